From an optimization exercise on the open Yosys and OpenROAD flow, aimed at small area; shortcuts taken in it are not production practice.
RTL that was checked went through simulation tests only; none was proved equivalent to the original.
Order is by start time. A run may have started before the one above it ended, and the first run may already hold edits.
Not every run is shown, and edits may drop behaviour that the tests do not exercise.
Function not checked in runs 4, 5, 14, 15, 17 to 20 and 22: the RTL went through the layout flow alone.
The clock cells of runs 6 to 24 come from the design's own scripts or RTL, not from TritonCTS.
The flow treats the clock pin as an ideal source. Dropping or thinning the clock tree relies on that and would not hold on a real chip.
Power figures rest on the tool's default switching activity, not on a simulated workload.

===== design/flow/run.sh =====
#!/bin/bash
# synth_recipe.tcl (not shown) runs the flow's synth.tcl, then flattens the netlist and writes it again
# the make line also repeats each setting of config.mk as NAME=value (left out here)
make -C /OpenROAD-flow-scripts/flow DESIGN_CONFIG=/design/flow/config.mk WORK_HOME=/design/flow/orfs CLKGATE_MAP_FILE= SYNTH_SCRIPT=/design/flow/synth_recipe.tcl finish

===== design/flow/config.mk =====
export PLATFORM = sky130hd
export DESIGN_NAME = top_time_clock
export DESIGN_NICKNAME = top_time_clock
export VERILOG_FILES = /design/flow/design.v
export SDC_FILE = /design/flow/constraint.sdc
export NUM_CORES = 4
export LEC_CHECK = 0
export CAP_MARGIN = 20
export CORE_MARGIN = 2
export CORE_UTILIZATION = 40
export SLEW_MARGIN = 20

===== design/flow/constraint.sdc =====
create_clock -name core_clock -period 12.0 [get_ports {i_clk}]
set_input_delay 2.4000 -clock core_clock [delete_from_list [all_inputs] [get_ports {i_clk}]]
set_output_delay 2.4000 -clock core_clock [all_outputs]
set_load 0.01 [all_outputs]

===== design/flow/design.v =====
`timescale 1ns / 1ps
module clock_divider(
    input i_clk,
    input i_reset,
    output o_clk,
    output o_tick
    );
    reg r_clk;
    reg [31:0] r_counter;
    assign o_clk = r_clk;
    assign o_tick = (r_counter == 5-1) && !r_clk;
    always @(posedge i_clk or posedge i_reset) begin
        if(i_reset) begin
            r_clk <= 1'b0;
            r_counter <= 0;
        end
        else begin
            if(r_counter == 5-1) begin
                r_counter <= 0;
                r_clk <= ~r_clk;
            end
            else begin
                r_counter <= r_counter + 1;
            end
        end
    end
endmodule
`timescale 1ns / 1ps
module counter_fnd(
    input i_clk,
    input i_reset,
    input i_en,
    output [2:0] o_counter
    );
    reg [2:0] r_counter;
    assign o_counter = r_counter;
    always @(posedge i_clk or posedge i_reset) begin
        if(i_reset) begin
            r_counter <= 0;
        end
        else if(i_en) begin
            r_counter <= r_counter + 1;
        end
    end
endmodule
`timescale 1ns / 1ps
module DecoderFndDigit(
    input [2:0] i_select,
    output [3:0] o_digitPosition
    );
    reg [3:0] r_digitPosition;
    assign o_digitPosition = r_digitPosition;
    always @(i_select) begin
        case(i_select)
            3'b000 : r_digitPosition = 4'b1110;
            3'b001 : r_digitPosition = 4'b1101;
            3'b010 : r_digitPosition = 4'b1011;
            3'b011 : r_digitPosition = 4'b0111;
            3'b100 : r_digitPosition = 4'b1110;
            3'b101 : r_digitPosition = 4'b1101;
            3'b110 : r_digitPosition = 4'b1011;
            3'b111 : r_digitPosition = 4'b0111;
        endcase
    end
endmodule
`timescale 1ns / 1ps
module time_clock_counter(
    input i_clk, i_reset, i_en,
    input i_inc_hour, i_inc_min, i_clr_sec,
    output [5:0] o_hour, o_min, o_sec,
    output [6:0] o_ms
    );
    reg [5:0] r_hour, r_min, r_sec;
    reg [9:0] r_ms;
    assign o_hour = r_hour;
    assign o_min = r_min;
    assign o_sec = r_sec;
    assign o_ms = r_ms/10;
    always @(posedge i_clk or posedge i_reset) begin
        if(i_reset) begin
            r_hour <= 0;
            r_min <= 0;
            r_sec <= 0;
            r_ms <= 0;
        end
        else begin
            if(i_en) begin
            if(r_ms == 999) begin
                r_ms <= 0;
                if(r_sec == 59) begin
                    r_sec <= 0;
                    if(r_min == 59) begin
                        r_min <= 0;
                        if(r_hour == 23) begin
                            r_hour <= 0;
                        end
                        else begin
                            r_hour <= r_hour + 1;
                        end
                    end
                    else begin
                        r_min <= r_min + 1;
                    end
                end
                else begin
                    r_sec <= r_sec + 1;
                end
            end
            else begin
                r_ms <= r_ms + 1;
            end
            end
            if(i_clr_sec) begin
                r_sec <= 0;
                r_ms <= 0;
            end
            if(i_inc_min) begin
                if(r_min == 59) r_min <= 0;
                else r_min <= r_min + 1;
            end
            if(i_inc_hour) begin
                if(r_hour == 23) r_hour <= 0;
                else r_hour <= r_hour + 1;
            end
        end
    end
endmodule
`timescale 1ns / 1ps
module digit_divider(
    input [5:0] i_a, i_b,
    output [3:0] o_four, o_three, o_two, o_one
    );
    assign o_four = i_a/10%10;
    assign o_three = i_a%10;
    assign o_two = i_b/10%10;
    assign o_one = i_b%10;
endmodule
`timescale 1ns / 1ps
module digit_divider_sec(
    input [5:0] i_a,
    input [6:0] i_b,
    output [3:0] o_four, o_three, o_two, o_one
    );
    assign o_four = i_a/10%10;
    assign o_three = i_a%10;
    assign o_two = i_b/10%10;
    assign o_one = i_b%10;
endmodule
`timescale 1ns / 1ps
module comparator(
    input [6:0] i_ms,
    output [3:0] o_fndDP
    );
    assign o_fndDP  = (i_ms < 50) ? 11 : 10;
endmodule
`timescale 1ns / 1ps
module Mux_8x1(
    input [3:0] i_a, i_b, i_c, i_d, i_a1, i_b1, i_c1, i_d1,
    input [2:0] i_sel,
    output [3:0] o_y
    );
    reg [3:0] r_y;
    assign o_y = r_y;
    always @(*) begin
        case (i_sel)
            3'b000 : r_y = i_a;
            3'b001 : r_y = i_b;
            3'b010 : r_y = i_c;
            3'b011 : r_y = i_d;
            3'b100 : r_y = i_a1;
            3'b101 : r_y = i_b1;
            3'b110 : r_y = i_c1;
            3'b111 : r_y = i_d1;
        endcase
    end
endmodule
`timescale 1ns / 1ps
module Mux_2x1(
    input [3:0] i_a, i_b,
    input i_mode, i_onOff,
    output [3:0] o_y
    );
    reg [3:0] r_y;
    assign o_y = r_y;
    always @(*) begin
        if(i_onOff) begin
            r_y = 8'hff;
        end
        else begin
            case (i_mode)
                1'b0 : r_y = i_a;
                1'b1 : r_y = i_b; 
            endcase
        end
    end
endmodule
`timescale 1ns / 1ps
module BCDtoFND_decoder(
    input [3:0] i_value,
    output [7:0] o_font
    );
    reg [7:0] r_font;
    assign o_font = r_font;
    always @(i_value) begin
        r_font = 8'hff;
        case (i_value)
            4'h0 : r_font = 8'hc0;
            4'h1 : r_font = 8'hf9;
            4'h2 : r_font = 8'ha4;
            4'h3 : r_font = 8'hb0;
            4'h4 : r_font = 8'h99;
            4'h5 : r_font = 8'h92;
            4'h6 : r_font = 8'h82;
            4'h7 : r_font = 8'hf8;
            4'h8 : r_font = 8'h80;
            4'h9 : r_font = 8'h90;
            4'ha : r_font = 8'h7f;
        endcase
    end
endmodule
`timescale 1ns / 1ps
module top_time_clock(
    input i_clk, i_reset, i_mode, i_onOff,
    input i_inc_hour, i_inc_min, i_clr_sec,
    output [7:0] o_font,
    output [3:0] o_digit
    );
    wire w_clk, w_tick;
    wire [2:0] w_fndCounter;
    wire [5:0] w_hour, w_min, w_sec;
    wire [6:0] w_ms;
    wire [3:0] w_four, w_three, w_two, w_one, w_hour_min, w_four_s, w_three_s, w_two_s, w_one_s, w_sec_ms, w_value;
    clock_divider clk_div(
        .i_clk(i_clk),
        .i_reset(i_reset),
        .o_clk(w_clk),
        .o_tick(w_tick)
    );
    counter_fnd cnt_fnd(
        .i_clk(i_clk),
        .i_reset(i_reset),
        .i_en(w_tick),
        .o_counter(w_fndCounter)
    );
    DecoderFndDigit fnd_decoder(
        .i_select(w_fndCounter),
        .o_digitPosition(o_digit)
    );
    time_clock_counter time_cnt(
        .i_clk(i_clk),
        .i_reset(i_reset),
        .i_en(w_tick),
        .i_inc_hour(i_inc_hour),
        .i_inc_min(i_inc_min),
        .i_clr_sec(i_clr_sec),
        .o_hour(w_hour),
        .o_min(w_min),
        .o_sec(w_sec),
        .o_ms(w_ms)
    );
    digit_divider hour_min_div(
        .i_a(w_hour),
        .i_b(w_min),
        .o_four(w_four),
        .o_three(w_three),
        .o_two(w_two),
        .o_one(w_one)
    );
    wire [3:0] w_fndDP;
    comparator cmp(
        .i_ms(w_ms),
        .o_fndDP(w_fndDP)
    );
    Mux_8x1 hour_min(
        .i_a(w_one),
        .i_b(w_two),
        .i_c(w_three),
        .i_d(w_four),
        .i_a1(11),
        .i_b1(11),
        .i_c1(w_fndDP),
        .i_d1(11),
        .i_sel(w_fndCounter),
        .o_y(w_hour_min)
    );
    digit_divider_sec sec_div(
        .i_a(w_sec),
        .i_b(w_ms),
        .o_four(w_four_s),
        .o_three(w_three_s),
        .o_two(w_two_s),
        .o_one(w_one_s)
    );
    Mux_8x1 sec(
        .i_a(w_one_s),
        .i_b(w_two_s),
        .i_c(w_three_s),
        .i_d(w_four_s),
        .i_a1(11),
        .i_b1(11),
        .i_c1(w_fndDP),
        .i_d1(11),
        .i_sel(w_fndCounter),
        .o_y(w_sec_ms)
    );
    Mux_2x1 hour_sec_mode(
        .i_onOff(i_onOff),
        .i_a(w_hour_min),
        .i_b(w_sec_ms),
        .i_mode(i_mode),
        .o_y(w_value)
    );
    BCDtoFND_decoder BCD(
        .i_value(w_value),
        .o_font(o_font)
    );
endmodule

==> flow_metrics.env, run 1 <==
export IMPL_outcome="timing/DRC/antenna clean"
export IMPL_slew_viol_final=0
export IMPL_fin_util_pct=44.05
export IMPL_grt_start_max_net_pins=65
export IMPL_grt_pass1_wl_mm=26.12
export IMPL_crit_type="flip-flop to output port"
export IMPL_r2r_end="clk_div.r_counter[31]$_DFF_PP0_"
export IMPL_ant_nets=0
export IMPL_synthToLayoutAreaGrowth_pct=8.847
export IMPL_clockBufferDepth=2
export IMPL_drt_total_wl_mm=15.56
export IMPL_p_clk_share_pct=33.0
export IMPL_ff2ff_setup_slack_ns=8.97
export IMPL_vias_per_cell=5.827
export IMPL_place_gp_congestion=0.8857
export IMPL_drv_cap=0
export IMPL_post_cts_buffers=0
export IMPL_cts_tree="built"
export IMPL_slew_headroom_pct=46.10
export IMPL_grt_overflow_total=0
export IMPL_io_pin_count=19
export IMPL_required_ns=9.60
export IMPL_max_freq_mhz=102.5
export IMPL_crit_path_start_kind="flip-flop"
export IMPL_comb_power_share_pct=34.8
export IMPL_final_setup_skew_ns=0.005806
export IMPL_dr_pass1_iters=5
export IMPL_crit_family="compound AO/OA/AOI/OAI gates"
export IMPL_timing_final_ws_setup_ns=2.241
export IMPL_synth_edf_count=0
export IMPL_synthDistinctLibCells=101
export IMPL_tightest_slew_ns=0.8037
export IMPL_cp_max_fo=19
export IMPL_drive_above_1_share_pct=8.965
export IMPL_synthCells=787
export IMPL_clk_pin_slew_ns=0.05
export IMPL_num_vias=5874
export IMPL_die_x_um=129.9
export IMPL_power_switching_mw=0.2844
export IMPL_cpPeakStageDelay_ns=0.57
export IMPL_synthFlopType="dfrtp_1"
export IMPL_first_global_vias=5246
export IMPL_syn_nets=825
export IMPL_clock_latency_ns=0.32
export IMPL_dp_slack_ns=2.704
export IMPL_nNetsFinal=825
export IMPL_h_tree_depth=3
export IMPL_cts_made_buffers=9
export IMPL_rr_worst_depth=13
export IMPL_setup_viol=0
export IMPL_start_util_pct=40.47
export IMPL_power_total_mw=0.8306
export IMPL_core_mm2=0.01566
export IMPL_synth_area_per_cell_um2=8.051
export IMPL_crit_buf_inv=4
export IMPL_design_area_mm2=0.006897
export IMPL_cp_end_kind="output port"
export IMPL_min_period_ns=9.759
export IMPL_row_count=46
export IMPL_grt_use_total_pct=19.02
export IMPL_drt_iter0_drc=560
export IMPL_irDropWorstVdd_mv=0.1813
export IMPL_numPlacedInstances=992
export IMPL_swShare_pct=34.25
export IMPL_dpl_hpwl_mm=11.75
export IMPL_p_per_area_mw_per_mm2=120.4
export IMPL_synth_async_sr_flop_share_pct=100.0
export IMPL_ys_ff_latch=64
export IMPL_startpoint="time_cnt.r_ms[7]$_DFFE_PP0P_"
export IMPL_crit_cells=27
export IMPL_yosysSeqAreaShare_pct=25.28
export IMPL_portBuffers=18
export IMPL_n_antenna_cell=0
export IMPL_netlist_area_mm2=0.006336
export IMPL_wl_per_cell_um=15.43
export IMPL_drc=0
export IMPL_cp_data_arrival_time_ns=7.36
export IMPL_whs_ns=0.4797
export IMPL_fin_cells=1008
export IMPL_hold_buffers=0
export IMPL_dpl_cell_area_mm2=0.006581
export IMPL_leakage_nw=2.758
export IMPL_worst_path_max_delay_cell="a211oi_2"
export IMPL_fin_crit_sh_pct=81.33
export IMPL_cts_resized=0
export IMPL_root_buffer="clkbuf_16"
export IMPL_fin_setup_tns_ns=0
export IMPL_cts_sinks=64
export IMPL_antenna_found_initial=0
export IMPL_min_path_type="flip-flop to flip-flop"
export IMPL_rsz0062_at_grt="false"
export IMPL_yosysWarnings=13
export IMPL_finalHoldViolations=0
export IMPL_r2r_start="clk_div.r_counter[6]$_DFF_PP0_"
export IMPL_p_int_mw=0.5461
export IMPL_critPathCapture="o_font[1]"
export IMPL_die_height_um=129.9
export IMPL_fp_dieArea_mm2=0.01686
export IMPL_seqPwrFrac_pct=32.2
==> state kept, by name (all words and copies together) (netlist names) <==
name and flops:
time_cnt.r_sec 6, clk_div.r_clk 1, time_cnt.r_hour 6, time_cnt.r_ms 10
cnt_fnd.r_counter 3, time_cnt.r_min 6, clk_div.r_counter 32
==> area by class of cell <==
cell class | instances | area (um2)
inverter | 41 | 153.9
sequential | 64 | 1602
clock buffer | 13 | 250.2
fill | 1609 | 8758
timing repair buffer | 23 | 217.7
multi-input combinational | 648 | 4338
clock inverter | 3 | 65.06
tap | 216 | 270.3
==> worst register-to-register path, delay by kind of cell, from the launching register on <==
family                    cells  cell delay, ns
xor gates and xnor gates      1            0.13
DFF                           1            0.41
and+or+nand+nor              12            2.39
==> how the worst min path moves through the flow <==
stage / startpoint / to / slack [ns] / cells after the start
2_1_floorplan: clk_div.r_clk$_DFFE_PP0N_ / clk_div.r_clk$_DFFE_PP0N_ / 0.44 / 1
3_3_place_gp: clk_div.r_clk$_DFFE_PP0N_ / clk_div.r_clk$_DFFE_PP0N_ / 0.46 / 1
3_5_place_dp: clk_div.r_counter[31]$_DFF_PP0_ / clk_div.r_counter[31]$_DFF_PP0_ / 0.47 / 1
4_1_cts: clk_div.r_counter[31]$_DFF_PP0_ / clk_div.r_counter[31]$_DFF_PP0_ / 0.48 / 1
5_1_grt: clk_div.r_clk$_DFFE_PP0N_ / clk_div.r_clk$_DFFE_PP0N_ / 0.50 / 1
6_report: clk_div.r_counter[31]$_DFF_PP0_ / clk_div.r_counter[31]$_DFF_PP0_ / 0.48 / 1
==> routing by layer <==
metal  track usage, %  wire (um)  vias to the layer above
met5                0          0                        -
li1                 -          -                     2920
met1            27.12       7345                     2750
met3            2.501        718                       30
met2            29.47       7118                      174
met4            7.021        375                        0
==> cells in the final DEF, fill, tap and decap left out, drive strengths merged, types with 6 or more instances in the layout <==
master / netlist / routed
a31oi: 13 / 13
clkbuf: 25 / 13
nor3: 28 / 28
nor2b: 8 / 8
nand4: 12 / 12
and2: 6 / 6
or2: 8 / 8
a21oi: 49 / 49
xnor2: 42 / 42
nand2b: 12 / 12
nand2: 69 / 69
clkdlybuf4s50: 0 / 18
a211oi: 15 / 15
nand3: 42 / 42
dfrtp: 64 / 64
o21ai: 48 / 48
inv: 41 / 41
mux2: 7 / 7
ha: 31 / 31
o31ai: 8 / 8
nor2: 81 / 81
a32oi: 6 / 6
mux2i: 14 / 14
o21a: 9 / 9
or3: 6 / 6
and3: 8 / 8
a311oi: 9 / 9
xor2: 8 / 8
a21o: 6 / 6
nor4: 10 / 10
o22ai: 6 / 6
==> cells in the mapped netlist (all sizes together) (15+ instances only) <==
cell type / n / area, um2
a211oi: 15 / 140.1
a21oi: 49 / 252.8
clkbuf: 25 / 153.9
dfrtp: 64 / 1602
ha: 31 / 387.9
inv: 41 / 153.9
nand2: 69 / 261.5
nand3: 42 / 215.2
nor2: 81 / 309.0
nor3: 28 / 150.1
o21ai: 48 / 240.2
xnor2: 42 / 367.9
==> cell families (layout without fill, tap and decap cells) <==
kind of cell / after synthesis / in the layout / synth area share (%)
xor+xnor: 50 / 50 / 6.912
fa+ha+maj: 31 / 31 / 6.122
flops: 64 / 64 / 25.28
buf+inv: 75 / 80 / 6.359
simple gates: 317 / 317 / 25.39
compound gates: 229 / 229 / 26.42
mux: 21 / 21 / 3.515
==> power groups by stage <==
| stage | Combinational, mW | Clock (mW) | Sequential [mW] |
|---|---|---|---|
| after global placement | 0.285 | 0 | 0.270 |
| after detailed placement | 0.286 | 0 | 0.270 |
| final | 0.289 | 0.274 | 0.268 |
| after CTS | 0.287 | 0.281 | 0.267 |
| after global routing | 0.329 | 0.291 | 0.272 |
| after floorplan | 0.239 | 0 | 0.260 |
==> inputs of run 2 (changes only) <==
==> design/flow/design.v (replaced) <==
`timescale 1ns / 1ps
module top_time_clock(
    input i_clk, i_reset, i_mode, i_onOff,
    input i_inc_hour, i_inc_min, i_clr_sec,
    output [7:0] o_font,
    output [3:0] o_digit
    );
    reg [3:0] r_p;                  
    reg [2:0] r_s;                  
    reg [3:0] r_u;                  
    reg [3:0] r_cu, r_ct;           
    reg [3:0] r_su;  reg [2:0] r_st;    
    reg [3:0] r_mu;  reg [2:0] r_mt;    
    reg [3:0] r_hu;  reg [1:0] r_ht;    
    wire tick   = (r_p == 4'd4);
    wire u9     = (r_u == 4'd9);
    wire cu9    = (r_cu == 4'd9);
    wire ct9    = (r_ct == 4'd9);
    wire su9    = (r_su == 4'd9);
    wire st5    = (r_st == 3'd5);
    wire mu9    = (r_mu == 4'd9);
    wire mt5    = (r_mt == 3'd5);
    wire hu9    = (r_hu == 4'd9);
    wire h23    = (r_ht == 2'd2) && (r_hu == 4'd3);
    wire cu_inc  = tick & u9;
    wire ct_inc  = cu_inc & cu9;
    wire su_inc  = ct_inc & ct9;
    wire st_inc  = su_inc & su9;
    wire m_carry = st_inc & st5;
    wire mu_inc  = i_inc_min | m_carry;
    wire mt_inc  = mu_inc & mu9;
    wire h_carry = m_carry & mu9 & mt5;
    wire hu_inc  = i_inc_hour | h_carry;
    always @(posedge i_clk or posedge i_reset) begin
        if (i_reset) begin
            r_p <= 0; r_s <= 0; r_u <= 0; r_cu <= 0; r_ct <= 0;
            r_su <= 0; r_st <= 0; r_mu <= 0; r_mt <= 0; r_hu <= 0; r_ht <= 0;
        end else begin
            r_p <= (r_p == 4'd9) ? 4'd0 : r_p + 4'd1;
            if (tick) r_s <= r_s + 3'd1;
            if (i_clr_sec) begin
                r_u <= 0; r_cu <= 0; r_ct <= 0; r_su <= 0; r_st <= 0;
            end else begin
                if (tick)   r_u  <= u9  ? 4'd0 : r_u + 4'd1;
                if (cu_inc) r_cu <= cu9 ? 4'd0 : r_cu + 4'd1;
                if (ct_inc) r_ct <= ct9 ? 4'd0 : r_ct + 4'd1;
                if (su_inc) r_su <= su9 ? 4'd0 : r_su + 4'd1;
                if (st_inc) r_st <= st5 ? 3'd0 : r_st + 3'd1;
            end
            if (mu_inc) r_mu <= mu9 ? 4'd0 : r_mu + 4'd1;
            if (mt_inc) r_mt <= mt5 ? 3'd0 : r_mt + 3'd1;
            if (hu_inc) begin
                if (h23) begin
                    r_hu <= 0; r_ht <= 0;
                end else if (hu9) begin
                    r_hu <= 0; r_ht <= r_ht + 2'd1;
                end else begin
                    r_hu <= r_hu + 4'd1;
                end
            end
        end
    end
    assign o_digit = ~(4'b0001 << r_s[1:0]);
    reg [3:0] digit;
    always @(*) begin
        case ({i_mode, r_s[1:0]})
            3'b000: digit = r_mu;
            3'b001: digit = {1'b0, r_mt};
            3'b010: digit = r_hu;
            3'b011: digit = {2'b00, r_ht};
            3'b100: digit = r_cu;
            3'b101: digit = r_ct;
            3'b110: digit = r_su;
            default: digit = {1'b0, r_st};
        endcase
    end
    reg [6:0] seg;
    always @(*) begin
        case (digit)
            4'd0: seg = 7'h40;
            4'd1: seg = 7'h79;
            4'd2: seg = 7'h24;
            4'd3: seg = 7'h30;
            4'd4: seg = 7'h19;
            4'd5: seg = 7'h12;
            4'd6: seg = 7'h02;
            4'd7: seg = 7'h78;
            4'd8: seg = 7'h00;
            default: seg = 7'h10;
        endcase
    end
    wire blank = i_onOff | r_s[2];
    assign o_font[6:0] = blank ? 7'h7f : seg;
    assign o_font[7] = ~(~i_onOff & (r_s == 3'd6) & (r_ct >= 4'd5));
endmodule
==> run 2 against run 1 <==
  * Still clean on timing, DRC and antenna
  * Hold slack gained 0.028 ns
  * Area after synthesis down 60%
  * Flip-flop and latch count is 25 lower
  * Via count decreased by 65%
  * Critical path depth down 19
==> flow_metrics.env, run 2 <==
export IMPL_nNetsFinal=319
export IMPL_drt_iter0_drc=103
export IMPL_row_count=29
export IMPL_tightest_slew_ns=0.9332
export IMPL_min_period_ns=7.490
export IMPL_n_antenna_cell=0
export IMPL_irDropWorstVdd_mv=0.07518
export IMPL_fin_crit_sh_pct=62.42
export IMPL_cp_data_arrival_time_ns=5.09
export IMPL_power_total_mw=0.3679
export IMPL_ant_nets=0
export IMPL_cp_end_kind="output port"
export IMPL_slew_headroom_pct=37.32
export IMPL_io_pin_count=19
export IMPL_grt_use_met1_pct=21.99
export IMPL_crit_buf_inv=2
export IMPL_crit_path_start_kind="input port"
export IMPL_antenna_found_initial=0
export IMPL_worst_path_max_delay_cell="clkdlybuf4s50_1"
export IMPL_drt_total_wl_mm=5.399
export IMPL_start_util_pct=40.82
export IMPL_layout_commonest_cell="dfrtp_1"
export IMPL_yosys_area_top_type_share_pct=38.09
export IMPL_root_buffer="clkbuf_8"
export IMPL_grt_busiest_layer="met2"
export IMPL_yosysSeqAreaShare_pct=38.09
export IMPL_grt_overflow_total=0
export IMPL_yosys_area_top_type="dfrtp_1"
export IMPL_cts_made_buffers=5
export IMPL_h_tree_depth=2
export IMPL_required_ns=9.60
export IMPL_timing_final_ws_setup_ns=4.510
export IMPL_cts_sinks=39
export IMPL_path_common_cell="clkdlybuf4s50_1"
export IMPL_synth_area_per_cell_um2=9.217
export IMPL_syn_nets=304
export IMPL_whs_ns=0.5077
export IMPL_die_height_um=84.04
export IMPL_yosysWarnings=1
export IMPL_wl_per_cell_um=14.55
export IMPL_synth_async_sr_flop_share_pct=100.0
export IMPL_rsz0062_at_grt="false"
export IMPL_first_global_vias=1862
export IMPL_grt_pass1_wl_mm=9.121
export IMPL_clk_pin_slew_ns=0.09
export IMPL_fin_cells=371
export IMPL_clockBufferDepth=2
export IMPL_core_mm2=0.006277
export IMPL_synth_most_common_cell="dfrtp_1"
export IMPL_hold_buffers=0
export IMPL_setup_viol=0
export IMPL_finalHoldViolations=0
export IMPL_grtUsageMet2_pct=25.32
export IMPL_clock_latency_ns=0.29
export IMPL_dpl_hpwl_mm=3.951
export IMPL_cts_resized=0
export IMPL_crit_family="buffers and inverters"
export IMPL_die_x_um=84.04
export IMPL_synth_area_leaders="dfrtp_1, ha_1, mux2i_1"
export IMPL_netlist_area_mm2=0.002562
export IMPL_max_freq_mhz=133.5
export IMPL_crit_type="input port to output port"
export IMPL_vias_per_cell=5.482
export IMPL_fin_setup_tns_ns=0
export IMPL_final_setup_skew_ns=0.008142
export IMPL_drive_above_1_share_pct=7.483
export IMPL_min_path_type="flip-flop to flip-flop"
export IMPL_grt_use_total_pct=15.85
export IMPL_slew_viol_final=0
export IMPL_outcome="timing/DRC/antenna clean"
export IMPL_nFillCells=621
export IMPL_grt_start_max_net_pins=40
export IMPL_fp_dieArea_mm2=0.007063
export IMPL_synthDistinctLibCells=52
export IMPL_synth_edf_count=0
export IMPL_dp_slack_ns=4.535
export IMPL_dr_pass1_iters=4
export IMPL_synthCells=278
export IMPL_post_cts_buffers=0
export IMPL_drc=0
export IMPL_cts_tree="built"
export IMPL_num_vias=2034
export IMPL_synthFlopType="dfrtp_1"
export IMPL_cp_max_fo=11
export IMPL_place_gp_congestion=0.8494
export IMPL_leakage_nw=1.233
export IMPL_met3_usage_pct=3.462
export IMPL_portBuffers=18
export IMPL_p_per_area_mw_per_mm2=127.2
export IMPL_path_cells="clkdlybuf4s50_1 -> nor2b_1 -> nor2_1 -> a22oi_1 -> ha_1 -> and2_1 -> o31ai_1 -> clkdlybuf4s50_1"
export IMPL_final_cell_mix="dfrtp_1, nand2_1, nor2_1"
export IMPL_drv_cap=0
export IMPL_synth_common_cells="dfrtp_1, nand2_1, nor2_1"
export IMPL_numPlacedInstances=363
export IMPL_cpPeakStageDelay_ns=0.63
export IMPL_synthToLayoutAreaGrowth_pct=12.89
export IMPL_ys_ff_latch=39
run 2: changes by cell type in the layout (fill, tap and decap cells not counted), sizes merged, moves of 11 or more:
cell / before / now
nor2: 81 / 23
nand2: 69 / 27
a21oi: 49 / 13
nand3: 42 / 8
o21ai: 48 / 15
xnor2: 42 / 10
dfrtp: 64 / 39
inv: 41 / 20
nor3: 28 / 8
a211oi: 15 / 1
ha: 31 / 19
nand2b: 12 / 1
nand4: 12 / 1
run 2: final cells by class:
class | instances | area, um2 | share of cell area, %
Multi-Input combinational cell | 207 | 1461 | 50.52
Sequential cell | 39 | 975.9 | 33.74
Timing Repair Buffer | 20 | 195.2 | 6.747
Tap cell | 77 | 96.34 | 3.330
Inverter | 20 | 75.07 | 2.595
Clock buffer | 5 | 68.82 | 2.379
Clock inverter | 3 | 20.02 | 0.6920
run 2: layer usage:
layer,vias to the layer above,routed length (um)
met5,-,0
met4,0,19
met3,2,229
met2,35,2603
met1,982,2546
li1,1015,-
run 2: cell families (layout without fill, tap and decap cells):
family,count (synthesis),in the layout,share of synthesized area (%)
compound gates,61,61,16.70
xor+xnor,13,13,4.443
fa+ha+maj,19,19,9.277
buf+inv,32,48,4.882
flops,39,39,38.09
mux,16,16,6.494
simple gates,98,98,20.12
run 2: final timing paths:
path,from,slack (ns),cells after the start,end
setup reg to reg,r_p[1]$_DFF_PP0_,8.87,5,r_mt[2]$_DFFE_PP0P_
max in group asynchronous,i_reset,9.12,3,r_ht[0]$_DFFE_PP0P_
min in group asynchronous,i_reset,2.53,3,r_u[1]$_DFFE_PP0P_
setup / recovery,i_mode,4.51,8,o_font[3]
hold reg to reg,r_s[2]$_DFFE_PP0N_,0.51,1,r_s[2]$_DFFE_PP0N_
hold / removal,r_s[2]$_DFFE_PP0N_,0.51,1,r_s[2]$_DFFE_PP0N_
run 2: report_power, final:
group	switching [mW]	internal [mW]
combinational	0.0418	0.0485
clock	0.0494	0.0405
sequential	0.0358	0.152
total	0.127	0.241
run 2: stage by stage:
| step | util (%) | area (um2) |
|---|---|---|
| finish | 46.08 | 2893 |
| global route | 46.08 | 2893 |
| CTS | 46.08 | 2893 |
| detailed placement | 44.67 | 2804 |
| global placement | 44.67 | 2804 |
| floorplan | - | 2562 |
==> inputs of run 3 (changes only) <==
==> design/flow/flow/run.sh (new file) <==
#!/bin/bash
# Own layout flow: the standard synthesis (standard.sh synth), then an area-oriented
# re-mapping of the combinational logic only (every register instance kept with its name
# and cell type), then the standard ORFS steps from floorplan to finish, with buf_1 port
# buffers and a small clock tree. Each tool writes its own log in this folder.
set -euo pipefail
source flow/params.sh
WORK=$PWD
RES=$WORK/orfs/results/$FLOW_PLATFORM/top_time_clock/base
export REMAP_LIB=$FLOW_HOME/platforms/$FLOW_PLATFORM/lib/sky130_fd_sc_hd__tt_025C_1v80.lib
export FLOW_TOP

bash standard.sh synth > 1_synth_standard.log 2>&1
cp $RES/1_2_yosys.v $WORK/synth_standard.v

best=""; best_area=""
for s in flow/abc_*.script; do
  n=$(basename $s .script)
  export REMAP_IN=$WORK/synth_standard.v REMAP_OUT=$WORK/remap_$n.v REMAP_SCRIPT=$WORK/$s
  if timeout 900 yosys -c flow/remap.tcl > remap_$n.log 2>&1; then
    a=$(awk '/Chip area/ {print $NF}' $REMAP_OUT.stat)
    echo "$n $a" >> remap_areas.log
    if [[ -z "$best" ]] || awk "BEGIN{exit !($a < $best_area)}"; then best=$REMAP_OUT; best_area=$a; fi
  fi
done
echo "best: $best $best_area" >> remap_areas.log
if [[ -n "$best" ]]; then
  cp $best $RES/1_2_yosys.v
  touch $RES/1_2_yosys.v
fi

bash standard.sh finish \
  "BUFFER_PORTS_ARGS=-buffer_cell sky130_fd_sc_hd__buf_1" \
  "CTS_ARGS=$CTS_ARGS" \
  > 2_finish_standard.log 2>&1
==> design/flow/flow/abc_a1.script (new file) <==
strash
&get -n
&st
&dch
&nf -a
&put
==> design/flow/flow/abc_b4.script (new file) <==
strash
&get -n
&deepsyn -T 20
&put
dch -f
amap
==> design/flow/flow/abc_b5.script (new file) <==
strash
&get -n
&deepsyn -T 20
&put
dch -f
map -a
topo
dnsize
==> design/flow/flow/params.sh (new file) <==
CTS_ARGS="-sink_clustering_enable -repair_clock_nets -buf_list sky130_fd_sc_hd__clkbuf_4 -dont_use_dummy_load"
==> design/flow/flow/remap.tcl (new file) <==
# Re-map the combinational logic of the standard synthesis netlist for area.
# Registers are kept as they are (instances, names and cell types).
yosys -import
set lib $::env(REMAP_LIB)
set du {}
foreach c {*probe* *lpflow* *clkdly* *dlygate* *dlymetal* *_16 *_12 *clkbuf* *clkinv* *bufbuf* *bufinv*} {
  lappend du -dont_use $c
}
read_liberty -ignore_miss_func $lib
read_verilog $::env(REMAP_IN)
hierarchy -top $::env(FLOW_TOP)
setattr -mod -set keep_hierarchy 1 sky130_fd_sc_hd__df*
flatten
setattr -mod -set blackbox 1 sky130_fd_sc_hd__df*
hierarchy -top $::env(FLOW_TOP)
yosys rename -hide w:*.*
opt_clean -purge
abc -liberty $lib {*}$du -script $::env(REMAP_SCRIPT)
opt_clean -purge
splitnets
opt_clean -purge
hilomap -singleton -hicell sky130_fd_sc_hd__conb_1 HI -locell sky130_fd_sc_hd__conb_1 LO
insbuf -buf sky130_fd_sc_hd__buf_1 A X
opt_clean -purge
tee -o $::env(REMAP_OUT).stat stat -liberty $lib
write_verilog -noattr -noexpr -nohex -nodec $::env(REMAP_OUT)
==> design/flow/standard.sh (new file) <==
#!/bin/bash
# synth_recipe.tcl (not shown) runs the flow's synth.tcl, then flattens the netlist and writes it again
# the make line also repeats each setting of config.mk as NAME=value (left out here)
make -C /OpenROAD-flow-scripts/flow DESIGN_CONFIG=/design/flow/config.mk WORK_HOME=/design/flow/orfs CLKGATE_MAP_FILE= SYNTH_SCRIPT=/design/flow/synth_recipe.tcl "${@:-finish}"
removed: design/flow/run.sh
==> run 3 against run 2 <==
  * Register-to-register slack got worse by 1.2 ns
  * Final area down 25%
  * Die area fell by 22%
  * Area after synthesis shrank 23%
  * Highest routed layer unchanged
  * Largest cell class is now flip-flops and latches
  * Worst setup slack improved by 1.1 ns
  * Fmax is 17% higher
  * Non-clock buffer count decreased by 1
  * Still clean
  * First-iteration DRC count grew 11%
==> flow_metrics.env, run 3 <==
export IMPL_netlist_area_mm2=0.001972
export IMPL_io_pin_count=19
export IMPL_required_ns=9.60
export IMPL_timing_final_ws_setup_ns=5.594
export IMPL_worst_path_max_delay_cell="o41ai_1"
export IMPL_dp_slack_ns=5.645
export IMPL_vias_per_cell=4.964
export IMPL_post_cts_buffers=0
export IMPL_clockBufferDepth=2
export IMPL_numPlacedInstances=333
export IMPL_wl_per_cell_um=12.48
export IMPL_irDropWorstVdd_mv=0.07133
export IMPL_grt_use_total_pct=17.25
export IMPL_cts_resized=0
export IMPL_crit_type="input port to output port"
export IMPL_dpl_hpwl_mm=3.252
export IMPL_drv_cap=0
export IMPL_tightest_slew_ns=0.7590
export IMPL_clock_latency_ns=0.34
export IMPL_drc=0
export IMPL_portBuffers=18
export IMPL_yosysWarnings=1
export IMPL_cp_end_kind="output port"
export IMPL_cts_made_buffers=5
export IMPL_max_freq_mhz=156.1
export IMPL_leakage_nw=0.9697
export IMPL_final_setup_skew_ns=0.01642
export IMPL_cts_sinks=39
export IMPL_h_tree_depth=2
export IMPL_cp_data_arrival_time_ns=4.01
export IMPL_fp_dieArea_mm2=0.005507
export IMPL_synthCells=247
export IMPL_die_height_um=74.21
export IMPL_drt_total_wl_mm=4.218
export IMPL_place_gp_congestion=0.8411
export IMPL_syn_nets=254
export IMPL_path_common_cell="buf_1"
export IMPL_first_global_vias=1572
export IMPL_grt_pass1_wl_mm=7.251
export IMPL_start_util_pct=41.75
export IMPL_dr_pass1_iters=4
export IMPL_row_count=25
export IMPL_layout_commonest_cell="nor2_1"
export IMPL_num_vias=1678
export IMPL_rsz0062_at_grt="false"
export IMPL_fin_util_pct=45.91
export IMPL_path_cells="buf_1 -> inv_1 -> o21ai_0 -> o41ai_1 -> nand2_1 -> nor2_1 -> nor3_1 -> or2_0 -> buf_1"
export IMPL_slew_headroom_pct=49.40
export IMPL_p_per_area_mw_per_mm2=126.4
export IMPL_setup_viol=0
export IMPL_min_period_ns=6.406
export IMPL_die_x_um=74.21
export IMPL_drive_above_1_share_pct=2.214
export IMPL_n_antenna_cell=0
export IMPL_nNetsFinal=280
export IMPL_finalHoldViolations=0
export IMPL_crit_path_start_kind="input port"
export IMPL_cp_max_fo=5
export IMPL_min_path_type="flip-flop to flip-flop"
export IMPL_cpPeakStageDelay_ns=0.50
export IMPL_final_cell_mix="nor2_1, inv_1, dfrtp_1"
export IMPL_cts_tree="built"
export IMPL_ff2ff_setup_slack_ns=7.65
export IMPL_fin_crit_sh_pct=53.38
export IMPL_clk_pin_slew_ns=0.09
export IMPL_drt_iter0_drc=114
export IMPL_antenna_found_initial=0
export IMPL_power_total_mw=0.2741
export IMPL_root_buffer="clkbuf_4"
export IMPL_core_mm2=0.004723
export IMPL_grt_start_max_net_pins=40
export IMPL_synth_area_per_cell_um2=7.983
export IMPL_fin_cells=338
export IMPL_ant_nets=0
export IMPL_slew_viol_final=0
export IMPL_synthToLayoutAreaGrowth_pct=9.962
export IMPL_outcome="timing/DRC/antenna clean"
export IMPL_grt_overflow_total=0
export IMPL_fin_setup_tns_ns=0
export IMPL_hold_buffers=0
-- run 3: cell type report --
class,instances,area (um2)
Clock buffer,5,37.54
Fill cell,479,2555
Inverter,49,183.9
Multi-Input combinational cell,159,812.0
Sequential cell,39,975.9
Tap cell,67,83.83
Timing Repair Buffer,19,75.07
-- run 3: worst paths after layout --
check                              startpoint                  end  cells after the start
setup / recovery                       i_mode            o_font[3]                      9
hold / removal             r_u[3]$_DFFE_PP0P_   r_u[3]$_DFFE_PP0P_                      1
setup reg to reg             r_p[1]$_DFF_PP0_  r_hu[3]$_DFFE_PP0P_                     27
hold reg to reg            r_u[3]$_DFFE_PP0P_   r_u[3]$_DFFE_PP0P_                      1
max in group asynchronous             i_reset  r_hu[1]$_DFFE_PP0P_                      3
min in group asynchronous             i_reset  r_st[1]$_DFFE_PP0P_                      3
-- run 3: report_power, final --
part | leakage [nW] | switching [mW] | total [mW] | internal (mW)
Sequential | 0.495 | 0.0119 | 0.162 | 0.150
Clock | 0.0230 | 0.0385 | 0.0581 | 0.0196
Combinational | 0.452 | 0.0349 | 0.0542 | 0.0193
Total | 0.970 | 0.0853 | 0.274 | 0.189
-- run 3: per-layer routing --
| layer | wire [um] | track usage, % | vias to the layer above | part of all wire [%] |
|---|---|---|---|---|
| li1 | - | - | 876 | - |
| met3 | 161 | 4.065 | 5 | 3.8 |
| met4 | 61 | 4.762 | 0 | 1.4 |
| met2 | 1834 | 26.19 | 25 | 43 |
| met1 | 2161 | 24.85 | 772 | 51 |
| met5 | 0 | 0 | - | 0 |
-- run 3: stage by stage --
stage                     instance area (um2)  hold slack (ns)
after floorplan                          1972           0.4371
after global placement                   2131           0.4664
after detailed placement                 2131           0.4641
after CTS                                2168           0.4859
after global routing                     2168           0.5237
final                                    2168           0.4828
-- run 3: worst max-delay path: cells and delay by family --
kind	cells	cell delay, ns
compound gates	2	0.59
buf+inv	3	0.36
simple gates	4	0.65
==> inputs of run 4 (changes only) <==
==> design/flow/design.v (replaced) <==
`timescale 1ns / 1ps
module top_time_clock(
    input i_clk, i_reset, i_mode, i_onOff,
    input i_inc_hour, i_inc_min, i_clr_sec,
    output [7:0] o_font,
    output [3:0] o_digit
    );
    reg [2:0] r_q; reg r_t;
    reg [2:0] r_s;
    reg [3:0] r_u;
    reg [6:0] r_c;
    reg [5:0] r_sec, r_min;
    reg [4:0] r_hour;
    wire w = r_q[2] & ~r_q[1];
    wire tick = w & ~r_t;
    wire u9 = (r_u == 4'd9);
    wire c99 = (r_c == 7'd99);
    wire s59 = (r_sec == 6'd59);
    wire m59 = (r_min == 6'd59);
    wire h23 = (r_hour == 5'd23);
    wire c_inc = tick & u9;
    wire s_inc = c_inc & c99;
    wire m_carry = s_inc & s59;
    wire m_inc = i_inc_min | m_carry;
    wire h_inc = i_inc_hour | (m_carry & m59);
    always @(posedge i_clk or posedge i_reset) begin
        if (i_reset) begin
            r_q <= 0; r_t <= 0; r_s <= 0; r_u <= 0; r_c <= 0; r_sec <= 0; r_min <= 0; r_hour <= 0;
        end else begin
            r_q <= {r_q[1:0], ~(r_q[1] | r_q[2])};
            if (w) r_t <= ~r_t;
            if (tick) r_s <= r_s + 3'd1;
            if (i_clr_sec) begin
                r_u <= 0; r_c <= 0; r_sec <= 0;
            end else begin
                if (tick) r_u <= u9 ? 4'd0 : r_u + 4'd1;
                if (c_inc) r_c <= c99 ? 7'd0 : r_c + 7'd1;
                if (s_inc) r_sec <= s59 ? 6'd0 : r_sec + 6'd1;
            end
            if (m_inc) r_min <= m59 ? 6'd0 : r_min + 6'd1;
            if (h_inc) r_hour <= h23 ? 5'd0 : r_hour + 5'd1;
        end
    end
    assign o_digit = ~(4'b0001 << r_s[1:0]);
    reg [6:0] x;
    always @(*) begin
        case ({i_mode, r_s[1]})
            2'b00: x = {1'b0, r_min};
            2'b01: x = {2'b0, r_hour};
            2'b10: x = r_c;
            default: x = {1'b0, r_sec};
        endcase
    end
    wire [3:0] digit = r_s[0] ? x / 7'd10 : x % 7'd10;
    reg [6:0] seg;
    always @(*) begin
        case (digit)
            4'd0: seg = 7'h40;
            4'd1: seg = 7'h79;
            4'd2: seg = 7'h24;
            4'd3: seg = 7'h30;
            4'd4: seg = 7'h19;
            4'd5: seg = 7'h12;
            4'd6: seg = 7'h02;
            4'd7: seg = 7'h78;
            4'd8: seg = 7'h00;
            default: seg = 7'h10;
        endcase
    end
    wire blank = i_onOff | r_s[2];
    assign o_font[6:0] = blank ? 7'h7f : seg;
    assign o_font[7] = ~(~i_onOff & (r_s == 3'd6) & (r_c >= 7'd50));
endmodule
==> design/flow/flow/abc_c1.script (new file) <==
strash
&get -n
&deepsyn -T 15 -S 1
&put
dch -f
amap -m
==> design/flow/flow/abc_c2.script (new file) <==
strash
&get -n
&deepsyn -T 15 -S 2
&put
dch -f
amap -m
==> design/flow/flow/abc_c3.script (new file) <==
strash
&get -n
&deepsyn -T 15 -S 3
&put
dch -f
amap -m
removed: design/flow/flow/abc_a1.script
removed: design/flow/flow/abc_b5.script
==> run 4 against run 3 <==
  * Largest cell class unchanged
  * Clock power shrank 6.0%
  * Die area fell by 4.4%
  * Count of clock-buffer cells in the layout is the same
  * Still clean
  * Global-route usage shrank 1.0 points
  * Cell count is 6.8% lower
  * Highest routed layer unchanged
  * Register-to-register slack improved by 0.49 ns
  * First-iteration DRC count decreased by 18%
  * Synthesized cell count decreased by 3.2%
  * Final area shrank 5.1%
==> flow_metrics.env, run 4 <==
export IMPL_outcome="timing/DRC/antenna clean"
export IMPL_multi_input_comb_area_um2=872.1
export IMPL_p_per_area_mw_per_mm2=137.4
export IMPL_cts_made_buffers=5
export IMPL_comb_power_share_pct=29.5
export IMPL_n_antenna_cell=0
export IMPL_synth_area_per_cell_um2=7.863
export IMPL_power_switching_mw=0.09983
export IMPL_reg_top3="r_c (7), r_min (6), r_sec (6)"
export IMPL_p_int_mw=0.1827
export IMPL_ant_nets=0
export IMPL_first_global_vias=1438
export IMPL_cts_resized=0
export IMPL_grt_pass1_wl_mm=6.658
export IMPL_required_ns=9.60
export IMPL_num_vias=1642
export IMPL_cts_tree="built"
export IMPL_layout_commonest_cell="nor2_1"
export IMPL_drv_cap=0
export IMPL_worst_path_max_delay_cell="o21ai_0"
export IMPL_die_height_um=72.55
export IMPL_synthCells=239
export IMPL_path_cells="buf_1 -> or2_0 -> o22ai_1 -> a31oi_1 -> o21ai_0 -> nor3_1 -> o21ai_0 -> a21oi_1 -> o21a_1 -> or2_0 -> a21boi_0 -> nand2_1 -> o21ai_0 -> o22ai_1 -> o21ai_0 -> a21oi_1 -> nor2b_1 -> o31ai_1 -> o21bai_1 -> buf_1"
export IMPL_start_util_pct=42.29
export IMPL_swShare_pct=35.33
export IMPL_seqPwrFrac_pct=51.2
export IMPL_vias_per_cell=5.213
export IMPL_grt_overflow_total=0
export IMPL_fin_setup_tns_ns=0
export IMPL_wl_per_cell_um=12.94
export IMPL_cpPeakStageDelay_ns=0.45
export IMPL_tightest_slew_ns=0.5716
export IMPL_regMostFlops="r_c"
export IMPL_rsz0062_at_grt="false"
export IMPL_cts_sinks=35
export IMPL_place_gp_congestion=0.8729
export IMPL_dr_pass1_iters=5
export IMPL_drt_iter0_drc=93
export IMPL_fin_cells=315
export IMPL_grt_use_total_pct=16.25
export IMPL_clockBufferDepth=2
export IMPL_nNetsFinal=272
export IMPL_cp_data_arrival_time_ns=6.40
export IMPL_slew_viol_final=0
export IMPL_synthToLayoutAreaGrowth_pct=9.454
export IMPL_setup_viol=0
export IMPL_fp_dieArea_mm2=0.005263
export IMPL_h_tree_depth=2
export IMPL_leakage_nw=0.8918
export IMPL_cp_max_fo=6
export IMPL_io_pin_count=19
export IMPL_drt_total_wl_mm=4.076
export IMPL_path_common_cell="o21ai_0"
export IMPL_max_freq_mhz=113.6
export IMPL_slew_headroom_pct=61.77
export IMPL_min_path_type="flip-flop to flip-flop"
export IMPL_p_clk_share_pct=19.3
export IMPL_final_setup_skew_ns=0.01191
export IMPL_finalHoldViolations=0
export IMPL_irDropWorstVdd_mv=0.06966
export IMPL_numPlacedInstances=310
export IMPL_grt_start_max_net_pins=36
export IMPL_die_x_um=72.55
export IMPL_seqCellArea_um2=875.8
export IMPL_post_cts_buffers=0
export IMPL_nFillCells=464
export IMPL_netlist_area_mm2=0.001879
export IMPL_hold_buffers=0
export IMPL_fin_crit_sh_pct=73.36
export IMPL_final_cell_mix="nor2_1, inv_1, dfrtp_1"
export IMPL_clock_latency_ns=0.33
export IMPL_drc=0
export IMPL_crit_type="input port to output port"
export IMPL_dpl_hpwl_mm=3.101
export IMPL_core_mm2=0.004444
export IMPL_min_period_ns=8.804
export IMPL_row_count=24
export IMPL_cp_end_kind="output port"
export IMPL_antenna_found_initial=0
export IMPL_syn_nets=246
export IMPL_largest_register_ffs=7
export IMPL_clk_pin_slew_ns=0.10
export IMPL_whs_ns=0.3634
export IMPL_drive_above_1_share_pct=2.281
export IMPL_yosysWarnings=1
export IMPL_portBuffers=18
export IMPL_root_buffer="clkbuf_4"
export IMPL_crit_path_start_kind="input port"
## run 4: through the flow
stage	power (mW)	utilization (%)	setup WS [ns]	cell area, um2
2_1_floorplan	0.2107	-	4.018	1879
4_1_cts	0.2853	46.28	3.275	2057
3_3_place_gp	0.2297	45.44	3.551	2019
6_report	0.2825	46.28	3.196	2057
5_1_grt	0.3056	46.28	2.622	2057
3_5_place_dp	0.2292	45.44	3.296	2019
## run 4: worst max-delay path, delay by kind of cell
family / cells / cell delay (ns)
AOI/OAI and AO/OA: 13 / 2.63
and+or+nand+nor: 5 / 1.03
buffers and inverters: 2 / 0.34
## run 4: final cells by class
class	instances	share of cell area (%)
Inverter	35	6.387
Tap cell	52	3.163
Multi-Input combinational cell	169	42.40
Sequential cell	35	42.58
Clock buffer	5	1.825
Timing Repair Buffer	19	3.650
## run 4: path summary, 6_finish.rpt
path                                  start              endpoint  slack [ns]  cells after the start
hold / removal             r_q[0]$_DFF_PP0_      r_q[1]$_DFF_PP0_        0.36                      0
max in group asynchronous           i_reset  r_sec[3]$_DFFE_PP0P_        9.55                      3
setup / recovery                     i_mode             o_font[3]        3.20                     20
hold reg to reg            r_q[0]$_DFF_PP0_      r_q[1]$_DFF_PP0_        0.36                      0
setup reg to reg           r_q[1]$_DFF_PP0_  r_min[4]$_DFFE_PP0P_        8.14                     21
min in group asynchronous           i_reset    r_u[1]$_DFFE_PP0P_        2.12                      3
## run 4: power by group through the flow
stage	sequential, mW	combinational (mW)	clock [mW]
global route	0.147	0.0962	0.0628
finish	0.145	0.0834	0.0546
detailed placement	0.147	0.0823	0
floorplan	0.143	0.0677	0
CTS	0.144	0.0828	0.0581
global placement	0.147	0.0830	0
## run 4: routing by layer
layer	GRT usage, %	routed length [um]	vias to the layer above
li1	-	-	867
met1	23.65	2106	722
met2	22.83	1702	43
met3	4.167	180	10
met4	6.790	87	0
met5	0	0	-
==> inputs of run 5 (changes only) <==
==> design/flow/flow/params.sh (replaced) <==
CTS_ARGS="-sink_clustering_enable -repair_clock_nets -buf_list sky130_fd_sc_hd__clkbuf_8 -sink_clustering_size 50 -sink_clustering_max_diameter 1000 -dont_use_dummy_load"
==> run 5 against run 4 <==
  * Largest power group unchanged
  * Combinational power barely moved
  * Highest routed layer unchanged
  * Non-clock buffer count is the same
  * Clock skew decreased by 0.0029 ns
==> flow_metrics.env, run 5 <==
export IMPL_p_int_mw=0.2007
export IMPL_grt_pass1_wl_mm=6.658
export IMPL_synthCells=239
export IMPL_grt_overflow_total=0
export IMPL_cts_resized=0
export IMPL_crit_type="input port to output port"
export IMPL_final_setup_skew_ns=0.008979
export IMPL_yosysWarnings=1
export IMPL_layout_commonest_cell="nor2_1"
export IMPL_r2r_end="r_min[4]$_DFFE_PP0P_"
export IMPL_wl_per_cell_um=12.93
export IMPL_fin_setup_tns_ns=0
export IMPL_start_util_pct=42.29
export IMPL_required_ns=9.60
export IMPL_netlist_area_mm2=0.001879
export IMPL_comb_power_share_pct=27.5
export IMPL_slew_viol_final=0
export IMPL_setup_viol=0
export IMPL_min_path_cells=0
export IMPL_seqPwrFrac_pct=47.7
export IMPL_drt_iter0_drc=78
export IMPL_cts_made_buffers=5
export IMPL_synthToLayoutAreaGrowth_pct=11.12
export IMPL_ant_nets=0
export IMPL_h_tree_depth=2
export IMPL_nNetsFinal=272
export IMPL_max_freq_mhz=113.3
export IMPL_portBuffers=18
export IMPL_drive_above_1_share_pct=2.281
export IMPL_drv_cap=0
export IMPL_regMostFlops="r_c"
export IMPL_worstHoldStart="r_q[0]$_DFF_PP0_"
export IMPL_post_cts_buffers=0
export IMPL_cts_sinks=35
export IMPL_cp_data_arrival_time_ns=6.43
export IMPL_crit_path_start_kind="input port"
export IMPL_antenna_found_initial=0
export IMPL_synth_area_per_cell_um2=7.863
export IMPL_finalHoldViolations=0
export IMPL_rr_worst_depth=21
export IMPL_row_count=24
export IMPL_core_mm2=0.004444
export IMPL_hold_buffers=0
export IMPL_die_height_um=72.55
export IMPL_grt_use_total_pct=16.34
export IMPL_rsz0062_at_grt="false"
export IMPL_slew_headroom_pct=61.77
export IMPL_largest_register_ffs=7
export IMPL_fin_crit_sh_pct=73.54
export IMPL_min_to="r_q[1]$_DFF_PP0_"
export IMPL_design_area_mm2=0.002088
export IMPL_drt_total_wl_mm=4.073
export IMPL_min_path_type="flip-flop to flip-flop"
export IMPL_drc=0
export IMPL_syn_nets=246
export IMPL_reg_top3="r_c (7), r_min (6), r_sec (6)"
export IMPL_final_cell_mix="nor2_1, inv_1, dfrtp_1"
export IMPL_dr_pass1_iters=5
export IMPL_irDropWorstVdd_mv=0.06630
export IMPL_place_gp_congestion=0.8729
export IMPL_leakage_nw=0.9047
export IMPL_r2r_start="r_q[1]$_DFF_PP0_"
export IMPL_n_antenna_cell=0
export IMPL_ff2ff_setup_slack_ns=8.14
export IMPL_power_switching_mw=0.1027
export IMPL_dpl_hpwl_mm=3.101
export IMPL_outcome="timing/DRC/antenna clean"
export IMPL_fp_dieArea_mm2=0.005263
export IMPL_io_pin_count=19
export IMPL_root_buffer="clkbuf_8"
export IMPL_first_global_vias=1438
export IMPL_p_per_area_mw_per_mm2=145.3
export IMPL_dpl_cell_area_mm2=0.002019
export IMPL_tightest_slew_ns=0.5717
export IMPL_num_vias=1643
export IMPL_min_period_ns=8.825
export IMPL_clockBufferDepth=2
export IMPL_clk_pin_slew_ns=0.07
export IMPL_cp_max_fo=6
export IMPL_swShare_pct=33.85
export IMPL_vias_per_cell=5.216
export IMPL_die_x_um=72.55
export IMPL_nFillCells=464
export IMPL_p_clk_share_pct=24.7
export IMPL_grt_start_max_net_pins=36
export IMPL_clock_latency_ns=0.28
export IMPL_cp_end_kind="output port"
export IMPL_cts_tree="built"
-- run 5: worst max-delay path, cell delays in order --
cell and delay [ns]:
buf_1 0.18, or2_0 0.31, o22ai_1 0.14, a31oi_1 0.15, o21ai_0 0.22, nor3_1 0.26
o21ai_0 0.17, a21oi_1 0.17, o21a_1 0.15, or2_0 0.14, a21boi_0 0.26, nand2_1 0.15
o21ai_0 0.34, o22ai_1 0.12, o21ai_0 0.45, a21oi_1 0.09, nor2b_1 0.17, o31ai_1 0.24
o21bai_1 0.15, buf_1 0.16
-- run 5: worst max-delay path by stage --
stage / from / to / slack, ns / cells past startpoint
after floorplan: i_mode / o_font[3] / 4.02 / 18
after global placement: i_mode / o_font[3] / 3.55 / 20
after detailed placement: i_mode / o_font[3] / 3.30 / 20
after CTS: i_mode / o_font[3] / 3.27 / 20
after global routing: i_mode / o_font[3] / 2.62 / 20
final: i_mode / o_font[3] / 3.17 / 20
-- run 5: area by class of cell --
| class | instances | area, um2 | area share [%] |
|---|---|---|---|
| Multi-Input combinational cell | 169 | 872.1 | 41.76 |
| Clock buffer | 5 | 68.82 | 3.295 |
| Timing Repair Buffer | 19 | 75.07 | 3.595 |
| Tap cell | 52 | 65.06 | 3.116 |
| Sequential cell | 35 | 875.8 | 41.94 |
| Inverter | 35 | 131.4 | 6.291 |
-- run 5: per-stage QoR --
stage	cells	worst slack [ns]	power, mW	hold slack, ns	util [%]
finish	315	3.175	0.3035	0.3556	46.99
floorplan	239	4.018	0.2107	0.3312	-
CTS	315	3.275	0.3051	0.3622	46.99
detailed placement	310	3.296	0.2292	0.3402	45.44
global route	315	2.622	0.3256	0.3750	46.99
global placement	310	3.551	0.2297	0.3415	45.44
-- run 5: per-layer routing --
metal / track usage (%) / part of all wire, %
met4: 7.407 / 3.1
met3: 4.167 / 3.8
met1: 23.74 / 52
met2: 22.73 / 41
met5: 0 / 0
-- run 5: power by group through the flow --
stage / clock [mW] / sequential, mW / combinational [mW]
6_report: 0.0751 / 0.145 / 0.0836
5_1_grt: 0.0828 / 0.147 / 0.0962
4_1_cts: 0.0777 / 0.145 / 0.0828
3_5_place_dp: 0 / 0.147 / 0.0823
3_3_place_gp: 0 / 0.147 / 0.0830
2_1_floorplan: 0 / 0.143 / 0.0677
==> inputs of run 6 (changes only) <==
--- a/design/flow/design.v
+++ b/design/flow/design.v
@@ -14,9 +14,9 @@
     wire w = r_q[2] & ~r_q[1];
     wire tick = w & ~r_t;
-    wire u9 = (r_u == 4'd9);
-    wire c99 = (r_c == 7'd99);
-    wire s59 = (r_sec == 6'd59);
-    wire m59 = (r_min == 6'd59);
-    wire h23 = (r_hour == 5'd23);
+    wire u9 = r_u[3] & r_u[0];
+    wire c99 = r_c[6] & r_c[5] & r_c[1] & r_c[0];
+    wire s59 = r_sec[5] & r_sec[4] & r_sec[3] & r_sec[1] & r_sec[0];
+    wire m59 = r_min[5] & r_min[4] & r_min[3] & r_min[1] & r_min[0];
+    wire h23 = r_hour[4] & r_hour[2] & r_hour[1] & r_hour[0];
     wire c_inc = tick & u9;
     wire s_inc = c_inc & c99;
@@ -52,5 +52,214 @@
         endcase
     end
-    wire [3:0] digit = r_s[0] ? x / 7'd10 : x % 7'd10;
+    reg [3:0] tens, ones;
+    always @(*) begin
+        case (x)
+            7'd0: tens = 4'd0;
+            7'd1: tens = 4'd0;
+            7'd2: tens = 4'd0;
+            7'd3: tens = 4'd0;
+            7'd4: tens = 4'd0;
+            7'd5: tens = 4'd0;
+            7'd6: tens = 4'd0;
+            7'd7: tens = 4'd0;
+            7'd8: tens = 4'd0;
+            7'd9: tens = 4'd0;
+            7'd10: tens = 4'd1;
+            7'd11: tens = 4'd1;
+            7'd12: tens = 4'd1;
+            7'd13: tens = 4'd1;
+            7'd14: tens = 4'd1;
+            7'd15: tens = 4'd1;
+            7'd16: tens = 4'd1;
+            7'd17: tens = 4'd1;
+            7'd18: tens = 4'd1;
+            7'd19: tens = 4'd1;
+            7'd20: tens = 4'd2;
+            7'd21: tens = 4'd2;
+            7'd22: tens = 4'd2;
+            7'd23: tens = 4'd2;
+            7'd24: tens = 4'd2;
+            7'd25: tens = 4'd2;
+            7'd26: tens = 4'd2;
+            7'd27: tens = 4'd2;
+            7'd28: tens = 4'd2;
+            7'd29: tens = 4'd2;
+            7'd30: tens = 4'd3;
+            7'd31: tens = 4'd3;
+            7'd32: tens = 4'd3;
+            7'd33: tens = 4'd3;
+            7'd34: tens = 4'd3;
+            7'd35: tens = 4'd3;
+            7'd36: tens = 4'd3;
+            7'd37: tens = 4'd3;
+            7'd38: tens = 4'd3;
+            7'd39: tens = 4'd3;
+            7'd40: tens = 4'd4;
+            7'd41: tens = 4'd4;
+            7'd42: tens = 4'd4;
+            7'd43: tens = 4'd4;
+            7'd44: tens = 4'd4;
+            7'd45: tens = 4'd4;
+            7'd46: tens = 4'd4;
+            7'd47: tens = 4'd4;
+            7'd48: tens = 4'd4;
+            7'd49: tens = 4'd4;
+            7'd50: tens = 4'd5;
+            7'd51: tens = 4'd5;
+            7'd52: tens = 4'd5;
+            7'd53: tens = 4'd5;
+            7'd54: tens = 4'd5;
+            7'd55: tens = 4'd5;
+            7'd56: tens = 4'd5;
+            7'd57: tens = 4'd5;
+            7'd58: tens = 4'd5;
+            7'd59: tens = 4'd5;
+            7'd60: tens = 4'd6;
+            7'd61: tens = 4'd6;
+            7'd62: tens = 4'd6;
+            7'd63: tens = 4'd6;
+            7'd64: tens = 4'd6;
+            7'd65: tens = 4'd6;
+            7'd66: tens = 4'd6;
+            7'd67: tens = 4'd6;
+            7'd68: tens = 4'd6;
+            7'd69: tens = 4'd6;
+            7'd70: tens = 4'd7;
+            7'd71: tens = 4'd7;
+            7'd72: tens = 4'd7;
+            7'd73: tens = 4'd7;
+            7'd74: tens = 4'd7;
+            7'd75: tens = 4'd7;
+            7'd76: tens = 4'd7;
+            7'd77: tens = 4'd7;
+            7'd78: tens = 4'd7;
+            7'd79: tens = 4'd7;
+            7'd80: tens = 4'd8;
+            7'd81: tens = 4'd8;
+            7'd82: tens = 4'd8;
+            7'd83: tens = 4'd8;
+            7'd84: tens = 4'd8;
+            7'd85: tens = 4'd8;
+            7'd86: tens = 4'd8;
+            7'd87: tens = 4'd8;
+            7'd88: tens = 4'd8;
+            7'd89: tens = 4'd8;
+            7'd90: tens = 4'd9;
+            7'd91: tens = 4'd9;
+            7'd92: tens = 4'd9;
+            7'd93: tens = 4'd9;
+            7'd94: tens = 4'd9;
+            7'd95: tens = 4'd9;
+            7'd96: tens = 4'd9;
+            7'd97: tens = 4'd9;
+            7'd98: tens = 4'd9;
+            7'd99: tens = 4'd9;
+            default: tens = 4'bx;
+        endcase
+        case (x)
+            7'd0: ones = 4'd0;
+            7'd1: ones = 4'd1;
+            7'd2: ones = 4'd2;
+            7'd3: ones = 4'd3;
+            7'd4: ones = 4'd4;
+            7'd5: ones = 4'd5;
+            7'd6: ones = 4'd6;
+            7'd7: ones = 4'd7;
+            7'd8: ones = 4'd8;
+            7'd9: ones = 4'd9;
+            7'd10: ones = 4'd0;
+            7'd11: ones = 4'd1;
+            7'd12: ones = 4'd2;
+            7'd13: ones = 4'd3;
+            7'd14: ones = 4'd4;
+            7'd15: ones = 4'd5;
+            7'd16: ones = 4'd6;
+            7'd17: ones = 4'd7;
+            7'd18: ones = 4'd8;
+            7'd19: ones = 4'd9;
+            7'd20: ones = 4'd0;
+            7'd21: ones = 4'd1;
+            7'd22: ones = 4'd2;
+            7'd23: ones = 4'd3;
+            7'd24: ones = 4'd4;
+            7'd25: ones = 4'd5;
+            7'd26: ones = 4'd6;
+            7'd27: ones = 4'd7;
+            7'd28: ones = 4'd8;
+            7'd29: ones = 4'd9;
+            7'd30: ones = 4'd0;
+            7'd31: ones = 4'd1;
+            7'd32: ones = 4'd2;
+            7'd33: ones = 4'd3;
+            7'd34: ones = 4'd4;
+            7'd35: ones = 4'd5;
+            7'd36: ones = 4'd6;
+            7'd37: ones = 4'd7;
+            7'd38: ones = 4'd8;
+            7'd39: ones = 4'd9;
+            7'd40: ones = 4'd0;
+            7'd41: ones = 4'd1;
+            7'd42: ones = 4'd2;
+            7'd43: ones = 4'd3;
+            7'd44: ones = 4'd4;
+            7'd45: ones = 4'd5;
+            7'd46: ones = 4'd6;
+            7'd47: ones = 4'd7;
+            7'd48: ones = 4'd8;
+            7'd49: ones = 4'd9;
+            7'd50: ones = 4'd0;
+            7'd51: ones = 4'd1;
+            7'd52: ones = 4'd2;
+            7'd53: ones = 4'd3;
+            7'd54: ones = 4'd4;
+            7'd55: ones = 4'd5;
+            7'd56: ones = 4'd6;
+            7'd57: ones = 4'd7;
+            7'd58: ones = 4'd8;
+            7'd59: ones = 4'd9;
+            7'd60: ones = 4'd0;
+            7'd61: ones = 4'd1;
+            7'd62: ones = 4'd2;
+            7'd63: ones = 4'd3;
+            7'd64: ones = 4'd4;
+            7'd65: ones = 4'd5;
+            7'd66: ones = 4'd6;
+            7'd67: ones = 4'd7;
+            7'd68: ones = 4'd8;
+            7'd69: ones = 4'd9;
+            7'd70: ones = 4'd0;
+            7'd71: ones = 4'd1;
+            7'd72: ones = 4'd2;
+            7'd73: ones = 4'd3;
+            7'd74: ones = 4'd4;
+            7'd75: ones = 4'd5;
+            7'd76: ones = 4'd6;
+            7'd77: ones = 4'd7;
+            7'd78: ones = 4'd8;
+            7'd79: ones = 4'd9;
+            7'd80: ones = 4'd0;
+            7'd81: ones = 4'd1;
+            7'd82: ones = 4'd2;
+            7'd83: ones = 4'd3;
+            7'd84: ones = 4'd4;
+            7'd85: ones = 4'd5;
+            7'd86: ones = 4'd6;
+            7'd87: ones = 4'd7;
+            7'd88: ones = 4'd8;
+            7'd89: ones = 4'd9;
+            7'd90: ones = 4'd0;
+            7'd91: ones = 4'd1;
+            7'd92: ones = 4'd2;
+            7'd93: ones = 4'd3;
+            7'd94: ones = 4'd4;
+            7'd95: ones = 4'd5;
+            7'd96: ones = 4'd6;
+            7'd97: ones = 4'd7;
+            7'd98: ones = 4'd8;
+            7'd99: ones = 4'd9;
+            default: ones = 4'bx;
+        endcase
+    end
+    wire [3:0] digit = r_s[0] ? tens : ones;
     reg [6:0] seg;
     always @(*) begin
--- a/design/flow/flow/run.sh
+++ b/design/flow/flow/run.sh
@@ -14,13 +14,19 @@
 cp $RES/1_2_yosys.v $WORK/synth_standard.v
 
+for s in flow/abc_*.script; do
+  n=$(basename $s .script)
+  ( export REMAP_IN=$WORK/synth_standard.v REMAP_OUT=$WORK/remap_$n.v REMAP_SCRIPT=$WORK/$s
+    timeout 900 yosys -c flow/remap.tcl > remap_$n.log 2>&1 || true ) &
+  while (( $(jobs -r | wc -l) >= ${NUM_CORES:-4} )); do sleep 1; done
+done
+wait
 best=""; best_area=""
 for s in flow/abc_*.script; do
   n=$(basename $s .script)
-  export REMAP_IN=$WORK/synth_standard.v REMAP_OUT=$WORK/remap_$n.v REMAP_SCRIPT=$WORK/$s
-  if timeout 900 yosys -c flow/remap.tcl > remap_$n.log 2>&1; then
-    a=$(awk '/Chip area/ {print $NF}' $REMAP_OUT.stat)
-    echo "$n $a" >> remap_areas.log
-    if [[ -z "$best" ]] || awk "BEGIN{exit !($a < $best_area)}"; then best=$REMAP_OUT; best_area=$a; fi
-  fi
+  f=$WORK/remap_$n.v
+  [[ -f $f.stat && -f $f ]] || continue
+  a=$(awk '/Chip area/ {print $NF}' $f.stat)
+  echo "$n $a" >> remap_areas.log
+  if [[ -z "$best" ]] || awk "BEGIN{exit !($a < $best_area)}"; then best=$f; best_area=$a; fi
 done
 echo "best: $best $best_area" >> remap_areas.log
@@ -33,3 +39,4 @@
   "BUFFER_PORTS_ARGS=-buffer_cell sky130_fd_sc_hd__buf_1" \
   "CTS_ARGS=$CTS_ARGS" \
+  "PRE_CTS_TCL=$PRE_CTS_TCL" \
   > 2_finish_standard.log 2>&1
==> design/flow/flow/abc_c4.script (new file) <==
strash
&get -n
&deepsyn -T 15 -S 28
&put
dch -f
amap -m
==> design/flow/flow/abc_c5.script (new file) <==
strash
&get -n
&deepsyn -T 15 -S 35
&put
dch -f
amap -m
==> design/flow/flow/abc_c6.script (new file) <==
strash
&get -n
&deepsyn -T 15 -S 42
&put
dch -f
amap -m
==> design/flow/flow/cts_single.tcl (new file) <==
# PRE_CTS hook: build the clock tree by hand as one clock buffer that drives every
# register clock pin (no skew between registers), and skip TritonCTS.
set block [ord::get_db_block]
set db [ord::get_db]
set bufname $::env(CLOCK_BUF_CELL)
set master [$db findMaster $bufname]
set clk_port [$block findBTerm $::env(CLOCK_PORT_NAME)]
set clknet [$clk_port getNet]
set newnet [odb::dbNet_create $block clknet_root]
$newnet setSigType CLOCK
set inst [odb::dbInst_create $block $master clkbuf_root]
set sx 0; set sy 0; set n 0
foreach it [$clknet getITerms] {
  set ii [$it getInst]
  set loc [$ii getLocation]
  set sx [expr {$sx + [lindex $loc 0]}]
  set sy [expr {$sy + [lindex $loc 1]}]
  incr n
  $it disconnect
  $it connect $newnet
}
puts "clock buffer $bufname drives $n clock pins"
[$inst findITerm A] connect $clknet
[$inst findITerm X] connect $newnet
$inst setLocation [expr {$sx / $n}] [expr {$sy / $n}]
$inst setPlacementStatus PLACED
rename clock_tree_synthesis orig_clock_tree_synthesis
proc clock_tree_synthesis { args } { puts "clock_tree_synthesis skipped: clock buffer built by hand" }
==> design/flow/flow/params.sh (replaced) <==
CTS_ARGS="-sink_clustering_enable -repair_clock_nets -buf_list sky130_fd_sc_hd__clkbuf_4 -dont_use_dummy_load"
# one hand-made clock buffer instead of TritonCTS (empty PRE_CTS_TCL keeps TritonCTS)
PRE_CTS_TCL=$PWD/flow/cts_single.tcl
export CLOCK_BUF_CELL=sky130_fd_sc_hd__clkbuf_16
export CLOCK_PORT_NAME=i_clk
==> run 6 against run 5 <==
  * Still clean on timing, DRC and antenna
  * Worst setup slack gained 0.73 ns
  * Final area shrank 3.1%
  * Synthesized cell count shrank 2.1%
  * Register-to-register slack gained 0.30 ns
  * Fmax grew 9.1%
  * Largest cell class unchanged
  * Largest power group unchanged
==> flow_metrics.env, run 6 <==
export IMPL_outcome="timing/DRC/antenna clean"
export IMPL_numPlacedInstances=305
export IMPL_crit_family="compound AO/OA/AOI/OAI gates"
export IMPL_p_clk_share_pct=17.5
export IMPL_slew_headroom_pct=61.78
export IMPL_min_path_type="flip-flop to flip-flop"
export IMPL_final_setup_skew_ns=0.002723
export IMPL_min_to="r_q[1]$_DFF_PP0_"
export IMPL_required_ns=9.60
export IMPL_max_freq_mhz=123.6
export IMPL_ff2ff_setup_slack_ns=8.44
export IMPL_rsz0062_at_grt="false"
export IMPL_timing_final_ws_setup_ns=3.908
export IMPL_cp_data_arrival_time_ns=5.69
export IMPL_ant_nets=0
export IMPL_synthCells=234
export IMPL_final_cell_mix="nor2_1, dfrtp_1, inv_1"
export IMPL_clk_pin_slew_ns=0.12
export IMPL_p_per_area_mw_per_mm2=125.8
export IMPL_irDropWorstVdd_mv=0.06569
export IMPL_min_path_cells=0
export IMPL_antenna_found_initial=0
export IMPL_nNetsFinal=263
export IMPL_hold_buffers=0
export IMPL_cp_end_kind="output port"
export IMPL_synthToLayoutAreaGrowth_pct=8.889
export IMPL_netlist_area_mm2=0.001858
export IMPL_fin_setup_tns_ns=0
export IMPL_layout_commonest_cell="nor2_1"
export IMPL_setup_viol=0
export IMPL_worst_path_max_delay_cell="a222oi_1"
export IMPL_place_gp_congestion=0.8831
export IMPL_swShare_pct=32.03
export IMPL_power_total_mw=0.2546
export IMPL_min_period_ns=8.092
export IMPL_syn_nets=241
export IMPL_wl_per_cell_um=13.03
export IMPL_path_cells="buf_1 -> inv_1 -> nand2_1 -> o22a_1 -> o221ai_1 -> inv_1 -> nor2_1 -> a21oi_1 -> inv_1 -> a32oi_1 -> a31oi_1 -> a222oi_1 -> inv_1 -> nor2_1 -> inv_1 -> a21oi_1 -> a21oi_1 -> nor2_1 -> a31oi_1 -> o21a_1 -> a21boi_0 -> buf_1"
export IMPL_drv_cap=0
export IMPL_rr_worst_depth=16
export IMPL_first_global_vias=1545
export IMPL_n_antenna_cell=0
export IMPL_row_count=24
export IMPL_drt_total_wl_mm=3.988
export IMPL_cp_max_fo=7
export IMPL_dr_pass1_iters=4
export IMPL_portBuffers=18
export IMPL_tightest_slew_ns=0.5681
export IMPL_drt_iter0_drc=145
export IMPL_start_util_pct=42.09
export IMPL_worstHoldStart="r_q[0]$_DFF_PP0_"
export IMPL_comb_power_share_pct=25.1
export IMPL_drc=0
export IMPL_regMostFlops="r_c"
export IMPL_r2r_end="r_hour[3]$_DFFE_PP0P_"
export IMPL_fp_dieArea_mm2=0.005206
export IMPL_fin_crit_sh_pct=67.43
export IMPL_core_mm2=0.004414
export IMPL_nFillCells=467
export IMPL_grt_start_max_net_pins=36
export IMPL_fin_util_pct=45.83
export IMPL_grt_use_total_pct=16.66
export IMPL_vias_per_cell=5.265
export IMPL_slew_viol_final=0
export IMPL_dpl_hpwl_mm=3.186
export IMPL_io_pin_count=19
export IMPL_r2r_start="r_q[1]$_DFF_PP0_"
export IMPL_reg_top3="r_c (7), r_min (6), r_sec (6)"
export IMPL_finalHoldViolations=0
export IMPL_crit_buf_inv=7
export IMPL_power_switching_mw=0.08156
export IMPL_crit_path_start_kind="input port"
export IMPL_cts_resized=0
export IMPL_post_cts_buffers=0
export IMPL_synth_area_per_cell_um2=7.940
export IMPL_cpPeakStageDelay_ns=0.35
export IMPL_leakage_nw=0.8547
export IMPL_drive_above_1_share_pct=0.7874
export IMPL_grt_pass1_wl_mm=7.155
export IMPL_yosysWarnings=1
export IMPL_crit_type="input port to output port"
export IMPL_die_x_um=72.16
export IMPL_num_vias=1611
export IMPL_p_int_mw=0.1730
export IMPL_seqPwrFrac_pct=57.4
export IMPL_grt_overflow_total=0
export IMPL_dp_slack_ns=3.971
export IMPL_clock_latency_ns=0.18
export IMPL_die_height_um=72.16
export IMPL_largest_register_ffs=7
export IMPL_path_common_cell="inv_1"
export IMPL_fin_cells=306
## run 6: power groups by stage
stage,clock network [mW],registers (mW),logic (mW)
finish,0.0446,0.146,0.0639
global placement,0,0.149,0.0635
floorplan,0,0.144,0.0515
CTS,0.0329,0.149,0.0641
detailed placement,0,0.149,0.0638
global route,0.0501,0.149,0.0739
## run 6: worst reg2reg max path, cell delays in order, from the launching register on
cell,delay [ns]
dfrtp_1,0.42
nor2b_1,0.14
nand2_1,0.13
inv_1,0.13
nand2_1,0.07
nor3_1,0.30
nand2_1,0.18
nor4_1,0.52
nand2_1,0.10
nor3_1,0.45
a21oi_1,0.17
nor2_1,0.19
and2_0,0.25
nand2_1,0.12
nor2_1,0.13
nor2_1,0.05
a31oi_1,0.13
## run 6: area by class of cell
cell class / count / area, um2 / share of cell area [%]
multi-input combinational: 165 / 854.6 / 42.24
sequential: 35 / 875.8 / 43.29
buffer: 1 / 25.02 / 1.237
inverter: 34 / 127.6 / 6.308
tap: 52 / 65.06 / 3.216
timing repair buffer: 19 / 75.07 / 3.711
## run 6: how the worst max path moves through the flow
stage               startpoint   endpoint  slack, ns  cells after the start
detailed placement      i_mode  o_font[0]       3.97                     22
CTS                     i_mode  o_font[0]       3.94                     22
global route            i_mode  o_font[0]       3.37                     22
global placement        i_mode  o_font[0]       4.02                     22
finish                  i_mode  o_font[0]       3.91                     22
floorplan               i_mode  o_font[0]       4.43                     19
## run 6: through the flow
| step | hold WS [ns] | instance area [um2] |
|---|---|---|
| CTS | 0.3459 | 2023 |
| global placement | 0.3343 | 1998 |
| global route | 0.3786 | 2023 |
| floorplan | 0.3312 | 1858 |
| detailed placement | 0.3435 | 1998 |
| finish | 0.3715 | 2023 |
## run 6: routing by layer
layer	global-route usage (%)	vias up	share of wire, %
met4	1.468	0	0.73
met5	0	-	0
met2	27.93	18	46
met3	0.8333	2	2.4
met1	24.93	740	51
li1	-	851	-
==> inputs of run 7 (changes only) <==
==> design/flow/flow/cts_single.tcl (replaced) <==
# PRE_CTS hook: build the clock tree by hand and skip TritonCTS. The register clock pins
# are split into CLOCK_BUF_COUNT groups by x position; each group gets one clock buffer
# at its centre, and every buffer is driven straight from the clock port (one level of
# buffers, so all registers see the same clock arrival).
set block [ord::get_db_block]
set db [ord::get_db]
set master [$db findMaster $::env(CLOCK_BUF_CELL)]
set nbuf $::env(CLOCK_BUF_COUNT)
set clknet [[$block findBTerm $::env(CLOCK_PORT_NAME)] getNet]
set sinks {}
foreach it [$clknet getITerms] {
  set loc [[$it getInst] getLocation]
  lappend sinks [list [lindex $loc 0] [lindex $loc 1] $it]
}
set sinks [lsort -integer -index 0 $sinks]
set n [llength $sinks]
for {set b 0} {$b < $nbuf} {incr b} {
  set lo [expr {($b * $n) / $nbuf}]
  set hi [expr {(($b + 1) * $n) / $nbuf - 1}]
  set net [odb::dbNet_create $block clknet_$b]
  $net setSigType CLOCK
  set inst [odb::dbInst_create $block $master clkbuf_$b]
  set sx 0; set sy 0; set k 0
  foreach s [lrange $sinks $lo $hi] {
    lassign $s x y it
    set sx [expr {$sx + $x}]; set sy [expr {$sy + $y}]; incr k
    $it disconnect
    $it connect $net
  }
  [$inst findITerm A] connect $clknet
  [$inst findITerm X] connect $net
  $inst setLocation [expr {$sx / $k}] [expr {$sy / $k}]
  $inst setPlacementStatus PLACED
  puts "clock buffer clkbuf_$b ($::env(CLOCK_BUF_CELL)) drives $k clock pins"
}
rename clock_tree_synthesis orig_clock_tree_synthesis
proc clock_tree_synthesis { args } { puts "clock_tree_synthesis skipped: clock buffers built by hand" }
==> design/flow/flow/params.sh (replaced) <==
CTS_ARGS="-sink_clustering_enable -repair_clock_nets -buf_list sky130_fd_sc_hd__clkbuf_4 -dont_use_dummy_load"
# one hand-made clock buffer instead of TritonCTS (empty PRE_CTS_TCL keeps TritonCTS)
PRE_CTS_TCL=$PWD/flow/cts_single.tcl
export CLOCK_BUF_CELL=sky130_fd_sc_hd__clkbuf_8
export CLOCK_BUF_COUNT=2
export CLOCK_PORT_NAME=i_clk
==> run 7 against run 6 <==
  * Critical path type unchanged
  * Final area is 0.19% higher
  * Largest power group unchanged
  * Critical endpoint unchanged
  * Sequential power hardly changed
  * Highest routed layer unchanged
  * Clock power is 3% higher
  * Still clean on timing, DRC and antenna
==> flow_metrics.env, run 7 <==
export IMPL_worst_path_max_delay_cell="o221ai_1"
export IMPL_slew_viol_final=0
export IMPL_syn_nets=249
export IMPL_n_antenna_cell=0
export IMPL_p_clk_share_pct=18.0
export IMPL_min_period_ns=8.426
export IMPL_core_mm2=0.004414
export IMPL_timing_final_ws_setup_ns=3.574
export IMPL_hold_buffers=0
export IMPL_path_common_cell="nor2_1"
export IMPL_die_x_um=72.18
export IMPL_p_per_area_mw_per_mm2=126.3
export IMPL_clk_pin_slew_ns=0.10
export IMPL_finalHoldViolations=0
export IMPL_ant_nets=0
export IMPL_dr_pass1_iters=4
export IMPL_rr_worst_depth=16
export IMPL_leakage_nw=0.8645
export IMPL_p_int_mw=0.1708
export IMPL_cts_resized=0
export IMPL_rsz0062_at_grt="false"
export IMPL_synth_area_per_cell_um2=7.683
export IMPL_grt_pass1_wl_mm=7.327
export IMPL_crit_type="input port to output port"
export IMPL_drc=0
export IMPL_crit_buf_inv=5
export IMPL_design_area_mm2=0.002027
export IMPL_synthToLayoutAreaGrowth_pct=9.017
export IMPL_path_cells="buf_1 -> inv_1 -> nand2_1 -> o221ai_1 -> inv_1 -> nor2_1 -> nor2_1 -> nor2_1 -> a21oi_1 -> nor2_1 -> nand2_1 -> o21ai_0 -> a31oi_1 -> o21ai_0 -> o21ai_0 -> a31oi_1 -> inv_1 -> a21oi_1 -> nor2_1 -> nor2_1 -> a31oi_1 -> o21a_1 -> o21a_1 -> buf_1"
export IMPL_startpoint="i_mode"
export IMPL_numPlacedInstances=313
export IMPL_drt_iter0_drc=164
export IMPL_power_switching_mw=0.08511
export IMPL_vias_per_cell=5.397
export IMPL_dpl_hpwl_mm=3.203
export IMPL_seqPwrFrac_pct=57.1
export IMPL_fp_dieArea_mm2=0.005209
export IMPL_drt_total_wl_mm=4.209
export IMPL_comb_power_share_pct=24.9
export IMPL_worstHoldStart="r_q[0]$_DFF_PP0_"
export IMPL_required_ns=9.60
export IMPL_max_freq_mhz=118.7
export IMPL_yosysWarnings=1
export IMPL_multi_input_comb_area_um2=855.8
export IMPL_nFillCells=448
export IMPL_crit_cells=24
export IMPL_drv_cap=0
export IMPL_crit_path_start_kind="input port"
export IMPL_final_cell_mix="nor2_1, dfrtp_1, inv_1"
export IMPL_post_cts_buffers=0
export IMPL_clock_latency_ns=0.17
export IMPL_reg_top3="r_c (7), r_min (6), r_sec (6)"
export IMPL_cp_data_arrival_time_ns=6.03
export IMPL_dpl_cell_area_mm2=0.001999
export IMPL_num_vias=1700
export IMPL_nNetsFinal=272
export IMPL_layout_commonest_cell="nor2_1"
export IMPL_row_count=24
export IMPL_synthCells=242
export IMPL_largest_register_ffs=7
export IMPL_tightest_slew_ns=0.6580
export IMPL_irDropWorstVdd_mv=0.08270
export IMPL_outcome="timing/DRC/antenna clean"
export IMPL_cp_max_fo=5
export IMPL_place_gp_congestion=0.8259
export IMPL_grt_use_total_pct=17.08
export IMPL_drive_above_1_share_pct=1.141
export IMPL_cp_end_kind="output port"
export IMPL_regMostFlops="r_c"
export IMPL_swShare_pct=33.26
export IMPL_portBuffers=18
export IMPL_io_pin_count=19
export IMPL_antenna_found_initial=0
export IMPL_netlist_area_mm2=0.001859
export IMPL_min_path_cells=0
export IMPL_start_util_pct=42.12
export IMPL_power_total_mw=0.2559
export IMPL_first_global_vias=1630
export IMPL_crit_family="compound AO/OA/AOI/OAI gates"
export IMPL_seqCellArea_um2=875.8
export IMPL_fin_setup_tns_ns=0
export IMPL_cpPeakStageDelay_ns=0.40
export IMPL_fin_crit_sh_pct=70.22
export IMPL_slew_headroom_pct=55.73
export IMPL_fin_cells=315
export IMPL_die_height_um=72.18
export IMPL_grt_start_max_net_pins=36
export IMPL_min_path_type="flip-flop to flip-flop"
export IMPL_grt_overflow_total=0
export IMPL_r2r_start="r_q[1]$_DFF_PP0_"
export IMPL_final_setup_skew_ns=0.01712
export IMPL_setup_viol=0
export IMPL_wl_per_cell_um=13.36
export IMPL_dp_slack_ns=3.650
==> run 7: changes by cell type in the layout (fill, tap and decap cells not counted), moves of 2 or more <==
cell / previous run / this run
a21oi_1: 12 / 16
o221ai_1: 4 / 2
o21ai_0: 13 / 18
or2_0: 3 / 1
a31oi_1: 7 / 5
a211oi_1: 4 / 7
nor2_1: 53 / 59
nand2_1: 21 / 24
clkbuf_8: 0 / 2
==> run 7: final timing paths <==
path | endpoint | slack (ns)
min reg2reg | r_q[1]$_DFF_PP0_ | 0.36
max in group asynchronous | r_c[3]$_DFFE_PP0P_ | 9.39
max | o_font[0] | 3.57
min | r_q[1]$_DFF_PP0_ | 0.36
max reg2reg | r_min[4]$_DFFE_PP0P_ | 8.66
min in group asynchronous | r_c[5]$_DFFE_PP0P_ | 2.28
==> run 7: power groups by stage <==
stage | clock network [mW] | registers (mW) | logic (mW)
detailed placement | 0 | 0.149 | 0.0635
floorplan | 0 | 0.144 | 0.0509
global placement | 0 | 0.149 | 0.0619
finish | 0.0460 | 0.146 | 0.0637
global route | 0.0520 | 0.148 | 0.0749
CTS | 0.0329 | 0.149 | 0.0638
==> run 7: layout make-up <==
type	instances	share of cell area (%)
Buffer	2	1.358
Inverter	34	6.296
Multi-Input combinational cell	173	42.22
Sequential cell	35	43.21
Tap cell	52	3.210
Timing Repair Buffer	19	3.704
==> run 7: worst reg2reg max path, cell delays in order (launching register included) <==
cell     delay, ns
dfrtp_1       0.41
nor2b_1       0.25
and3_1        0.29
nand2_1       0.11
nor2_1        0.14
inv_1         0.09
nor4_1        0.57
nand2_1       0.13
nor3_1        0.31
nor2_1        0.11
nor2_1        0.14
inv_1         0.08
nor2_1        0.18
o21a_1        0.20
nand2_1       0.10
nand2_1       0.07
o21ai_0       0.07
==> run 7: per-stage QoR <==
stage,utilization (%),hold slack [ns]
2_1_floorplan,-,0.3312
3_3_place_gp,45.29,0.3343
3_5_place_dp,45.29,0.3428
4_1_cts,45.92,0.3389
5_1_grt,45.92,0.3651
6_report,45.92,0.3586
==> run 7: per-layer routing <==
metal  share of wire (%)  vias up  GRT usage (%)
li1                    -      874              -
met1                  49      782          24.10
met2                  44       37          29.05
met3                 5.5        7          1.806
met4                 1.4        0          2.725
met5                   0        -              0
==> inputs of run 8 (changes only) <==
==> design/flow/flow/params.sh (replaced) <==
CTS_ARGS="-sink_clustering_enable -repair_clock_nets -buf_list sky130_fd_sc_hd__clkbuf_4 -dont_use_dummy_load"
# one hand-made clock buffer instead of TritonCTS (empty PRE_CTS_TCL keeps TritonCTS)
PRE_CTS_TCL=$PWD/flow/cts_single.tcl
export CLOCK_BUF_CELL=sky130_fd_sc_hd__clkbuf_16
export CLOCK_BUF_COUNT=1
export CLOCK_PORT_NAME=i_clk
--- a/design/flow/config.mk
+++ b/design/flow/config.mk
@@ -8,4 +8,5 @@
 export CAP_MARGIN = 20
 export CORE_MARGIN = 2
-export CORE_UTILIZATION = 40
+export CORE_UTILIZATION = 60
+export PLACE_DENSITY = 0.7
 export SLEW_MARGIN = 20
==> run 8 against run 7 <==
  * Worst setup slack better by 0.25 ns
  * Cell count shrank 8.9%
  * Fmax increased by 3.1%
  * Final area decreased by 1.4%
  * Synthesized cell count decreased by 3.3%
  * Flip-flop and latch count unchanged
  * Critical path depth fell by 2
  * First-iteration DRC count is 23% lower
  * Largest power group unchanged
  * Die area is 32% lower
  * Clock power fell by 8.3%
  * Global-route usage is 5.6 points higher
==> flow_metrics.env, run 8 <==
export IMPL_clk_pin_slew_ns=0.12
export IMPL_startpoint="i_mode"
export IMPL_first_global_vias=1485
export IMPL_nNetsFinal=263
export IMPL_core_mm2=0.003003
export IMPL_slew_headroom_pct=61.43
export IMPL_finalHoldViolations=0
export IMPL_reg_top3="r_c (7), r_min (6), r_sec (6)"
export IMPL_vias_per_cell=5.711
export IMPL_drv_cap=0
export IMPL_regMostFlops="r_c"
export IMPL_yosysWarnings=1
export IMPL_dpl_hpwl_mm=2.996
export IMPL_clock_latency_ns=0.17
export IMPL_outcome="timing/DRC/antenna clean"
export IMPL_setup_viol=0
export IMPL_drt_iter0_drc=127
export IMPL_cp_data_arrival_time_ns=5.77
export IMPL_grt_overflow_total=0
export IMPL_row_count=20
export IMPL_crit_type="input port to output port"
export IMPL_fin_crit_sh_pct=68.10
export IMPL_die_height_um=59.65
export IMPL_fin_setup_tns_ns=0
export IMPL_largest_register_ffs=7
export IMPL_slew_viol_final=0
export IMPL_num_vias=1639
export IMPL_min_path_type="flip-flop to flip-flop"
export IMPL_layout_commonest_cell="nor2_1"
export IMPL_grt_start_max_net_pins=36
export IMPL_n_antenna_cell=0
export IMPL_min_path_cells=0
export IMPL_synthToLayoutAreaGrowth_pct=7.610
export IMPL_final_setup_skew_ns=0.003460
export IMPL_design_area_mm2=0.001999
export IMPL_irDropWorstVdd_mv=0.1239
export IMPL_worstHoldStart="r_q[0]$_DFF_PP0_"
export IMPL_io_pin_count=19
export IMPL_drive_above_1_share_pct=0.7874
export IMPL_cp_max_fo=6
export IMPL_r2r_start="r_q[1]$_DFF_PP0_"
export IMPL_crit_path_start_kind="input port"
export IMPL_synthCells=234
export IMPL_rsz0062_at_grt="false"
export IMPL_ant_nets=0
export IMPL_portBuffers=18
export IMPL_wl_per_cell_um=13.00
export IMPL_antenna_found_initial=0
export IMPL_min_period_ns=8.171
export IMPL_cp_end_kind="output port"
export IMPL_fp_dieArea_mm2=0.003558
export IMPL_hold_buffers=0
export IMPL_cts_resized=0
export IMPL_leakage_nw=0.8547
export IMPL_place_gp_congestion=0.8705
export IMPL_p_per_area_mw_per_mm2=126.4
export IMPL_dr_pass1_iters=5
export IMPL_max_freq_mhz=122.4
export IMPL_tightest_slew_ns=0.5732
export IMPL_required_ns=9.60
export IMPL_rr_worst_depth=16
export IMPL_synth_area_per_cell_um2=7.940
export IMPL_grt_pass1_wl_mm=6.382
export IMPL_die_x_um=59.65
export IMPL_final_cell_mix="nor2_1, dfrtp_1, inv_1"
export IMPL_drt_total_wl_mm=3.730
export IMPL_grt_use_total_pct=22.69
export IMPL_post_cts_buffers=0
export IMPL_drc=0
export IMPL_dpl_cell_area_mm2=0.001974
export IMPL_syn_nets=241
export IMPL_netlist_area_mm2=0.001858
export IMPL_start_util_pct=61.87
[run 8: cell type report]
cell class | count | area [um2]
Buffer | 1 | 25.02
Fill cell | 268 | 1003
Multi-Input combinational cell | 165 | 854.6
Sequential cell | 35 | 875.8
Inverter | 34 | 127.6
Timing Repair Buffer | 19 | 75.07
Tap cell | 33 | 41.29
[run 8: report_power, final]
| part | internal [mW] | switching, mW | total (mW) |
|---|---|---|---|
| clock network | 0.0156 | 0.0266 | 0.0422 |
| registers | 0.133 | 0.0131 | 0.146 |
| logic | 0.0244 | 0.0401 | 0.0644 |
[run 8: layer usage]
metal	GRT usage, %	routed length, um	vias up
li1	-	-	851
met1	33.81	1807	764
met2	38.35	1770	20
met3	0.6494	100	4
met4	2.857	51	0
met5	0	0	-
[run 8: path summary, 6_finish.rpt]
kind | slack [ns] | endpoint
min reg2reg | 0.37 | r_q[1]$_DFF_PP0_
max in group asynchronous | 9.44 | r_u[3]$_DFFE_PP0P_
max | 3.83 | o_font[0]
max reg2reg | 8.37 | r_hour[3]$_DFFE_PP0P_
min | 0.37 | r_q[1]$_DFF_PP0_
min in group asynchronous | 2.26 | r_q[0]$_DFF_PP0_
[run 8: worst max-delay path, cell delays in order]
cell      delay, ns
buf_1          0.20
inv_1          0.12
nand2_1        0.16
o22ai_1        0.09
a31oi_1        0.40
nor2b_1        0.12
nor2_1         0.15
inv_1          0.07
nor2_1         0.13
o221a_1        0.24
a31oi_1        0.08
a222oi_1       0.39
inv_1          0.10
nor2_1         0.13
inv_1          0.07
a21oi_1        0.16
a21oi_1        0.07
nor2_1         0.13
a31oi_1        0.07
o21a_1         0.22
a21boi_0       0.12
buf_1          0.16
[run 8: per-stage QoR]
| stage | std cells | hold slack [ns] | worst slack, ns | utilization (%) | power (mW) |
|---|---|---|---|---|---|
| 2_1_floorplan | 234 | 0.3312 | 4.435 | - | 0.1959 |
| 3_3_place_gp | 286 | 0.3397 | 3.928 | 65.75 | 0.2117 |
| 3_5_place_dp | 286 | 0.3357 | 3.888 | 65.75 | 0.2125 |
| 4_1_cts | 287 | 0.3460 | 3.870 | 66.58 | 0.2456 |
| 5_1_grt | 287 | 0.3955 | 3.431 | 66.58 | 0.2709 |
| 6_report | 287 | 0.3677 | 3.829 | 66.58 | 0.2527 |
==> inputs of run 9 (changes only) <==
==> design/flow/flow/abc_j1.script (new file) <==
strash
&get -n
&deepsyn -J 400 -T 240 -S 11
&put
dch -f
amap -m
==> design/flow/flow/abc_j2.script (new file) <==
strash
&get -n
&deepsyn -J 400 -T 240 -S 22
&put
dch -f
amap -m
==> design/flow/flow/abc_j3.script (new file) <==
strash
&get -n
&deepsyn -J 400 -T 240 -S 33
&put
dch -f
amap -m
==> design/flow/flow/abc_j4.script (new file) <==
strash
&get -n
&deepsyn -J 400 -T 240 -S 44
&put
dch -f
amap -m
==> design/flow/flow/abc_j5.script (new file) <==
strash
&get -n
&deepsyn -J 400 -T 240 -S 55
&put
dch -f
amap -m
==> design/flow/flow/abc_j6.script (new file) <==
strash
&get -n
&deepsyn -J 400 -T 240 -S 66
&put
dch -f
amap -m
==> design/flow/flow/abc_j7.script (new file) <==
strash
&get -n
&deepsyn -J 400 -T 240 -S 77
&put
dch -f
amap -m
==> design/flow/flow/abc_j8.script (new file) <==
strash
&get -n
&deepsyn -J 400 -T 240 -S 88
&put
dch -f
amap -m
==> design/flow/flow/abc_k1.script (new file) <==
strash
&get -n
&deepsyn -J 400 -T 240 -S 5
&put
dch -f
map -a
--- a/design/flow/config.mk
+++ b/design/flow/config.mk
@@ -8,5 +8,4 @@
 export CAP_MARGIN = 20
 export CORE_MARGIN = 2
-export CORE_UTILIZATION = 60
-export PLACE_DENSITY = 0.7
+export CORE_UTILIZATION = 40
 export SLEW_MARGIN = 20
removed: design/flow/flow/abc_b4.script
removed: design/flow/flow/abc_c1.script
removed: design/flow/flow/abc_c2.script
removed: design/flow/flow/abc_c3.script
removed: design/flow/flow/abc_c4.script
removed: design/flow/flow/abc_c5.script
removed: design/flow/flow/abc_c6.script
==> run 9 against run 8 <==
  * Cell count is 7.3% higher
  * Clock power is 7.3% higher
  * Critical path depth is 2 lower
  * Highest routed layer unchanged
  * Core utilization is 21 points lower
  * Still clean on timing, DRC and antenna
  * Total power is 4.4% higher
  * Critical path type unchanged
==> flow_metrics.env, run 9 <==
export IMPL_outcome="timing/DRC/antenna clean"
export IMPL_drv_cap=0
export IMPL_drc=0
export IMPL_grt_use_total_pct=15.84
export IMPL_die_height_um=72.11
export IMPL_core_mm2=0.004414
export IMPL_finalHoldViolations=0
export IMPL_fin_util_pct=45.78
export IMPL_antenna_found_initial=0
export IMPL_leakage_nw=0.8689
export IMPL_min_path_type="flip-flop to flip-flop"
export IMPL_vias_per_cell=5.208
export IMPL_fp_dieArea_mm2=0.005200
export IMPL_r2r_start="r_q[1]$_DFF_PP0_"
export IMPL_fin_cells=308
export IMPL_synthCells=236
export IMPL_tightest_slew_ns=0.9546
export IMPL_nNetsFinal=265
export IMPL_cp_data_arrival_time_ns=5.82
export IMPL_required_ns=9.60
export IMPL_clk_pin_slew_ns=0.12
export IMPL_cp_max_fo=6
export IMPL_largest_register_ffs=7
export IMPL_drt_total_wl_mm=3.859
export IMPL_dpl_cell_area_mm2=0.001996
export IMPL_yosysWarnings=1
export IMPL_min_to="r_q[1]$_DFF_PP0_"
export IMPL_crit_path_start_kind="input port"
export IMPL_worstHoldStart="r_q[0]$_DFF_PP0_"
export IMPL_ff2ff_setup_slack_ns=8.82
export IMPL_final_setup_skew_ns=0.004337
export IMPL_rr_worst_depth=16
export IMPL_io_pin_count=19
export IMPL_die_x_um=72.11
export IMPL_cp_end_kind="output port"
export IMPL_clock_latency_ns=0.18
export IMPL_p_per_area_mw_per_mm2=130.5
export IMPL_first_global_vias=1537
export IMPL_layout_commonest_cell="nor2_1"
export IMPL_synthToLayoutAreaGrowth_pct=8.901
export IMPL_grt_overflow_total=0
export IMPL_irDropWorstVdd_mv=0.07449
export IMPL_wl_per_cell_um=12.53
export IMPL_place_gp_congestion=0.8182
export IMPL_min_path_cells=0
export IMPL_max_freq_mhz=121.7
export IMPL_r2r_end="r_hour[3]$_DFFE_PP0P_"
export IMPL_slew_headroom_pct=34.71
export IMPL_reg_top3="r_c (7), r_min (6), r_sec (6)"
export IMPL_dpl_hpwl_mm=3.022
export IMPL_drt_iter0_drc=107
export IMPL_portBuffers=18
export IMPL_setup_viol=0
export IMPL_seqPwrFrac_pct=54.0
export IMPL_grt_pass1_wl_mm=6.858
export IMPL_power_total_mw=0.2638
export IMPL_num_vias=1604
export IMPL_p_clk_share_pct=17.2
export IMPL_fin_crit_sh_pct=68.50
export IMPL_row_count=24
export IMPL_design_area_mm2=0.002021
export IMPL_power_switching_mw=0.08842
export IMPL_slew_viol_final=0
export IMPL_fin_setup_tns_ns=0
export IMPL_comb_power_share_pct=28.9
export IMPL_cts_resized=0
export IMPL_swShare_pct=33.52
export IMPL_rsz0062_at_grt="false"
export IMPL_syn_nets=243
export IMPL_crit_type="input port to output port"
export IMPL_synth_area_per_cell_um2=7.862
export IMPL_netlist_area_mm2=0.001856
export IMPL_drive_above_1_share_pct=0.7813
export IMPL_min_period_ns=8.220
export IMPL_dr_pass1_iters=4
export IMPL_dp_slack_ns=3.844
export IMPL_whs_ns=0.3653
export IMPL_grt_start_max_net_pins=36
export IMPL_regMostFlops="r_c"
export IMPL_start_util_pct=42.04
export IMPL_timing_final_ws_setup_ns=3.780
export IMPL_hold_buffers=0
export IMPL_post_cts_buffers=0
export IMPL_n_antenna_cell=0
export IMPL_ant_nets=0
export IMPL_numPlacedInstances=307
export IMPL_final_cell_mix="nor2_1, inv_1, dfrtp_1"
export IMPL_p_int_mw=0.1754
run 9: critical path, cell delays in order:
cell and delay [ns]:
buf_1 0.13, or2_0 0.31, o22a_1 0.23, o21ai_0 0.09
nor2b_1 0.31, or2_0 0.21, nor2_1 0.07, inv_1 0.07
o21ai_0 0.08, o21bai_1 0.19, nor3_1 0.16, a211oi_1 0.08
a31oi_1 0.25, inv_1 0.10, nor2b_1 0.23, o21ai_0 0.14
o21ai_0 0.27, o32a_1 0.22, o21a_1 0.13, buf_1 0.14
run 9: power by group through the flow:
stage | clock (mW) | combinational [mW] | sequential (mW)
floorplan | 0 | 0.0611 | 0.142
global placement | 0 | 0.0758 | 0.144
detailed placement | 0 | 0.0764 | 0.144
CTS | 0.0329 | 0.0766 | 0.145
global route | 0.0520 | 0.0902 | 0.145
finish | 0.0453 | 0.0762 | 0.142
run 9: worst max path at each step:
stage	start	to	slack [ns]	cells past startpoint
2_1_floorplan	i_mode	o_font[4]	4.20	18
3_3_place_gp	i_mode	o_font[4]	4.01	20
3_5_place_dp	i_mode	o_font[4]	3.84	20
4_1_cts	i_mode	o_font[0]	3.82	20
5_1_grt	i_mode	o_font[4]	3.32	20
6_report	i_mode	o_font[0]	3.78	20
run 9: area by class of cell:
type,instances,area (um2)
plain buffers,1,25.02
fillers,461,2394
inverters,38,142.6
multi-input cells,163,837.1
flip-flops and latches,35,875.8
well taps,52,65.06
repair buffers,19,75.07
run 9: per-layer routing:
metal	wire, um	part of all wire, %	track usage [%]	vias to the layer above
li1	-	-	-	846
met1	1995	52	23.13	718
met2	1641	43	26.20	32
met3	113	2.9	0.5556	8
met4	108	2.8	3.774	0
met5	0	0	0	-
==> inputs of run 10 (changes only) <==
--- a/design/flow/config.mk
+++ b/design/flow/config.mk
@@ -9,3 +9,4 @@
 export CORE_MARGIN = 2
 export CORE_UTILIZATION = 40
+export PLACE_DENSITY = 0.75
 export SLEW_MARGIN = 20
==> run 10 against run 9 <==
  * Via count rose by 2.1%
  * Critical path depth did not move
  * First-iteration DRC count fell by 16%
  * Register-to-register slack barely moved
  * Clock power barely moved
  * Area after synthesis did not move
  * Global-route usage fell by 0.82 points
  * Combinational power rose by 0.9%
  * Flip-flop and latch count did not move
  * Synthesized cell count did not move
  * Final area did not move
==> flow_metrics.env, run 10 <==
export IMPL_outcome="timing/DRC/antenna clean"
export IMPL_design_area_mm2=0.002021
export IMPL_post_cts_buffers=0
export IMPL_syn_nets=243
export IMPL_yosysWarnings=1
export IMPL_netlist_area_mm2=0.001856
export IMPL_irDropWorstVdd_mv=0.06581
export IMPL_regMostFlops="r_c"
export IMPL_layout_commonest_cell="nor2_1"
export IMPL_slew_headroom_pct=33.15
export IMPL_tightest_slew_ns=0.9775
export IMPL_drv_cap=0
export IMPL_worst_path_max_delay_cell="or2_0"
export IMPL_finalHoldViolations=0
export IMPL_power_total_mw=0.2649
export IMPL_required_ns=9.60
export IMPL_r2r_start="r_q[1]$_DFF_PP0_"
export IMPL_p_per_area_mw_per_mm2=131.1
export IMPL_grt_start_max_net_pins=36
export IMPL_start_util_pct=42.04
export IMPL_path_cells="buf_1 -> or2_0 -> o22a_1 -> o21ai_0 -> nor2b_1 -> or2_0 -> nor2_1 -> inv_1 -> o21ai_0 -> o21bai_1 -> nor3_1 -> a211oi_1 -> a31oi_1 -> inv_1 -> nor2b_1 -> o21ai_0 -> o21ai_0 -> o32a_1 -> o21a_1 -> buf_1"
export IMPL_io_pin_count=19
export IMPL_grt_pass1_wl_mm=6.561
export IMPL_crit_family="compound AO/OA/AOI/OAI gates"
export IMPL_nNetsFinal=265
export IMPL_die_height_um=72.11
export IMPL_whs_ns=0.3656
export IMPL_die_x_um=72.11
export IMPL_grt_use_total_pct=15.02
export IMPL_r2r_end="r_hour[3]$_DFFE_PP0P_"
export IMPL_cp_max_fo=6
export IMPL_num_vias=1637
export IMPL_fin_util_pct=45.78
export IMPL_clk_pin_slew_ns=0.12
export IMPL_min_to="r_q[1]$_DFF_PP0_"
export IMPL_drt_total_wl_mm=3.766
export IMPL_swShare_pct=33.79
export IMPL_fin_crit_sh_pct=68.75
export IMPL_antenna_found_initial=0
export IMPL_fp_dieArea_mm2=0.005200
export IMPL_slew_viol_final=0
export IMPL_power_switching_mw=0.08949
export IMPL_cts_resized=0
export IMPL_final_setup_skew_ns=0.006339
export IMPL_dr_pass1_iters=4
export IMPL_fin_setup_tns_ns=0
export IMPL_rsz0062_at_grt="false"
export IMPL_vias_per_cell=5.315
export IMPL_p_int_mw=0.1754
export IMPL_drive_above_1_share_pct=0.7813
export IMPL_min_period_ns=8.250
export IMPL_crit_buf_inv=4
export IMPL_synthCells=236
export IMPL_clock_latency_ns=0.18
export IMPL_setup_viol=0
export IMPL_place_gp_congestion=0.8240
export IMPL_p_clk_share_pct=17.2
export IMPL_cp_data_arrival_time_ns=5.85
export IMPL_crit_path_start_kind="input port"
export IMPL_ff2ff_setup_slack_ns=8.81
export IMPL_row_count=24
export IMPL_cpPeakStageDelay_ns=0.31
export IMPL_wl_per_cell_um=12.23
export IMPL_drt_iter0_drc=90
export IMPL_dpl_cell_area_mm2=0.001996
export IMPL_max_freq_mhz=121.2
export IMPL_reg_top3="r_c (7), r_min (6), r_sec (6)"
export IMPL_grt_overflow_total=0
export IMPL_comb_power_share_pct=29.0
export IMPL_portBuffers=18
export IMPL_dpl_hpwl_mm=2.896
export IMPL_hold_buffers=0
export IMPL_first_global_vias=1556
export IMPL_synth_area_per_cell_um2=7.862
export IMPL_n_antenna_cell=0
export IMPL_worstHoldStart="r_q[0]$_DFF_PP0_"
export IMPL_core_mm2=0.004414
export IMPL_path_common_cell="o21ai_0"
export IMPL_min_path_type="flip-flop to flip-flop"
export IMPL_largest_register_ffs=7
export IMPL_ant_nets=0
export IMPL_final_cell_mix="nor2_1, inv_1, dfrtp_1"
export IMPL_crit_type="input port to output port"
export IMPL_seqPwrFrac_pct=53.8
export IMPL_min_path_cells=0
export IMPL_rr_worst_depth=16
export IMPL_drc=0
export IMPL_leakage_nw=0.8689
export IMPL_cp_end_kind="output port"
export IMPL_synthToLayoutAreaGrowth_pct=8.901
[run 10: worst reg2reg max path: stages, from the launching register on]
cell,delay (ns)
dfrtp_1,0.41
nor2b_1,0.13
nand2_1,0.12
inv_1,0.12
nand2_1,0.08
nor3_1,0.29
nand2_1,0.16
nor3_1,0.30
nand2_1,0.14
nor2_1,0.13
and4_1,0.27
a21oi_1,0.11
nor2_1,0.20
nand2_1,0.12
nor2_1,0.23
inv_1,0.09
o32ai_1,0.22
[run 10: layout make-up]
cell class	instances	area (um2)
tap	52	65.06
timing repair buffer	19	75.07
sequential	35	875.8
fill	448	2394
multi-input combinational	163	837.1
buffer	1	25.02
inverter	38	142.6
[run 10: power groups by stage]
stage	sequential [mW]	clock [mW]	combinational [mW]
after detailed placement	0.145	0	0.0760
after global routing	0.144	0.0501	0.0876
final	0.142	0.0455	0.0769
after floorplan	0.142	0	0.0611
after global placement	0.144	0	0.0737
after CTS	0.145	0.0329	0.0763
[run 10: layer usage]
layer  vias to the layer above  GRT usage [%]  wire, um
li1                        850              -         -
met1                       744          21.40      1896
met2                        39          26.20      1688
met3                         4         0.8333       154
met4                         0          1.677        26
met5                         -              0         0
[run 10: worst max-delay path by stage]
stage | start | end | slack, ns | cells past startpoint
3_3_place_gp | i_mode | o_font[0] | 4.07 | 20
2_1_floorplan | i_mode | o_font[4] | 4.20 | 18
6_report | i_mode | o_font[0] | 3.75 | 20
3_5_place_dp | i_mode | o_font[4] | 3.84 | 20
4_1_cts | i_mode | o_font[4] | 3.83 | 20
5_1_grt | i_mode | o_font[4] | 3.37 | 20
[run 10: through the flow]
stage | std cells | setup WS [ns]
global route | 308 | 3.368
finish | 308 | 3.750
CTS | 308 | 3.828
global placement | 307 | 4.067
detailed placement | 307 | 3.843
floorplan | 236 | 4.204
==> inputs of run 11 (changes only) <==
==> design/flow/flow/params.sh (replaced) <==
CTS_ARGS="-sink_clustering_enable -repair_clock_nets -buf_list sky130_fd_sc_hd__clkbuf_4 -dont_use_dummy_load"
# one hand-made clock buffer instead of TritonCTS (empty PRE_CTS_TCL keeps TritonCTS)
PRE_CTS_TCL=$PWD/flow/cts_single.tcl
export CLOCK_BUF_CELL=sky130_fd_sc_hd__clkbuf_8
export CLOCK_BUF_COUNT=2
export CLOCK_PORT_NAME=i_clk
--- a/design/flow/config.mk
+++ b/design/flow/config.mk
@@ -9,4 +9,3 @@
 export CORE_MARGIN = 2
 export CORE_UTILIZATION = 40
-export PLACE_DENSITY = 0.75
 export SLEW_MARGIN = 20
==> run 11 against run 10 <==
  * Total power decreased by 0.38%
  * Sequential power about the same
  * Area after synthesis unchanged
  * Fmax increased by 0.16%
  * Critical path depth unchanged
==> flow_metrics.env, run 11 <==
export IMPL_crit_path_start_kind="input port"
export IMPL_power_total_mw=0.2638
export IMPL_wl_per_cell_um=12.59
export IMPL_worst_path_max_delay_cell="nor2b_1"
export IMPL_numPlacedInstances=307
export IMPL_place_gp_congestion=0.8182
export IMPL_drv_cap=0
export IMPL_dpl_cell_area_mm2=0.001996
export IMPL_antenna_found_initial=0
export IMPL_tightest_slew_ns=0.9439
export IMPL_worstHoldStart="r_q[0]$_DFF_PP0_"
export IMPL_drive_above_1_share_pct=1.167
export IMPL_reg_top3="r_c (7), r_min (6), r_sec (6)"
export IMPL_nNetsFinal=266
export IMPL_min_path_type="flip-flop to flip-flop"
export IMPL_seqPwrFrac_pct=53.9
export IMPL_grt_start_max_net_pins=36
export IMPL_min_path_cells=0
export IMPL_fin_crit_sh_pct=68.64
export IMPL_cp_data_arrival_time_ns=5.84
export IMPL_core_mm2=0.004414
export IMPL_slew_headroom_pct=35.44
export IMPL_netlist_area_mm2=0.001856
export IMPL_max_freq_mhz=121.4
export IMPL_drt_total_wl_mm=3.891
export IMPL_rr_worst_depth=16
export IMPL_cp_end_kind="output port"
export IMPL_dr_pass1_iters=4
export IMPL_power_switching_mw=0.08860
export IMPL_drt_iter0_drc=102
export IMPL_regMostFlops="r_c"
export IMPL_comb_power_share_pct=28.8
export IMPL_ant_nets=0
export IMPL_grt_pass1_wl_mm=6.900
export IMPL_portBuffers=18
export IMPL_slew_viol_final=0
export IMPL_leakage_nw=0.8709
export IMPL_yosysWarnings=1
export IMPL_finalHoldViolations=0
export IMPL_fin_cells=309
export IMPL_cts_resized=0
export IMPL_io_pin_count=19
export IMPL_min_period_ns=8.237
export IMPL_post_cts_buffers=0
export IMPL_hold_buffers=0
export IMPL_grt_overflow_total=0
export IMPL_path_common_cell="o21ai_0"
export IMPL_largest_register_ffs=7
export IMPL_cp_max_fo=6
export IMPL_drc=0
export IMPL_p_clk_share_pct=17.2
export IMPL_fin_util_pct=45.83
export IMPL_synth_area_per_cell_um2=7.862
export IMPL_cpPeakStageDelay_ns=0.32
export IMPL_start_util_pct=42.04
export IMPL_irDropWorstVdd_mv=0.1131
export IMPL_n_antenna_cell=0
export IMPL_vias_per_cell=5.139
export IMPL_dpl_hpwl_mm=3.022
export IMPL_outcome="timing/DRC/antenna clean"
export IMPL_first_global_vias=1538
export IMPL_rsz0062_at_grt="false"
export IMPL_setup_viol=0
export IMPL_syn_nets=243
export IMPL_fin_setup_tns_ns=0
export IMPL_synthCells=236
export IMPL_die_height_um=72.11
export IMPL_crit_type="input port to output port"
export IMPL_fp_dieArea_mm2=0.005200
export IMPL_path_cells="buf_1 -> or2_0 -> o22a_1 -> o21ai_0 -> nor2b_1 -> or2_0 -> nor2_1 -> inv_1 -> o21ai_0 -> o21bai_1 -> nor3_1 -> a211oi_1 -> a31oi_1 -> inv_1 -> nor2b_1 -> o21ai_0 -> o21ai_0 -> o32a_1 -> o21a_1 -> buf_1"
export IMPL_swShare_pct=33.58
export IMPL_row_count=24
export IMPL_clk_pin_slew_ns=0.10
export IMPL_num_vias=1588
export IMPL_startpoint="i_mode"
export IMPL_layout_commonest_cell="nor2_1"
export IMPL_r2r_start="r_q[1]$_DFF_PP0_"
export IMPL_p_int_mw=0.1752
export IMPL_clock_latency_ns=0.16
export IMPL_p_per_area_mw_per_mm2=130.4
export IMPL_final_cell_mix="nor2_1, inv_1, dfrtp_1"
export IMPL_final_setup_skew_ns=0.007876
export IMPL_design_area_mm2=0.002023
export IMPL_die_x_um=72.11
export IMPL_required_ns=9.60
export IMPL_synthToLayoutAreaGrowth_pct=9.036
export IMPL_grt_use_total_pct=15.96
run 11: cell types whose count changed in the layout (fill, tap and decap cells not counted):
| cell | before | now |
|---|---|---|
| clkbuf_8 | 0 | 2 |
| clkbuf_16 | 1 | 0 |
run 11: layer usage:
metal  up-vias  wire (um)  track usage (%)
met5         -          0                0
met4         0        108            3.774
met3         8        133           0.9722
met2        33       1656            26.20
met1       698       1993            23.21
li1        849          -                -
run 11: power by group through the flow:
stage          Combinational [mW]  Clock, mW  Sequential (mW)
4_1_cts                    0.0766     0.0329            0.145
5_1_grt                    0.0902     0.0519            0.145
6_report                   0.0761     0.0454            0.142
3_5_place_dp               0.0764          0            0.144
3_3_place_gp               0.0758          0            0.144
2_1_floorplan              0.0611          0            0.142
run 11: path summary, 6_finish.rpt:
path	to	slack [ns]
hold / removal	r_q[1]$_DFF_PP0_	0.36
max in group asynchronous	r_u[0]$_DFFE_PP0P_	9.39
setup / recovery	o_font[0]	3.76
min in group asynchronous	r_c[1]$_DFFE_PP0P_	2.29
setup reg to reg	r_hour[3]$_DFFE_PP0P_	8.84
hold reg to reg	r_q[1]$_DFF_PP0_	0.36
run 11: final cells by class:
class,count,area (um2)
repair buffers,19,75.07
multi-input cells,163,837.1
fillers,460,2391
well taps,52,65.06
flip-flops and latches,35,875.8
inverters,38,142.6
plain buffers,2,27.53
run 11: worst max-delay path: cells and delay by family:
family | cells | cell delay (ns)
and+or+nand+nor | 6 | 1.30
buffers and inverters | 4 | 0.44
AOI/OAI and AO/OA | 10 | 1.71
run 11: stage by stage:
step / worst slack [ns] / hold WS (ns)
after CTS: 3.823 / 0.3411
after global placement: 4.009 / 0.3339
after detailed placement: 3.844 / 0.3449
final: 3.763 / 0.3601
after global routing: 3.324 / 0.3699
after floorplan: 4.204 / 0.3312
==> inputs of run 12 (changes only) <==
==> design/flow/design.v (replaced) <==
`timescale 1ns / 1ps
module top_time_clock(
    input i_clk, i_reset, i_mode, i_onOff,
    input i_inc_hour, i_inc_min, i_clr_sec,
    output [7:0] o_font,
    output [3:0] o_digit
    );
    reg [2:0] r_q; reg r_t;
    reg [2:0] r_s;
    reg [3:0] r_u;
    reg [6:0] r_c;
    reg [5:0] r_sec, r_min;
    reg [4:0] r_hour;
    wire w = r_q[2] & ~r_q[1];
    wire tick = w & ~r_t;
    wire u9 = r_u[3] & r_u[0];
    wire c99 = r_c[6] & r_c[5] & r_c[1] & r_c[0];
    wire s59 = r_sec[5] & r_sec[4] & r_sec[3] & r_sec[1] & r_sec[0];
    wire m59 = r_min[5] & r_min[4] & r_min[3] & r_min[1] & r_min[0];
    wire h23 = r_hour[4] & r_hour[2] & r_hour[1] & r_hour[0];
    wire c_inc = tick & u9;
    wire s_inc = c_inc & c99;
    wire m_carry = s_inc & s59;
    wire m_inc = i_inc_min | m_carry;
    wire h_inc = i_inc_hour | (m_carry & m59);
    always @(posedge i_clk or posedge i_reset) begin
        if (i_reset) begin
            r_q <= 0; r_t <= 0; r_s <= 0; r_u <= 0; r_c <= 0; r_sec <= 0; r_min <= 0; r_hour <= 0;
        end else begin
            r_q <= {r_q[1:0], ~(r_q[1] | r_q[2])};
            if (w) r_t <= ~r_t;
            if (tick) r_s <= r_s + 3'd1;
            if (i_clr_sec) begin
                r_u <= 0; r_c <= 0; r_sec <= 0;
            end else begin
                if (tick) r_u <= u9 ? 4'd0 : r_u + 4'd1;
                if (c_inc) r_c <= c99 ? 7'd0 : r_c + 7'd1;
                if (s_inc) r_sec <= s59 ? 6'd0 : r_sec + 6'd1;
            end
            if (m_inc) r_min <= m59 ? 6'd0 : r_min + 6'd1;
            if (h_inc) r_hour <= h23 ? 5'd0 : r_hour + 5'd1;
        end
    end
    assign o_digit = ~(4'b0001 << r_s[1:0]);
    reg [6:0] x;
    always @(*) begin
        case ({i_mode, r_s[1]})
            2'b00: x = {1'b0, r_min};
            2'b01: x = {2'b0, r_hour};
            2'b10: x = r_c;
            default: x = {1'b0, r_sec};
        endcase
    end
    function [3:0] a3; input [3:0] v; a3 = (v >= 4'd5) ? v + 4'd3 : v; endfunction
    wire [3:0] dd_a = a3({1'b0, x[6:4]});
    wire [3:0] dd_b = a3({dd_a[2:0], x[3]});
    wire [3:0] dd_c = a3({dd_b[2:0], x[2]});
    wire [3:0] dd_d = a3({dd_c[2:0], x[1]});
    wire [3:0] ones = {dd_d[2:0], x[0]};
    wire [3:0] tens = {dd_a[3], dd_b[3], dd_c[3], dd_d[3]};
    wire [3:0] digit = r_s[0] ? tens : ones;
    reg [6:0] seg;
    always @(*) begin
        case (digit)
            4'd0: seg = 7'h40;
            4'd1: seg = 7'h79;
            4'd2: seg = 7'h24;
            4'd3: seg = 7'h30;
            4'd4: seg = 7'h19;
            4'd5: seg = 7'h12;
            4'd6: seg = 7'h02;
            4'd7: seg = 7'h78;
            4'd8: seg = 7'h00;
            default: seg = 7'h10;
        endcase
    end
    wire blank = i_onOff | r_s[2];
    assign o_font[6:0] = blank ? 7'h7f : seg;
    assign o_font[7] = ~(~i_onOff & (r_s == 3'd6) & (r_c >= 7'd50));
endmodule
==> run 12 against run 11 <==
  * Still clean
  * First-iteration DRC count is 29% higher
  * Final area fell by 0.93%
  * Sequential share of layout area increased by 0.41 points
  * Die area decreased by 0.95%
  * Total power shrank 2.1%
  * Hold slack better by 0.00057 ns
  * Clock power up 2%
  * Global-route usage decreased by 0.61 points
  * Register-to-register slack worse by 0.58 ns
  * Clock skew up 0.0024 ns
  * Flip-flop and latch count did not move
  * Synthesized cell count increased by 0.85%
  * Largest power group unchanged
  * Highest routed layer unchanged
==> flow_metrics.env, run 12 <==
export IMPL_min_to="r_q[1]$_DFF_PP0_"
export IMPL_r2r_start="r_q[1]$_DFF_PP0_"
export IMPL_fin_crit_sh_pct=65.34
export IMPL_clk_pin_slew_ns=0.10
export IMPL_nFillCells=470
export IMPL_final_cell_mix="nor2_1, inv_1, dfrtp_1"
export IMPL_cts_resized=0
export IMPL_die_height_um=71.77
export IMPL_crit_type="input port to output port"
export IMPL_start_util_pct=41.89
export IMPL_core_mm2=0.004384
export IMPL_grt_overflow_total=0
export IMPL_netlist_area_mm2=0.001837
export IMPL_setup_viol=0
export IMPL_io_pin_count=19
export IMPL_rsz0062_at_grt="false"
export IMPL_dpl_cell_area_mm2=0.001977
export IMPL_post_cts_buffers=0
export IMPL_rr_worst_depth=18
export IMPL_cp_max_fo=7
export IMPL_crit_path_start_kind="input port"
export IMPL_first_global_vias=1559
export IMPL_wl_per_cell_um=12.13
export IMPL_synthCells=238
export IMPL_cp_end_kind="output port"
export IMPL_slew_viol_final=0
export IMPL_drive_above_1_share_pct=1.158
export IMPL_regMostFlops="r_c"
export IMPL_finalHoldViolations=0
export IMPL_reg_top3="r_c (7), r_min (6), r_sec (6)"
export IMPL_fin_setup_tns_ns=0
export IMPL_design_area_mm2=0.002004
export IMPL_num_vias=1598
export IMPL_drc=0
export IMPL_final_setup_skew_ns=0.01025
export IMPL_min_path_cells=0
export IMPL_syn_nets=245
export IMPL_portBuffers=18
export IMPL_antenna_found_initial=0
export IMPL_tightest_slew_ns=0.5888
export IMPL_grt_start_max_net_pins=36
export IMPL_ff2ff_setup_slack_ns=8.26
export IMPL_die_x_um=71.77
export IMPL_n_antenna_cell=0
export IMPL_max_freq_mhz=127.5
export IMPL_min_path_type="flip-flop to flip-flop"
export IMPL_place_gp_congestion=0.8943
export IMPL_vias_per_cell=5.138
export IMPL_r2r_end="r_min[5]$_DFFE_PP0P_"
export IMPL_drt_total_wl_mm=3.772
export IMPL_synth_area_per_cell_um2=7.717
export IMPL_cp_data_arrival_time_ns=5.44
export IMPL_irDropWorstVdd_mv=0.06838
export IMPL_p_per_area_mw_per_mm2=128.8
export IMPL_fp_dieArea_mm2=0.005150
export IMPL_drv_cap=0
export IMPL_largest_register_ffs=7
export IMPL_drt_iter0_drc=132
export IMPL_layout_commonest_cell="nor2_1"
export IMPL_grt_use_total_pct=15.35
export IMPL_outcome="timing/DRC/antenna clean"
export IMPL_grt_pass1_wl_mm=6.644
export IMPL_dr_pass1_iters=4
export IMPL_ant_nets=0
export IMPL_clock_latency_ns=0.17
export IMPL_leakage_nw=0.8791
export IMPL_dpl_hpwl_mm=2.944
export IMPL_row_count=24
export IMPL_yosysWarnings=1
export IMPL_nNetsFinal=268
export IMPL_synthToLayoutAreaGrowth_pct=9.128
export IMPL_hold_buffers=0
export IMPL_worstHoldStart="r_q[0]$_DFF_PP0_"
export IMPL_min_period_ns=7.840
export IMPL_slew_headroom_pct=60.39
export IMPL_required_ns=9.60
run 12: layer usage:
layer / up-vias / GRT usage (%) / wire length [um]
met1: 729 / 20.90 / 1910
met2: 27 / 26.44 / 1678
li1: 839 / - / -
met4: 0 / 3.564 / 34
met5: - / 0 / 0
met3: 3 / 1.547 / 149
run 12: per-stage QoR:
stage               total power, mW  util, %  hold WS, ns  setup slack [ns]  std cells
CTS                          0.2472    45.72       0.3373             4.199        311
floorplan                    0.1969        -       0.3312             4.570        238
global route                 0.2784    45.72       0.3834             3.726        311
finish                       0.2582    45.72       0.3607             4.160        311
detailed placement           0.2139    45.09       0.3373             4.208        309
global placement             0.2138    45.09       0.3333             4.212        309
run 12: layout make-up:
type	count	area (um2)	area share, %
inverter	42	157.7	7.865
timing repair buffer	19	75.07	3.745
sequential	35	875.8	43.70
multi-input combinational	161	803.3	40.07
tap	52	65.06	3.246
buffer	2	27.53	1.373
run 12: power breakdown:
| group | switching (mW) | leakage, nW | total, mW | internal, mW |
|---|---|---|---|---|
| Sequential | 0.0120 | 0.442 | 0.145 | 0.133 |
| Clock | 0.0307 | 0.0144 | 0.0462 | 0.0156 |
| Combinational | 0.0421 | 0.423 | 0.0667 | 0.0246 |
run 12: how the worst max path moves through the flow:
stage | from | endpoint | slack (ns) | cells after the start
4_1_cts | i_mode | o_font[0] | 4.20 | 21
3_5_place_dp | i_mode | o_font[0] | 4.21 | 17
5_1_grt | i_mode | o_font[0] | 3.73 | 21
2_1_floorplan | i_mode | o_font[0] | 4.57 | 17
3_3_place_gp | i_mode | o_font[0] | 4.21 | 21
6_report | i_mode | o_font[0] | 4.16 | 21
run 12: worst max-delay path, stage by stage:
cell and delay [ns]:
buf_1 0.08, nand2_1 0.21, a21oi_1 0.09, o21a_1 0.12, nor2_1 0.09, o21ai_0 0.17, nor2_1 0.22, nor2_1 0.08
nand2_1 0.09, o21ai_0 0.10, a31o_1 0.21, or2_0 0.25, o21ai_0 0.32, and3_1 0.24, nor2_1 0.06, nor2_1 0.11
nor2_1 0.07, a21oi_1 0.14, o21ai_0 0.13, nor2_1 0.11, buf_1 0.15
==> inputs of run 13 (changes only) <==
==> design/flow/design.v (replaced) <==
`timescale 1ns / 1ps
module top_time_clock(
    input i_clk, i_reset, i_mode, i_onOff,
    input i_inc_hour, i_inc_min, i_clr_sec,
    output [7:0] o_font,
    output [3:0] o_digit
    );
    reg [2:0] r_q; reg r_t;         
    reg [2:0] r_s;                  
    reg [3:0] r_u;                  
    reg [3:0] r_cu, r_ct;           
    reg [5:0] r_sec, r_min;
    reg [4:0] r_hour;
    wire w = r_q[2] & ~r_q[1];
    wire tick = w & ~r_t;
    wire u9 = r_u[3] & r_u[0];
    wire cu9 = r_cu[3] & r_cu[0];
    wire ct9 = r_ct[3] & r_ct[0];
    wire s59 = r_sec[5] & r_sec[4] & r_sec[3] & r_sec[1] & r_sec[0];
    wire m59 = r_min[5] & r_min[4] & r_min[3] & r_min[1] & r_min[0];
    wire h23 = r_hour[4] & r_hour[2] & r_hour[1] & r_hour[0];
    wire cu_inc = tick & u9;
    wire ct_inc = cu_inc & cu9;
    wire s_inc = ct_inc & ct9;
    wire m_carry = s_inc & s59;
    wire m_inc = i_inc_min | m_carry;
    wire h_inc = i_inc_hour | (m_carry & m59);
    always @(posedge i_clk or posedge i_reset) begin
        if (i_reset) begin
            r_q <= 0; r_t <= 0; r_s <= 0; r_u <= 0; r_cu <= 0; r_ct <= 0;
            r_sec <= 0; r_min <= 0; r_hour <= 0;
        end else begin
            r_q <= {r_q[1:0], ~(r_q[1] | r_q[2])};
            if (w) r_t <= ~r_t;
            if (tick) r_s <= r_s + 3'd1;
            if (i_clr_sec) begin
                r_u <= 0; r_cu <= 0; r_ct <= 0; r_sec <= 0;
            end else begin
                if (tick) r_u <= u9 ? 4'd0 : r_u + 4'd1;
                if (cu_inc) r_cu <= cu9 ? 4'd0 : r_cu + 4'd1;
                if (ct_inc) r_ct <= ct9 ? 4'd0 : r_ct + 4'd1;
                if (s_inc) r_sec <= s59 ? 6'd0 : r_sec + 6'd1;
            end
            if (m_inc) r_min <= m59 ? 6'd0 : r_min + 6'd1;
            if (h_inc) r_hour <= h23 ? 5'd0 : r_hour + 5'd1;
        end
    end
    assign o_digit = ~(4'b0001 << r_s[1:0]);
    reg [5:0] x;
    always @(*) begin
        case ({i_mode, r_s[1]})
            2'b00: x = r_min;
            2'b01: x = {1'b0, r_hour};
            default: x = r_sec;
        endcase
    end
    function [3:0] a3; input [3:0] v; a3 = (v >= 4'd5) ? v + 4'd3 : v; endfunction
    wire [3:0] dd_a = a3({1'b0, x[5:3]});
    wire [3:0] dd_b = a3({dd_a[2:0], x[2]});
    wire [3:0] dd_c = a3({dd_b[2:0], x[1]});
    wire [3:0] ones = {dd_c[2:0], x[0]};
    wire [3:0] tens = {1'b0, dd_a[3], dd_b[3], dd_c[3]};
    wire [3:0] digit = (i_mode & ~r_s[1]) ? (r_s[0] ? r_ct : r_cu) : (r_s[0] ? tens : ones);
    reg [6:0] seg;
    always @(*) begin
        case (digit)
            4'd0: seg = 7'h40;
            4'd1: seg = 7'h79;
            4'd2: seg = 7'h24;
            4'd3: seg = 7'h30;
            4'd4: seg = 7'h19;
            4'd5: seg = 7'h12;
            4'd6: seg = 7'h02;
            4'd7: seg = 7'h78;
            4'd8: seg = 7'h00;
            default: seg = 7'h10;
        endcase
    end
    wire blank = i_onOff | r_s[2];
    assign o_font[6:0] = blank ? 7'h7f : seg;
    assign o_font[7] = ~(~i_onOff & (r_s == 3'd6) & (r_ct[3] | (r_ct[2] & (r_ct[1] | r_ct[0]))));
endmodule
==> run 13 against run 12 <==
  * Still clean
  * Sequential share of layout area is 1.6 points higher
  * Via count decreased by 2.5%
  * Die area decreased by 0.78%
  * Area after synthesis fell by 0.82%
  * Flip-flop and latch count up 1
  * Critical path type unchanged
==> flow_metrics.env, run 13 <==
export IMPL_final_setup_skew_ns=0.01265
export IMPL_whs_ns=0.3596
export IMPL_fin_setup_tns_ns=0
export IMPL_clock_latency_ns=0.17
export IMPL_cts_resized=0
export IMPL_num_vias=1558
export IMPL_max_freq_mhz=126.2
export IMPL_drt_iter0_drc=116
export IMPL_cp_max_fo=9
export IMPL_grt_pass1_wl_mm=6.127
export IMPL_wl_per_cell_um=12.50
export IMPL_hold_buffers=0
export IMPL_grt_overflow_total=0
export IMPL_worstHoldStart="r_q[0]$_DFF_PP0_"
export IMPL_drv_cap=0
export IMPL_nNetsFinal=253
export IMPL_yosysWarnings=1
export IMPL_fin_crit_sh_pct=66.05
export IMPL_min_period_ns=7.927
export IMPL_core_mm2=0.004384
export IMPL_rr_worst_depth=16
export IMPL_syn_nets=230
export IMPL_setup_viol=0
export IMPL_final_cell_mix="nor2_1, dfrtp_1, inv_1"
export IMPL_r2r_start="r_q[1]$_DFF_PP0_"
export IMPL_leakage_nw=0.8483
export IMPL_nFillCells=438
export IMPL_drive_above_1_share_pct=1.230
export IMPL_finalHoldViolations=0
export IMPL_p_per_area_mw_per_mm2=146.8
export IMPL_cp_end_kind="output port"
export IMPL_r2r_end="r_hour[3]$_DFFE_PP0P_"
export IMPL_rsz0062_at_grt="false"
export IMPL_crit_type="input port to output port"
export IMPL_outcome="timing/DRC/antenna clean"
export IMPL_synthCells=223
export IMPL_fp_dieArea_mm2=0.005110
export IMPL_synthToLayoutAreaGrowth_pct=9.203
export IMPL_design_area_mm2=0.001989
export IMPL_antenna_found_initial=0
export IMPL_irDropWorstVdd_mv=0.08554
export IMPL_grt_use_total_pct=14.43
export IMPL_grt_start_max_net_pins=37
export IMPL_synth_area_per_cell_um2=8.169
export IMPL_ant_nets=0
export IMPL_place_gp_congestion=0.8159
export IMPL_dr_pass1_iters=4
export IMPL_io_pin_count=19
export IMPL_vias_per_cell=5.264
export IMPL_crit_path_start_kind="input port"
export IMPL_clk_pin_slew_ns=0.10
export IMPL_tightest_slew_ns=0.6878
export IMPL_start_util_pct=41.55
export IMPL_row_count=24
export IMPL_post_cts_buffers=0
export IMPL_dpl_hpwl_mm=2.896
export IMPL_first_global_vias=1310
export IMPL_min_to="r_q[1]$_DFF_PP0_"
export IMPL_n_antenna_cell=0
export IMPL_portBuffers=18
export IMPL_min_path_type="flip-flop to flip-flop"
export IMPL_slew_headroom_pct=54.14
export IMPL_drc=0
export IMPL_slew_viol_final=0
export IMPL_reg_top3="r_min (6), r_sec (6), r_hour (5)"
export IMPL_ff2ff_setup_slack_ns=8.80
export IMPL_min_path_cells=0
export IMPL_required_ns=9.60
export IMPL_dpl_cell_area_mm2=0.001962
export IMPL_die_height_um=71.49
export IMPL_cp_data_arrival_time_ns=5.53
export IMPL_drt_total_wl_mm=3.699
export IMPL_die_x_um=71.49
export IMPL_netlist_area_mm2=0.001822
export IMPL_layout_commonest_cell="nor2_1"
-- run 13: layout make-up --
class	instances	area [um2]	area share (%)
plain buffers	2	27.53	1.384
inverters	25	93.84	4.717
multi-input cells	162	827.0	41.57
flip-flops and latches	36	900.9	45.28
well taps	52	65.06	3.270
repair buffers	19	75.07	3.774
-- run 13: how the worst max path moves through the flow --
stage / from / to / slack (ns) / depth (start not counted)
after floorplan: i_mode / o_font[0] / 4.65 / 15
after global placement: i_mode / o_font[0] / 4.28 / 17
after detailed placement: i_mode / o_font[0] / 4.10 / 17
after CTS: i_mode / o_font[0] / 4.10 / 17
after global routing: i_mode / o_font[0] / 3.71 / 17
final: i_mode / o_font[0] / 4.07 / 17
-- run 13: metrics by stage --
| step | total power, mW | util (%) | worst slack (ns) | std cells |
|---|---|---|---|---|
| 3_3_place_gp | 0.2464 | 44.75 | 4.276 | 294 |
| 4_1_cts | 0.2803 | 45.38 | 4.098 | 296 |
| 3_5_place_dp | 0.2463 | 44.75 | 4.101 | 294 |
| 2_1_floorplan | 0.2246 | - | 4.651 | 223 |
| 6_report | 0.2920 | 45.38 | 4.073 | 296 |
| 5_1_grt | 0.3167 | 45.38 | 3.707 | 296 |
-- run 13: report_power, final --
| group | leakage (nW) | internal, mW | switching, mW | total (mW) |
|---|---|---|---|---|
| logic | 0.379 | 0.0367 | 0.0563 | 0.0930 |
| clock network | 0.0144 | 0.0156 | 0.0313 | 0.0469 |
| registers | 0.455 | 0.137 | 0.0152 | 0.152 |
-- run 13: worst max-delay path: stages --
cell	delay, ns
buf_1	0.26
nor2_1	0.14
a222oi_1	0.41
nand2_1	0.18
o21ai_0	0.17
nor2_1	0.07
o21ai_0	0.18
nor2b_1	0.21
a221oi_1	0.09
nor4_1	0.46
a21oi_1	0.17
inv_1	0.09
nand2_1	0.06
o21ai_0	0.21
o21a_1	0.17
o21a_1	0.11
buf_1	0.14
-- run 13: layer usage --
metal | routed length [um] | track usage (%) | up-vias
met5 | 0 | 0 | -
met4 | 28 | 1.048 | 0
met3 | 130 | 0.5626 | 3
met2 | 1648 | 23.97 | 38
met1 | 1891 | 22.10 | 709
li1 | - | - | 808
==> inputs of run 14 (changes only) <==
--- a/design/flow/design.v
+++ b/design/flow/design.v
@@ -10,5 +10,6 @@
     reg [3:0] r_u;                  
     reg [3:0] r_cu, r_ct;           
-    reg [5:0] r_sec, r_min;
+    reg [3:0] r_su; reg [2:0] r_st;  
+    reg [5:0] r_min;
     reg [4:0] r_hour;
     wire w = r_q[2] & ~r_q[1];
@@ -17,5 +18,6 @@
     wire cu9 = r_cu[3] & r_cu[0];
     wire ct9 = r_ct[3] & r_ct[0];
-    wire s59 = r_sec[5] & r_sec[4] & r_sec[3] & r_sec[1] & r_sec[0];
+    wire su9 = r_su[3] & r_su[0];
+    wire st5 = r_st[2] & r_st[0];
     wire m59 = r_min[5] & r_min[4] & r_min[3] & r_min[1] & r_min[0];
     wire h23 = r_hour[4] & r_hour[2] & r_hour[1] & r_hour[0];
@@ -23,5 +25,6 @@
     wire ct_inc = cu_inc & cu9;
     wire s_inc = ct_inc & ct9;
-    wire m_carry = s_inc & s59;
+    wire st_inc = s_inc & su9;
+    wire m_carry = st_inc & st5;
     wire m_inc = i_inc_min | m_carry;
     wire h_inc = i_inc_hour | (m_carry & m59);
@@ -29,5 +32,5 @@
         if (i_reset) begin
             r_q <= 0; r_t <= 0; r_s <= 0; r_u <= 0; r_cu <= 0; r_ct <= 0;
-            r_sec <= 0; r_min <= 0; r_hour <= 0;
+            r_su <= 0; r_st <= 0; r_min <= 0; r_hour <= 0;
         end else begin
             r_q <= {r_q[1:0], ~(r_q[1] | r_q[2])};
@@ -35,10 +38,11 @@
             if (tick) r_s <= r_s + 3'd1;
             if (i_clr_sec) begin
-                r_u <= 0; r_cu <= 0; r_ct <= 0; r_sec <= 0;
+                r_u <= 0; r_cu <= 0; r_ct <= 0; r_su <= 0; r_st <= 0;
             end else begin
                 if (tick) r_u <= u9 ? 4'd0 : r_u + 4'd1;
                 if (cu_inc) r_cu <= cu9 ? 4'd0 : r_cu + 4'd1;
                 if (ct_inc) r_ct <= ct9 ? 4'd0 : r_ct + 4'd1;
-                if (s_inc) r_sec <= s59 ? 6'd0 : r_sec + 6'd1;
+                if (s_inc) r_su <= su9 ? 4'd0 : r_su + 4'd1;
+                if (st_inc) r_st <= st5 ? 3'd0 : r_st + 3'd1;
             end
             if (m_inc) r_min <= m59 ? 6'd0 : r_min + 6'd1;
@@ -47,12 +51,5 @@
     end
     assign o_digit = ~(4'b0001 << r_s[1:0]);
-    reg [5:0] x;
-    always @(*) begin
-        case ({i_mode, r_s[1]})
-            2'b00: x = r_min;
-            2'b01: x = {1'b0, r_hour};
-            default: x = r_sec;
-        endcase
-    end
+    wire [5:0] x = r_s[1] ? {1'b0, r_hour} : r_min;
     function [3:0] a3; input [3:0] v; a3 = (v >= 4'd5) ? v + 4'd3 : v; endfunction
     wire [3:0] dd_a = a3({1'b0, x[5:3]});
@@ -61,5 +58,14 @@
     wire [3:0] ones = {dd_c[2:0], x[0]};
     wire [3:0] tens = {1'b0, dd_a[3], dd_b[3], dd_c[3]};
-    wire [3:0] digit = (i_mode & ~r_s[1]) ? (r_s[0] ? r_ct : r_cu) : (r_s[0] ? tens : ones);
+    reg [3:0] digit;
+    always @(*) begin
+        case ({i_mode, r_s[1:0]})
+            3'b100: digit = r_cu;
+            3'b101: digit = r_ct;
+            3'b110: digit = r_su;
+            3'b111: digit = {1'b0, r_st};
+            default: digit = r_s[0] ? tens : ones;
+        endcase
+    end
     reg [6:0] seg;
     always @(*) begin
==> run 14 against run 13 <==
  * Fmax grew 19%
  * Cell count up 2.7%
  * Area after synthesis grew 2.5%
  * Total power down 0.64%
  * Clock power grew 3%
  * First-iteration DRC count is 2.6% lower
  * Register-to-register slack got worse by 0.07 ns
  * Synthesized cell count up 3.6%
  * Largest cell class unchanged
==> flow_metrics.env, run 14 <==
export IMPL_ant_nets=0
export IMPL_drv_cap=0
export IMPL_irDropWorstVdd_mv=0.06747
export IMPL_slew_headroom_pct=68.57
export IMPL_fp_dieArea_mm2=0.005233
export IMPL_leakage_nw=0.9180
export IMPL_crit_path_start_kind="input port"
export IMPL_die_x_um=72.34
export IMPL_reg_top3="r_min (6), r_hour (5)"
export IMPL_yosysWarnings=1
export IMPL_tightest_slew_ns=0.4714
export IMPL_setup_viol=0
export IMPL_netlist_area_mm2=0.001868
export IMPL_finalHoldViolations=0
export IMPL_final_setup_skew_ns=0.01566
export IMPL_nFillCells=426
export IMPL_n_antenna_cell=0
export IMPL_comb_power_share_pct=30.0
export IMPL_grt_overflow_total=0
export IMPL_ff2ff_setup_slack_ns=8.73
export IMPL_grt_start_max_net_pins=38
export IMPL_wl_per_cell_um=12.22
export IMPL_fin_util_pct=46.12
export IMPL_post_cts_buffers=0
export IMPL_regMostFlops="r_min"
export IMPL_clock_latency_ns=0.17
export IMPL_required_ns=9.60
export IMPL_seqPwrFrac_pct=53.4
export IMPL_swShare_pct=34.85
export IMPL_drive_above_1_share_pct=1.190
export IMPL_p_int_mw=0.1890
export IMPL_layout_commonest_cell="nor2_1"
export IMPL_max_freq_mhz=150.7
export IMPL_cts_resized=0
export IMPL_nNetsFinal=261
export IMPL_drt_iter0_drc=113
export IMPL_largest_register_ffs=6
export IMPL_synthCells=231
export IMPL_rsz0062_at_grt="false"
export IMPL_crit_type="input port to output port"
export IMPL_synthToLayoutAreaGrowth_pct=8.975
export IMPL_num_vias=1584
export IMPL_row_count=24
export IMPL_min_period_ns=6.635
export IMPL_worstHoldStart="r_q[0]$_DFF_PP0_"
export IMPL_drc=0
export IMPL_outcome="timing/DRC/antenna clean"
export IMPL_core_mm2=0.004414
export IMPL_cp_max_fo=7
export IMPL_min_path_cells=0
export IMPL_grt_pass1_wl_mm=6.465
export IMPL_clk_pin_slew_ns=0.10
export IMPL_power_switching_mw=0.1011
export IMPL_start_util_pct=42.32
export IMPL_min_path_type="flip-flop to flip-flop"
export IMPL_final_cell_mix="nor2_1, dfrtp_1, inv_1"
export IMPL_drt_total_wl_mm=3.715
export IMPL_portBuffers=18
export IMPL_whs_ns=0.3595
export IMPL_io_pin_count=19
export IMPL_syn_nets=238
export IMPL_dr_pass1_iters=4
export IMPL_min_to="r_q[1]$_DFF_PP0_"
export IMPL_r2r_start="r_q[1]$_DFF_PP0_"
export IMPL_dpl_hpwl_mm=2.831
export IMPL_p_clk_share_pct=16.6
export IMPL_grt_use_total_pct=14.92
export IMPL_place_gp_congestion=0.8152
export IMPL_vias_per_cell=5.211
export IMPL_antenna_found_initial=0
export IMPL_die_height_um=72.34
export IMPL_first_global_vias=1442
export IMPL_cp_end_kind="output port"
export IMPL_p_per_area_mw_per_mm2=142.5
export IMPL_hold_buffers=0
export IMPL_cp_data_arrival_time_ns=4.23
export IMPL_rr_worst_depth=18
export IMPL_fin_crit_sh_pct=55.29
export IMPL_r2r_end="r_min[5]$_DFFE_PP0P_"
export IMPL_synth_area_per_cell_um2=8.087
export IMPL_slew_viol_final=0
export IMPL_fin_setup_tns_ns=0
==> run 14: per-stage QoR <==
| step | area (um2) | worst slack [ns] | std cells | total power, mW |
|---|---|---|---|---|
| after global routing | 2036 | 5.079 | 304 | 0.3147 |
| after CTS | 2036 | 5.375 | 304 | 0.2783 |
| after detailed placement | 2008 | 5.395 | 302 | 0.2439 |
| after global placement | 2008 | 5.441 | 302 | 0.2449 |
| final | 2036 | 5.365 | 304 | 0.2901 |
| after floorplan | 1868 | 5.672 | 231 | 0.2244 |
==> run 14: worst max-delay path, stage by stage <==
cell and delay (ns):
buf_1 0.22, nor2_1 0.12, o21ai_0 0.09, nor2_1 0.06, a211oi_1 0.37, o21ai_0 0.17, inv_1 0.12, nor2_1 0.05
o211ai_1 0.21, o21a_1 0.17, o21a_1 0.12, buf_1 0.14
==> run 14: worst max-delay path by stage <==
stage                      start        end  slack [ns]  cells after the start
after floorplan           i_mode  o_font[0]        5.67                      9
after global placement    i_mode  o_font[0]        5.44                     12
after detailed placement  i_mode  o_font[0]        5.40                     12
after CTS                 i_mode  o_font[0]        5.37                     12
after global routing      i_mode  o_font[0]        5.08                     12
final                     i_mode  o_font[0]        5.37                     12
==> run 14: layout make-up <==
type	instances	area [um2]	area share, %
multi-input combinational	170	852.1	41.86
sequential	37	925.9	45.48
inverter	24	90.09	4.425
buffer	2	27.53	1.352
tap	52	65.06	3.196
timing repair buffer	19	75.07	3.688
==> run 14: routing by layer <==
layer	vias up	global-route usage [%]	part of all wire, %
li1	828	-	-
met1	708	22.61	52
met2	41	23.85	41
met3	7	0.9722	5.6
met4	0	2.516	2.1
met5	-	0	0
==> run 14: power groups by stage <==
stage	registers (mW)	logic (mW)	clock network [mW]
CTS	0.157	0.0874	0.0339
global placement	0.157	0.0877	0
global route	0.157	0.103	0.0544
finish	0.155	0.0872	0.0482
detailed placement	0.157	0.0869	0
floorplan	0.152	0.0721	0
==> inputs of run 15 (changes only) <==
--- a/design/flow/design.v
+++ b/design/flow/design.v
@@ -12,5 +12,5 @@
     reg [3:0] r_su; reg [2:0] r_st;  
     reg [5:0] r_min;
-    reg [4:0] r_hour;
+    reg [3:0] r_hu; reg [1:0] r_ht;   
     wire w = r_q[2] & ~r_q[1];
     wire tick = w & ~r_t;
@@ -21,5 +21,6 @@
     wire st5 = r_st[2] & r_st[0];
     wire m59 = r_min[5] & r_min[4] & r_min[3] & r_min[1] & r_min[0];
-    wire h23 = r_hour[4] & r_hour[2] & r_hour[1] & r_hour[0];
+    wire hu9 = r_hu[3] & r_hu[0];
+    wire h23 = r_ht[1] & r_hu[1] & r_hu[0];
     wire cu_inc = tick & u9;
     wire ct_inc = cu_inc & cu9;
@@ -32,5 +33,5 @@
         if (i_reset) begin
             r_q <= 0; r_t <= 0; r_s <= 0; r_u <= 0; r_cu <= 0; r_ct <= 0;
-            r_su <= 0; r_st <= 0; r_min <= 0; r_hour <= 0;
+            r_su <= 0; r_st <= 0; r_min <= 0; r_hu <= 0; r_ht <= 0;
         end else begin
             r_q <= {r_q[1:0], ~(r_q[1] | r_q[2])};
@@ -47,9 +48,17 @@
             end
             if (m_inc) r_min <= m59 ? 6'd0 : r_min + 6'd1;
-            if (h_inc) r_hour <= h23 ? 5'd0 : r_hour + 5'd1;
+            if (h_inc) begin
+                if (h23) begin
+                    r_hu <= 0; r_ht <= 0;
+                end else if (hu9) begin
+                    r_hu <= 0; r_ht <= r_ht + 2'd1;
+                end else begin
+                    r_hu <= r_hu + 4'd1;
+                end
+            end
         end
     end
     assign o_digit = ~(4'b0001 << r_s[1:0]);
-    wire [5:0] x = r_s[1] ? {1'b0, r_hour} : r_min;
+    wire [5:0] x = r_min;
     function [3:0] a3; input [3:0] v; a3 = (v >= 4'd5) ? v + 4'd3 : v; endfunction
     wire [3:0] dd_a = a3({1'b0, x[5:3]});
@@ -65,4 +74,6 @@
             3'b110: digit = r_su;
             3'b111: digit = {1'b0, r_st};
+            3'b010: digit = r_hu;
+            3'b011: digit = {2'b00, r_ht};
             default: digit = r_s[0] ? tens : ones;
         endcase
==> run 15 against run 14 <==
  * Fmax is 3.2% lower
  * Core utilization is 0.85 points lower
  * Flip-flop and latch count is 1 higher
  * Global-route usage is 0.91 points higher
  * Largest power group unchanged
  * Largest cell class unchanged
  * Total power is 6.4% higher
  * Worst setup slack worse by 0.22 ns
  * Sequential share of layout area is 1.0 points lower
==> flow_metrics.env, run 15 <==
export IMPL_io_pin_count=19
export IMPL_finalHoldViolations=0
export IMPL_fp_dieArea_mm2=0.005455
export IMPL_max_freq_mhz=145.9
export IMPL_hold_buffers=0
export IMPL_syn_nets=253
export IMPL_p_per_area_mw_per_mm2=144.4
export IMPL_start_util_pct=41.32
export IMPL_drv_cap=0
export IMPL_synthToLayoutAreaGrowth_pct=9.551
export IMPL_core_mm2=0.004723
export IMPL_path_common_cell="o21a_1"
export IMPL_path_cells="buf_1 -> o21ai_0 -> o41ai_1 -> inv_1 -> o21ai_0 -> o21a_1 -> or3_1 -> o21a_1 -> o21a_1 -> buf_1"
export IMPL_grtUsageMet2_pct=28.37
export IMPL_largest_register_ffs=6
export IMPL_place_gp_congestion=0.8665
export IMPL_min_path_type="flip-flop to flip-flop"
export IMPL_dr_pass1_iters=4
export IMPL_drt_iter0_drc=101
export IMPL_grt_use_total_pct=15.82
export IMPL_layout_commonest_cell="nor2_1"
export IMPL_grt_overflow_total=0
export IMPL_drt_total_wl_mm=4.001
export IMPL_dpl_cell_area_mm2=0.002111
export IMPL_worst_path_max_delay_cell="o41ai_1"
export IMPL_synthCells=246
export IMPL_cts_resized=0
export IMPL_grt_busiest_layer="met2"
export IMPL_crit_family="compound AO/OA/AOI/OAI gates"
export IMPL_ant_nets=0
export IMPL_outcome="timing/DRC/antenna clean"
export IMPL_first_global_vias=1640
export IMPL_nNetsFinal=276
export IMPL_slew_viol_final=0
export IMPL_rsz0062_at_grt="false"
export IMPL_crit_type="input port to output port"
export IMPL_drc=0
export IMPL_vias_per_cell=5.003
export IMPL_drive_above_1_share_pct=1.124
export IMPL_cp_max_fo=8
export IMPL_slew_headroom_pct=56.16
export IMPL_synth_area_per_cell_um2=7.934
export IMPL_met3_usage_pct=0.8230
export IMPL_clock_latency_ns=0.17
export IMPL_num_vias=1671
export IMPL_cp_data_arrival_time_ns=4.46
export IMPL_final_cell_mix="nor2_1, inv_1, dfrtp_1"
export IMPL_crit_path_start_kind="input port"
export IMPL_tightest_slew_ns=0.6491
export IMPL_timing_final_ws_setup_ns=5.144
export IMPL_fin_setup_tns_ns=0
export IMPL_design_area_mm2=0.002138
export IMPL_portBuffers=18
export IMPL_min_period_ns=6.856
export IMPL_dpl_hpwl_mm=3.121
export IMPL_row_count=25
export IMPL_dp_slack_ns=5.158
export IMPL_required_ns=9.60
export IMPL_cp_end_kind="output port"
export IMPL_cpPeakStageDelay_ns=0.56
export IMPL_grt_start_max_net_pins=39
export IMPL_grt_pass1_wl_mm=7.038
export IMPL_fin_crit_sh_pct=57.14
export IMPL_setup_viol=0
export IMPL_post_cts_buffers=0
export IMPL_die_height_um=73.86
export IMPL_leakage_nw=0.9681
export IMPL_whs_ns=0.3561
export IMPL_antenna_found_initial=0
export IMPL_clk_pin_slew_ns=0.10
export IMPL_final_setup_skew_ns=0.01735
export IMPL_n_antenna_cell=0
export IMPL_grt_use_met1_pct=21.89
export IMPL_die_x_um=73.86
export IMPL_netlist_area_mm2=0.001952
export IMPL_wl_per_cell_um=11.98
export IMPL_irDropWorstVdd_mv=0.08258
export IMPL_crit_buf_inv=3
export IMPL_regMostFlops="r_min"
export IMPL_yosysWarnings=1
run 15: through the flow:
step	util [%]	total power, mW	cells
3_5_place_dp	44.69	0.2638	332
6_report	45.27	0.3087	334
2_1_floorplan	-	0.2404	246
5_1_grt	45.27	0.3353	334
3_3_place_gp	44.69	0.2635	332
4_1_cts	45.27	0.2991	334
run 15: final cells by class:
class | count | area [um2]
plain buffers | 2 | 27.53
flip-flops and latches | 38 | 950.9
fillers | 465 | 2585
inverters | 38 | 142.6
multi-input cells | 170 | 858.3
well taps | 67 | 83.83
repair buffers | 19 | 75.07
run 15: final timing paths:
| kind | from | end | slack, ns | depth (start not counted) |
|---|---|---|---|---|
| setup / recovery | i_mode | o_font[0] | 5.14 | 10 |
| hold reg to reg | r_q[0]$_DFF_PP0_ | r_q[1]$_DFF_PP0_ | 0.36 | 0 |
| max in group asynchronous | i_reset | r_u[0]$_DFFE_PP0P_ | 9.36 | 3 |
| min in group asynchronous | i_reset | r_ct[2]$_DFFE_PP0P_ | 2.28 | 3 |
| setup reg to reg | r_q[1]$_DFF_PP0_ | r_ht[0]$_DFFE_PP0P_ | 8.75 | 17 |
| hold / removal | r_q[0]$_DFF_PP0_ | r_q[1]$_DFF_PP0_ | 0.36 | 0 |
run 15: layer usage:
layer,wire [um],share of wire [%],up-vias
li1,-,-,871
met1,1970,49,773
met5,0,0,-
met4,14,0.35,0
met2,1864,47,25
met3,151,3.8,2
run 15: worst register-to-register path: stages, from the launching register on:
cell	delay, ns
dfrtp_1	0.40
nor2b_1	0.14
nand2_1	0.16
inv_1	0.11
and3_1	0.20
nand2_1	0.11
nor2_1	0.17
nand2_1	0.09
inv_1	0.11
nand3_1	0.15
nor2_1	0.26
nand2_1	0.14
o31ai_1	0.40
nand2_1	0.21
inv_1	0.11
and3_1	0.17
nor2_1	0.06
o22a_1	0.17
run 15: report_power, final:
group	internal, mW	switching [mW]	total [mW]
logic	0.0367	0.0654	0.102
registers	0.145	0.0148	0.160
clock network	0.0156	0.0314	0.0470
==> inputs of run 16 (changes only) <==
==> design/flow/design.v: back to that of run 13 <==
==> design/flow/flow/abc_j10.script (new file) <==
strash
&get -n
&deepsyn -J 400 -T 240 -S 110
&put
dch -f
amap -m
==> design/flow/flow/abc_j11.script (new file) <==
strash
&get -n
&deepsyn -J 400 -T 240 -S 121
&put
dch -f
amap -m
==> design/flow/flow/abc_j12.script (new file) <==
strash
&get -n
&deepsyn -J 400 -T 240 -S 132
&put
dch -f
amap -m
==> design/flow/flow/abc_j9.script (new file) <==
strash
&get -n
&deepsyn -J 400 -T 240 -S 99
&put
dch -f
amap -m
removed: design/flow/flow/abc_k1.script
==> run 16 against run 15 <==
  * Die area is 6.3% lower
  * Critical path depth up 7
  * Critical endpoint unchanged
  * Synthesized cell count shrank 9.3%
  * Routed wire length fell by 7.5%
  * Total power fell by 5.4%
  * First-iteration DRC count grew 15%
  * Combinational power decreased by 9%
  * Sequential power is 5% lower
  * Critical path type unchanged
  * Still clean on timing, DRC and antenna
  * Cell count decreased by 11%
  * Clock skew is 0.0047 ns lower
  * Largest cell class unchanged
  * Global-route usage is 1.4 points lower
  * Hold slack better by 0.0035 ns
==> flow_metrics.env, run 16 <==
export IMPL_outcome="timing/DRC/antenna clean"
export IMPL_portBuffers=18
export IMPL_crit_buf_inv=3
export IMPL_die_x_um=71.49
export IMPL_path_cells="buf_1 -> nor2_1 -> a222oi_1 -> nand2_1 -> o21ai_0 -> nor2_1 -> o21ai_0 -> nor2b_1 -> a221oi_1 -> nor4_1 -> a21oi_1 -> inv_1 -> nand2_1 -> o21ai_0 -> o21a_1 -> o21a_1 -> buf_1"
export IMPL_power_total_mw=0.2920
export IMPL_path_common_cell="o21ai_0"
export IMPL_drv_cap=0
export IMPL_wl_per_cell_um=12.50
export IMPL_clock_latency_ns=0.17
export IMPL_slew_headroom_pct=54.14
export IMPL_drt_iter0_drc=116
export IMPL_finalHoldViolations=0
export IMPL_syn_nets=230
export IMPL_first_global_vias=1310
export IMPL_antenna_found_initial=0
export IMPL_crit_type="input port to output port"
export IMPL_multi_input_comb_area_um2=827.0
export IMPL_layout_commonest_cell="nor2_1"
export IMPL_worst_path_max_delay_cell="nor4_1"
export IMPL_rsz0062_at_grt="false"
export IMPL_crit_family="compound AO/OA/AOI/OAI gates"
export IMPL_row_count=24
export IMPL_nFillCells=438
export IMPL_whs_ns=0.3596
export IMPL_fin_setup_tns_ns=0
export IMPL_hold_buffers=0
export IMPL_seqCellArea_um2=900.9
export IMPL_ant_nets=0
export IMPL_final_cell_mix="nor2_1, dfrtp_1, inv_1"
export IMPL_min_path_type="flip-flop to flip-flop"
export IMPL_dpl_cell_area_mm2=0.001962
export IMPL_drive_above_1_share_pct=1.230
export IMPL_synthToLayoutAreaGrowth_pct=9.203
export IMPL_setup_viol=0
export IMPL_yosysWarnings=1
export IMPL_synth_area_per_cell_um2=8.169
export IMPL_io_pin_count=19
export IMPL_fin_crit_sh_pct=66.05
export IMPL_core_mm2=0.004384
export IMPL_max_freq_mhz=126.2
export IMPL_cpPeakStageDelay_ns=0.46
export IMPL_cts_resized=0
export IMPL_start_util_pct=41.55
export IMPL_grt_pass1_wl_mm=6.127
export IMPL_die_height_um=71.49
export IMPL_p_per_area_mw_per_mm2=146.8
export IMPL_netlist_area_mm2=0.001822
export IMPL_design_area_mm2=0.001989
export IMPL_dpl_hpwl_mm=2.896
export IMPL_cp_max_fo=9
export IMPL_grt_overflow_total=0
export IMPL_irDropWorstVdd_mv=0.08554
export IMPL_place_gp_congestion=0.8159
export IMPL_post_cts_buffers=0
export IMPL_drc=0
export IMPL_drt_total_wl_mm=3.699
export IMPL_n_antenna_cell=0
export IMPL_clk_pin_slew_ns=0.10
export IMPL_min_period_ns=7.927
export IMPL_leakage_nw=0.8483
export IMPL_tightest_slew_ns=0.6878
export IMPL_cp_data_arrival_time_ns=5.53
export IMPL_cp_end_kind="output port"
export IMPL_dr_pass1_iters=4
export IMPL_reg_top3="r_min (6), r_sec (6), r_hour (5)"
export IMPL_required_ns=9.60
export IMPL_synthCells=223
export IMPL_crit_path_start_kind="input port"
export IMPL_vias_per_cell=5.264
export IMPL_nNetsFinal=253
export IMPL_fp_dieArea_mm2=0.005110
export IMPL_num_vias=1558
export IMPL_final_setup_skew_ns=0.01265
export IMPL_grt_use_total_pct=14.43
export IMPL_slew_viol_final=0
export IMPL_grt_start_max_net_pins=37
## run 16: changes by cell type in the layout (fill, tap and decap cells not counted), moves of 3 or more
cell / previous run / this run
and3_1: 6 / 3
nor2_1: 62 / 56
o22ai_1: 7 / 0
or3_1: 3 / 0
inv_1: 38 / 25
a222oi_1: 0 / 4
and2_0: 0 / 3
## run 16: cell type report
class,count,share of cell area [%]
well taps,52,3.270
multi-input cells,162,41.57
flip-flops and latches,36,45.28
repair buffers,19,3.774
plain buffers,2,1.384
inverters,25,4.717
## run 16: metrics by stage
step                      instances  util [%]  setup slack, ns
after floorplan                 223         -            4.651
after global placement          294     44.75            4.276
after detailed placement        294     44.75            4.101
after CTS                       296     45.38            4.098
after global routing            296     45.38            3.707
final                           296     45.38            4.073
## run 16: per-layer routing
metal | GRT usage (%) | part of all wire, %
met4 | 1.048 | 0.76
met5 | 0 | 0
met3 | 0.5626 | 3.5
met1 | 22.10 | 51
met2 | 23.97 | 45
## run 16: where the power goes
part / switching, mW / internal, mW / leakage (nW)
registers: 0.0152 / 0.137 / 0.455
clock network: 0.0313 / 0.0156 / 0.0144
logic: 0.0563 / 0.0367 / 0.379
## run 16: final timing paths
kind	slack, ns	to	depth (start not counted)	startpoint
max in group asynchronous	9.40	r_t$_DFFE_PP0P_	3	i_reset
min reg2reg	0.36	r_q[1]$_DFF_PP0_	0	r_q[0]$_DFF_PP0_
min in group asynchronous	2.28	r_hour[4]$_DFFE_PP0P_	3	i_reset
max	4.07	o_font[0]	17	i_mode
max reg2reg	8.80	r_hour[3]$_DFFE_PP0P_	16	r_q[1]$_DFF_PP0_
min	0.36	r_q[1]$_DFF_PP0_	0	r_q[0]$_DFF_PP0_
==> inputs of run 17 (changes only) <==
--- a/design/flow/design.v
+++ b/design/flow/design.v
@@ -26,4 +26,10 @@
     wire m_inc = i_inc_min | m_carry;
     wire h_inc = i_inc_hour | (m_carry & m59);
+    function [3:0] inc9; input [3:0] b;
+        inc9 = {(b[3] & ~b[0]) | (b[2] & b[1] & b[0]),
+                b[2] ^ (b[1] & b[0]),
+                (b[1] ^ b[0]) & ~b[3],
+                ~b[0]};
+    endfunction
     always @(posedge i_clk or posedge i_reset) begin
         if (i_reset) begin
@@ -37,7 +43,7 @@
                 r_u <= 0; r_cu <= 0; r_ct <= 0; r_sec <= 0;
             end else begin
-                if (tick) r_u <= u9 ? 4'd0 : r_u + 4'd1;
-                if (cu_inc) r_cu <= cu9 ? 4'd0 : r_cu + 4'd1;
-                if (ct_inc) r_ct <= ct9 ? 4'd0 : r_ct + 4'd1;
+                if (tick) r_u <= inc9(r_u);
+                if (cu_inc) r_cu <= inc9(r_cu);
+                if (ct_inc) r_ct <= inc9(r_ct);
                 if (s_inc) r_sec <= s59 ? 6'd0 : r_sec + 6'd1;
             end
@@ -55,5 +61,10 @@
         endcase
     end
-    function [3:0] a3; input [3:0] v; a3 = (v >= 4'd5) ? v + 4'd3 : v; endfunction
+    function [3:0] a3; input [3:0] v;
+        a3 = {v[3] | (v[2] & (v[1] | v[0])),
+              (v[2] & ~v[1] & ~v[0]) | (v[3] & v[0]),
+              (~v[2] & v[1]) | (v[2] & v[1] & v[0]) | (v[3] & ~v[0]),
+              (~v[3] & ~v[2] & v[0]) | (v[2] & v[1] & ~v[0]) | (v[3] & ~v[0])};
+    endfunction
     wire [3:0] dd_a = a3({1'b0, x[5:3]});
     wire [3:0] dd_b = a3({dd_a[2:0], x[2]});
==> run 17 against run 16 <==
  * Still clean
  * Cell count grew 0.34%
  * Core utilization grew 0.31 points
  * Critical path depth shrank 2
  * Flip-flop and latch count is the same
  * Global-route usage grew 1.6 points
  * Sequential power is essentially flat
  * Routed wire length grew 3.5%
  * Register-to-register slack lost 0.51 ns
  * Critical endpoint is now o_font[1]
  * Largest power group unchanged
  * Highest routed layer unchanged
==> flow_metrics.env, run 17 <==
export IMPL_outcome="timing/DRC/antenna clean"
export IMPL_max_freq_mhz=123.9
export IMPL_leakage_nw=0.8237
export IMPL_start_util_pct=41.89
export IMPL_grt_pass1_wl_mm=6.941
export IMPL_nFillCells=460
export IMPL_dr_pass1_iters=6
export IMPL_fin_setup_tns_ns=0
export IMPL_top_layer_used="met4"
export IMPL_drv_cap=0
export IMPL_synthCells=224
export IMPL_drt_total_wl_mm=3.830
export IMPL_netlist_area_mm2=0.001849
export IMPL_n_antenna_cell=0
export IMPL_met3_length_um=125
export IMPL_cp_max_fo=8
export IMPL_fin_util_pct=45.69
export IMPL_num_vias=1560
export IMPL_min_path_type="flip-flop to flip-flop"
export IMPL_p_per_area_mw_per_mm2=144.9
export IMPL_core_mm2=0.004414
export IMPL_nNetsFinal=254
export IMPL_synthToLayoutAreaGrowth_pct=9.066
export IMPL_crit_type="input port to output port"
export IMPL_timing_final_ws_setup_ns=3.931
export IMPL_rsz0062_at_grt="false"
export IMPL_design_area_mm2=0.002017
export IMPL_dp_slack_ns=3.979
export IMPL_power_total_mw=0.2923
export IMPL_reg_top3="r_min (6), r_sec (6), r_hour (5)"
export IMPL_setup_viol=0
export IMPL_min_period_ns=8.069
export IMPL_clock_latency_ns=0.17
export IMPL_slew_headroom_pct=52.26
export IMPL_hold_buffers=0
export IMPL_layout_commonest_cell="nor2_1"
export IMPL_portBuffers=18
export IMPL_dpl_hpwl_mm=3.013
export IMPL_final_cell_mix="nor2_1, dfrtp_1, inv_1"
export IMPL_grt_overflow_total=0
export IMPL_wl_per_cell_um=12.90
export IMPL_drc=0
export IMPL_io_pin_count=19
export IMPL_final_setup_skew_ns=0.01399
export IMPL_fin_crit_sh_pct=67.24
export IMPL_syn_nets=231
export IMPL_antenna_found_initial=0
export IMPL_grt_start_max_net_pins=37
export IMPL_slew_viol_final=0
export IMPL_cp_end_kind="output port"
export IMPL_drive_above_1_share_pct=1.224
export IMPL_clk_pin_slew_ns=0.10
export IMPL_crit_path_start_kind="input port"
export IMPL_post_cts_buffers=0
export IMPL_first_global_vias=1485
export IMPL_drt_iter0_drc=99
export IMPL_tightest_slew_ns=0.7160
export IMPL_dpl_cell_area_mm2=0.001989
export IMPL_wl_met1_mm=2.020
export IMPL_irDropWorstVdd_mv=0.07703
export IMPL_yosysWarnings=1
export IMPL_cts_resized=0
export IMPL_dr_wl_met2_mm=1.635
export IMPL_die_x_um=72.00
export IMPL_required_ns=9.60
export IMPL_ff2ff_setup_slack_ns=8.29
export IMPL_finalHoldViolations=0
export IMPL_place_gp_congestion=0.9024
export IMPL_die_height_um=72.00
export IMPL_synth_area_per_cell_um2=8.256
export IMPL_cp_data_arrival_time_ns=5.67
export IMPL_fp_dieArea_mm2=0.005183
export IMPL_vias_per_cell=5.253
export IMPL_row_count=24
export IMPL_grt_use_total_pct=16.07
export IMPL_ant_nets=0
==> run 17: worst max-delay path: stages <==
cell	delay [ns]
buf_1	0.24
nor2_1	0.16
a222oi_1	0.52
nand2_1	0.18
o21ai_0	0.31
o21ai_0	0.18
nor2b_1	0.16
inv_1	0.06
or2_0	0.19
a311oi_1	0.42
nor4_1	0.15
nor3_1	0.27
nor2b_1	0.12
o21ai_0	0.14
buf_1	0.16
==> run 17: final cells by class <==
class,count,area (um2),share of cell area [%]
Sequential cell,36,900.9,44.67
Multi-Input combinational cell,156,828.3,41.07
Inverter,32,120.1,5.955
Timing Repair Buffer,19,75.07,3.722
Tap cell,52,65.06,3.226
Buffer,2,27.53,1.365
==> run 17: routing by layer <==
layer  GRT usage, %  up-vias
met3         0.9722        4
met1          25.07      702
met4          1.468        0
li1               -      829
met5              0        -
met2          25.72       25
==> run 17: path summary, 6_finish.rpt <==
path | from | to | depth (start not counted)
setup / recovery | i_mode | o_font[1] | 15
hold / removal | r_q[0]$_DFF_PP0_ | r_q[1]$_DFF_PP0_ | 0
hold reg to reg | r_q[0]$_DFF_PP0_ | r_q[1]$_DFF_PP0_ | 0
max in group asynchronous | i_reset | r_u[3]$_DFFE_PP0P_ | 3
setup reg to reg | r_q[1]$_DFF_PP0_ | r_min[5]$_DFFE_PP0P_ | 18
min in group asynchronous | i_reset | r_s[1]$_DFFE_PP0P_ | 3
==> run 17: where the power goes <==
group          total [mW]  leakage, nW  switching, mW  internal [mW]
logic              0.0957        0.355         0.0587         0.0370
clock network      0.0468       0.0144         0.0312         0.0156
registers           0.150        0.454         0.0130          0.137
total               0.292        0.824          0.103          0.189
==> run 17: metrics by stage <==
step,hold slack [ns],instances
after floorplan,0.3312,224
after global placement,0.3346,295
after detailed placement,0.3418,295
after CTS,0.3442,297
after global routing,0.3923,297
final,0.3629,297
==> inputs of run 18 (changes only) <==
--- a/design/flow/design.v
+++ b/design/flow/design.v
@@ -8,5 +8,5 @@
     reg [2:0] r_q; reg r_t;         
     reg [2:0] r_s;                  
-    reg [3:0] r_u;                  
+    reg [2:0] r_uq; reg r_ut;       
     reg [3:0] r_cu, r_ct;           
     reg [5:0] r_sec, r_min;
@@ -14,5 +14,6 @@
     wire w = r_q[2] & ~r_q[1];
     wire tick = w & ~r_t;
-    wire u9 = r_u[3] & r_u[0];
+    wire u4 = r_uq[2] & ~r_uq[1];
+    wire u9 = u4 & r_ut;
     wire cu9 = r_cu[3] & r_cu[0];
     wire ct9 = r_ct[3] & r_ct[0];
@@ -34,5 +35,5 @@
     always @(posedge i_clk or posedge i_reset) begin
         if (i_reset) begin
-            r_q <= 0; r_t <= 0; r_s <= 0; r_u <= 0; r_cu <= 0; r_ct <= 0;
+            r_q <= 0; r_t <= 0; r_s <= 0; r_uq <= 0; r_ut <= 0; r_cu <= 0; r_ct <= 0;
             r_sec <= 0; r_min <= 0; r_hour <= 0;
         end else begin
@@ -41,7 +42,10 @@
             if (tick) r_s <= r_s + 3'd1;
             if (i_clr_sec) begin
-                r_u <= 0; r_cu <= 0; r_ct <= 0; r_sec <= 0;
+                r_uq <= 0; r_ut <= 0; r_cu <= 0; r_ct <= 0; r_sec <= 0;
             end else begin
-                if (tick) r_u <= inc9(r_u);
+                if (tick) begin
+                    r_uq <= {r_uq[1:0], ~(r_uq[1] | r_uq[2])};
+                    if (u4) r_ut <= ~r_ut;
+                end
                 if (cu_inc) r_cu <= inc9(r_cu);
                 if (ct_inc) r_ct <= inc9(r_ct);
==> run 18 against run 17 <==
  * Area after synthesis down 0.81%
  * Via count up 0.90%
  * Critical path type unchanged
  * Synthesized cell count up 1.3%
  * Total power down 0.81%
  * Fmax up 6.5%
==> flow_metrics.env, run 18 <==
export IMPL_post_cts_buffers=0
export IMPL_row_count=24
export IMPL_grt_busiest_layer="met2"
export IMPL_design_area_mm2=0.002002
export IMPL_dpl_hpwl_mm=2.960
export IMPL_n_antenna_cell=0
export IMPL_fin_crit_sh_pct=63.15
export IMPL_grt_use_total_pct=15.79
export IMPL_drc=0
export IMPL_drive_above_1_share_pct=1.210
export IMPL_slew_viol_final=0
export IMPL_vias_per_cell=5.247
export IMPL_rsz0062_at_grt="false"
export IMPL_dr_pass1_iters=4
export IMPL_power_total_mw=0.2899
export IMPL_numPlacedInstances=298
export IMPL_grt_use_met1_pct=22.88
export IMPL_nNetsFinal=257
export IMPL_netlist_area_mm2=0.001834
export IMPL_finalHoldViolations=0
export IMPL_place_gp_congestion=0.8288
export IMPL_path_cells="buf_1 -> nor2_1 -> a222oi_1 -> nor2_1 -> inv_1 -> nor2_1 -> a31oi_1 -> o221a_1 -> nand2_1 -> o21ai_0 -> nor2_1 -> a21oi_1 -> o32ai_1 -> o21bai_1 -> buf_1"
export IMPL_crit_buf_inv=3
export IMPL_nFillCells=431
export IMPL_crit_family="compound AO/OA/AOI/OAI gates"
export IMPL_min_path_type="flip-flop to flip-flop"
export IMPL_cp_data_arrival_time_ns=5.18
export IMPL_tightest_slew_ns=0.6172
export IMPL_clock_latency_ns=0.17
export IMPL_antenna_found_initial=0
export IMPL_met3_usage_pct=1.125
export IMPL_required_ns=9.60
export IMPL_slew_headroom_pct=58.27
export IMPL_drv_cap=0
export IMPL_grt_pass1_wl_mm=6.748
export IMPL_setup_viol=0
export IMPL_die_height_um=71.72
export IMPL_fp_dieArea_mm2=0.005143
export IMPL_leakage_nw=0.8787
export IMPL_crit_path_start_kind="input port"
export IMPL_clk_pin_slew_ns=0.11
export IMPL_drt_total_wl_mm=3.871
export IMPL_worst_path_max_delay_cell="a222oi_1"
export IMPL_syn_nets=234
export IMPL_grtUsageMet2_pct=26.85
export IMPL_ant_nets=0
export IMPL_p_per_area_mw_per_mm2=144.8
export IMPL_first_global_vias=1463
export IMPL_max_freq_mhz=132.0
export IMPL_cp_end_kind="output port"
export IMPL_wl_per_cell_um=12.90
export IMPL_fin_cells=300
export IMPL_yosysWarnings=1
export IMPL_hold_buffers=0
export IMPL_final_setup_skew_ns=0.01263
export IMPL_grt_overflow_total=0
export IMPL_synthToLayoutAreaGrowth_pct=9.141
export IMPL_cp_max_fo=7
export IMPL_portBuffers=18
export IMPL_reg_top3="r_min (6), r_sec (6), r_hour (5)"
export IMPL_final_cell_mix="nor2_1, dfrtp_1, inv_1"
export IMPL_timing_final_ws_setup_ns=4.422
export IMPL_io_pin_count=19
export IMPL_dp_slack_ns=4.449
export IMPL_grt_start_max_net_pins=37
export IMPL_die_x_um=71.72
export IMPL_min_period_ns=7.578
export IMPL_synthCells=227
export IMPL_cts_resized=0
export IMPL_drt_iter0_drc=120
export IMPL_layout_commonest_cell="nor2_1"
export IMPL_cpPeakStageDelay_ns=0.53
export IMPL_outcome="timing/DRC/antenna clean"
export IMPL_synth_area_per_cell_um2=8.080
export IMPL_crit_type="input port to output port"
export IMPL_dpl_cell_area_mm2=0.001974
export IMPL_start_util_pct=41.84
export IMPL_num_vias=1574
export IMPL_core_mm2=0.004384
export IMPL_path_common_cell="nor2_1"
export IMPL_fin_setup_tns_ns=0
export IMPL_irDropWorstVdd_mv=0.07015
==> run 18: cell count changes in the layout (fill, tap and decap cells not counted), moves of 4 or more <==
| cell | before | now |
|---|---|---|
| a21oi_1 | 13 | 8 |
| a22oi_1 | 0 | 6 |
| nor2_1 | 50 | 56 |
| nor3b_1 | 4 | 0 |
| o21a_1 | 7 | 3 |
| o21ai_0 | 12 | 16 |
==> run 18: stage by stage <==
| step | hold WS (ns) | utilization [%] |
|---|---|---|
| 2_1_floorplan | 0.3312 | - |
| 3_3_place_gp | 0.3351 | 45.03 |
| 3_5_place_dp | 0.3404 | 45.03 |
| 4_1_cts | 0.3460 | 45.66 |
| 5_1_grt | 0.3820 | 45.66 |
| 6_report | 0.3679 | 45.66 |
==> run 18: worst reg2reg max path: stages (launching register included) <==
cell     delay, ns
dfrtp_1       0.41
nor2b_1       0.14
nand2_1       0.16
inv_1         0.15
and3_1        0.19
nand2_1       0.09
nor2_1        0.17
inv_1         0.10
nor2b_1       0.20
nand2_1       0.14
nor3_1        0.36
nand2_1       0.14
nor4b_1       0.55
nor2_1        0.12
nor2_1        0.19
nand2_1       0.12
inv_1         0.09
nand2_1       0.08
o21ai_0       0.11
inv_1         0.09
nor2_1        0.13
o21ai_0       0.09
nor2_1        0.09
==> run 18: per-layer routing <==
metal / vias to the layer above / wire length (um)
met5: - / 0
met4: 0 / 43
met3: 4 / 158
met2: 29 / 1726
met1: 722 / 1943
li1: 819 / -
==> run 18: worst paths after layout <==
check / from / endpoint / cells past startpoint / slack, ns
max: i_mode / o_font[3] / 15 / 4.42
min: r_q[0]$_DFF_PP0_ / r_q[1]$_DFF_PP0_ / 0 / 0.37
max reg2reg: r_q[1]$_DFF_PP0_ / r_min[4]$_DFFE_PP0P_ / 22 / 8.05
min reg2reg: r_q[0]$_DFF_PP0_ / r_q[1]$_DFF_PP0_ / 0 / 0.37
max in group asynchronous: i_reset / r_sec[3]$_DFFE_PP0P_ / 3 / 9.39
min in group asynchronous: i_reset / r_ut$_DFFE_PP0P_ / 3 / 2.28
==> run 18: area by class of cell <==
| cell class | instances | area, um2 | share of cell area (%) |
|---|---|---|---|
| multi-input combinational | 158 | 809.5 | 40.44 |
| tap | 52 | 65.06 | 3.250 |
| inverter | 33 | 123.9 | 6.188 |
| timing repair buffer | 19 | 75.07 | 3.750 |
| sequential | 36 | 900.9 | 45.00 |
| buffer | 2 | 27.53 | 1.375 |
==> run 18: where the power goes <==
group          internal [mW]  switching [mW]
Sequential             0.137          0.0136
Combinational         0.0346          0.0570
Clock                 0.0156          0.0324
==> inputs of run 19 (changes only) <==
--- a/design/flow/design.v
+++ b/design/flow/design.v
@@ -27,10 +27,4 @@
     wire m_inc = i_inc_min | m_carry;
     wire h_inc = i_inc_hour | (m_carry & m59);
-    function [3:0] inc9; input [3:0] b;
-        inc9 = {(b[3] & ~b[0]) | (b[2] & b[1] & b[0]),
-                b[2] ^ (b[1] & b[0]),
-                (b[1] ^ b[0]) & ~b[3],
-                ~b[0]};
-    endfunction
     always @(posedge i_clk or posedge i_reset) begin
         if (i_reset) begin
@@ -48,6 +42,6 @@
                     if (u4) r_ut <= ~r_ut;
                 end
-                if (cu_inc) r_cu <= inc9(r_cu);
-                if (ct_inc) r_ct <= inc9(r_ct);
+                if (cu_inc) r_cu <= cu9 ? 4'd0 : r_cu + 4'd1;
+                if (ct_inc) r_ct <= ct9 ? 4'd0 : r_ct + 4'd1;
                 if (s_inc) r_sec <= s59 ? 6'd0 : r_sec + 6'd1;
             end
@@ -65,10 +59,5 @@
         endcase
     end
-    function [3:0] a3; input [3:0] v;
-        a3 = {v[3] | (v[2] & (v[1] | v[0])),
-              (v[2] & ~v[1] & ~v[0]) | (v[3] & v[0]),
-              (~v[2] & v[1]) | (v[2] & v[1] & v[0]) | (v[3] & ~v[0]),
-              (~v[3] & ~v[2] & v[0]) | (v[2] & v[1] & ~v[0]) | (v[3] & ~v[0])};
-    endfunction
+    function [3:0] a3; input [3:0] v; a3 = (v >= 4'd5) ? v + 4'd3 : v; endfunction
     wire [3:0] dd_a = a3({1'b0, x[5:3]});
     wire [3:0] dd_b = a3({dd_a[2:0], x[2]});
==> run 19 against run 18 <==
  * Still clean on timing, DRC and antenna
  * Cell count fell by 1.3%
  * Hold slack worse by 0.0052 ns
  * Worst setup slack got worse by 0.61 ns
  * Sequential power about the same
  * Register-to-register slack gained 0.20 ns
  * Routed wire length is 0.34% higher
  * Critical path depth rose by 3
  * Clock skew up 0.0023 ns
==> flow_metrics.env, run 19 <==
export IMPL_grt_use_total_pct=16.19
export IMPL_cpPeakStageDelay_ns=0.52
export IMPL_worstHoldStart="r_q[0]$_DFF_PP0_"
export IMPL_cp_data_arrival_time_ns=5.79
export IMPL_vias_per_cell=5.250
export IMPL_clock_latency_ns=0.17
export IMPL_io_pin_count=19
export IMPL_leakage_nw=0.8676
export IMPL_grt_pass1_wl_mm=6.872
export IMPL_min_path_cells=0
export IMPL_timing_final_ws_setup_ns=3.812
export IMPL_syn_nets=230
export IMPL_slew_headroom_pct=57.95
export IMPL_ff2ff_setup_slack_ns=8.25
export IMPL_worst_path_max_delay_cell="a222oi_1"
export IMPL_synth_area_per_cell_um2=8.186
export IMPL_cts_resized=0
export IMPL_fin_util_pct=45.46
export IMPL_portBuffers=18
export IMPL_setup_viol=0
export IMPL_drt_total_wl_mm=3.884
export IMPL_final_setup_skew_ns=0.01492
export IMPL_min_period_ns=8.188
export IMPL_final_cell_mix="nor2_1, dfrtp_1, inv_1"
export IMPL_fin_setup_tns_ns=0
export IMPL_grt_overflow_total=0
export IMPL_drt_iter0_drc=171
export IMPL_cp_max_fo=6
export IMPL_antenna_found_initial=0
export IMPL_hold_buffers=0
export IMPL_slew_viol_final=0
export IMPL_drc=0
export IMPL_reg_top3="r_min (6), r_sec (6), r_hour (5)"
export IMPL_num_vias=1554
export IMPL_finalHoldViolations=0
export IMPL_ant_nets=0
export IMPL_r2r_end="r_hour[4]$_DFFE_PP0P_"
export IMPL_dp_slack_ns=3.890
export IMPL_wl_per_cell_um=13.12
export IMPL_netlist_area_mm2=0.001826
export IMPL_crit_type="input port to output port"
export IMPL_drive_above_1_share_pct=1.230
export IMPL_tightest_slew_ns=0.6250
export IMPL_dpl_hpwl_mm=3.026
export IMPL_power_total_mw=0.2778
export IMPL_n_antenna_cell=0
export IMPL_start_util_pct=41.64
export IMPL_cp_end_kind="output port"
export IMPL_layout_commonest_cell="nor2_1"
export IMPL_synthCells=223
export IMPL_synthToLayoutAreaGrowth_pct=9.184
export IMPL_min_path_type="flip-flop to flip-flop"
export IMPL_required_ns=9.60
export IMPL_place_gp_congestion=0.8004
export IMPL_crit_path_start_kind="input port"
export IMPL_outcome="timing/DRC/antenna clean"
export IMPL_crit_buf_inv=4
export IMPL_core_mm2=0.004384
export IMPL_max_freq_mhz=122.1
export IMPL_nNetsFinal=253
export IMPL_row_count=24
export IMPL_yosysWarnings=1
export IMPL_irDropWorstVdd_mv=0.09302
export IMPL_fin_crit_sh_pct=68.23
export IMPL_drv_cap=0
export IMPL_p_per_area_mw_per_mm2=139.4
export IMPL_r2r_start="r_q[1]$_DFF_PP0_"
export IMPL_die_x_um=71.56
export IMPL_die_height_um=71.56
export IMPL_post_cts_buffers=0
export IMPL_rsz0062_at_grt="false"
export IMPL_grt_start_max_net_pins=37
export IMPL_crit_family="compound AO/OA/AOI/OAI gates"
export IMPL_rr_worst_depth=17
export IMPL_min_to="r_q[1]$_DFF_PP0_"
export IMPL_clk_pin_slew_ns=0.10
export IMPL_path_cells="buf_1 -> nor2_1 -> a222oi_1 -> nand2_1 -> o21ai_0 -> inv_1 -> a31oi_1 -> a21oi_1 -> a311oi_1 -> nand2_1 -> nor2_1 -> inv_1 -> and3_1 -> nor3_1 -> o21a_1 -> a21o_1 -> o21a_1 -> buf_1"
export IMPL_nFillCells=449
export IMPL_first_global_vias=1550
export IMPL_dr_pass1_iters=4
export IMPL_fp_dieArea_mm2=0.005120
## run 19: final cells by class
| cell class | count | area, um2 | area share (%) |
|---|---|---|---|
| inverters | 32 | 120.1 | 6.026 |
| flip-flops and latches | 36 | 900.9 | 45.20 |
| repair buffers | 19 | 75.07 | 3.766 |
| plain buffers | 2 | 27.53 | 1.381 |
| multi-input cells | 155 | 804.5 | 40.36 |
| well taps | 52 | 65.06 | 3.264 |
## run 19: where the power goes
part | switching (mW) | leakage [nW] | internal [mW]
logic | 0.0479 | 0.399 | 0.0322
registers | 0.0153 | 0.455 | 0.137
clock network | 0.0301 | 0.0144 | 0.0156
## run 19: metal layers
| layer | up-vias | track usage (%) | routed length, um |
|---|---|---|---|
| met5 | - | 0 | 0 |
| met4 | 0 | 1.468 | 29 |
| met3 | 3 | 1.969 | 219 |
| met2 | 28 | 28.40 | 1798 |
| met1 | 703 | 22.41 | 1836 |
| li1 | 820 | - | - |
## run 19: how the worst max path moves through the flow
stage,slack [ns],to,from,depth (start not counted)
final,3.81,o_font[6],i_mode,18
after global routing,3.39,o_font[6],i_mode,18
after CTS,3.85,o_font[6],i_mode,18
after detailed placement,3.89,o_font[6],i_mode,18
after global placement,4.02,o_font[6],i_mode,17
after floorplan,4.49,o_font[6],i_mode,16
## run 19: metrics by stage
stage | instance area (um2) | cells | hold WS [ns]
2_1_floorplan | 1826 | 223 | 0.3312
3_3_place_gp | 1966 | 294 | 0.3335
3_5_place_dp | 1966 | 294 | 0.3394
4_1_cts | 1993 | 296 | 0.3418
5_1_grt | 1993 | 296 | 0.3792
6_report | 1993 | 296 | 0.3627
## run 19: worst reg2reg max path, stage by stage, from the launching register on
cell and delay (ns):
dfrtp_1 0.41, nor2b_1 0.18, nand2_1 0.18, nor2_1 0.24
and3_1 0.25, nand2_1 0.08, nor2_1 0.14, nand2_1 0.16
nor3_1 0.34, nand2_1 0.13, nor4_1 0.49, a41oi_1 0.22
nor2_1 0.19, and2_0 0.24, nand2_1 0.11, nor2_1 0.14
nor2_1 0.05, a31oi_1 0.14
==> inputs of run 20 (changes only) <==
==> design/flow/design.v (replaced) <==
`timescale 1ns / 1ps
module top_time_clock(
    input i_clk, i_reset, i_mode, i_onOff,
    input i_inc_hour, i_inc_min, i_clr_sec,
    output [7:0] o_font,
    output [3:0] o_digit
    );
    reg [2:0] r_q; reg r_t;         
    reg [2:0] r_s;                  
    reg [6:0] r_m;                  
    reg [3:0] r_ct;                 
    reg [5:0] r_sec, r_min;
    reg [4:0] r_hour;
    wire w = r_q[2] & ~r_q[1];
    wire tick = w & ~r_t;
    wire m99 = r_m[6] & r_m[5] & r_m[1] & r_m[0];
    wire ct9 = r_ct[3] & r_ct[0];
    wire s59 = r_sec[5] & r_sec[4] & r_sec[3] & r_sec[1] & r_sec[0];
    wire m59 = r_min[5] & r_min[4] & r_min[3] & r_min[1] & r_min[0];
    wire h23 = r_hour[4] & r_hour[2] & r_hour[1] & r_hour[0];
    wire ct_inc = tick & m99;
    wire s_inc = ct_inc & ct9;
    wire m_carry = s_inc & s59;
    wire m_inc = i_inc_min | m_carry;
    wire h_inc = i_inc_hour | (m_carry & m59);
    always @(posedge i_clk or posedge i_reset) begin
        if (i_reset) begin
            r_q <= 0; r_t <= 0; r_s <= 0; r_m <= 0; r_ct <= 0;
            r_sec <= 0; r_min <= 0; r_hour <= 0;
        end else begin
            r_q <= {r_q[1:0], ~(r_q[1] | r_q[2])};
            if (w) r_t <= ~r_t;
            if (tick) r_s <= r_s + 3'd1;
            if (i_clr_sec) begin
                r_m <= 0; r_ct <= 0; r_sec <= 0;
            end else begin
                if (tick) r_m <= m99 ? 7'd0 : r_m + 7'd1;
                if (ct_inc) r_ct <= ct9 ? 4'd0 : r_ct + 4'd1;
                if (s_inc) r_sec <= s59 ? 6'd0 : r_sec + 6'd1;
            end
            if (m_inc) r_min <= m59 ? 6'd0 : r_min + 6'd1;
            if (h_inc) r_hour <= h23 ? 5'd0 : r_hour + 5'd1;
        end
    end
    assign o_digit = ~(4'b0001 << r_s[1:0]);
    reg [6:0] x;
    always @(*) begin
        case ({i_mode, r_s[1]})
            2'b00: x = {1'b0, r_min};
            2'b01: x = {2'b0, r_hour};
            2'b10: x = r_m;
            default: x = {1'b0, r_sec};
        endcase
    end
    function [3:0] a3; input [3:0] v; a3 = (v >= 4'd5) ? v + 4'd3 : v; endfunction
    wire [3:0] dd_a = a3({1'b0, x[6:4]});
    wire [3:0] dd_b = a3({dd_a[2:0], x[3]});
    wire [3:0] dd_c = a3({dd_b[2:0], x[2]});
    wire [3:0] dd_d = a3({dd_c[2:0], x[1]});
    wire [3:0] ones = {dd_d[2:0], x[0]};
    wire [3:0] tens = {dd_a[3], dd_b[3], dd_c[3], dd_d[3]};
    wire hund = i_mode & ~r_s[1];
    wire [3:0] digit = (hund & r_s[0]) ? r_ct : ((r_s[0] | hund) ? tens : ones);
    reg [6:0] seg;
    always @(*) begin
        case (digit)
            4'd0: seg = 7'h40;
            4'd1: seg = 7'h79;
            4'd2: seg = 7'h24;
            4'd3: seg = 7'h30;
            4'd4: seg = 7'h19;
            4'd5: seg = 7'h12;
            4'd6: seg = 7'h02;
            4'd7: seg = 7'h78;
            4'd8: seg = 7'h00;
            default: seg = 7'h10;
        endcase
    end
    wire blank = i_onOff | r_s[2];
    assign o_font[6:0] = blank ? 7'h7f : seg;
    assign o_font[7] = ~(~i_onOff & (r_s == 3'd6) & (r_ct[3] | (r_ct[2] & (r_ct[1] | r_ct[0]))));
endmodule
==> run 20 against run 19 <==
  * Largest power group unchanged
  * Worst setup slack worse by 0.092 ns
  * Fmax shrank 1.1%
  * Cell count up 5.4%
  * Combinational power fell by 15%
  * Global-route usage decreased by 0.098 points
  * Flip-flop and latch count fell by 1
  * Highest routed layer unchanged
  * Via count grew 4.3%
  * First-iteration DRC count fell by 60%
  * Largest cell class unchanged
==> flow_metrics.env, run 20 <==
export IMPL_setup_viol=0
export IMPL_grt_start_max_net_pins=36
export IMPL_dp_slack_ns=3.780
export IMPL_cp_end_kind="output port"
export IMPL_grt_use_total_pct=16.09
export IMPL_cpPeakStageDelay_ns=0.34
export IMPL_fp_dieArea_mm2=0.005203
export IMPL_final_setup_skew_ns=0.02386
export IMPL_netlist_area_mm2=0.001857
export IMPL_first_global_vias=1537
export IMPL_cp_data_arrival_time_ns=5.88
export IMPL_core_mm2=0.004414
export IMPL_critPathCapture="o_font[1]"
export IMPL_syn_nets=246
export IMPL_ff2ff_setup_slack_ns=8.62
export IMPL_num_vias=1621
export IMPL_finalHoldViolations=0
export IMPL_p_per_area_mw_per_mm2=128.5
export IMPL_rsz0062_at_grt="false"
export IMPL_power_total_mw=0.2602
export IMPL_cp_max_fo=5
export IMPL_startpoint="i_mode"
export IMPL_r2r_end="r_hour[4]$_DFFE_PP0P_"
export IMPL_drt_total_wl_mm=3.955
export IMPL_timing_final_ws_setup_ns=3.720
export IMPL_wl_per_cell_um=12.68
export IMPL_grt_use_met1_pct=23.37
export IMPL_drc=0
export IMPL_synthToLayoutAreaGrowth_pct=9.030
export IMPL_grt_busiest_layer="met2"
export IMPL_die_height_um=72.13
export IMPL_fin_crit_sh_pct=69.00
export IMPL_place_gp_congestion=0.8536
export IMPL_antenna_found_initial=0
export IMPL_synth_area_per_cell_um2=7.769
export IMPL_hold_buffers=0
export IMPL_slew_viol_final=0
export IMPL_outcome="timing/DRC/antenna clean"
export IMPL_portBuffers=18
export IMPL_regMostFlops="r_m"
export IMPL_worstHoldStart="r_q[0]$_DFF_PP0_"
export IMPL_synthCells=239
export IMPL_required_ns=9.60
export IMPL_grtUsageMet2_pct=27.12
export IMPL_rr_worst_depth=15
export IMPL_row_count=24
export IMPL_grt_pass1_wl_mm=6.900
export IMPL_cts_resized=0
export IMPL_leakage_nw=0.8754
export IMPL_yosysWarnings=1
export IMPL_start_util_pct=42.06
export IMPL_design_area_mm2=0.002024
export IMPL_die_x_um=72.13
export IMPL_whs_ns=0.3597
export IMPL_min_path_type="flip-flop to flip-flop"
export IMPL_reg_top3="r_m (7), r_min (6), r_sec (6)"
export IMPL_drt_iter0_drc=69
export IMPL_drive_above_1_share_pct=1.154
export IMPL_nNetsFinal=269
export IMPL_fin_setup_tns_ns=0
export IMPL_clock_latency_ns=0.18
export IMPL_dpl_cell_area_mm2=0.001997
export IMPL_vias_per_cell=5.196
export IMPL_grt_overflow_total=0
export IMPL_final_cell_mix="nor2_1, dfrtp_1, inv_1"
export IMPL_post_cts_buffers=0
export IMPL_largest_register_ffs=7
export IMPL_max_freq_mhz=120.8
export IMPL_crit_path_start_kind="input port"
export IMPL_worst_path_max_delay_cell="a222oi_1"
export IMPL_ant_nets=0
export IMPL_numPlacedInstances=310
export IMPL_irDropWorstVdd_mv=0.08365
export IMPL_fin_cells=312
export IMPL_layout_commonest_cell="nor2_1"
export IMPL_dpl_hpwl_mm=3.115
export IMPL_io_pin_count=19
export IMPL_dr_pass1_iters=4
export IMPL_slew_headroom_pct=71.03
export IMPL_clk_pin_slew_ns=0.10
export IMPL_tightest_slew_ns=0.4300
export IMPL_n_antenna_cell=0
export IMPL_crit_type="input port to output port"
export IMPL_met3_usage_pct=1.250
export IMPL_fin_util_pct=45.86
export IMPL_r2r_start="r_q[1]$_DFF_PP0_"
export IMPL_drv_cap=0
export IMPL_min_period_ns=8.280
-- run 20: layer usage --
layer  routed length, um  part of all wire [%]  vias to the layer above
met1                2020                    51                      734
met3                 138                   3.5                        3
li1                    -                     -                      861
met2                1760                    45                       23
met4                  36                  0.91                        0
met5                   0                     0                        -
-- run 20: report_power, final --
group	switching [mW]	leakage (nW)	internal, mW
Clock	0.0310	0.0144	0.0156
Sequential	0.0122	0.441	0.133
Combinational	0.0425	0.420	0.0256
-- run 20: area by class of cell --
class / instances / area (um2)
Tap cell: 52 / 65.06
Buffer: 2 / 27.53
Multi-Input combinational cell: 170 / 853.3
Fill cell: 469 / 2390
Sequential cell: 35 / 875.8
Inverter: 34 / 127.6
Timing Repair Buffer: 19 / 75.07
-- run 20: critical path, delay by kind of cell --
| kind | cells | cell delay [ns] |
|---|---|---|
| buf+inv | 8 | 0.88 |
| simple gates | 8 | 1.07 |
| compound gates | 10 | 1.56 |
-- run 20: how the worst min path moves through the flow --
stage / to / slack (ns) / cells after the start
floorplan: r_q[1]$_DFF_PP0_ / 0.33 / 0
global placement: r_q[1]$_DFF_PP0_ / 0.33 / 0
detailed placement: r_q[1]$_DFF_PP0_ / 0.34 / 0
CTS: r_q[1]$_DFF_PP0_ / 0.34 / 0
global route: r_q[1]$_DFF_PP0_ / 0.37 / 0
finish: r_q[1]$_DFF_PP0_ / 0.36 / 0
==> inputs of run 21 (changes only) <==
==> design/flow/design.v: back to that of run 13 <==
--- a/design/flow/flow/run.sh
+++ b/design/flow/flow/run.sh
@@ -14,19 +14,23 @@
 cp $RES/1_2_yosys.v $WORK/synth_standard.v
 
-for s in flow/abc_*.script; do
-  n=$(basename $s .script)
-  ( export REMAP_IN=$WORK/synth_standard.v REMAP_OUT=$WORK/remap_$n.v REMAP_SCRIPT=$WORK/$s
-    timeout 900 yosys -c flow/remap.tcl > remap_$n.log 2>&1 || true ) &
-  while (( $(jobs -r | wc -l) >= ${NUM_CORES:-4} )); do sleep 1; done
-done
-wait
 best=""; best_area=""
-for s in flow/abc_*.script; do
-  n=$(basename $s .script)
-  f=$WORK/remap_$n.v
-  [[ -f $f.stat && -f $f ]] || continue
-  a=$(awk '/Chip area/ {print $NF}' $f.stat)
-  echo "$n $a" >> remap_areas.log
-  if [[ -z "$best" ]] || awk "BEGIN{exit !($a < $best_area)}"; then best=$f; best_area=$a; fi
+input=$WORK/synth_standard.v
+for round in 1 2; do
+  for s in flow/abc_*.script; do
+    n=r${round}_$(basename $s .script)
+    ( export REMAP_IN=$input REMAP_OUT=$WORK/remap_$n.v REMAP_SCRIPT=$WORK/$s
+      timeout 900 yosys -c flow/remap.tcl > remap_$n.log 2>&1 || true ) &
+    while (( $(jobs -r | wc -l) >= ${NUM_CORES:-4} )); do sleep 1; done
+  done
+  wait
+  for s in flow/abc_*.script; do
+    n=r${round}_$(basename $s .script)
+    f=$WORK/remap_$n.v
+    [[ -f $f.stat && -f $f ]] || continue
+    a=$(awk '/Chip area/ {print $NF}' $f.stat)
+    echo "$n $a" >> remap_areas.log
+    if [[ -z "$best" ]] || awk "BEGIN{exit !($a < $best_area)}"; then best=$f; best_area=$a; fi
+  done
+  [[ -n "$best" ]] && input=$best
 done
 echo "best: $best $best_area" >> remap_areas.log
==> run 21 against run 20 <==
  * Critical endpoint is now o_font[0]
  * Clock skew fell by 0.0083 ns
  * Routed wire length fell by 5.8%
  * Flip-flop and latch count rose by 1
  * Core utilization fell by 0.32 points
  * Largest power group unchanged
  * Cell count fell by 4.8%
  * Worst setup slack improved by 0.079 ns
  * Combinational power rose by 26%
==> flow_metrics.env, run 21 <==
export IMPL_min_to="r_q[1]$_DFF_PP0_"
export IMPL_p_int_mw=0.1848
export IMPL_cpPeakStageDelay_ns=0.79
export IMPL_worst_path_max_delay_cell="a2111oi_0"
export IMPL_post_cts_buffers=0
export IMPL_portBuffers=18
export IMPL_fin_crit_sh_pct=68.35
export IMPL_clk_pin_slew_ns=0.10
export IMPL_timing_final_ws_setup_ns=3.798
export IMPL_nNetsFinal=254
export IMPL_final_cell_mix="nor2_1, dfrtp_1, nand2_1"
export IMPL_yosysWarnings=1
export IMPL_io_pin_count=19
export IMPL_outcome="timing/DRC/antenna clean"
export IMPL_crit_path_start_kind="input port"
export IMPL_grt_start_max_net_pins=37
export IMPL_synthCells=224
export IMPL_slew_headroom_pct=44.84
export IMPL_finalHoldViolations=0
export IMPL_place_gp_congestion=0.7972
export IMPL_synthToLayoutAreaGrowth_pct=9.235
export IMPL_worstHoldStart="r_q[0]$_DFF_PP0_"
export IMPL_cp_data_arrival_time_ns=5.80
export IMPL_irDropWorstVdd_mv=0.09552
export IMPL_tightest_slew_ns=0.8066
export IMPL_netlist_area_mm2=0.001815
export IMPL_rsz0062_at_grt="false"
export IMPL_setup_viol=0
export IMPL_drc=0
export IMPL_dp_slack_ns=3.829
export IMPL_max_freq_mhz=121.9
export IMPL_crit_type="input port to output port"
export IMPL_r2r_start="r_q[1]$_DFF_PP0_"
export IMPL_r2r_end="r_hour[4]$_DFFE_PP0P_"
export IMPL_drive_above_1_share_pct=1.224
export IMPL_core_mm2=0.004354
export IMPL_p_clk_share_pct=16.6
export IMPL_seqPwrFrac_pct=53.4
export IMPL_cts_resized=0
export IMPL_dpl_hpwl_mm=2.852
export IMPL_fin_setup_tns_ns=0
export IMPL_swShare_pct=35.52
export IMPL_slew_viol_final=0
export IMPL_required_ns=9.60
export IMPL_leakage_nw=0.8586
export IMPL_grt_use_total_pct=15.24
export IMPL_power_switching_mw=0.1018
export IMPL_design_area_mm2=0.001983
export IMPL_min_path_type="flip-flop to flip-flop"
export IMPL_p_per_area_mw_per_mm2=144.5
export IMPL_drt_total_wl_mm=3.726
export IMPL_ant_nets=0
export IMPL_grt_pass1_wl_mm=6.458
export IMPL_dpl_cell_area_mm2=0.001956
export IMPL_numPlacedInstances=295
export IMPL_die_x_um=71.37
export IMPL_start_util_pct=41.70
export IMPL_whs_ns=0.3604
export IMPL_cp_end_kind="output port"
export IMPL_ff2ff_setup_slack_ns=8.36
export IMPL_wl_per_cell_um=12.55
export IMPL_min_period_ns=8.202
export IMPL_rr_worst_depth=18
export IMPL_layout_commonest_cell="nor2_1"
export IMPL_drt_iter0_drc=151
export IMPL_fp_dieArea_mm2=0.005094
export IMPL_nFillCells=427
export IMPL_vias_per_cell=5.148
export IMPL_num_vias=1529
export IMPL_cp_max_fo=8
export IMPL_min_path_cells=0
export IMPL_first_global_vias=1375
export IMPL_fin_cells=297
export IMPL_n_antenna_cell=0
export IMPL_comb_power_share_pct=29.9
export IMPL_grt_overflow_total=0
export IMPL_row_count=24
export IMPL_clock_latency_ns=0.17
export IMPL_syn_nets=231
export IMPL_hold_buffers=0
export IMPL_reg_top3="r_min (6), r_sec (6), r_hour (5)"
export IMPL_path_cells="buf_1 -> nor2_1 -> a222oi_1 -> nand2_1 -> and2_0 -> nor3_1 -> o221ai_1 -> a2111oi_0 -> inv_1 -> o21ai_0 -> inv_1 -> nor2_1 -> nand2_1 -> nand2_1 -> o21ai_0 -> o21ai_0 -> buf_1"
export IMPL_drv_cap=0
export IMPL_antenna_found_initial=0
export IMPL_dr_pass1_iters=5
export IMPL_die_height_um=71.37
export IMPL_final_setup_skew_ns=0.01560
export IMPL_power_total_mw=0.2866
export IMPL_synth_area_per_cell_um2=8.105
export IMPL_fin_util_pct=45.55
[run 21: cell type report]
cell class	instances	area, um2	share of cell area, %
sequential	36	900.9	45.43
multi-input combinational	162	817.0	41.20
inverter	26	97.59	4.921
timing repair buffer	19	75.07	3.785
tap	52	65.06	3.281
buffer	2	27.53	1.388
[run 21: per-layer routing]
metal  vias up  GRT usage [%]  routed length (um)
met5         -              0                   0
met4         0          1.048                  29
met3         3         0.7032                 107
met2        23          25.72                1703
met1       690          22.91                1885
li1        813              -                   -
[run 21: power groups by stage]
stage	clock network, mW	logic, mW	registers [mW]
CTS	0.0334	0.0857	0.156
global placement	0	0.0844	0.155
finish	0.0476	0.0858	0.153
global route	0.0548	0.101	0.155
floorplan	0	0.0704	0.149
detailed placement	0	0.0856	0.155
[run 21: worst max path at each step]
stage | from | endpoint | depth (start not counted)
after floorplan | i_mode | o_font[0] | 15
after global placement | i_mode | o_font[0] | 17
after detailed placement | i_mode | o_font[0] | 18
after CTS | i_mode | o_font[0] | 18
after global routing | i_mode | o_font[0] | 17
final | i_mode | o_font[0] | 17
[run 21: worst max-delay path, delay by kind of cell]
kind	cells	cell delay (ns)
compound gates	6	1.79
buf+inv	4	0.58
simple gates	7	1.02
==> inputs of run 22 (changes only) <==
--- a/design/flow/design.v
+++ b/design/flow/design.v
@@ -10,5 +10,6 @@
     reg [3:0] r_u;                  
     reg [3:0] r_cu, r_ct;           
-    reg [5:0] r_sec, r_min;
+    reg [5:0] r_sec;
+    reg [3:0] r_mu; reg [2:0] r_mt;   
     reg [4:0] r_hour;
     wire w = r_q[2] & ~r_q[1];
@@ -18,5 +19,6 @@
     wire ct9 = r_ct[3] & r_ct[0];
     wire s59 = r_sec[5] & r_sec[4] & r_sec[3] & r_sec[1] & r_sec[0];
-    wire m59 = r_min[5] & r_min[4] & r_min[3] & r_min[1] & r_min[0];
+    wire mu9 = r_mu[3] & r_mu[0];
+    wire mt5 = r_mt[2] & r_mt[0];
     wire h23 = r_hour[4] & r_hour[2] & r_hour[1] & r_hour[0];
     wire cu_inc = tick & u9;
@@ -25,9 +27,10 @@
     wire m_carry = s_inc & s59;
     wire m_inc = i_inc_min | m_carry;
-    wire h_inc = i_inc_hour | (m_carry & m59);
+    wire mt_inc = m_inc & mu9;
+    wire h_inc = i_inc_hour | (m_carry & mu9 & mt5);
     always @(posedge i_clk or posedge i_reset) begin
         if (i_reset) begin
             r_q <= 0; r_t <= 0; r_s <= 0; r_u <= 0; r_cu <= 0; r_ct <= 0;
-            r_sec <= 0; r_min <= 0; r_hour <= 0;
+            r_sec <= 0; r_mu <= 0; r_mt <= 0; r_hour <= 0;
         end else begin
             r_q <= {r_q[1:0], ~(r_q[1] | r_q[2])};
@@ -42,17 +45,11 @@
                 if (s_inc) r_sec <= s59 ? 6'd0 : r_sec + 6'd1;
             end
-            if (m_inc) r_min <= m59 ? 6'd0 : r_min + 6'd1;
+            if (m_inc) r_mu <= mu9 ? 4'd0 : r_mu + 4'd1;
+            if (mt_inc) r_mt <= mt5 ? 3'd0 : r_mt + 3'd1;
             if (h_inc) r_hour <= h23 ? 5'd0 : r_hour + 5'd1;
         end
     end
     assign o_digit = ~(4'b0001 << r_s[1:0]);
-    reg [5:0] x;
-    always @(*) begin
-        case ({i_mode, r_s[1]})
-            2'b00: x = r_min;
-            2'b01: x = {1'b0, r_hour};
-            default: x = r_sec;
-        endcase
-    end
+    wire [5:0] x = i_mode ? r_sec : {1'b0, r_hour};
     function [3:0] a3; input [3:0] v; a3 = (v >= 4'd5) ? v + 4'd3 : v; endfunction
     wire [3:0] dd_a = a3({1'b0, x[5:3]});
@@ -61,5 +58,14 @@
     wire [3:0] ones = {dd_c[2:0], x[0]};
     wire [3:0] tens = {1'b0, dd_a[3], dd_b[3], dd_c[3]};
-    wire [3:0] digit = (i_mode & ~r_s[1]) ? (r_s[0] ? r_ct : r_cu) : (r_s[0] ? tens : ones);
+    reg [3:0] digit;
+    always @(*) begin
+        case ({i_mode, r_s[1:0]})
+            3'b000: digit = r_mu;
+            3'b001: digit = {1'b0, r_mt};
+            3'b100: digit = r_cu;
+            3'b101: digit = r_ct;
+            default: digit = r_s[0] ? tens : ones;
+        endcase
+    end
     reg [6:0] seg;
     always @(*) begin
--- a/design/flow/flow/run.sh
+++ b/design/flow/flow/run.sh
@@ -14,23 +14,19 @@
 cp $RES/1_2_yosys.v $WORK/synth_standard.v
 
+for s in flow/abc_*.script; do
+  n=$(basename $s .script)
+  ( export REMAP_IN=$WORK/synth_standard.v REMAP_OUT=$WORK/remap_$n.v REMAP_SCRIPT=$WORK/$s
+    timeout 900 yosys -c flow/remap.tcl > remap_$n.log 2>&1 || true ) &
+  while (( $(jobs -r | wc -l) >= ${NUM_CORES:-4} )); do sleep 1; done
+done
+wait
 best=""; best_area=""
-input=$WORK/synth_standard.v
-for round in 1 2; do
-  for s in flow/abc_*.script; do
-    n=r${round}_$(basename $s .script)
-    ( export REMAP_IN=$input REMAP_OUT=$WORK/remap_$n.v REMAP_SCRIPT=$WORK/$s
-      timeout 900 yosys -c flow/remap.tcl > remap_$n.log 2>&1 || true ) &
-    while (( $(jobs -r | wc -l) >= ${NUM_CORES:-4} )); do sleep 1; done
-  done
-  wait
-  for s in flow/abc_*.script; do
-    n=r${round}_$(basename $s .script)
-    f=$WORK/remap_$n.v
-    [[ -f $f.stat && -f $f ]] || continue
-    a=$(awk '/Chip area/ {print $NF}' $f.stat)
-    echo "$n $a" >> remap_areas.log
-    if [[ -z "$best" ]] || awk "BEGIN{exit !($a < $best_area)}"; then best=$f; best_area=$a; fi
-  done
-  [[ -n "$best" ]] && input=$best
+for s in flow/abc_*.script; do
+  n=$(basename $s .script)
+  f=$WORK/remap_$n.v
+  [[ -f $f.stat && -f $f ]] || continue
+  a=$(awk '/Chip area/ {print $NF}' $f.stat)
+  echo "$n $a" >> remap_areas.log
+  if [[ -z "$best" ]] || awk "BEGIN{exit !($a < $best_area)}"; then best=$f; best_area=$a; fi
 done
 echo "best: $best $best_area" >> remap_areas.log
==> run 22 against run 21 <==
  * Synthesized cell count grew 3.6%
  * Combinational power fell by 27%
  * Global-route usage rose by 0.32 points
  * Cell count increased by 2.7%
  * Hold slack better by 0.0012 ns
  * Final area rose by 2.8%
  * Die area up 2.9%
  * Critical endpoint is now o_font[3]
  * Largest power group unchanged
  * Highest routed layer unchanged
==> flow_metrics.env, run 22 <==
export IMPL_vias_per_cell=5.203
export IMPL_start_util_pct=42.09
export IMPL_cp_end_kind="output port"
export IMPL_whs_ns=0.3616
export IMPL_row_count=24
export IMPL_post_cts_buffers=0
export IMPL_layout_commonest_cell="nor2_1"
export IMPL_max_freq_mhz=133.7
export IMPL_grt_pass1_wl_mm=6.748
export IMPL_rsz0062_at_grt="false"
export IMPL_outcome="timing/DRC/antenna clean"
export IMPL_cpPeakStageDelay_ns=0.38
export IMPL_clock_latency_ns=0.17
export IMPL_fp_dieArea_mm2=0.005240
export IMPL_grt_overflow_total=0
export IMPL_required_ns=9.60
export IMPL_rr_worst_depth=14
export IMPL_path_cells="buf_1 -> inv_1 -> o22ai_1 -> inv_1 -> nor2_1 -> a21oi_1 -> o221ai_1 -> nor2_1 -> a21oi_1 -> a21oi_1 -> nor2b_1 -> o31ai_1 -> o21bai_1 -> buf_1"
export IMPL_ff2ff_setup_slack_ns=8.60
export IMPL_core_mm2=0.004444
export IMPL_r2r_end="r_hour[3]$_DFFE_PP0P_"
export IMPL_ant_nets=0
export IMPL_regMostFlops="r_sec"
export IMPL_irDropWorstVdd_mv=0.05444
export IMPL_drive_above_1_share_pct=1.186
export IMPL_slew_viol_final=0
export IMPL_drv_cap=0
export IMPL_crit_buf_inv=4
export IMPL_p_per_area_mw_per_mm2=130.4
export IMPL_startpoint="i_mode"
export IMPL_cp_data_arrival_time_ns=5.08
export IMPL_slew_headroom_pct=52.05
export IMPL_netlist_area_mm2=0.001871
export IMPL_dpl_hpwl_mm=3.001
export IMPL_synthCells=232
export IMPL_antenna_found_initial=0
export IMPL_num_vias=1587
export IMPL_drc=0
export IMPL_min_path_type="flip-flop to flip-flop"
export IMPL_dp_slack_ns=4.551
export IMPL_yosysWarnings=1
export IMPL_nNetsFinal=262
export IMPL_final_setup_skew_ns=0.008600
export IMPL_die_x_um=72.39
export IMPL_fin_crit_sh_pct=62.33
export IMPL_fin_setup_tns_ns=0
export IMPL_crit_cells=14
export IMPL_tightest_slew_ns=0.7127
export IMPL_grt_use_total_pct=15.56
export IMPL_synth_area_per_cell_um2=8.063
export IMPL_path_common_cell="a21oi_1"
export IMPL_worst_path_max_delay_cell="buf_1"
export IMPL_cts_resized=0
export IMPL_finalHoldViolations=0
export IMPL_syn_nets=239
export IMPL_crit_family="compound AO/OA/AOI/OAI gates"
export IMPL_timing_final_ws_setup_ns=4.520
export IMPL_setup_viol=0
export IMPL_leakage_nw=0.9185
export IMPL_reg_top3="r_sec (6), r_hour (5)"
export IMPL_hold_buffers=0
export IMPL_portBuffers=18
export IMPL_final_cell_mix="nor2_1, dfrtp_1, inv_1"
export IMPL_place_gp_congestion=0.8752
export IMPL_drt_iter0_drc=93
export IMPL_largest_register_ffs=6
export IMPL_io_pin_count=19
export IMPL_r2r_start="r_q[1]$_DFF_PP0_"
export IMPL_crit_type="input port to output port"
export IMPL_cp_max_fo=14
export IMPL_clk_pin_slew_ns=0.12
export IMPL_die_height_um=72.39
export IMPL_grt_start_max_net_pins=38
export IMPL_min_period_ns=7.480
export IMPL_first_global_vias=1477
export IMPL_synthToLayoutAreaGrowth_pct=8.963
export IMPL_dr_pass1_iters=4
export IMPL_critPathCapture="o_font[3]"
export IMPL_n_antenna_cell=0
export IMPL_wl_per_cell_um=12.78
export IMPL_crit_path_start_kind="input port"
export IMPL_drt_total_wl_mm=3.899
==> run 22: worst register-to-register path, stage by stage (launching register included) <==
cell     delay, ns
dfrtp_1       0.43
nor2b_1       0.14
nand2_1       0.14
nor2b_1       0.26
nand2_1       0.13
nor2_1        0.24
nand2_1       0.14
nor2_1        0.25
nand2_1       0.12
nor4_1        0.56
a31oi_1       0.20
nor2_1        0.21
and3_1        0.25
o21ai_0       0.14
o21a_1        0.12
==> run 22: layout make-up <==
cell class	count	area (um2)
Sequential cell	37	925.9
Timing Repair Buffer	19	75.07
Fill cell	464	2406
Buffer	2	27.53
Multi-Input combinational cell	165	832.0
Inverter	30	112.6
Tap cell	52	65.06
==> run 22: worst min path at each step <==
stage	from	to	slack, ns	cells past startpoint
after detailed placement	r_q[0]$_DFF_PP0_	r_q[1]$_DFF_PP0_	0.35	0
after global placement	r_q[0]$_DFF_PP0_	r_q[1]$_DFF_PP0_	0.33	0
after CTS	r_q[0]$_DFF_PP0_	r_q[1]$_DFF_PP0_	0.34	0
after floorplan	r_q[0]$_DFF_PP0_	r_q[1]$_DFF_PP0_	0.33	0
after global routing	r_q[0]$_DFF_PP0_	r_q[1]$_DFF_PP0_	0.37	0
final	r_q[0]$_DFF_PP0_	r_q[1]$_DFF_PP0_	0.36	0
==> run 22: report_power, final <==
| part | total (mW) | switching (mW) | internal, mW |
|---|---|---|---|
| Clock | 0.0481 | 0.0325 | 0.0156 |
| Combinational | 0.0627 | 0.0386 | 0.0242 |
| Sequential | 0.155 | 0.0131 | 0.142 |
| Total | 0.266 | 0.0841 | 0.182 |
==> run 22: routing by layer <==
| metal | up-vias | GRT usage [%] | part of all wire, % |
|---|---|---|---|
| met4 | 0 | 2.058 | 1.5 |
| li1 | 841 | - | - |
| met5 | - | 0 | 0 |
| met2 | 23 | 25.48 | 44 |
| met3 | 5 | 1.250 | 3.1 |
| met1 | 718 | 23.27 | 52 |
==> run 22: metrics by stage <==
stage	instance area, um2	util, %	std cells	power, mW
CTS	2038	45.86	305	0.2553
floorplan	1871	-	232	0.2034
detailed placement	2011	45.24	303	0.2209
global placement	2011	45.24	303	0.2198
finish	2038	45.86	305	0.2659
global route	2038	45.86	305	0.2856
==> inputs of run 23 (changes only) <==
==> design/flow/design.v: back to that of run 13 <==
--- a/design/flow/flow/run.sh
+++ b/design/flow/flow/run.sh
@@ -14,19 +14,23 @@
 cp $RES/1_2_yosys.v $WORK/synth_standard.v
 
-for s in flow/abc_*.script; do
-  n=$(basename $s .script)
-  ( export REMAP_IN=$WORK/synth_standard.v REMAP_OUT=$WORK/remap_$n.v REMAP_SCRIPT=$WORK/$s
-    timeout 900 yosys -c flow/remap.tcl > remap_$n.log 2>&1 || true ) &
-  while (( $(jobs -r | wc -l) >= ${NUM_CORES:-4} )); do sleep 1; done
-done
-wait
 best=""; best_area=""
-for s in flow/abc_*.script; do
-  n=$(basename $s .script)
-  f=$WORK/remap_$n.v
-  [[ -f $f.stat && -f $f ]] || continue
-  a=$(awk '/Chip area/ {print $NF}' $f.stat)
-  echo "$n $a" >> remap_areas.log
-  if [[ -z "$best" ]] || awk "BEGIN{exit !($a < $best_area)}"; then best=$f; best_area=$a; fi
+input=$WORK/synth_standard.v
+for round in 1 2 3; do
+  for s in flow/abc_*.script; do
+    n=r${round}_$(basename $s .script)
+    ( export REMAP_IN=$input REMAP_OUT=$WORK/remap_$n.v REMAP_SCRIPT=$WORK/$s
+      timeout 900 yosys -c flow/remap.tcl > remap_$n.log 2>&1 || true ) &
+    while (( $(jobs -r | wc -l) >= ${NUM_CORES:-4} )); do sleep 1; done
+  done
+  wait
+  for s in flow/abc_*.script; do
+    n=r${round}_$(basename $s .script)
+    f=$WORK/remap_$n.v
+    [[ -f $f.stat && -f $f ]] || continue
+    a=$(awk '/Chip area/ {print $NF}' $f.stat)
+    echo "$n $a" >> remap_areas.log
+    if [[ -z "$best" ]] || awk "BEGIN{exit !($a < $best_area)}"; then best=$f; best_area=$a; fi
+  done
+  [[ -n "$best" ]] && input=$best
 done
 echo "best: $best $best_area" >> remap_areas.log
==> design/flow/flow/abc_j13.script (new file) <==
strash
&get -n
&deepsyn -J 400 -T 240 -S 42
&put
dch -f
amap -m
==> design/flow/flow/abc_j14.script (new file) <==
strash
&get -n
&deepsyn -J 400 -T 240 -S 53
&put
dch -f
amap -m
==> design/flow/flow/abc_j15.script (new file) <==
strash
&get -n
&deepsyn -J 400 -T 240 -S 64
&put
dch -f
amap -m
==> design/flow/flow/abc_j16.script (new file) <==
strash
&get -n
&deepsyn -J 400 -T 240 -S 75
&put
dch -f
amap -m
==> run 23 against run 22 <==
  * Hold slack improved by 0.0085 ns
  * Area after synthesis is 3.4% lower
  * Still clean on timing, DRC and antenna
  * Final area fell by 3.1%
  * Highest routed layer unchanged
  * Largest power group unchanged
  * Global-route usage shrank 0.70 points
  * Worst setup slack got worse by 0.33 ns
  * Clock skew hardly changed
  * Sequential share of layout area is 0.20 points higher
  * Flip-flop and latch count fell by 1
  * Die area decreased by 3.2%
==> flow_metrics.env, run 23 <==
export IMPL_outcome="timing/DRC/antenna clean"
export IMPL_rsz0062_at_grt="false"
export IMPL_p_clk_share_pct=16.8
export IMPL_slew_viol_final=0
export IMPL_start_util_pct=41.49
export IMPL_final_cell_mix="nor2_1, dfrtp_1, nand2_1"
export IMPL_core_mm2=0.004354
export IMPL_syn_nets=227
export IMPL_synthToLayoutAreaGrowth_pct=9.280
export IMPL_power_switching_mw=0.09553
export IMPL_fin_crit_sh_pct=65.06
export IMPL_leakage_nw=0.8700
export IMPL_dr_pass1_iters=4
export IMPL_whs_ns=0.3700
export IMPL_netlist_area_mm2=0.001807
export IMPL_required_ns=9.60
export IMPL_row_count=24
export IMPL_r2r_start="r_q[1]$_DFF_PP0_"
export IMPL_first_global_vias=1381
export IMPL_nNetsFinal=250
export IMPL_grt_start_max_net_pins=37
export IMPL_crit_path_start_kind="input port"
export IMPL_seqPwrFrac_pct=54.4
export IMPL_fin_cells=293
export IMPL_rr_worst_depth=17
export IMPL_yosysWarnings=1
export IMPL_tightest_slew_ns=0.5638
export IMPL_place_gp_congestion=0.8716
export IMPL_clock_latency_ns=0.17
export IMPL_grt_use_total_pct=14.86
export IMPL_drive_above_1_share_pct=1.245
export IMPL_comb_power_share_pct=28.7
export IMPL_p_per_area_mw_per_mm2=141.8
export IMPL_hold_buffers=0
export IMPL_die_height_um=71.21
export IMPL_io_pin_count=19
export IMPL_die_x_um=71.21
export IMPL_crit_type="input port to output port"
export IMPL_dpl_hpwl_mm=2.850
export IMPL_cp_data_arrival_time_ns=5.41
export IMPL_synthCells=220
export IMPL_nFillCells=431
export IMPL_drv_cap=0
export IMPL_drc=0
export IMPL_p_int_mw=0.1845
export IMPL_slew_headroom_pct=62.42
export IMPL_portBuffers=18
export IMPL_drt_iter0_drc=106
export IMPL_ant_nets=0
export IMPL_max_freq_mhz=128.1
export IMPL_ff2ff_setup_slack_ns=8.77
export IMPL_fp_dieArea_mm2=0.005070
export IMPL_irDropWorstVdd_mv=0.08006
export IMPL_drt_total_wl_mm=3.684
export IMPL_final_setup_skew_ns=0.008554
export IMPL_finalHoldViolations=0
export IMPL_cp_end_kind="output port"
export IMPL_swShare_pct=34.12
export IMPL_min_to="r_q[1]$_DFF_PP0_"
export IMPL_cp_max_fo=8
export IMPL_post_cts_buffers=0
export IMPL_setup_viol=0
export IMPL_vias_per_cell=5.328
export IMPL_n_antenna_cell=0
export IMPL_grt_pass1_wl_mm=6.320
export IMPL_clk_pin_slew_ns=0.11
export IMPL_startpoint="i_mode"
export IMPL_min_path_type="flip-flop to flip-flop"
export IMPL_grt_overflow_total=0
export IMPL_reg_top3="r_min (6), r_sec (6), r_hour (5)"
export IMPL_dpl_cell_area_mm2=0.001947
export IMPL_numPlacedInstances=291
export IMPL_worstHoldStart="r_q[0]$_DFF_PP0_"
export IMPL_r2r_end="r_min[5]$_DFFE_PP0P_"
export IMPL_wl_per_cell_um=12.57
export IMPL_num_vias=1561
export IMPL_layout_commonest_cell="nor2_1"
export IMPL_synth_area_per_cell_um2=8.212
export IMPL_cts_resized=0
export IMPL_fin_setup_tns_ns=0
export IMPL_min_period_ns=7.808
export IMPL_min_path_cells=0
export IMPL_design_area_mm2=0.001974
export IMPL_antenna_found_initial=0
-- run 23: layout make-up --
| class | instances | area (um2) | area share (%) |
|---|---|---|---|
| flip-flops and latches | 36 | 900.9 | 45.63 |
| inverters | 20 | 75.07 | 3.802 |
| plain buffers | 2 | 27.53 | 1.394 |
| well taps | 52 | 65.06 | 3.295 |
| repair buffers | 19 | 75.07 | 3.802 |
| multi-input cells | 164 | 830.8 | 42.08 |
-- run 23: worst max-delay path: stages --
cell	delay, ns
buf_1	0.24
nor2_1	0.14
a222oi_1	0.42
inv_1	0.11
nand2_1	0.10
inv_1	0.05
nor2_1	0.08
nor2_1	0.06
o21ai_0	0.15
o221ai_1	0.13
a311oi_1	0.45
a21oi_1	0.15
inv_1	0.10
nand2_1	0.07
o21ai_0	0.23
o21a_1	0.18
a21boi_0	0.17
buf_1	0.17
-- run 23: through the flow --
step	util (%)	worst slack (ns)	power (mW)
after floorplan	-	4.623	0.2160
after global placement	44.71	4.291	0.2345
after detailed placement	44.71	4.203	0.2349
after CTS	45.34	4.209	0.2689
after global routing	45.34	3.736	0.2996
final	45.34	4.192	0.2800
-- run 23: worst max path at each step --
stage	end	cells past startpoint
after global routing	o_font[0]	18
final	o_font[0]	18
after floorplan	o_font[0]	15
after CTS	o_font[0]	18
after detailed placement	o_font[0]	18
after global placement	o_font[0]	16
-- run 23: per-layer routing --
metal	track usage [%]	vias to the layer above	share of wire (%)
met3	0.9972	4	4.4
met5	0	-	0
li1	-	806	-
met1	22.76	719	50
met4	1.258	0	0.95
met2	24.18	32	45
-- run 23: power by group through the flow --
stage	Clock, mW	Combinational (mW)	Sequential, mW
floorplan	0	0.0670	0.149
global placement	0	0.0803	0.154
detailed placement	0	0.0804	0.154
CTS	0.0334	0.0808	0.155
global route	0.0528	0.0924	0.155
finish	0.0471	0.0805	0.152
==> inputs of run 24 (changes only) <==
--- a/design/flow/flow/run.sh
+++ b/design/flow/flow/run.sh
@@ -44,3 +44,4 @@
   "CTS_ARGS=$CTS_ARGS" \
   "PRE_CTS_TCL=$PRE_CTS_TCL" \
+  "PRE_GLOBAL_PLACE_TCL=$PRE_GLOBAL_PLACE_TCL" \
   > 2_finish_standard.log 2>&1
--- a/design/flow/flow/params.sh
+++ b/design/flow/flow/params.sh
@@ -5,2 +5,5 @@
 export CLOCK_BUF_COUNT=2
 export CLOCK_PORT_NAME=i_clk
+# upsize the reset-net inverter before placement (empty PRE_GLOBAL_PLACE_TCL skips it)
+PRE_GLOBAL_PLACE_TCL=$PWD/flow/reset_drv.tcl
+export RESET_DRIVER_CELL=sky130_fd_sc_hd__inv_4
==> design/flow/flow/reset_drv.tcl (new file) <==
# PRE_GLOBAL_PLACE hook: the inverter that drives the registers' RESET_B pins is upsized
# (same function), so that repair_design need not add a buffer on that net.
set block [ord::get_db_block]
set db [ord::get_db]
set done {}
foreach inst [$block getInsts] {
  set it [$inst findITerm RESET_B]
  if {$it == "NULL" || $it == ""} { continue }
  set net [$it getNet]
  if {$net == "NULL"} { continue }
  foreach d [$net getITerms] {
    if {![$d isOutputSignal]} { continue }
    set drv [$d getInst]
    if {[lsearch $done [$drv getName]] >= 0} { continue }
    if {[[$drv getMaster] getName] eq "sky130_fd_sc_hd__inv_1"} {
      $drv swapMaster [$db findMaster $::env(RESET_DRIVER_CELL)]
      puts "reset driver [$drv getName] resized to $::env(RESET_DRIVER_CELL)"
    }
    lappend done [$drv getName]
  }
}
==> run 24 against run 23 <==
  * Global-route usage rose by 0.24 points
  * Sequential share of layout area rose by 0.12 points
  * Hold slack got worse by 0.0073 ns
  * Worst setup slack got worse by 0.015 ns
  * Critical path depth fell by 2
  * Synthesized cell count did not move
  * Area after synthesis did not move
  * Fmax fell by 0.19%
  * Clock power barely moved
  * Core utilization fell by 0.11 points
  * Cell count fell by 0.34%
==> flow_metrics.env, run 24 <==
export IMPL_p_clk_share_pct=16.7
export IMPL_crit_family="compound AO/OA/AOI/OAI gates"
export IMPL_setup_viol=0
export IMPL_drc=0
export IMPL_yosysWarnings=1
export IMPL_seqPwrFrac_pct=54.2
export IMPL_crit_path_start_kind="input port"
export IMPL_layout_commonest_cell="nor2_1"
export IMPL_hold_buffers=0
export IMPL_row_count=24
export IMPL_die_x_um=71.21
export IMPL_syn_nets=227
export IMPL_clock_latency_ns=0.17
export IMPL_wl_met1_mm=1.891
export IMPL_num_vias=1541
export IMPL_start_util_pct=41.49
export IMPL_fin_cells=292
export IMPL_drv_cap=0
export IMPL_leakage_nw=0.8644
export IMPL_ant_nets=0
export IMPL_swShare_pct=34.44
export IMPL_cpPeakStageDelay_ns=0.41
export IMPL_final_cell_mix="nor2_1, dfrtp_1, nand2_1"
export IMPL_synth_area_per_cell_um2=8.212
export IMPL_crit_type="input port to output port"
export IMPL_required_ns=9.60
export IMPL_min_path_type="flip-flop to flip-flop"
export IMPL_power_switching_mw=0.09682
export IMPL_place_gp_congestion=0.8668
export IMPL_reg_top3="r_min (6), r_sec (6), r_hour (5)"
export IMPL_grt_pass1_wl_mm=6.368
export IMPL_outcome="timing/DRC/antenna clean"
export IMPL_max_freq_mhz=127.8
export IMPL_design_area_mm2=0.001969
export IMPL_grt_use_total_pct=15.10
export IMPL_dpl_cell_area_mm2=0.001942
export IMPL_p_per_area_mw_per_mm2=142.7
export IMPL_grt_overflow_total=0
export IMPL_synthToLayoutAreaGrowth_pct=9.003
export IMPL_cts_resized=0
export IMPL_nNetsFinal=249
export IMPL_tightest_slew_ns=0.5573
export IMPL_top_layer_used="met4"
export IMPL_crit_buf_inv=3
export IMPL_cp_data_arrival_time_ns=5.42
export IMPL_cp_max_fo=8
export IMPL_netlist_area_mm2=0.001807
export IMPL_rsz0062_at_grt="false"
export IMPL_n_antenna_cell=0
export IMPL_core_mm2=0.004354
export IMPL_fin_util_pct=45.23
export IMPL_slew_viol_final=0
export IMPL_numPlacedInstances=290
export IMPL_vias_per_cell=5.277
export IMPL_drt_total_wl_mm=3.702
export IMPL_irDropWorstVdd_mv=0.08971
export IMPL_drive_above_1_share_pct=1.250
export IMPL_grt_start_max_net_pins=37
export IMPL_path_cells="buf_1 -> nor2_1 -> a222oi_1 -> inv_1 -> nand2_1 -> nor2_1 -> nor2b_1 -> o21ai_0 -> or3_1 -> o2111ai_1 -> o21bai_1 -> nand2_1 -> nand3b_1 -> o21a_1 -> a21boi_0 -> buf_1"
export IMPL_p_int_mw=0.1843
export IMPL_fin_setup_tns_ns=0
export IMPL_post_cts_buffers=0
export IMPL_clk_pin_slew_ns=0.10
export IMPL_synthCells=220
export IMPL_whs_ns=0.3628
export IMPL_fp_dieArea_mm2=0.005070
export IMPL_min_period_ns=7.822
export IMPL_finalHoldViolations=0
export IMPL_dr_wl_met2_mm=1.566
export IMPL_worst_path_max_delay_cell="a222oi_1"
export IMPL_first_global_vias=1387
export IMPL_fin_crit_sh_pct=65.19
export IMPL_die_height_um=71.21
export IMPL_antenna_found_initial=0
export IMPL_dr_pass1_iters=5
export IMPL_drt_iter0_drc=93
export IMPL_slew_headroom_pct=62.85
export IMPL_wl_per_cell_um=12.68
export IMPL_dpl_hpwl_mm=2.893
export IMPL_io_pin_count=19
export IMPL_met3_length_um=157
export IMPL_cp_end_kind="output port"
export IMPL_comb_power_share_pct=29.1
export IMPL_portBuffers=18
export IMPL_final_setup_skew_ns=0.01137
## run 24: power by group through the flow
| stage | Combinational [mW] | Clock, mW | Sequential, mW |
|---|---|---|---|
| after floorplan | 0.0670 | 0 | 0.149 |
| after global placement | 0.0801 | 0 | 0.154 |
| after detailed placement | 0.0817 | 0 | 0.155 |
| after CTS | 0.0822 | 0.0334 | 0.155 |
| after global routing | 0.0950 | 0.0529 | 0.155 |
| final | 0.0819 | 0.0470 | 0.152 |
## run 24: path summary, 6_finish.rpt
path | slack, ns | cells past startpoint | from | to
setup / recovery | 4.18 | 16 | i_mode | o_font[0]
hold / removal | 0.36 | 0 | r_q[0]$_DFF_PP0_ | r_q[1]$_DFF_PP0_
setup reg to reg | 8.74 | 17 | r_q[1]$_DFF_PP0_ | r_min[5]$_DFFE_PP0P_
hold reg to reg | 0.36 | 0 | r_q[0]$_DFF_PP0_ | r_q[1]$_DFF_PP0_
max in group asynchronous | 9.46 | 2 | i_reset | r_hour[2]$_DFFE_PP0P_
min in group asynchronous | 2.22 | 2 | i_reset | r_cu[0]$_DFFE_PP0P_
## run 24: area by class of cell
cell class / instances / area [um2]
timing repair buffer: 18 / 67.56
fill: 432 / 2385
inverter: 20 / 77.57
tap: 52 / 65.06
multi-input combinational: 164 / 830.8
buffer: 2 / 27.53
sequential: 36 / 900.9
## run 24: per-stage QoR
| step | power [mW] | setup WS, ns |
|---|---|---|
| floorplan | 0.2160 | 4.623 |
| global placement | 0.2343 | 4.286 |
| detailed placement | 0.2363 | 4.215 |
| CTS | 0.2702 | 4.205 |
| global route | 0.3026 | 3.691 |
| finish | 0.2811 | 4.178 |
## run 24: layer usage
metal,global-route usage [%],vias up
met5,0,-
met4,2.935,0
met2,24.69,31
li1,-,806
met3,1.140,10
met1,22.24,694

==> re-timing with driven ports <==
No port has a modelled driver above. Below, the same layouts with a new extraction and two added sets of constraints.
Step 1: set_driving_cell puts a clkbuf_16 on i_clk and a buf_2 on each other input, an assumption about the parent block.
Step 2, shift: input delay + t, output delay - t, t = (earliest + latest rising clock arrival at the registers) / 2. This alone moves slack from input paths to output paths.
Slacks: ideal / step 1 / step 2; pairs: ideal / step 1.
| run | shift t [ns] | setup slack, ns | worst setup path at the end | clock arrival spread, ns |
|---|---|---|---|---|
| run 1 | 0.354 | 2.241 / 2.207 / 2.562 | register to output | 0.006 / 0.005 |
| run 2 | 0.315 | 4.510 / 4.477 / 4.477 | input to output | 0.008 / 0.008 |
| run 3 | 0.360 | 5.594 / 5.571 / 5.571 | input to output | 0.016 / 0.016 |
| run 4 | 0.347 | 3.196 / 3.169 / 3.169 | input to output | 0.012 / 0.012 |
| run 5 | 0.305 | 3.175 / 3.147 / 3.147 | input to output | 0.009 / 0.008 |
| run 6 | 0.208 | 3.908 / 3.871 / 3.871 | input to output | 0.002 / 0.003 |
| run 7 | 0.199 | 3.574 / 3.549 / 3.549 | input to output | 0.017 / 0.018 |
| run 8 | 0.200 | 3.829 / 3.807 / 3.807 | input to output | 0.003 / 0.004 |
| run 9 | 0.208 | 3.780 / 3.751 / 3.751 | input to output | 0.004 / 0.005 |
| run 10 | 0.211 | 3.750 / 3.723 / 3.723 | input to output | 0.007 / 0.006 |
| run 11 | 0.192 | 3.763 / 3.735 / 3.735 | input to output | 0.008 / 0.008 |
| run 12 | 0.199 | 4.160 / 4.136 / 4.136 | input to output | 0.011 / 0.010 |
| run 13 | 0.199 | 4.073 / 4.040 / 4.040 | input to output | 0.013 / 0.012 |
| run 14 | 0.202 | 5.365 / 5.333 / 5.333 | input to output | 0.015 / 0.016 |
| run 15 | 0.200 | 5.144 / 5.109 / 5.109 | input to output | 0.018 / 0.017 |
| run 16 | 0.199 | 4.073 / 4.040 / 4.040 | input to output | 0.013 / 0.012 |
| run 17 | 0.197 | 3.931 / 3.898 / 3.898 | input to output | 0.014 / 0.014 |
| run 18 | 0.202 | 4.422 / 4.400 / 4.400 | input to output | 0.013 / 0.013 |
| run 19 | 0.196 | 3.812 / 3.789 / 3.789 | input to output | 0.015 / 0.015 |
| run 20 | 0.200 | 3.720 / 3.687 / 3.687 | input to output | 0.024 / 0.024 |
| run 21 | 0.198 | 3.798 / 3.768 / 3.768 | input to output | 0.015 / 0.016 |
| run 22 | 0.206 | 4.520 / 4.497 / 4.497 | input to output | 0.009 / 0.009 |
| run 23 | 0.203 | 4.192 / 4.166 / 4.166 | input to output | 0.009 / 0.009 |
| run 24 | 0.198 | 4.178 / 4.153 / 4.153 | input to output | 0.011 / 0.012 |
After both steps every run listed still meets setup and hold. For run 6, which loses most, drivers alone change the setup slack by -0.037 ns; drivers and shift together by -0.037 ns.
